Source: an optimization exercise on an open RTL-to-GDS flow (aim: small area). Production flows keep margins and buffers that such runs may drop. RTL that was checked went through simulation tests only; none was proved equivalent to the original. Runs are listed by start time; runs that overlapped did not see each other's results, and the first one shown may already differ from the original design. Some runs may be left out. An edit can pass the tests and still lose a function that they never use. Function not checked in runs 1 and 3: the RTL went through the layout flow alone. No driver is modelled on the clock port, so clocking that relies on it looks cheaper here than on a real chip.

==> flow/design.v <==
module control
#(
    parameter NB_COUNTER = 2                 
)
(
    output [NB_COUNTER - 1 : 0] o_counter,   
    input                       i_rst    ,   
    input                       clk          
);
    reg [NB_COUNTER - 1 : 0] counter;        
    always @(posedge clk) begin
        if (i_rst) begin
            counter <= {NB_COUNTER{1'b0}};
        end
        else begin
            if (counter == 2'b11) begin
                counter <= 2'b00;
            end
            else begin
                counter <= counter + 1'b1;
            end
        end
    end
    assign o_counter = counter;
endmodule
module prbs9
#(
    parameter NB_REG = 9           ,   
    parameter SEED   = 9'b110101010    
)
(
    output         o_out_bit      ,    
    input  [1 : 0] i_enable_sample,    
    input          i_EnbTx        ,    
    input          i_rst          ,    
    input          clk                 
);
    reg [NB_REG - 1 : 0] bit_reg;      
    reg                  init   ;      
    always @(posedge clk) begin
        if (i_rst) begin
            bit_reg <= {NB_REG{1'b0}};
            init    <= 1'b0          ;
        end
        else begin
            if (init == 1'b0) begin
                bit_reg <= SEED;
                init    <= 1'b1;
            end
            else begin
                if ((i_EnbTx == 1'b1) && (i_enable_sample == 2'b11) && (init == 1'b1)) begin
                    bit_reg <= {bit_reg[NB_REG - 2 : 0], bit_reg[8] ^ bit_reg[4]};
                end
                else begin
                  bit_reg <= bit_reg;
                end
            end
        end
    end
    assign o_out_bit = bit_reg[NB_REG - 1];
endmodule
module fir_filter
#(
    parameter NB_SAMPLE  = 6 ,                                            
    parameter N_COEFF    = 6 ,                                            
    parameter NB_COEFF   = 12,                                            
    parameter NB_OUTPUT  = 12                                             
)
(
    output signed [NB_OUTPUT - 1 : 0] o_rcTx_data   ,                     
    input         [1             : 0] i_select_phase,                     
    input                             i_rcTx_input  ,                     
    input                             i_EnbTx       ,                     
    input                             i_rst         ,                     
    input                             clk                                 
);
    localparam NB_PROD = NB_COEFF        ;                                
    localparam N_PROD  = N_COEFF         ;                                
    localparam N_SUM   = N_COEFF  - 1    ;                                
    localparam NB_SUM  = NB_COEFF + N_SUM;                                
    reg         [NB_SAMPLE - 1 : 0] samples_register                  ;   
    reg signed  [NB_PROD   - 1 : 0] prod             [N_PROD  - 1 : 0];   
    wire signed [NB_COEFF - 1 : 0] phase0            [N_COEFF - 1 : 0];   
    wire signed [NB_COEFF - 1 : 0] phase1            [N_COEFF - 1 : 0];   
    wire signed [NB_COEFF - 1 : 0] phase2            [N_COEFF - 1 : 0];   
    wire signed [NB_COEFF - 1 : 0] phase3            [N_COEFF - 1 : 0];   
    wire signed [NB_SUM   - 1 : 0] sum               [N_SUM   - 1 : 0];   
    assign phase0[0] = 12'b0000_0000_0000;   
    assign phase0[1] = 12'b1111_1111_1111;   
    assign phase0[2] = 12'b0000_0000_0000;   
    assign phase0[3] = 12'b0100_0000_0000;   
    assign phase0[4] = 12'b1111_1111_1111;   
    assign phase0[5] = 12'b0000_0000_0000;   
    assign phase1[0] = 12'b0000_0000_0100;   
    assign phase1[1] = 12'b1111_1100_0101;   
    assign phase1[2] = 12'b0001_0000_1100;   
    assign phase1[3] = 12'b0011_1000_1100;   
    assign phase1[4] = 12'b1111_1000_0010;   
    assign phase1[5] = 12'b0000_0001_0111;   
    assign phase2[0] = 12'b0000_0001_0001;   
    assign phase2[1] = 12'b1111_1000_0101;   
    assign phase2[2] = 12'b0010_0110_0110;   
    assign phase2[3] = 12'b0010_0110_0110;   
    assign phase2[4] = 12'b1111_1000_0101;   
    assign phase2[5] = 12'b0000_0001_0001;   
    assign phase3[0] = 12'b0000_0001_0111;   
    assign phase3[1] = 12'b1111_1000_0010;   
    assign phase3[2] = 12'b0011_1000_1100;   
    assign phase3[3] = 12'b0001_0000_1100;   
    assign phase3[4] = 12'b1111_1100_0101;   
    assign phase3[5] = 12'b0000_0000_0100;   
    integer ptr;
    always @(posedge clk) begin
        if (i_rst) begin
            samples_register <= {NB_SAMPLE{1'b0}};
            for (ptr = 0; ptr < N_PROD; ptr = ptr + 1) begin
                prod[ptr] <= {NB_PROD{1'b0}};
            end
        end
        else begin
            if (i_EnbTx == 1'b1) begin
                if (i_select_phase == 2'b11) begin
                    samples_register <= {samples_register[NB_SAMPLE - 2 : 0], i_rcTx_input};
                end
                else begin
                    samples_register <= samples_register;
                end
                if (i_select_phase == 2'b00) begin
                    for (ptr = 0; ptr < NB_SAMPLE; ptr = ptr + 1) begin
                        if (samples_register[ptr] == 1'b0) begin
                            prod[ptr] <= phase0[ptr];
                        end
                        else begin
                            prod[ptr] <= -phase0[ptr];
                        end
                    end
                end
                else if (i_select_phase == 2'b01) begin
                    for (ptr = 0; ptr < NB_SAMPLE; ptr = ptr + 1) begin
                        if (samples_register[ptr] == 1'b0) begin
                            prod[ptr] <= phase1[ptr];
                        end
                        else begin
                            prod[ptr] <= -phase1[ptr];
                        end
                    end
                end
                else if (i_select_phase == 2'b10) begin
                    for (ptr = 0; ptr < NB_SAMPLE; ptr = ptr + 1) begin
                        if (samples_register[ptr] == 1'b0) begin
                            prod[ptr] <= phase2[ptr];
                        end
                        else begin
                            prod[ptr] <= -phase2[ptr];
                        end
                    end
                end
                else begin
                    for (ptr = 0; ptr < NB_SAMPLE; ptr = ptr + 1) begin
                        if (samples_register[ptr] == 1'b0) begin
                            prod[ptr] <= phase3[ptr];
                        end
                        else begin
                            prod[ptr] <= -phase3[ptr];
                        end
                    end
                end
            end
            else begin
                samples_register <= samples_register;
                for (ptr = 0; ptr < N_PROD; ptr = ptr + 1) begin
                    prod[ptr] <= prod[ptr];
                end
            end
        end
    end
    generate
        genvar ptr2;
        for(ptr2 = 0; ptr2 < N_SUM; ptr2 = ptr2 + 1) begin
            if (ptr2 == 0) begin 
                assign sum[ptr2] = prod[ptr2] + prod[ptr2 + 1];
            end
            else begin
                assign sum[ptr2] = sum[ptr2 - 1] + prod[ptr2 + 1];
            end
        end
    endgenerate
    assign o_rcTx_data = ( ~|sum[4][NB_SUM-1 -: N_SUM] || &sum[4][NB_SUM-1 -: N_SUM]) ? sum[4][0 +: NB_OUTPUT] :
                          (sum[4][NB_SUM-1]) ? {{1'b1},{NB_OUTPUT-1{1'b0}}} : {{1'b0},{NB_OUTPUT-1{1'b1}}};
endmodule
module downsampler
#(
    parameter NB_SAMPLE = 4 ,                                              
    parameter NB_OUTPUT = 12,                                              
    parameter NB_SELECT = 2                                                
)
(
    output signed [NB_OUTPUT - 1 : 0] o_data         ,                     
    input  signed [NB_OUTPUT - 1 : 0] i_rcTx_data    ,                     
    input         [NB_SELECT - 1 : 0] i_select       ,                     
    input         [1             : 0] i_enable_sample,                     
    input                             i_rst          ,                     
    input                             clk                                  
);
    reg signed [NB_OUTPUT - 1 : 0] samples_register [NB_SAMPLE - 1 : 0];   
    reg signed [NB_OUTPUT - 1 : 0] output_register                     ;   
    integer ptr;
    always @(posedge clk) begin
        if (i_rst) begin
            for (ptr = 0; ptr < NB_SAMPLE; ptr = ptr + 1) begin
                samples_register[ptr] <= {NB_OUTPUT{1'b0}};
            end
            output_register <= {NB_OUTPUT{1'b0}};
        end
        else begin
            for (ptr = 0; ptr < NB_SAMPLE; ptr = ptr + 1) begin
                if (ptr == 0) begin
                    samples_register[ptr] <= i_rcTx_data;
                end
                else begin
                    samples_register[ptr] <= samples_register[ptr - 1];
                end
            end
            if (i_enable_sample == 2'b11) begin
                if (i_select == 2'b00) begin
                    output_register <= samples_register[0];
                end
                else if (i_select == 2'b01) begin
                    output_register <= samples_register[1];
                end
                else if (i_select == 2'b10) begin
                    output_register <= samples_register[2];
                end
                else begin
                    output_register <= samples_register[3];
                end
            end
            else begin
                output_register <= output_register;
            end
        end
    end
    assign o_data = output_register;
endmodule
module ber_counter
#(
    parameter NB_INTPUT   = 12  ,                      
    parameter NB_BITS_REG = 1024,                      
    parameter NB_COUNT    = 9   ,
    parameter NB_ADDR_REG = 10  ,
    parameter NB_SAMPLES  = 64  ,
    parameter NB_ERRORS   = 64  
)
(
    output                           o_out_bit ,
    output                           o_led     ,         
    output       [NB_ERRORS   - 1 : 0] o_errors  ,       
    output       [NB_ADDR_REG - 1 : 0] o_min_addr,       
    output       [NB_COUNT    - 1 : 0] o_min_sum ,       
    output                           o_lock    ,         
    input signed [NB_INTPUT - 1 : 0] i_data    ,         
    input        [1             : 0] i_enable  ,         
    input                            i_prbs_bit,         
    input                            i_EnbRx   ,         
    input                            i_rst     ,         
    input                            clk                 
);                                                      
    reg [NB_BITS_REG - 1 : 0] prbs_input_reg;
    reg [NB_ADDR_REG - 1 : 0] input_reg_addr;
    reg [NB_COUNT    - 1 : 0] sum_reg       ;
    reg [NB_COUNT    - 1 : 0] min_sum_reg   ;
    reg [NB_ADDR_REG - 1 : 0] min_sum_addr  ;
    reg [NB_COUNT    - 1 : 0] counter       ;
    reg [NB_SAMPLES  - 1 : 0] samples       ;
    reg [NB_ERRORS   - 1 : 0] errors        ;
    reg                       stop_cal      ;
    always @(posedge clk) begin
        if (i_rst) begin
            prbs_input_reg <= {NB_BITS_REG{1'b0}};
            input_reg_addr <= {NB_ADDR_REG{1'b0}};
            sum_reg        <= {NB_COUNT{1'b0}   };
            min_sum_reg    <= {NB_COUNT{1'b0}   };
            min_sum_addr   <= {NB_ADDR_REG{1'b0}};
            counter        <= {NB_COUNT{1'b0}   };
            samples        <= {NB_SAMPLES{1'b0} };
            errors         <= {NB_ERRORS{1'b0}  };
            stop_cal       <= 1'b0               ;
        end
        else begin
            if (i_EnbRx == 1'b1) begin
                if (i_enable == 2'b11) begin
                    if (stop_cal == 1'b0) begin
                        prbs_input_reg <= {prbs_input_reg[NB_BITS_REG - 2 : 0], i_prbs_bit};
                        if (counter == {NB_COUNT{1'b1}}) begin
                            counter <= {NB_COUNT{1'b0}};
                            sum_reg <= {NB_COUNT{1'b0}};
                            if (input_reg_addr == {NB_ADDR_REG{1'b1}}) begin
                                input_reg_addr <= input_reg_addr;
                                stop_cal       <= 1'b1;
                                if (sum_reg < min_sum_reg) begin
                                    min_sum_reg  <= sum_reg       ;
                                    min_sum_addr <= input_reg_addr;
                                end
                                else begin
                                    min_sum_reg  <= min_sum_reg ;
                                    min_sum_addr <= min_sum_addr;
                                end
                            end
                            else if (input_reg_addr == {NB_ADDR_REG{1'b0}}) begin
                                input_reg_addr <= input_reg_addr + 1'b1;
                                stop_cal       <= stop_cal             ;
                                min_sum_reg    <= sum_reg              ;
                                min_sum_addr   <= input_reg_addr       ;
                            end
                            else begin
                                input_reg_addr <= input_reg_addr + 1'b1;
                                stop_cal       <= stop_cal             ;
                                if (sum_reg < min_sum_reg) begin
                                    min_sum_reg  <= sum_reg       ;
                                    min_sum_addr <= input_reg_addr;
                                end
                                else begin
                                    min_sum_reg  <= min_sum_reg ;
                                    min_sum_addr <= min_sum_addr;
                                end
                            end
                        end
                        else begin
                            input_reg_addr <= input_reg_addr                                                    ;
                            sum_reg        <= sum_reg + (prbs_input_reg[input_reg_addr] ^ i_data[NB_INTPUT - 1]);
                            min_sum_reg    <= min_sum_reg                                                       ;
                            min_sum_addr   <= min_sum_addr                                                      ;
                            counter        <= counter + 1'b1                                                    ;
                            samples        <= samples                                                           ;
                            errors         <= errors                                                            ;
                            stop_cal       <= stop_cal                                                          ;
                        end
                    end
                    else begin
                        prbs_input_reg <= {prbs_input_reg[NB_BITS_REG - 2 : 0], i_prbs_bit              };
                        input_reg_addr <= {NB_ADDR_REG{1'b0}                                            };
                        sum_reg        <= {NB_COUNT{1'b0}                                               };
                        min_sum_reg    <= min_sum_reg                                                    ;
                        min_sum_addr   <= min_sum_addr                                                   ;
                        counter        <= {NB_COUNT{1'b0}                                               };
                        samples        <= {samples[NB_SAMPLES - 2 : 0], i_data[NB_INTPUT - 1]           };
                        errors         <= errors + (prbs_input_reg[min_sum_addr] ^ i_data[NB_INTPUT - 1]);
                        stop_cal       <= 1'b1                                                           ;
                    end
                end
            end
            else begin
                prbs_input_reg <= prbs_input_reg;
                input_reg_addr <= input_reg_addr;
                sum_reg        <= sum_reg       ;
                min_sum_reg    <= min_sum_reg   ;
                min_sum_addr   <= min_sum_addr  ;
                counter        <= counter       ;
                samples        <= samples       ;
                errors         <= errors        ;
                stop_cal       <= stop_cal      ;
            end
        end
    end
    assign o_led     = (min_sum_reg == 1'b0)           ? 1'b1 : 1'b0;
    assign o_out_bit = (i_data[NB_INTPUT - 1] == 1'b0) ? 1'b0 : 1'b1;
    assign o_errors   = errors      ;
    assign o_min_addr = min_sum_addr;
    assign o_min_sum  = min_sum_reg ;
    assign o_lock     = stop_cal    ;
endmodule
module top
#(
    parameter NB_LEDS        = 4           ,
    parameter NB_SW          = 4           ,
    parameter NB_COUNTER     = 2           ,   
    parameter NB_REG         = 9           ,   
    parameter SEED_I         = 9'b110101010,   
    parameter SEED_Q         = 9'b111111110,   
    parameter NB_SAMPLE      = 5           ,   
    parameter N_COEFF        = 6           ,   
    parameter NB_COEFF       = 12          ,   
    parameter NB_OUTPUT      = 12          ,   
    parameter NB_DOWNSAMPLER = 4           ,   
    parameter NB_SELECT      = 2           ,   
    parameter NB_INTPUT    = 12  ,             
    parameter NB_BITS_REG  = 1024,             
    parameter NB_COUNT     = 9   , 
    parameter NB_ADDR_REG = 10   ,
    parameter NB_SAMPLES  = 64   ,
    parameter NB_ERRORS   = 64 
)
(
    output [NB_LEDS - 1  : 0] o_led,
    output [NB_OUTPUT   - 1 : 0] o_tx_i      ,   
    output [NB_OUTPUT   - 1 : 0] o_tx_q      ,   
    output [NB_OUTPUT   - 1 : 0] o_rx_i      ,   
    output [NB_OUTPUT   - 1 : 0] o_rx_q      ,   
    output [NB_ERRORS   - 1 : 0] o_errors_i  ,   
    output [NB_ERRORS   - 1 : 0] o_errors_q  ,   
    output [NB_ADDR_REG - 1 : 0] o_min_addr_i,   
    output [NB_ADDR_REG - 1 : 0] o_min_addr_q,   
    output [NB_COUNT    - 1 : 0] o_min_sum_i ,   
    output [NB_COUNT    - 1 : 0] o_min_sum_q ,   
    output                       o_lock_i    ,   
    output                       o_lock_q    ,   
    input  [NB_SW   - 1  : 0] i_sw ,
    input                     i_rst,
    input                     clk
);
    wire [NB_COUNTER - 1 : 0] connect_control_counter             ;   
    wire                      connect_prbs9I_output               ;   
    wire                      connect_prbs9Q_output               ;   
    wire [NB_OUTPUT  - 1 : 0] connect_rcTxI_downsampler_I         ;   
    wire [NB_OUTPUT  - 1 : 0] connect_rcTxQ_downsampler_Q         ;   
    wire [NB_OUTPUT  - 1 : 0] connect_downsamplerI_to_berI_counter;   
    wire [NB_OUTPUT  - 1 : 0] connect_downsamplerQ_to_berQ_counter;   
    wire                      out_ber_bit_I                       ;
    wire                      out_ber_bit_Q                       ;
    assign o_led[NB_LEDS - 1 : 2] = {(NB_LEDS - 2){1'b0}};
    assign o_tx_i = connect_rcTxI_downsampler_I;
    assign o_tx_q = connect_rcTxQ_downsampler_Q;
    assign o_rx_i = connect_downsamplerI_to_berI_counter;
    assign o_rx_q = connect_downsamplerQ_to_berQ_counter;
    control
    #(
        .NB_COUNTER(NB_COUNTER)
    )
        u_control
        (
            .o_counter (connect_control_counter),
            .i_rst     (~i_rst                 ),
            .clk       (clk                    )
        );
    prbs9
    #(
        .NB_REG (NB_REG),
        .SEED   (SEED_I)
    )
        u_prbs9_I
        (
            .o_out_bit       (connect_prbs9I_output  ),
            .i_enable_sample (connect_control_counter),
            .i_EnbTx         (i_sw[0]                ),
            .i_rst           (~i_rst                 ),
            .clk             (clk                    )
        );
    prbs9
    #(
        .NB_REG (NB_REG),
        .SEED   (SEED_Q)
    )
        u_prbs9_Q
        (
            .o_out_bit       (connect_prbs9Q_output  ),
            .i_enable_sample (connect_control_counter),
            .i_EnbTx         (i_sw[0]                ),
            .i_rst           (~i_rst                 ),
            .clk             (clk                    )
        );
    fir_filter
    #(
        .NB_SAMPLE (NB_SAMPLE),
        .N_COEFF   (N_COEFF  ),
        .NB_COEFF  (NB_COEFF ),
        .NB_OUTPUT (NB_OUTPUT)
    )
        u_fir_filter_I
        (
            .o_rcTx_data    (connect_rcTxI_downsampler_I),   
            .i_rcTx_input   (connect_prbs9I_output      ),   
            .i_select_phase (connect_control_counter    ),   
            .i_EnbTx        (i_sw[0]                    ),   
            .i_rst          (~i_rst                     ),   
            .clk            (clk                        )    
        );
    fir_filter
    #(
        .NB_SAMPLE (NB_SAMPLE),
        .N_COEFF   (N_COEFF  ),
        .NB_COEFF  (NB_COEFF ),
        .NB_OUTPUT (NB_OUTPUT)
    )
        u_fir_filter_Q
        (
            .o_rcTx_data    (connect_rcTxQ_downsampler_Q),   
            .i_rcTx_input   (connect_prbs9Q_output      ),   
            .i_select_phase (connect_control_counter    ),   
            .i_EnbTx        (i_sw[0]                    ),   
            .i_rst          (~i_rst                     ),   
            .clk            (clk                        )    
        );
    downsampler
    #(
        .NB_SAMPLE (NB_DOWNSAMPLER),   
        .NB_OUTPUT (NB_OUTPUT     ),   
        .NB_SELECT (NB_SELECT     )    
    )
        u_downsampler_I
        (
            .o_data          (connect_downsamplerI_to_berI_counter),   
            .i_rcTx_data     (connect_rcTxI_downsampler_I         ),   
            .i_select        (i_sw[NB_SW - 1 -: 2]                ),   
            .i_enable_sample (connect_control_counter             ),   
            .i_rst           (~i_rst                              ),   
            .clk             (clk                                 )    
        );
    downsampler
    #(
        .NB_SAMPLE (NB_DOWNSAMPLER),   
        .NB_OUTPUT (NB_OUTPUT     ),   
        .NB_SELECT (NB_SELECT     )    
    )
        u_downsampler_Q
        (
            .o_data          (connect_downsamplerQ_to_berQ_counter),   
            .i_rcTx_data     (connect_rcTxQ_downsampler_Q         ),   
            .i_select        (i_sw[NB_SW - 1 -: 2]                ),   
            .i_enable_sample (connect_control_counter             ),   
            .i_rst           (~i_rst                              ),   
            .clk             (clk                                 )    
        );
    ber_counter
    #(
        .NB_INTPUT    (NB_INTPUT   ),   
        .NB_BITS_REG  (NB_BITS_REG ),   
        .NB_COUNT     (NB_COUNT    ), 
        .NB_ADDR_REG  (NB_ADDR_REG ),
        .NB_SAMPLES   (NB_SAMPLES  ),
        .NB_ERRORS    (NB_ERRORS   )
    )
        u_ber_counter_I
        (
            .o_out_bit  (out_ber_bit_I                       ),   
            .o_led      (o_led[0]                            ),   
            .o_errors   (o_errors_i                          ),
            .o_min_addr (o_min_addr_i                        ),
            .o_min_sum  (o_min_sum_i                         ),
            .o_lock     (o_lock_i                            ),
            .i_data     (connect_downsamplerI_to_berI_counter),   
            .i_enable   (connect_control_counter             ),   
            .i_prbs_bit (connect_prbs9I_output               ),   
            .i_EnbRx    (i_sw[1]                             ),   
            .i_rst      (~i_rst                              ),   
            .clk        (clk                                 )    
        );
    ber_counter
    #(
        .NB_INTPUT    (NB_INTPUT   ),   
        .NB_BITS_REG  (NB_BITS_REG ),   
        .NB_COUNT     (NB_COUNT    ),
        .NB_ADDR_REG  (NB_ADDR_REG ),
        .NB_SAMPLES   (NB_SAMPLES  ),
        .NB_ERRORS    (NB_ERRORS   )
    )
        u_ber_counter_Q
        (
            .o_out_bit  (out_ber_bit_Q                       ),   
            .o_led      (o_led[1]                            ),   
            .o_errors   (o_errors_q                          ),
            .o_min_addr (o_min_addr_q                        ),
            .o_min_sum  (o_min_sum_q                         ),
            .o_lock     (o_lock_q                            ),
            .i_data     (connect_downsamplerQ_to_berQ_counter),   
            .i_enable   (connect_control_counter             ),   
            .i_prbs_bit (connect_prbs9Q_output               ),   
            .i_EnbRx    (i_sw[1]                             ),   
            .i_rst      (~i_rst                              ),   
            .clk        (clk                                 )    
        );
endmodule
==> flow/run.sh <==
#!/bin/bash
# synth_recipe.tcl (not shown) runs the flow's synth.tcl, then flattens the netlist and writes it again
# the make line also repeats each setting of config.mk as NAME=value (left out here)
make -C /OpenROAD-flow-scripts/flow DESIGN_CONFIG=/design/flow/config.mk WORK_HOME=/design/flow/orfs CLKGATE_MAP_FILE= SYNTH_SCRIPT=/design/flow/synth_recipe.tcl finish
==> flow/config.mk <==
export PLATFORM = sky130hd
export DESIGN_NAME = top
export DESIGN_NICKNAME = top
export VERILOG_FILES = /design/flow/design.v
export SDC_FILE = /design/flow/constraint.sdc
export NUM_CORES = 4
export LEC_CHECK = 0
export CAP_MARGIN = 20
export CORE_MARGIN = 2
export CORE_UTILIZATION = 40
export SLEW_MARGIN = 20
==> flow/constraint.sdc <==
create_clock -name core_clock -period 9.0 [get_ports {clk}]
set_input_delay 1.8000 -clock core_clock [delete_from_list [all_inputs] [get_ports {clk}]]
set_output_delay 1.8000 -clock core_clock [all_outputs]
set_load 0.01 [all_outputs]
==> impl_metrics.json, run 1 <==
{
  "cts.path.max_buffers": 4,
  "final_common_cell": "nand2_1",
  "detail_route.drc_violations": 0,
  "worstSetupEndpointType": "output pin",
  "post-dp-hpwl_um": 217000,
  "die-width_um": 558,
  "final_nets": 13200,
  "globalplace.congestion": 0.844,
  "finalNonFillerCells": 17400,
  "initial_core_util": 0.402,
  "synth-main-ff-cell": "dfxtp_1",
  "use_met3": 0.0370,
  "syn_area_per_cell_um2": 9.06,
  "seq_area_um2": 49800,
  "post_route_cells_drive_above_1_share": 0.137,
  "final_cell_mix": "4441 x nand2_1, 2460 x dfxtp_1, 2250 x a21oi_1, 1132 x mux4_2, 330 x nor2_1",
  "report.final.setup_viol": 0,
  "via_count": 98900,
  "grt_pass1_vias": 91600,
  "slew_headroom": 0.169,
  "gr-usage-met2": 0.340,
  "synth.yosys.warnings": 8,
  "grt_first_pass_wirelength_um": 552000,
  "synth.cell_area_um2": 123000,
  "antenna_violations_before_repair": 6,
  "largest_net_degree_at_the_start_of_global_routing": 220,
  "worst_path_largest_cell_delay_ns": 0.65,
  "clock_root_cell": "clkbuf_16",
  "number_of_enable_type_register_cells_in_the_synthesized_netlist": 0,
  "design.portCount": 226,
  "busiest_layer": "met2",
  "arrival_ns": 6.61,
  "worstMarginPinSlew_ns": 1.25,
  "fin_hold_ws_ns": 0.447,
  "async_s_r_ff_share_synth": 0,
  "std_cell_rows": 203,
  "worst_clock_skew_on_the_final_layout_ns": 0.0479,
  "synthDistinctLibCells": 81,
  "h-tree-depth": 5,
  "avgViaCountPerCell": 5.68,
  "path_class": "register to output pin",
  "finalHoldViolCount": 0,
  "multi_input_comb_area_um2": 68200,
  "die_height_um": 558,
  "dr.pass1.iters": 7,
  "worst_setup_hold_path_clk_slew_ns": 0.06,
  "postSynthRegisterBits": 2483,
  "clk-insertion-delay-late_ns": 0.89,
  "timing.hold.worst_path_depth": 1,
  "overflow": 0,
  "timing_max_transition_violations_final": 0,
  "worstPathMaxFanout": 8,
  "numPortBuffers": 223,
  "drt_first_iter_violations": 10400,
  "met1_usage": 0.314,
  "cts_sinks": 2483,
  "core_ar_um2": 306000,
  "worstPathCellList": "ha_1 > inv_1 > fa_1 > inv_1 > a21oi_1 > o21ai_0 > a21oi_1 > o21ai_0 > and2_1 > o31ai_1 > fa_1 > ha_1 > or3_1 > o2111a_1 > or2_1 > xnor2_1 > o211ai_1 > buf_4 > o21a_1 > clkdlybuf4s50_1",
  "timing.final.crit_period_ns": 8.41,
  "post_route_clock_period_utilization": 0.935,
  "cpMaxStageDelayCell": "o211ai_1",
  "max_clock_freq_mhz": 119,
  "cts_hold_buf": 0,
  "cp-start-kind": "register",
  "finalWorstSetupSlack_ns": 0.585,
  "worstHoldPathType": "register to register",
  "globalRouteTotalUtil": 0.220,
  "route.antenna.remaining_nets": 0,
  "rr_worst_depth": 22,
  "rsz_0062_raised_after_global_routing": "no",
  "fillerInstances": 29100,
  "post_synth_inst_count": 13600,
  "maxCapViolCount": 0,
  "wl_per_cell_um": 20.2,
  "placedCellCount": 16900,
  "area_delta_synth_final_pct": 11.6,
  "cts-buffers-inserted": 284,
  "synth.yosys.seq_area_share": 0.405,
  "drt_wl_total_um": 352000,
  "clock_tree_from_tritoncts": "yes",
  "timing.setup.tns_ns": 0,
  "pre_cts_setup_slack_ns": 1.14,
  "run_status": "no timing/DRC/antenna violations",
  "floorplan.die_area_um2": 311000,
  "cp.required_ns": 7.20
}
==> worst max-delay path, delay by kind of cell, from the launching register on <==
kind	cells	cell delay, ns
compound gates	8	1.93
xor+xnor	1	0.14
fa+ha+maj	4	1.37
buf+inv	4	1.03
flops	1	0.34
simple gates	3	0.91
==> metrics by stage <==
step	utilization	area, um^2
6_report	0.448	137000
5_1_grt	0.448	137000
4_1_cts	0.448	137000
3_5_place_dp	0.417	128000
3_3_place_gp	0.417	128000
2_1_floorplan	-	123000
==> layout make-up <==
type                    count  area share
inverters                  90     0.00252
repair buffers            399      0.0295
well taps                4100      0.0374
multi-input cells        9836       0.498
flip-flops and latches   2483       0.363
diodes                      2   0.0000365
clock buffers             428      0.0617
clock inverters            72     0.00731
==> cells in the mapped netlist, drive strengths merged, types with 121 or more instances <==
master | count | area share
a21oi | 2250 | 0.092
a22oi | 121 | 0.0074
and2 | 126 | 0.0064
buf | 280 | 0.011
clkbuf | 863 | 0.026
dfxtp | 2483 | 0.40
mux2i | 225 | 0.018
mux4 | 1132 | 0.21
nand2 | 4442 | 0.14
nand3 | 140 | 0.0057
nor2 | 335 | 0.010
o21ai | 133 | 0.0054
==> metal layers <==
metal	wire length, um	share of wire	up-vias
met1	158000	0.45	48700
li1	-	-	46600
met3	24900	0.071	522
met4	10600	0.030	2
met2	159000	0.45	3050
met5	13	0.000037	-
==> path summary, 6_finish.rpt <==
check	start	to	slack [ns]
max	u_fir_filter_I.prod[0][0]	o_tx_q[11]	0.59
min	u_downsampler_Q.samples_register[2][10]	u_downsampler_Q.samples_register[3][10]	0.45
min reg2reg	u_downsampler_Q.samples_register[2][10]	u_downsampler_Q.samples_register[3][10]	0.45
max reg2reg	u_ber_counter_I.min_sum_addr[0]	u_ber_counter_I.errors[61]	1.06
==> timing repair <==
item	CTS	global route
endpoints found under the setup margin	0	1
resized for setup	0	1
setup buffers	0	0
endpoints found under the hold margin	0	0
==> logic make-up (layout without fill, tap and decap cells) <==
group	Yosys count	after routing	share of synthesized area
muxes	1381	1381	0.228
AOI/OAI and AO/OA	2798	2798	0.124
buffers and inverters	1233	989	0.0402
and+or+nand+nor	5330	5330	0.173
DFF	2483	2483	0.405
adders and majority gates	143	143	0.0175
xor gates and xnor gates	182	182	0.0130
other	1	4	0.0000305
Power of run 1 is not shown: the default activity estimate is doubtful for this run.
==> inputs of run 2 (changes only) <==
--- a/flow/design.v
+++ b/flow/design.v
@@ -244,130 +244,94 @@
 endmodule
 module ber_counter
 #(
-    parameter NB_INTPUT   = 12  ,                      
-    parameter NB_BITS_REG = 1024,                      
+    parameter NB_BITS_REG = 1024,
     parameter NB_COUNT    = 9   ,
     parameter NB_ADDR_REG = 10  ,
-    parameter NB_SAMPLES  = 64  ,
-    parameter NB_ERRORS   = 64  
+    parameter NB_ERRORS   = 64  ,
+    parameter NB_FINE     = 4                           
 )
 (
-    output                           o_out_bit ,
-    output                           o_led     ,         
-    output       [NB_ERRORS   - 1 : 0] o_errors  ,       
-    output       [NB_ADDR_REG - 1 : 0] o_min_addr,       
-    output       [NB_COUNT    - 1 : 0] o_min_sum ,       
-    output                           o_lock    ,         
-    input signed [NB_INTPUT - 1 : 0] i_data    ,         
-    input        [1             : 0] i_enable  ,         
-    input                            i_prbs_bit,         
-    input                            i_EnbRx   ,         
-    input                            i_rst     ,         
-    input                            clk                 
-);                                                      
-    reg [NB_BITS_REG - 1 : 0] prbs_input_reg;
-    reg [NB_ADDR_REG - 1 : 0] input_reg_addr;
-    reg [NB_COUNT    - 1 : 0] sum_reg       ;
-    reg [NB_COUNT    - 1 : 0] min_sum_reg   ;
-    reg [NB_ADDR_REG - 1 : 0] min_sum_addr  ;
-    reg [NB_COUNT    - 1 : 0] counter       ;
-    reg [NB_SAMPLES  - 1 : 0] samples       ;
-    reg [NB_ERRORS   - 1 : 0] errors        ;
-    reg                       stop_cal      ;
+    output                       o_led     ,
+    output     [NB_ERRORS   - 1 : 0] o_errors  ,
+    output     [NB_ADDR_REG - 1 : 0] o_min_addr,
+    output     [NB_COUNT    - 1 : 0] o_min_sum ,
+    input                        i_data_sign,             
+    input                        i_prbs_bit ,             
+    input                        i_ev       ,             
+    input                        i_shift    ,             
+    input                        i_hold     ,             
+    input                        i_stop     ,             
+    input                        i_wend     ,             
+    input  [NB_ADDR_REG - 1 : 0] i_addr     ,             
+    input                        i_rst      ,             
+    input                        clk
+);
+    localparam N_FINE = 1 << NB_FINE;
+    localparam N_TAP  = NB_BITS_REG >> NB_FINE;
+    localparam NB_TAP = NB_ADDR_REG - NB_FINE;
+    reg  [NB_BITS_REG - 1 : 0] hist    ;
+    reg  [N_FINE      - 2 : 0] fine_s  ;                  
+    reg  [N_FINE      - 2 : 0] fine_m  ;                  
+    reg  [NB_COUNT    - 1 : 0] sum_reg ;
+    reg  [NB_COUNT    - 1 : 0] min_sum ;
+    reg  [NB_ADDR_REG - 1 : 0] min_addr;
+    reg  [NB_ERRORS   - 1 : 0] errors  ;
+    wire [N_TAP - 1 : 0] taps;
+    genvar g;
+    generate
+        for (g = 0; g < N_TAP; g = g + 1) begin : g_tap
+            assign taps[g] = hist[g << NB_FINE];
+        end
+    endgenerate
+    wire                  tap_s  = taps[i_addr  [NB_ADDR_REG - 1 -: NB_TAP]];
+    wire                  tap_m  = taps[min_addr[NB_ADDR_REG - 1 -: NB_TAP]];
+    wire [N_FINE - 1 : 0] line_s = {fine_s, tap_s};
+    wire [N_FINE - 1 : 0] line_m = {fine_m, tap_m};
+    wire                  bit_s  = line_s[i_addr  [NB_FINE - 1 : 0]];
+    wire                  bit_m  = line_m[min_addr[NB_FINE - 1 : 0]];
+    wire search = i_ev & ~i_stop;
+    wire upd    = search & i_wend & ((i_addr == {NB_ADDR_REG{1'b0}}) | (sum_reg < min_sum));
+    reg prbs_bit_d;
+    always @(posedge clk)
+        prbs_bit_d <= i_prbs_bit;
+    always @(posedge clk)
+        hist <= ({NB_BITS_REG{i_shift}} & {hist[NB_BITS_REG - 2 : 0], prbs_bit_d}) |
+                ({NB_BITS_REG{i_hold }} &  hist);
+    always @(posedge clk) begin
+        if (i_ev) begin
+            fine_s <= {fine_s[N_FINE - 3 : 0], tap_s};
+            if (upd)
+                fine_m <= {fine_s[N_FINE - 3 : 0], tap_s};
+            else
+                fine_m <= {fine_m[N_FINE - 3 : 0], tap_m};
+        end
+    end
     always @(posedge clk) begin
         if (i_rst) begin
-            prbs_input_reg <= {NB_BITS_REG{1'b0}};
-            input_reg_addr <= {NB_ADDR_REG{1'b0}};
-            sum_reg        <= {NB_COUNT{1'b0}   };
-            min_sum_reg    <= {NB_COUNT{1'b0}   };
-            min_sum_addr   <= {NB_ADDR_REG{1'b0}};
-            counter        <= {NB_COUNT{1'b0}   };
-            samples        <= {NB_SAMPLES{1'b0} };
-            errors         <= {NB_ERRORS{1'b0}  };
-            stop_cal       <= 1'b0               ;
+            sum_reg  <= {NB_COUNT{1'b0}};
+            min_sum  <= {NB_COUNT{1'b0}};
+            min_addr <= {NB_ADDR_REG{1'b0}};
+            errors   <= {NB_ERRORS{1'b0}};
         end
         else begin
-            if (i_EnbRx == 1'b1) begin
-                if (i_enable == 2'b11) begin
-                    if (stop_cal == 1'b0) begin
-                        prbs_input_reg <= {prbs_input_reg[NB_BITS_REG - 2 : 0], i_prbs_bit};
-                        if (counter == {NB_COUNT{1'b1}}) begin
-                            counter <= {NB_COUNT{1'b0}};
-                            sum_reg <= {NB_COUNT{1'b0}};
-                            if (input_reg_addr == {NB_ADDR_REG{1'b1}}) begin
-                                input_reg_addr <= input_reg_addr;
-                                stop_cal       <= 1'b1;
-                                if (sum_reg < min_sum_reg) begin
-                                    min_sum_reg  <= sum_reg       ;
-                                    min_sum_addr <= input_reg_addr;
-                                end
-                                else begin
-                                    min_sum_reg  <= min_sum_reg ;
-                                    min_sum_addr <= min_sum_addr;
-                                end
-                            end
-                            else if (input_reg_addr == {NB_ADDR_REG{1'b0}}) begin
-                                input_reg_addr <= input_reg_addr + 1'b1;
-                                stop_cal       <= stop_cal             ;
-                                min_sum_reg    <= sum_reg              ;
-                                min_sum_addr   <= input_reg_addr       ;
-                            end
-                            else begin
-                                input_reg_addr <= input_reg_addr + 1'b1;
-                                stop_cal       <= stop_cal             ;
-                                if (sum_reg < min_sum_reg) begin
-                                    min_sum_reg  <= sum_reg       ;
-                                    min_sum_addr <= input_reg_addr;
-                                end
-                                else begin
-                                    min_sum_reg  <= min_sum_reg ;
-                                    min_sum_addr <= min_sum_addr;
-                                end
-                            end
-                        end
-                        else begin
-                            input_reg_addr <= input_reg_addr                                                    ;
-                            sum_reg        <= sum_reg + (prbs_input_reg[input_reg_addr] ^ i_data[NB_INTPUT - 1]);
-                            min_sum_reg    <= min_sum_reg                                                       ;
-                            min_sum_addr   <= min_sum_addr                                                      ;
-                            counter        <= counter + 1'b1                                                    ;
-                            samples        <= samples                                                           ;
-                            errors         <= errors                                                            ;
-                            stop_cal       <= stop_cal                                                          ;
-                        end
-                    end
-                    else begin
-                        prbs_input_reg <= {prbs_input_reg[NB_BITS_REG - 2 : 0], i_prbs_bit              };
-                        input_reg_addr <= {NB_ADDR_REG{1'b0}                                            };
-                        sum_reg        <= {NB_COUNT{1'b0}                                               };
-                        min_sum_reg    <= min_sum_reg                                                    ;
-                        min_sum_addr   <= min_sum_addr                                                   ;
-                        counter        <= {NB_COUNT{1'b0}                                               };
-                        samples        <= {samples[NB_SAMPLES - 2 : 0], i_data[NB_INTPUT - 1]           };
-                        errors         <= errors + (prbs_input_reg[min_sum_addr] ^ i_data[NB_INTPUT - 1]);
-                        stop_cal       <= 1'b1                                                           ;
-                    end
-                end
+            if (search) begin
+                if (i_wend)
+                    sum_reg <= {NB_COUNT{1'b0}};
+                else
+                    sum_reg <= sum_reg + (bit_s ^ i_data_sign);
             end
-            else begin
-                prbs_input_reg <= prbs_input_reg;
-                input_reg_addr <= input_reg_addr;
-                sum_reg        <= sum_reg       ;
-                min_sum_reg    <= min_sum_reg   ;
-                min_sum_addr   <= min_sum_addr  ;
-                counter        <= counter       ;
-                samples        <= samples       ;
-                errors         <= errors        ;
-                stop_cal       <= stop_cal      ;
+            if (upd) begin
+                min_sum  <= sum_reg;
+                min_addr <= i_addr;
             end
+            if (i_ev & i_stop)
+                errors <= errors + (bit_m ^ i_data_sign);
         end
     end
-    assign o_led     = (min_sum_reg == 1'b0)           ? 1'b1 : 1'b0;
-    assign o_out_bit = (i_data[NB_INTPUT - 1] == 1'b0) ? 1'b0 : 1'b1;
-    assign o_errors   = errors      ;
-    assign o_min_addr = min_sum_addr;
-    assign o_min_sum  = min_sum_reg ;
-    assign o_lock     = stop_cal    ;
+    assign o_led      = (min_sum == {NB_COUNT{1'b0}});
+    assign o_errors   = errors  ;
+    assign o_min_addr = min_addr;
+    assign o_min_sum  = min_sum ;
 endmodule
 module top
 #(
@@ -520,52 +484,80 @@
             .i_rst           (~i_rst                              ),   
             .clk             (clk                                 )    
         );
+    reg  [NB_COUNT    - 1 : 0] win_cnt ;
+    reg  [NB_ADDR_REG - 1 : 0] cand    ;
+    reg                        stop_cal;
+    wire rx_ev = i_sw[1] & (connect_control_counter == 2'b11);
+    wire wend  = &win_cnt;
+    reg  hist_shift, hist_hold;
+    always @(posedge clk) begin
+        hist_shift <=  rx_ev & i_rst;
+        hist_hold  <= ~rx_ev & i_rst;
+    end
+    always @(posedge clk) begin
+        if (~i_rst) begin
+            win_cnt  <= {NB_COUNT{1'b0}};
+            cand     <= {NB_ADDR_REG{1'b0}};
+            stop_cal <= 1'b0;
+        end
+        else if (rx_ev & ~stop_cal) begin
+            win_cnt <= win_cnt + 1'b1;
+            if (wend) begin
+                if (&cand)
+                    stop_cal <= 1'b1;
+                else
+                    cand <= cand + 1'b1;
+            end
+        end
+    end
+    assign o_lock_i = stop_cal;
+    assign o_lock_q = stop_cal;
     ber_counter
     #(
-        .NB_INTPUT    (NB_INTPUT   ),   
-        .NB_BITS_REG  (NB_BITS_REG ),   
-        .NB_COUNT     (NB_COUNT    ), 
-        .NB_ADDR_REG  (NB_ADDR_REG ),
-        .NB_SAMPLES   (NB_SAMPLES  ),
-        .NB_ERRORS    (NB_ERRORS   )
+        .NB_BITS_REG (NB_BITS_REG),
+        .NB_COUNT    (NB_COUNT   ),
+        .NB_ADDR_REG (NB_ADDR_REG),
+        .NB_ERRORS   (NB_ERRORS  )
     )
         u_ber_counter_I
         (
-            .o_out_bit  (out_ber_bit_I                       ),   
-            .o_led      (o_led[0]                            ),   
-            .o_errors   (o_errors_i                          ),
-            .o_min_addr (o_min_addr_i                        ),
-            .o_min_sum  (o_min_sum_i                         ),
-            .o_lock     (o_lock_i                            ),
-            .i_data     (connect_downsamplerI_to_berI_counter),   
-            .i_enable   (connect_control_counter             ),   
-            .i_prbs_bit (connect_prbs9I_output               ),   
-            .i_EnbRx    (i_sw[1]                             ),   
-            .i_rst      (~i_rst                              ),   
-            .clk        (clk                                 )    
+            .o_led       (o_led[0]                                ),
+            .o_errors    (o_errors_i                              ),
+            .o_min_addr  (o_min_addr_i                            ),
+            .o_min_sum   (o_min_sum_i                             ),
+            .i_data_sign (connect_downsamplerI_to_berI_counter[NB_OUTPUT-1]),
+            .i_prbs_bit  (connect_prbs9I_output                   ),
+            .i_ev        (rx_ev                                   ),
+            .i_shift     (hist_shift                              ),
+            .i_hold      (hist_hold                               ),
+            .i_stop      (stop_cal                                ),
+            .i_wend      (wend                                    ),
+            .i_addr      (cand                                    ),
+            .i_rst       (~i_rst                                  ),
+            .clk         (clk                                     )
         );
     ber_counter
     #(
-        .NB_INTPUT    (NB_INTPUT   ),   
-        .NB_BITS_REG  (NB_BITS_REG ),   
-        .NB_COUNT     (NB_COUNT    ),
-        .NB_ADDR_REG  (NB_ADDR_REG ),
-        .NB_SAMPLES   (NB_SAMPLES  ),
-        .NB_ERRORS    (NB_ERRORS   )
+        .NB_BITS_REG (NB_BITS_REG),
+        .NB_COUNT    (NB_COUNT   ),
+        .NB_ADDR_REG (NB_ADDR_REG),
+        .NB_ERRORS   (NB_ERRORS  )
     )
         u_ber_counter_Q
         (
-            .o_out_bit  (out_ber_bit_Q                       ),   
-            .o_led      (o_led[1]                            ),   
-            .o_errors   (o_errors_q                          ),
-            .o_min_addr (o_min_addr_q                        ),
-            .o_min_sum  (o_min_sum_q                         ),
-            .o_lock     (o_lock_q                            ),
-            .i_data     (connect_downsamplerQ_to_berQ_counter),   
-            .i_enable   (connect_control_counter             ),   
-            .i_prbs_bit (connect_prbs9Q_output               ),   
-            .i_EnbRx    (i_sw[1]                             ),   
-            .i_rst      (~i_rst                              ),   
-            .clk        (clk                                 )    
+            .o_led       (o_led[1]                                ),
+            .o_errors    (o_errors_q                              ),
+            .o_min_addr  (o_min_addr_q                            ),
+            .o_min_sum   (o_min_sum_q                             ),
+            .i_data_sign (connect_downsamplerQ_to_berQ_counter[NB_OUTPUT-1]),
+            .i_prbs_bit  (connect_prbs9Q_output                   ),
+            .i_ev        (rx_ev                                   ),
+            .i_shift     (hist_shift                              ),
+            .i_hold      (hist_hold                               ),
+            .i_stop      (stop_cal                                ),
+            .i_wend      (wend                                    ),
+            .i_addr      (cand                                    ),
+            .i_rst       (~i_rst                                  ),
+            .clk         (clk                                     )
         );
 endmodule
==> run 2 against run 1 <==
Register-to-register slack better by 1.1 ns. Die area shrank 31%. Critical path depth rose by 1. Critical endpoint is now o_tx_i[2]. Cell count is 43% lower. Hold slack got worse by 0.030 ns. Highest routed layer is now met4. Still clean on timing, DRC and antenna. Utilization rose by 1.3 points. Non-clock buffer count shrank 126. Flip-flop and latch count up 14. Final area decreased by 29%. First-iteration DRC count down 59%.
==> impl_metrics.json, run 2 <==
{
  "grt_first_pass_wirelength_um": 278000,
  "async_s_r_ff_share_synth": 0,
  "rrSetupSlack_ns": 2.19,
  "post_synth_inst_count": 6982,
  "worstHoldPathType": "register to register",
  "path_class": "register to output pin",
  "worst_path_largest_cell_delay_ns": 0.71,
  "final_cell_mix": "2433 x dfxtp_1, 2018 x a22o_1, 261 x nor2_1, 237 x clkbuf_16, 220 x clkdlybuf4s50_1",
  "crit_path_frequent_cell": "nand2_1",
  "post_route_cells_drive_above_1_share": 0.0812,
  "die_height_um": 464,
  "cts_sinks": 2497,
  "finish.utilization": 0.461,
  "synth-main-ff-cell": "dfxtp_1",
  "placedCellCount": 9469,
  "h-tree-depth": 4,
  "via_count": 53500,
  "rr_worst_depth": 16,
  "critical_path.top_delay_family": "compound AO/OA/AOI/OAI gates",
  "cts-buffers-inserted": 234,
  "synthMostInstantiatedCell": "dfxtp_1",
  "drt_first_iter_violations": 4227,
  "worstPathMaxFanout": 12,
  "cp-start-kind": "register",
  "route.antenna.remaining_nets": 0,
  "cts_hold_buf": 0,
  "arrival_ns": 6.27,
  "synthDominantCellAreaShare": 0.577,
  "postSynthRegisterBits": 2497,
  "fillerInstances": 18700,
  "timing.critical_path.depth": 21,
  "critical_path.n_buffers_inverters": 2,
  "detail_route.drc_violations": 0,
  "finalNonFillerCells": 9903,
  "worst_setup_path_endpoint": "o_tx_i[2]",
  "die-width_um": 464,
  "clk-insertion-delay-late_ns": 0.88,
  "avgViaCountPerCell": 5.41,
  "syn_area_per_cell_um2": 12.1,
  "worstPathCellList": "ha_1 > inv_1 > fa_1 > nor2b_1 > o21ai_1 > a21boi_1 > o21ai_1 > nand2_1 > and2_1 > o31ai_1 > fa_1 > ha_1 > a21o_1 > nand2_1 > a22oi_1 > or3_1 > nand3_1 > mux2i_1 > o31ai_1 > nand2_1 > clkdlybuf4s50_1",
  "std_cell_rows": 168,
  "max_clock_freq_mhz": 124,
  "worst_clock_skew_on_the_final_layout_ns": 0.0501,
  "numPortBuffers": 223,
  "finalHoldViolCount": 0,
  "postCtsSetupBuffers": 0,
  "timing_max_transition_violations_final": 0,
  "report.final.setup_viol": 0,
  "worstMarginPinSlew_ns": 1.18,
  "clock_tree_from_tritoncts": "yes",
  "cts_resized": 0,
  "synth.yosys.seq_area_share": 0.598,
  "grt_pass1_vias": 50500,
  "wl_per_cell_um": 17.3,
  "synthDistinctLibCells": 71,
  "initial_core_util": 0.403,
  "antenna_violations_before_repair": 3,
  "worstReg2RegStart": "u_ber_counter_I.min_addr[4]",
  "maxCapViolCount": 0,
  "drt_wl_total_um": 172000,
  "run_status": "no timing/DRC/antenna violations",
  "clock_root_cell": "clkbuf_16",
  "core_ar_um2": 210000,
  "number_of_enable_type_register_cells_in_the_synthesized_netlist": 60,
  "cpMaxStageDelayCell": "mux2i_1",
  "final_common_cell": "dfxtp_1",
  "rsz_0062_raised_after_global_routing": "no",
  "post-dp-hpwl_um": 103000,
  "timing.setup.tns_ns": 0,
  "synth_top_area_cell": "dfxtp_1",
  "slew_headroom": 0.211,
  "worst_setup_hold_path_clk_slew_ns": 0.06,
  "globalRouteTotalUtil": 0.154,
  "overflow": 0,
  "floorplan.die_area_um2": 215000,
  "worstSetupStartpoint": "u_fir_filter_I.prod[1][0]",
  "timing.final.crit_period_ns": 8.07,
  "design.portCount": 226,
  "worstSetupEndpointType": "output pin",
  "final_nets": 7047,
  "synth.yosys.warnings": 9,
  "globalplace.congestion": 0.834,
  "r2r_end": "u_ber_counter_I.errors[50]",
  "cp.required_ns": 7.20,
  "synth.cell_area_um2": 84600,
  "netlist_top_cells_area": "dfxtp_1 58%, a22o_1 21%, mux4_2 3.0%",
  "post_route_clock_period_utilization": 0.896,
  "area_delta_synth_final_pct": 14.4,
  "dr.pass1.iters": 6,
  "synthTopCellsByCount": "2437 x dfxtp_1, 2018 x a22o_1, 537 x clkbuf_1, 262 x nor2_1, 207 x nand2_1",
  "cts.path.max_buffers": 3,
  "largest_net_degree_at_the_start_of_global_routing": 254
}
run 2: changes by cell type in the layout (fill, tap and decap cells not counted), sizes merged, moves of 114 or more:
| cell | delta |
|---|---|
| a21oi | -2081 |
| a22o | +1994 |
| a22oi | -114 |
| buf | -126 |
| mux2i | -160 |
| mux4 | -1017 |
| nand2 | -4235 |
run 2: metrics by stage:
step                setup slack (ns)  hold slack, ns  cell area (um^2)
floorplan                       2.88           0.376             84600
global placement                1.97           0.416             88600
detailed placement              1.79           0.410             88600
CTS                            0.845           0.422             96700
global route                   0.362           0.429             96700
finish                         0.935           0.417             96800
run 2: layout make-up:
| class | count | area (um^2) | share of cell area |
|---|---|---|---|
| tap | 2805 | 3510 | 0.0363 |
| sequential | 2497 | 50600 | 0.523 |
| clock inverter | 100 | 1400 | 0.0145 |
| multi-input combinational | 3811 | 31400 | 0.325 |
| antenna | 2 | 5.00 | 0.0000517 |
| clock buffer | 330 | 6720 | 0.0694 |
| inverter | 85 | 327 | 0.00338 |
| timing repair buffer | 273 | 2790 | 0.0288 |
run 2: worst min-delay path by stage:
stage | from | to | slack [ns] | depth (start not counted)
floorplan | u_prbs9_I.bit_reg[8] | u_ber_counter_I.prbs_bit_d | 0.38 | 0
detailed placement | u_prbs9_Q.bit_reg[8] | u_ber_counter_Q.prbs_bit_d | 0.41 | 0
CTS | u_prbs9_Q.bit_reg[8] | u_ber_counter_Q.prbs_bit_d | 0.42 | 0
global placement | u_prbs9_Q.bit_reg[8] | u_ber_counter_Q.prbs_bit_d | 0.42 | 0
global route | u_prbs9_Q.bit_reg[8] | u_ber_counter_Q.prbs_bit_d | 0.43 | 0
finish | u_prbs9_Q.bit_reg[8] | u_ber_counter_Q.prbs_bit_d | 0.42 | 0
run 2: cell families (layout without fill, tap and decap cells):
| group | count (synthesis) | count (layout) | synth area share |
|---|---|---|---|
| flops | 2497 | 2497 | 0.598 |
| compound gates | 2442 | 2442 | 0.238 |
| simple gates | 855 | 855 | 0.0486 |
| buf+inv | 675 | 788 | 0.0308 |
| mux | 214 | 214 | 0.0429 |
| xor+xnor | 159 | 159 | 0.0165 |
| fa+ha+maj | 139 | 139 | 0.0248 |
| other cells | 1 | 4 | 0.0000443 |
run 2: metal layers:
layer | up-vias | track usage | wire [um]
li1 | 26100 | - | -
met1 | 26300 | 0.220 | 85100
met2 | 851 | 0.236 | 75600
met3 | 240 | 0.0270 | 6850
met4 | 0 | 0.0471 | 4030
met5 | - | 0 | 0
run 2: worst register-to-register path: stages (launching register included):
cell      delay [ns]
dfxtp_1         0.88
mux4_2          0.64
mux4_2          0.52
mux4_2          0.55
mux4_2          0.48
nor2b_4         0.14
a211oi_2        0.19
a21oi_1         0.09
xor2_1          0.57
ha_1            0.32
ha_1            0.20
nand3_1         0.17
nor4_1          0.79
and4_1          0.46
nand2_1         0.23
or3_1           0.35
a21oi_1         0.17
Power of run 2 is not shown: the default activity estimate is doubtful for this run.
==> inputs of run 3 (changes only) <==
==> flow/design.v (replaced) <==
module control
#(
    parameter NB_COUNTER = 2                 
)
(
    output [NB_COUNTER - 1 : 0] o_counter,   
    input                       i_rst    ,   
    input                       clk          
);
    reg [NB_COUNTER - 1 : 0] counter;        
    always @(posedge clk) begin
        if (i_rst) begin
            counter <= {NB_COUNTER{1'b0}};
        end
        else begin
            if (counter == 2'b11) begin
                counter <= 2'b00;
            end
            else begin
                counter <= counter + 1'b1;
            end
        end
    end
    assign o_counter = counter;
endmodule
module prbs9
#(
    parameter NB_REG = 9           ,   
    parameter SEED   = 9'b110101010    
)
(
    output           o_out_bit,        
    output [8 : 1]   o_past   ,        
    input            i_init   ,        
    input            i_step   ,        
    input            i_rst    ,        
    input            clk               
);
    reg [NB_REG - 1 : 0] bit_reg;
    reg [8 : 1]          past   ;
    always @(posedge clk) begin
        if (i_rst) begin
            bit_reg <= {NB_REG{1'b0}};
            past    <= 8'd0;
        end
        else if (~i_init)
            bit_reg <= SEED;
        else if (i_step) begin
            bit_reg <= {bit_reg[NB_REG - 2 : 0], bit_reg[8] ^ bit_reg[4]};
            past    <= {past[7 : 1], bit_reg[8]};
        end
    end
    assign o_out_bit = bit_reg[NB_REG - 1];
    assign o_past    = past;
endmodule
module fir_filter
#(
    parameter NB_OUTPUT = 12
)
(
    output signed [NB_OUTPUT - 1 : 0] o_data ,
    input                             i_valid,    
    input         [1 : 0]             i_phase,    
    input         [1 : 0]             i_back ,    
    input         [8 : 1]             i_past      
);
    reg  [4 : 0] sym;
    integer j;
    always @(*) begin
        for (j = 0; j < 5; j = j + 1)
            sym[j] = i_past[j + 1 + i_back];
    end
    reg signed [NB_OUTPUT - 1 : 0] rom;
    always @(*) begin
        case ({i_phase, sym})
            7'd0: rom = 12'h3fe;
            7'd1: rom = 12'h3fe;
            7'd2: rom = 12'h400;
            7'd3: rom = 12'h400;
            7'd4: rom = 12'h3fe;
            7'd5: rom = 12'h3fe;
            7'd6: rom = 12'h400;
            7'd7: rom = 12'h400;
            7'd8: rom = 12'hbfe;
            7'd9: rom = 12'hbfe;
            7'd10: rom = 12'hc00;
            7'd11: rom = 12'hc00;
            7'd12: rom = 12'hbfe;
            7'd13: rom = 12'hbfe;
            7'd14: rom = 12'hc00;
            7'd15: rom = 12'hc00;
            7'd16: rom = 12'h400;
            7'd17: rom = 12'h400;
            7'd18: rom = 12'h402;
            7'd19: rom = 12'h402;
            7'd20: rom = 12'h400;
            7'd21: rom = 12'h400;
            7'd22: rom = 12'h402;
            7'd23: rom = 12'h402;
            7'd24: rom = 12'hc00;
            7'd25: rom = 12'hc00;
            7'd26: rom = 12'hc02;
            7'd27: rom = 12'hc02;
            7'd28: rom = 12'hc00;
            7'd29: rom = 12'hc00;
            7'd30: rom = 12'hc02;
            7'd31: rom = 12'hc02;
            7'd32: rom = 12'h3e3;
            7'd33: rom = 12'h3db;
            7'd34: rom = 12'h459;
            7'd35: rom = 12'h451;
            7'd36: rom = 12'h1cb;
            7'd37: rom = 12'h1c3;
            7'd38: rom = 12'h241;
            7'd39: rom = 12'h239;
            7'd40: rom = 12'hccb;
            7'd41: rom = 12'hcc3;
            7'd42: rom = 12'hd41;
            7'd43: rom = 12'hd39;
            7'd44: rom = 12'hab3;
            7'd45: rom = 12'haab;
            7'd46: rom = 12'hb29;
            7'd47: rom = 12'hb21;
            7'd48: rom = 12'h4df;
            7'd49: rom = 12'h4d7;
            7'd50: rom = 12'h555;
            7'd51: rom = 12'h54d;
            7'd52: rom = 12'h2c7;
            7'd53: rom = 12'h2bf;
            7'd54: rom = 12'h33d;
            7'd55: rom = 12'h335;
            7'd56: rom = 12'hdc7;
            7'd57: rom = 12'hdbf;
            7'd58: rom = 12'he3d;
            7'd59: rom = 12'he35;
            7'd60: rom = 12'hbaf;
            7'd61: rom = 12'hba7;
            7'd62: rom = 12'hc25;
            7'd63: rom = 12'hc1d;
            7'd64: rom = 12'h3e7;
            7'd65: rom = 12'h3c5;
            7'd66: rom = 12'h4dd;
            7'd67: rom = 12'h4bb;
            7'd68: rom = 12'hf1b;
            7'd69: rom = 12'hef9;
            7'd70: rom = 12'h011;
            7'd71: rom = 12'hfef;
            7'd72: rom = 12'hf1b;
            7'd73: rom = 12'hef9;
            7'd74: rom = 12'h011;
            7'd75: rom = 12'hfef;
            7'd76: rom = 12'ha4f;
            7'd77: rom = 12'ha2d;
            7'd78: rom = 12'hb45;
            7'd79: rom = 12'hb23;
            7'd80: rom = 12'h4dd;
            7'd81: rom = 12'h4bb;
            7'd82: rom = 12'h5d3;
            7'd83: rom = 12'h5b1;
            7'd84: rom = 12'h011;
            7'd85: rom = 12'hfef;
            7'd86: rom = 12'h107;
            7'd87: rom = 12'h0e5;
            7'd88: rom = 12'h011;
            7'd89: rom = 12'hfef;
            7'd90: rom = 12'h107;
            7'd91: rom = 12'h0e5;
            7'd92: rom = 12'hb45;
            7'd93: rom = 12'hb23;
            7'd94: rom = 12'hc3b;
            7'd95: rom = 12'hc19;
            7'd96: rom = 12'h3f6;
            7'd97: rom = 12'h3c8;
            7'd98: rom = 12'h4f2;
            7'd99: rom = 12'h4c4;
            7'd100: rom = 12'hcde;
            7'd101: rom = 12'hcb0;
            7'd102: rom = 12'hdda;
            7'd103: rom = 12'hdac;
            7'd104: rom = 12'h1de;
            7'd105: rom = 12'h1b0;
            7'd106: rom = 12'h2da;
            7'd107: rom = 12'h2ac;
            7'd108: rom = 12'hac6;
            7'd109: rom = 12'ha98;
            7'd110: rom = 12'hbc2;
            7'd111: rom = 12'hb94;
            7'd112: rom = 12'h46c;
            7'd113: rom = 12'h43e;
            7'd114: rom = 12'h568;
            7'd115: rom = 12'h53a;
            7'd116: rom = 12'hd54;
            7'd117: rom = 12'hd26;
            7'd118: rom = 12'he50;
            7'd119: rom = 12'he22;
            7'd120: rom = 12'h254;
            7'd121: rom = 12'h226;
            7'd122: rom = 12'h350;
            7'd123: rom = 12'h322;
            7'd124: rom = 12'hb3c;
            7'd125: rom = 12'hb0e;
            7'd126: rom = 12'hc38;
            7'd127: rom = 12'hc0a;
            default: rom = 12'h000;
        endcase
    end
    assign o_data = i_valid ? rom : {NB_OUTPUT{1'b0}};
endmodule
module downsampler
(
    output reg         o_valid ,                   
    output reg [1 : 0] o_phase ,                   
    output reg [1 : 0] o_back  ,                   
    input              i_valid ,                   
    input      [1 : 0] i_phase ,                   
    input      [1 : 0] i_select,                   
    input              i_strobe,                   
    input              i_step  ,                   
    input              i_rst   ,                   
    input              clk                         
);
    reg [2 : 0] slot [3 : 0];
    reg         step_d;                            
    wire [2 : 0] sel = slot[i_select];
    wire [1 : 0] back = {1'b0, &sel[1:0]} + {1'b0, (&i_select) & step_d} + {1'b0, i_step};
    integer ptr;
    always @(posedge clk) begin
        if (i_rst) begin
            for (ptr = 0; ptr < 4; ptr = ptr + 1)
                slot[ptr] <= 3'b000;
            step_d  <= 1'b0;
            o_valid <= 1'b0;
            o_phase <= 2'b00;
            o_back  <= 2'b00;
        end
        else begin
            slot[0] <= {i_valid, i_phase};
            for (ptr = 1; ptr < 4; ptr = ptr + 1)
                slot[ptr] <= slot[ptr - 1];
            if (i_strobe) begin
                step_d  <= i_step;
                o_valid <= sel[2];
                o_phase <= sel[1:0];
                o_back  <= back;
            end
        end
    end
endmodule
module ber_counter
#(
    parameter NB_BITS_REG = 1024,
    parameter NB_COUNT    = 9   ,
    parameter NB_ADDR_REG = 10  ,
    parameter NB_ERRORS   = 64  ,
    parameter NB_FINE     = 4                           
)
(
    output                       o_led     ,
    output     [NB_ERRORS   - 1 : 0] o_errors  ,
    output     [NB_ADDR_REG - 1 : 0] o_min_addr,
    output     [NB_COUNT    - 1 : 0] o_min_sum ,
    input                        i_data_sign,             
    input                        i_prbs_bit ,             
    input  [1 : 0]               i_cnt      ,             
    input                        i_ev       ,             
    input                        i_shift    ,             
    input                        i_hold     ,             
    input                        i_stop     ,             
    input                        i_wend     ,             
    input  [NB_ADDR_REG - 1 : 0] i_addr     ,             
    input                        i_rst      ,             
    input                        clk
);
    localparam N_FINE = 1 << NB_FINE;
    localparam N_TAP  = NB_BITS_REG >> NB_FINE;
    localparam NB_TAP = NB_ADDR_REG - NB_FINE;
    reg  [NB_BITS_REG - 1 : 0] hist    ;
    reg  [N_FINE      - 2 : 0] fine_s  ;                  
    reg  [N_FINE      - 2 : 0] fine_m  ;                  
    reg  [NB_COUNT    - 1 : 0] sum_reg ;
    reg  [NB_COUNT    - 1 : 0] min_sum ;
    reg  [NB_ADDR_REG - 1 : 0] min_addr;
    reg  [NB_ERRORS   - 1 : 0] errors  ;
    wire [N_TAP - 1 : 0] taps;
    genvar g;
    generate
        for (g = 0; g < N_TAP; g = g + 1) begin : g_tap
            assign taps[g] = hist[g << NB_FINE];
        end
    endgenerate
    wire [NB_TAP - 1 : 0] tap_sel = i_cnt[0] ? i_addr  [NB_ADDR_REG - 1 -: NB_TAP]
                                             : min_addr[NB_ADDR_REG - 1 -: NB_TAP];
    wire                  tap_s   = taps[tap_sel];
    reg                   tap_m;
    always @(posedge clk)
        tap_m <= tap_s;
    wire [N_FINE - 1 : 0] line_s = {fine_s, tap_s};
    wire [N_FINE - 1 : 0] line_m = {fine_m, tap_m};
    wire                  bit_s  = line_s[i_addr  [NB_FINE - 1 : 0]];
    wire                  bit_m  = (&min_addr) ? fine_s[N_FINE - 2]
                                               : line_m[min_addr[NB_FINE - 1 : 0]];
    wire search = i_ev & ~i_stop;
    wire upd    = search & i_wend & ((i_addr == {NB_ADDR_REG{1'b0}}) | (sum_reg < min_sum));
    reg prbs_bit_d;
    always @(posedge clk)
        prbs_bit_d <= i_prbs_bit;
    always @(posedge clk)
        hist <= ({NB_BITS_REG{i_shift}} & {hist[NB_BITS_REG - 2 : 0], prbs_bit_d}) |
                ({NB_BITS_REG{i_hold }} &  hist);
    always @(posedge clk) begin
        if (i_ev) begin
            fine_s <= {fine_s[N_FINE - 3 : 0], tap_s};
            fine_m <= {fine_m[N_FINE - 3 : 0], tap_m};
        end
    end
    always @(posedge clk) begin
        if (i_rst) begin
            sum_reg  <= {NB_COUNT{1'b0}};
            min_sum  <= {NB_COUNT{1'b0}};
            min_addr <= {NB_ADDR_REG{1'b0}};
            errors   <= {NB_ERRORS{1'b0}};
        end
        else begin
            if (search) begin
                if (i_wend)
                    sum_reg <= {NB_COUNT{1'b0}};
                else
                    sum_reg <= sum_reg + (bit_s ^ i_data_sign);
            end
            if (upd) begin
                min_sum  <= sum_reg;
                min_addr <= i_addr;
            end
            if (i_ev & i_stop)
                errors <= errors + (bit_m ^ i_data_sign);
        end
    end
    assign o_led      = (min_sum == {NB_COUNT{1'b0}});
    assign o_errors   = errors  ;
    assign o_min_addr = min_addr;
    assign o_min_sum  = min_sum ;
endmodule
module top
#(
    parameter NB_LEDS        = 4           ,
    parameter NB_SW          = 4           ,
    parameter NB_COUNTER     = 2           ,   
    parameter NB_REG         = 9           ,   
    parameter SEED_I         = 9'b110101010,   
    parameter SEED_Q         = 9'b111111110,   
    parameter NB_OUTPUT      = 12          ,   
    parameter NB_BITS_REG    = 1024        ,   
    parameter NB_COUNT       = 9           ,
    parameter NB_ADDR_REG    = 10          ,
    parameter NB_ERRORS      = 64          ,
    parameter NB_FINE        = 4               
)
(
    output [NB_LEDS - 1  : 0] o_led,
    output [NB_OUTPUT   - 1 : 0] o_tx_i      ,   
    output [NB_OUTPUT   - 1 : 0] o_tx_q      ,   
    output [NB_OUTPUT   - 1 : 0] o_rx_i      ,   
    output [NB_OUTPUT   - 1 : 0] o_rx_q      ,   
    output [NB_ERRORS   - 1 : 0] o_errors_i  ,   
    output [NB_ERRORS   - 1 : 0] o_errors_q  ,   
    output [NB_ADDR_REG - 1 : 0] o_min_addr_i,   
    output [NB_ADDR_REG - 1 : 0] o_min_addr_q,   
    output [NB_COUNT    - 1 : 0] o_min_sum_i ,   
    output [NB_COUNT    - 1 : 0] o_min_sum_q ,   
    output                       o_lock_i    ,   
    output                       o_lock_q    ,   
    input  [NB_SW   - 1  : 0] i_sw ,
    input                     i_rst,
    input                     clk
);
    wire                      rst = ~i_rst;
    wire [NB_COUNTER - 1 : 0] cnt;
    wire                      strobe = (cnt == 2'b11);
    assign o_led[NB_LEDS - 1 : 2] = {(NB_LEDS - 2){1'b0}};
    control
    #(
        .NB_COUNTER(NB_COUNTER)
    )
        u_control
        (
            .o_counter (cnt),
            .i_rst     (rst),
            .clk       (clk)
        );
    reg          init ;                  
    reg          tx_valid;               
    reg  [1 : 0] tx_phase;               
    wire         step = i_sw[0] & strobe;
    always @(posedge clk) begin
        if (rst) begin
            init     <= 1'b0;
            tx_valid <= 1'b0;
            tx_phase <= 2'b00;
        end
        else begin
            init <= 1'b1;
            if (i_sw[0]) begin
                tx_valid <= 1'b1;
                tx_phase <= cnt;
            end
        end
    end
    wire         bit_i, bit_q;
    wire [8 : 1] past_i, past_q;
    prbs9 #(.NB_REG(NB_REG), .SEED(SEED_I)) u_prbs9_I
        (.o_out_bit(bit_i), .o_past(past_i), .i_init(init), .i_step(step), .i_rst(rst), .clk(clk));
    prbs9 #(.NB_REG(NB_REG), .SEED(SEED_Q)) u_prbs9_Q
        (.o_out_bit(bit_q), .o_past(past_q), .i_init(init), .i_step(step), .i_rst(rst), .clk(clk));
    wire [1 : 0] tx_back = {1'b0, &tx_phase};
    fir_filter #(.NB_OUTPUT(NB_OUTPUT)) u_fir_tx_I
        (.o_data(o_tx_i), .i_valid(tx_valid), .i_phase(tx_phase), .i_back(tx_back), .i_past(past_i));
    fir_filter #(.NB_OUTPUT(NB_OUTPUT)) u_fir_tx_Q
        (.o_data(o_tx_q), .i_valid(tx_valid), .i_phase(tx_phase), .i_back(tx_back), .i_past(past_q));
    wire         rx_valid;
    wire [1 : 0] rx_phase, rx_back;
    downsampler u_downsampler
        (
            .o_valid  (rx_valid  ),
            .o_phase  (rx_phase  ),
            .o_back   (rx_back   ),
            .i_valid  (tx_valid  ),
            .i_phase  (tx_phase  ),
            .i_select (i_sw[3:2] ),
            .i_strobe (strobe    ),
            .i_step   (step      ),
            .i_rst    (rst       ),
            .clk      (clk       )
        );
    fir_filter #(.NB_OUTPUT(NB_OUTPUT)) u_fir_rx_I
        (.o_data(o_rx_i), .i_valid(rx_valid), .i_phase(rx_phase), .i_back(rx_back), .i_past(past_i));
    fir_filter #(.NB_OUTPUT(NB_OUTPUT)) u_fir_rx_Q
        (.o_data(o_rx_q), .i_valid(rx_valid), .i_phase(rx_phase), .i_back(rx_back), .i_past(past_q));
    reg  [NB_COUNT    - 1 : 0] win_cnt ;
    reg  [NB_ADDR_REG - 1 : 0] cand    ;
    reg                        stop_cal;
    reg                        hist_shift, hist_hold;
    wire rx_ev = i_sw[1] & strobe;
    wire wend  = &win_cnt;
    always @(posedge clk) begin
        if (rst) begin
            win_cnt  <= {NB_COUNT{1'b0}};
            cand     <= {NB_ADDR_REG{1'b0}};
            stop_cal <= 1'b0;
        end
        else if (rx_ev & ~stop_cal) begin
            win_cnt <= win_cnt + 1'b1;
            if (wend) begin
                if (&cand)
                    stop_cal <= 1'b1;
                else
                    cand <= cand + 1'b1;
            end
        end
    end
    always @(posedge clk) begin
        hist_shift <=  rx_ev & ~rst;
        hist_hold  <= ~rx_ev & ~rst;
    end
    assign o_lock_i = stop_cal;
    assign o_lock_q = stop_cal;
    ber_counter
    #(
        .NB_BITS_REG (NB_BITS_REG),
        .NB_COUNT    (NB_COUNT   ),
        .NB_ADDR_REG (NB_ADDR_REG),
        .NB_ERRORS   (NB_ERRORS  ),
        .NB_FINE     (NB_FINE    )
    )
        u_ber_counter_I
        (
            .o_led       (o_led[0]            ),
            .o_errors    (o_errors_i          ),
            .o_min_addr  (o_min_addr_i        ),
            .o_min_sum   (o_min_sum_i         ),
            .i_data_sign (o_rx_i[NB_OUTPUT-1] ),
            .i_prbs_bit  (bit_i               ),
            .i_cnt       (cnt                 ),
            .i_ev        (rx_ev               ),
            .i_shift     (hist_shift          ),
            .i_hold      (hist_hold           ),
            .i_stop      (stop_cal            ),
            .i_wend      (wend                ),
            .i_addr      (cand                ),
            .i_rst       (rst                 ),
            .clk         (clk                 )
        );
    ber_counter
    #(
        .NB_BITS_REG (NB_BITS_REG),
        .NB_COUNT    (NB_COUNT   ),
        .NB_ADDR_REG (NB_ADDR_REG),
        .NB_ERRORS   (NB_ERRORS  ),
        .NB_FINE     (NB_FINE    )
    )
        u_ber_counter_Q
        (
            .o_led       (o_led[1]            ),
            .o_errors    (o_errors_q          ),
            .o_min_addr  (o_min_addr_q        ),
            .o_min_sum   (o_min_sum_q         ),
            .i_data_sign (o_rx_q[NB_OUTPUT-1] ),
            .i_prbs_bit  (bit_q               ),
            .i_cnt       (cnt                 ),
            .i_ev        (rx_ev               ),
            .i_shift     (hist_shift          ),
            .i_hold      (hist_hold           ),
            .i_stop      (stop_cal            ),
            .i_wend      (wend                ),
            .i_addr      (cand                ),
            .i_rst       (rst                 ),
            .clk         (clk                 )
        );
endmodule
--- a/flow/config.mk
+++ b/flow/config.mk
@@ -7,5 +7,9 @@
 export LEC_CHECK = 0
 export CAP_MARGIN = 20
 export CORE_MARGIN = 2
-export CORE_UTILIZATION = 40
+export CORE_UTILIZATION = 75
+export CTS_BUF_LIST = sky130_fd_sc_hd__clkbuf_16
+export CTS_CLUSTER_DIAMETER = 60
+export CTS_CLUSTER_SIZE = 30
+export PLACE_DENSITY = 0.85
 export SLEW_MARGIN = 20
==> run 3 against run 2 <==
Fmax is 11% higher. Synthesized cell count is 1.5% lower. Clock skew is 0.022 ns lower. Highest routed layer unchanged. Hold slack better by 0.0040 ns.
==> impl_metrics.json, run 3 <==
{
  "cp.required_ns": 7.20,
  "worstSetupStartpoint": "u_downsampler.o_back[1]",
  "final_cell_mix": "2283 x dfxtp_1, 2020 x a22o_1, 268 x nand2_1, 258 x nor2_1, 223 x clkdlybuf4s50_1",
  "drt_wl_total_um": 163000,
  "post_route_clock_period_utilization": 0.807,
  "finalHoldViolCount": 0,
  "netlist_top_cells_area": "dfxtp_1 57%, a22o_1 22%, clkbuf_1 2.4%",
  "multi_input_comb_area_um2": 30200,
  "core_ar_um2": 107000,
  "worstReg2RegStart": "u_downsampler.o_back[1]",
  "area_delta_synth_final_pct": 7.84,
  "worstHoldPathType": "register to register",
  "arrival_ns": 5.46,
  "synth_top_area_cell": "dfxtp_1",
  "floorplan.die_area_um2": 110000,
  "largest_net_degree_at_the_start_of_global_routing": 271,
  "globalRouteTotalUtil": 0.285,
  "max_clock_freq_mhz": 138,
  "design.portCount": 226,
  "grt_pass1_vias": 50100,
  "syn_area_per_cell_um2": 11.7,
  "worstMarginPinSlew_ns": 1.18,
  "initial_core_util": 0.753,
  "final_common_cell": "dfxtp_1",
  "slew_headroom": 0.213,
  "rrSetupSlack_ns": 2.40,
  "cts-buffers-inserted": 116,
  "via_count": 53400,
  "std_cell_rows": 120,
  "synth.yosys.warnings": 8,
  "synthDominantCellAreaShare": 0.569,
  "worst_setup_hold_path_clk_slew_ns": 0.10,
  "post_synth_inst_count": 6877,
  "worstPathMaxFanout": 15,
  "final_nets": 6780,
  "clock_tree_from_tritoncts": "yes",
  "grt_first_pass_wirelength_um": 265000,
  "synth.cell_area_um2": 80400,
  "seq_area_um2": 47600,
  "timing_max_transition_violations_final": 0,
  "fin_hold_ws_ns": 0.421,
  "synthTopCellsByCount": "2286 x dfxtp_1, 2020 x a22o_1, 523 x clkbuf_1, 268 x nand2_1, 258 x nor2_1",
  "h-tree-depth": 3,
  "synth-main-ff-cell": "dfxtp_1",
  "worst_clock_skew_on_the_final_layout_ns": 0.0283,
  "cts.path.max_buffers": 3,
  "dr.pass1.iters": 6,
  "cts_resized": 0,
  "timing.setup.tns_ns": 0,
  "worstSetupEndpointType": "output pin",
  "run_status": "no timing/DRC/antenna violations",
  "postCtsSetupBuffers": 0,
  "clock_root_cell": "clkbuf_16",
  "synthMostInstantiatedCell": "dfxtp_1",
  "cp-start-kind": "register",
  "synth.yosys.seq_area_share": 0.592,
  "die-width_um": 331,
  "fillerInstances": 6143,
  "number_of_enable_type_register_cells_in_the_synthesized_netlist": 60,
  "overflow": 0,
  "cts_hold_buf": 0,
  "async_s_r_ff_share_synth": 0,
  "timing.final.crit_period_ns": 7.26,
  "synthDistinctLibCells": 87,
  "detail_route.drc_violations": 0,
  "postSynthRegisterBits": 2346,
  "maxCapViolCount": 0,
  "die_height_um": 331,
  "wl_per_cell_um": 19.9,
  "report.final.setup_viol": 0,
  "post_route_cells_drive_above_1_share": 0.0530,
  "drt_first_iter_violations": 4443,
  "min_from": "u_prbs9_Q.bit_reg[8]",
  "clk-insertion-delay-late_ns": 0.75,
  "cts_sinks": 2346,
  "avgViaCountPerCell": 6.54,
  "finish.utilization": 0.812,
  "post-dp-hpwl_um": 97900,
  "globalplace.congestion": 0.918,
  "route.antenna.remaining_nets": 0,
  "numPortBuffers": 223,
  "path_class": "register to output pin",
  "antenna_violations_before_repair": 0,
  "rsz_0062_raised_after_global_routing": "no"
}
[run 3: cell count changes after synthesis, sizes merged, moves of 21 or more]
cell    before   now
fa          48     1
nor3        21    48
dfxtp     2437  2286
nand2      207   268
buf         53    80
nand3       91   116
mux4       115    48
a211oi      15    40
o211ai       1    25
ha          91   112
and2        83    37
[run 3: per-stage QoR]
stage / std cells / area (um^2) / setup slack (ns)
floorplan: 6878 / 80400 / 3.29
global placement: 7944 / 82500 / 2.52
detailed placement: 7944 / 82500 / 2.35
CTS: 8162 / 86600 / 1.67
global route: 8164 / 86700 / 1.39
finish: 8165 / 86700 / 1.74
[run 3: final timing paths]
path                            cells past startpoint                    endpoint
worst max-delay path                               13                  o_rx_i[11]
worst min-delay path                                0  u_ber_counter_Q.prbs_bit_d
worst max register to register                     22  u_ber_counter_I.errors[52]
worst min register to register                      0  u_ber_counter_Q.prbs_bit_d
[run 3: logic make-up after synthesis]
family                   after synthesis  share of synthesized area
AND/OR/NAND/NOR                      892                     0.0520
flip-flops                          2346                      0.592
buffers and inverters                669                     0.0327
multiplexers                         144                     0.0262
AO/OA/AOI/OAI                       2544                      0.261
XOR/XNOR                             168                     0.0188
other                                  1                  0.0000467
adder cells (fa/ha/maj)              113                     0.0177
[run 3: per-layer routing]
metal / vias to the layer above / wire length (um) / track usage
li1: 25500 / - / -
met1: 26300 / 74200 / 0.403
met2: 1278 / 75700 / 0.454
met3: 265 / 8360 / 0.0409
met5: - / 0 / 0
met4: 0 / 4620 / 0.0936
[run 3: cell type report]
cell class / count / area share
sequential: 2346 / 0.549
tap: 1403 / 0.0202
timing repair buffer: 268 / 0.0318
inverter: 66 / 0.00297
antenna: 1 / 0.0000289
multi-input combinational: 3863 / 0.349
clock inverter: 98 / 0.0130
clock buffer: 120 / 0.0346
[run 3: critical path, cell delays in order (launching register included)]
cell             delay (ns)
dfxtp_1                0.41
inv_1                  0.09
ha_1                   0.70
mux4_2                 0.58
nor2_1                 0.10
a21oi_1                0.05
buf_4                  0.20
inv_1                  0.35
ha_1                   0.34
inv_1                  0.08
mux2_4                 0.27
o211ai_1               0.16
o2111a_1               0.58
clkdlybuf4s50_1        0.82
Power of run 3 is not shown: the default activity estimate is doubtful for this run.
==> inputs of run 4 (changes only) <==
--- a/flow/design.v
+++ b/flow/design.v
@@ -70,142 +70,150 @@
         for (j = 0; j < 5; j = j + 1)
             sym[j] = i_past[j + 1 + i_back];
     end
-    reg signed [NB_OUTPUT - 1 : 0] rom;
-    always @(*) begin
-        case ({i_phase, sym})
-            7'd0: rom = 12'h3fe;
-            7'd1: rom = 12'h3fe;
-            7'd2: rom = 12'h400;
-            7'd3: rom = 12'h400;
-            7'd4: rom = 12'h3fe;
-            7'd5: rom = 12'h3fe;
-            7'd6: rom = 12'h400;
-            7'd7: rom = 12'h400;
-            7'd8: rom = 12'hbfe;
-            7'd9: rom = 12'hbfe;
-            7'd10: rom = 12'hc00;
-            7'd11: rom = 12'hc00;
-            7'd12: rom = 12'hbfe;
-            7'd13: rom = 12'hbfe;
-            7'd14: rom = 12'hc00;
-            7'd15: rom = 12'hc00;
-            7'd16: rom = 12'h400;
-            7'd17: rom = 12'h400;
-            7'd18: rom = 12'h402;
-            7'd19: rom = 12'h402;
-            7'd20: rom = 12'h400;
-            7'd21: rom = 12'h400;
-            7'd22: rom = 12'h402;
-            7'd23: rom = 12'h402;
-            7'd24: rom = 12'hc00;
-            7'd25: rom = 12'hc00;
-            7'd26: rom = 12'hc02;
-            7'd27: rom = 12'hc02;
-            7'd28: rom = 12'hc00;
-            7'd29: rom = 12'hc00;
-            7'd30: rom = 12'hc02;
-            7'd31: rom = 12'hc02;
-            7'd32: rom = 12'h3e3;
-            7'd33: rom = 12'h3db;
-            7'd34: rom = 12'h459;
-            7'd35: rom = 12'h451;
-            7'd36: rom = 12'h1cb;
-            7'd37: rom = 12'h1c3;
-            7'd38: rom = 12'h241;
-            7'd39: rom = 12'h239;
-            7'd40: rom = 12'hccb;
-            7'd41: rom = 12'hcc3;
-            7'd42: rom = 12'hd41;
-            7'd43: rom = 12'hd39;
-            7'd44: rom = 12'hab3;
-            7'd45: rom = 12'haab;
-            7'd46: rom = 12'hb29;
-            7'd47: rom = 12'hb21;
-            7'd48: rom = 12'h4df;
-            7'd49: rom = 12'h4d7;
-            7'd50: rom = 12'h555;
-            7'd51: rom = 12'h54d;
-            7'd52: rom = 12'h2c7;
-            7'd53: rom = 12'h2bf;
-            7'd54: rom = 12'h33d;
-            7'd55: rom = 12'h335;
-            7'd56: rom = 12'hdc7;
-            7'd57: rom = 12'hdbf;
-            7'd58: rom = 12'he3d;
-            7'd59: rom = 12'he35;
-            7'd60: rom = 12'hbaf;
-            7'd61: rom = 12'hba7;
-            7'd62: rom = 12'hc25;
-            7'd63: rom = 12'hc1d;
-            7'd64: rom = 12'h3e7;
-            7'd65: rom = 12'h3c5;
-            7'd66: rom = 12'h4dd;
-            7'd67: rom = 12'h4bb;
-            7'd68: rom = 12'hf1b;
-            7'd69: rom = 12'hef9;
-            7'd70: rom = 12'h011;
-            7'd71: rom = 12'hfef;
-            7'd72: rom = 12'hf1b;
-            7'd73: rom = 12'hef9;
-            7'd74: rom = 12'h011;
-            7'd75: rom = 12'hfef;
-            7'd76: rom = 12'ha4f;
-            7'd77: rom = 12'ha2d;
-            7'd78: rom = 12'hb45;
-            7'd79: rom = 12'hb23;
-            7'd80: rom = 12'h4dd;
-            7'd81: rom = 12'h4bb;
-            7'd82: rom = 12'h5d3;
-            7'd83: rom = 12'h5b1;
-            7'd84: rom = 12'h011;
-            7'd85: rom = 12'hfef;
-            7'd86: rom = 12'h107;
-            7'd87: rom = 12'h0e5;
-            7'd88: rom = 12'h011;
-            7'd89: rom = 12'hfef;
-            7'd90: rom = 12'h107;
-            7'd91: rom = 12'h0e5;
-            7'd92: rom = 12'hb45;
-            7'd93: rom = 12'hb23;
-            7'd94: rom = 12'hc3b;
-            7'd95: rom = 12'hc19;
-            7'd96: rom = 12'h3f6;
-            7'd97: rom = 12'h3c8;
-            7'd98: rom = 12'h4f2;
-            7'd99: rom = 12'h4c4;
-            7'd100: rom = 12'hcde;
-            7'd101: rom = 12'hcb0;
-            7'd102: rom = 12'hdda;
-            7'd103: rom = 12'hdac;
-            7'd104: rom = 12'h1de;
-            7'd105: rom = 12'h1b0;
-            7'd106: rom = 12'h2da;
-            7'd107: rom = 12'h2ac;
-            7'd108: rom = 12'hac6;
-            7'd109: rom = 12'ha98;
-            7'd110: rom = 12'hbc2;
-            7'd111: rom = 12'hb94;
-            7'd112: rom = 12'h46c;
-            7'd113: rom = 12'h43e;
-            7'd114: rom = 12'h568;
-            7'd115: rom = 12'h53a;
-            7'd116: rom = 12'hd54;
-            7'd117: rom = 12'hd26;
-            7'd118: rom = 12'he50;
-            7'd119: rom = 12'he22;
-            7'd120: rom = 12'h254;
-            7'd121: rom = 12'h226;
-            7'd122: rom = 12'h350;
-            7'd123: rom = 12'h322;
-            7'd124: rom = 12'hb3c;
-            7'd125: rom = 12'hb0e;
-            7'd126: rom = 12'hc38;
-            7'd127: rom = 12'hc0a;
-            default: rom = 12'h000;
-        endcase
-    end
+    wire [NB_OUTPUT - 1 : 0] rom;
+    fir_rom u_rom (.p(i_phase), .g(sym), .o(rom));
     assign o_data = i_valid ? rom : {NB_OUTPUT{1'b0}};
 endmodule
+module fir_rom(input [1:0] p, input [4:0] g, output [11:0] o);
+  wire new_n20, new_n21, new_n23, new_n24, new_n25, new_n26, new_n27, new_n28, new_n29, new_n30, new_n31, new_n32, new_n33, new_n34, new_n35, new_n37, new_n38, new_n39, new_n40, new_n41, new_n42, new_n43, new_n44, new_n45, new_n46, new_n47, new_n48, new_n49, new_n50, new_n51, new_n52, new_n53, new_n54, new_n55, new_n56, new_n57, new_n58, new_n60, new_n61, new_n62, new_n63, new_n64, new_n65, new_n66, new_n67, new_n68, new_n69, new_n70, new_n71, new_n72, new_n73, new_n74, new_n75, new_n77, new_n78, new_n80, new_n81, new_n82, new_n83, new_n84, new_n85, new_n86, new_n87, new_n88, new_n89, new_n90, new_n91, new_n92, new_n93, new_n94, new_n95, new_n97, new_n98, new_n99, new_n100, new_n101, new_n102, new_n103, new_n104, new_n105, new_n106, new_n107, new_n108, new_n109, new_n110, new_n111, new_n112, new_n113, new_n114, new_n115, new_n116, new_n117, new_n118, new_n119, new_n121, new_n122, new_n123, new_n124, new_n125, new_n126, new_n127, new_n128, new_n129, new_n130, new_n131, new_n132, new_n133, new_n134, new_n135, new_n137, new_n138, new_n139, new_n140, new_n141, new_n142, new_n143, new_n144, new_n147, new_n148, new_n149, new_n150, new_n151, new_n152, new_n153, new_n155;
+  assign new_n20 = p[0]& ~p[1];
+  assign new_n21 = ~p[0]& p[1];
+  assign o[0]= new_n20 | new_n21;
+  assign new_n23 = ~g[1]& ~g[4];
+  assign new_n24 = g[1]& g[4];
+  assign new_n25 = ~p[0]& ~new_n24;
+  assign new_n26 = ~p[1]& g[1];
+  assign new_n27 = p[0]& g[4];
+  assign new_n28 = p[1]& new_n27;
+  assign new_n29 = ~new_n26 & ~new_n28;
+  assign new_n30 = p[0]& ~new_n29;
+  assign new_n31 = ~new_n25 & ~new_n30;
+  assign new_n32 = ~new_n23 & ~new_n31;
+  assign new_n33 = p[1]& g[0];
+  assign new_n34 = new_n32 & ~new_n33;
+  assign new_n35 = ~new_n32 & new_n33;
+  assign o[1]= ~new_n34 & ~new_n35;
+  assign new_n37 = g[2]& g[3];
+  assign new_n38 = ~g[2]& ~g[3];
+  assign new_n39 = ~new_n37 & ~new_n38;
+  assign new_n40 = ~p[0]& ~p[1];
+  assign new_n41 = new_n39 & ~new_n40;
+  assign new_n42 = p[1]& g[2];
+  assign new_n43 = p[0]& p[1];
+  assign new_n44 = g[3]& ~new_n43;
+  assign new_n45 = ~new_n42 & ~new_n44;
+  assign new_n46 = ~new_n23 & ~new_n24;
+  assign new_n47 = ~p[0]& new_n39;
+  assign new_n48 = p[1]& ~g[0];
+  assign new_n49 = new_n47 & new_n48;
+  assign new_n50 = ~new_n40 & ~new_n49;
+  assign new_n51 = ~new_n45 & new_n50;
+  assign new_n52 = new_n46 & new_n51;
+  assign new_n53 = ~new_n23 & ~new_n52;
+  assign new_n54 = new_n21 & new_n37;
+  assign new_n55 = g[4]& new_n40;
+  assign new_n56 = new_n29 & ~new_n55;
+  assign new_n57 = ~new_n54 & new_n56;
+  assign new_n58 = new_n53 & new_n57;
+  assign o[11]= ~new_n45 & ~new_n58;
+  assign new_n60 = new_n41 & o[11];
+  assign new_n61 = new_n21 & ~new_n60;
+  assign new_n62 = new_n33 & new_n46;
+  assign new_n63 = ~new_n61 & new_n62;
+  assign new_n64 = new_n24 & new_n47;
+  assign new_n65 = p[1]& ~new_n64;
+  assign new_n66 = ~p[1]& ~new_n27;
+  assign new_n67 = ~new_n65 & ~new_n66;
+  assign new_n68 = ~g[1]& new_n48;
+  assign new_n69 = p[0]& ~new_n68;
+  assign new_n70 = new_n23 & ~new_n41;
+  assign new_n71 = ~new_n47 & new_n48;
+  assign new_n72 = ~new_n24 & new_n71;
+  assign new_n73 = ~new_n70 & ~new_n72;
+  assign new_n74 = ~new_n69 & ~new_n73;
+  assign new_n75 = ~new_n67 & ~new_n74;
+  assign o[2]= new_n63 | ~new_n75;
+  assign new_n77 = ~new_n46 & ~new_n55;
+  assign new_n78 = ~new_n51 & new_n77;
+  assign o[8]= new_n52 | new_n78;
+  assign new_n80 = ~new_n39 & ~o[8];
+  assign new_n81 = new_n61 & ~new_n80;
+  assign new_n82 = g[0]& ~g[1];
+  assign new_n83 = ~g[4]& ~new_n82;
+  assign new_n84 = ~new_n39 & ~new_n83;
+  assign new_n85 = new_n39 & new_n83;
+  assign new_n86 = p[0]& ~new_n85;
+  assign new_n87 = ~new_n84 & new_n86;
+  assign new_n88 = ~new_n81 & ~new_n87;
+  assign new_n89 = ~g[0]& g[1];
+  assign new_n90 = ~new_n82 & ~new_n89;
+  assign new_n91 = p[0]& new_n90;
+  assign new_n92 = ~p[1]& ~new_n23;
+  assign new_n93 = ~new_n91 & new_n92;
+  assign new_n94 = ~new_n88 & ~new_n93;
+  assign new_n95 = new_n88 & new_n93;
+  assign o[3]= ~new_n94 & ~new_n95;
+  assign new_n97 = ~g[0]& ~new_n38;
+  assign new_n98 = g[0]& ~g[3];
+  assign new_n99 = ~new_n97 & ~new_n98;
+  assign new_n100 = new_n27 & new_n99;
+  assign new_n101 = g[0]& ~new_n23;
+  assign new_n102 = new_n39 & ~new_n101;
+  assign new_n103 = ~g[3]& ~new_n23;
+  assign new_n104 = new_n25 & ~new_n103;
+  assign new_n105 = p[0]& ~g[4];
+  assign new_n106 = ~new_n99 & new_n105;
+  assign new_n107 = ~new_n104 & ~new_n106;
+  assign new_n108 = ~new_n39 & new_n107;
+  assign new_n109 = ~new_n102 & ~new_n108;
+  assign new_n110 = ~new_n100 & ~new_n109;
+  assign new_n111 = new_n65 & new_n110;
+  assign new_n112 = new_n23 & new_n40;
+  assign new_n113 = ~g[4]& ~new_n38;
+  assign new_n114 = ~new_n37 & ~new_n90;
+  assign new_n115 = ~new_n113 & new_n114;
+  assign new_n116 = new_n90 & ~new_n110;
+  assign new_n117 = ~new_n115 & ~new_n116;
+  assign new_n118 = new_n20 & ~new_n117;
+  assign new_n119 = ~new_n112 & ~new_n118;
+  assign o[4]= new_n111 | ~new_n119;
+  assign new_n121 = ~g[0]& ~new_n109;
+  assign new_n122 = ~p[0]& new_n121;
+  assign new_n123 = ~new_n97 & ~new_n122;
+  assign new_n124 = ~new_n37 & ~new_n123;
+  assign new_n125 = ~new_n38 & ~new_n110;
+  assign new_n126 = ~new_n37 & new_n110;
+  assign new_n127 = g[0]& ~new_n126;
+  assign new_n128 = ~new_n125 & new_n127;
+  assign new_n129 = g[0]& new_n109;
+  assign new_n130 = new_n125 & ~new_n129;
+  assign new_n131 = ~new_n128 & ~new_n130;
+  assign new_n132 = ~new_n124 & new_n131;
+  assign new_n133 = p[0]& new_n39;
+  assign new_n134 = new_n53 & new_n133;
+  assign new_n135 = ~new_n53 & ~new_n133;
+  assign o[9]= new_n134 | new_n135;
+  assign new_n137 = ~new_n132 & ~o[9];
+  assign new_n138 = ~new_n40 & ~new_n132;
+  assign new_n139 = ~p[1]& ~o[9];
+  assign new_n140 = ~new_n138 & ~new_n139;
+  assign new_n141 = ~new_n37 & ~o[4];
+  assign new_n142 = new_n20 & ~new_n141;
+  assign new_n143 = ~new_n38 & new_n142;
+  assign new_n144 = ~new_n140 & ~new_n143;
+  assign o[5]= ~new_n137 & ~new_n144;
+  assign o[7]= ~new_n49 & new_n57;
+  assign new_n147 = ~new_n133 & o[7];
+  assign new_n148 = ~new_n71 & ~new_n147;
+  assign new_n149 = ~g[0]& new_n57;
+  assign new_n150 = ~new_n39 & ~new_n149;
+  assign new_n151 = new_n110 & new_n150;
+  assign new_n152 = ~new_n148 & ~new_n151;
+  assign new_n153 = ~new_n20 & ~new_n152;
+  assign o[6]= ~new_n143 & ~new_n153;
+  assign new_n155 = ~new_n41 & new_n53;
+  assign o[10]= new_n60 | new_n155;
+endmodule
 module downsampler
 (
     output reg         o_valid ,                   
==> run 4 against run 3 <==
Hold slack got worse by 0.012 ns. Utilization increased by 0.89 points. Routed wire length is 8.8% lower. Die area fell by 2.3%. Worst setup slack got worse by 0.80 ns. First-iteration DRC count is 6.6% lower. Final area is 1.8% lower. Synthesized cell count fell by 4.8%. Critical path depth up 3. Non-clock buffer count unchanged. Synthesized area down 2.4%. Via count is 5.6% lower. Critical path type unchanged.
==> impl_metrics.json, run 4 <==
{
  "numPortBuffers": 223,
  "cts_resized": 0,
  "final_common_cell": "dfxtp_1",
  "fillerInstances": 6039,
  "worst_clock_skew_on_the_final_layout_ns": 0.0519,
  "met1_usage": 0.389,
  "critical_path.top_delay_family": "adder cells",
  "rrSetupSlack_ns": 1.64,
  "synthMostInstantiatedCell": "dfxtp_1",
  "timing.critical_path.depth": 16,
  "postSynthRegisterBits": 2346,
  "netlist_top_cells_area": "dfxtp_1 58%, a22o_1 23%, clkbuf_1 2.4%",
  "floorplan.die_area_um2": 107000,
  "multi_input_comb_area_um2": 28300,
  "drt_first_iter_violations": 4150,
  "timing_max_transition_violations_final": 0,
  "worst_path_largest_cell_delay_ns": 0.73,
  "antenna_cells": 0,
  "worstReg2RegStart": "u_downsampler.o_back[0]",
  "synth.cell_area_um2": 78500,
  "worstPathCellList": "inv_2 > ha_1 > ha_1 > mux4_2 > mux2i_1 > nor2_1 > ha_1 > nand2b_1 > nor3_1 > nor3b_1 > and2_1 > a2111o_1 > a32oi_1 > xor2_1 > and2_1 > clkdlybuf4s50_1",
  "timing.hold.worst_path_depth": 0,
  "max_clock_freq_mhz": 124,
  "clk-insertion-delay-late_ns": 0.76,
  "worst_setup_path_endpoint": "o_rx_i[3]",
  "timing.final.crit_period_ns": 8.07,
  "run_status": "no timing/DRC/antenna violations",
  "antenna_violations_before_repair": 0,
  "seq_area_um2": 47600,
  "timing.setup.tns_ns": 0,
  "r2r_end": "u_ber_counter_I.errors[40]",
  "synthDominantCellAreaShare": 0.583,
  "busiest_layer": "met2",
  "finalHoldViolCount": 0,
  "cts.path.max_buffers": 3,
  "gr-usage-met2": 0.416,
  "placedCellCount": 7625,
  "post_route_cells_drive_above_1_share": 0.0607,
  "globalplace.congestion": 0.870,
  "clock_root_cell": "clkbuf_16",
  "synth-main-ff-cell": "dfxtp_1",
  "overflow": 0,
  "h-tree-depth": 3,
  "finalWorstSetupSlack_ns": 0.933,
  "arrival_ns": 6.27,
  "cts_sinks": 2346,
  "finish.utilization": 0.821,
  "maxCapViolCount": 0,
  "pre_cts_setup_slack_ns": 1.70,
  "initial_core_util": 0.757,
  "core_ar_um2": 104000,
  "critical_path.n_buffers_inverters": 2,
  "postCtsSetupBuffers": 0,
  "worstMarginPinSlew_ns": 1.12,
  "area_delta_synth_final_pct": 8.42,
  "via_count": 50400,
  "slew_headroom": 0.255,
  "die-width_um": 327,
  "use_met3": 0.0357,
  "post_synth_inst_count": 6550,
  "async_s_r_ff_share_synth": 0,
  "rsz_0062_raised_after_global_routing": "no",
  "worstPathMaxFanout": 16,
  "wl_per_cell_um": 18.9,
  "grt_pass1_vias": 46600,
  "largest_net_degree_at_the_start_of_global_routing": 292,
  "crit_path_frequent_cell": "ha_1",
  "worstHoldPathType": "register to register",
  "post-dp-hpwl_um": 87100,
  "globalRouteTotalUtil": 0.265,
  "worstSetupStartpoint": "u_downsampler.o_back[0]",
  "detail_route.drc_violations": 0,
  "worst_setup_hold_path_clk_slew_ns": 0.10,
  "drt_wl_total_um": 149000,
  "clock_tree_from_tritoncts": "yes",
  "route.antenna.remaining_nets": 0,
  "syn_area_per_cell_um2": 12.0,
  "final_nets": 6439,
  "cpMaxStageDelayCell": "dfxtp_1",
  "cp-start-kind": "register",
  "synthTopCellsByCount": "2286 x dfxtp_1, 2019 x a22o_1, 508 x clkbuf_1, 208 x nor2_1, 201 x nand2_1",
  "number_of_enable_type_register_cells_in_the_synthesized_netlist": 60,
  "dr.pass1.iters": 7,
  "die_height_um": 327,
  "std_cell_rows": 118,
  "post_route_clock_period_utilization": 0.896,
  "synthDistinctLibCells": 91,
  "avgViaCountPerCell": 6.42,
  "finalNonFillerCells": 7853,
  "worstSetupEndpointType": "output pin",
  "cp.required_ns": 7.20,
  "grt_first_pass_wirelength_um": 242000,
  "synth_top_area_cell": "dfxtp_1",
  "path_class": "register to output pin",
  "report.final.setup_viol": 0,
  "cts-buffers-inserted": 121,
  "synth.yosys.warnings": 8,
  "final_cell_mix": "2284 x dfxtp_1, 2019 x a22o_1, 223 x clkdlybuf4s50_1, 208 x nor2_1, 201 x nand2_1",
  "rr_worst_depth": 21,
  "design.portCount": 226,
  "cts_hold_buf": 0,
  "synth.yosys.seq_area_share": 0.606
}
## run 4: cell types whose count changed in the layout (fill, tap and decap cells not counted), sizes merged, moves of 16 or more
cell / delta
a21oi: -24
ha: -50
nand2: -65
nand3: -24
nor2: -49
o211ai: -16
o21ai: -30
xor2: -19
## run 4: how the worst min path moves through the flow
stage                    startpoint                          to  slack, ns
6_report       u_prbs9_Q.bit_reg[8]  u_ber_counter_Q.prbs_bit_d       0.41
5_1_grt        u_prbs9_Q.bit_reg[8]  u_ber_counter_Q.prbs_bit_d       0.42
4_1_cts        u_prbs9_Q.bit_reg[8]  u_ber_counter_Q.prbs_bit_d       0.40
3_3_place_gp   u_prbs9_Q.bit_reg[8]  u_ber_counter_Q.prbs_bit_d       0.41
2_1_floorplan  u_prbs9_I.bit_reg[8]  u_ber_counter_I.prbs_bit_d       0.38
3_5_place_dp   u_prbs9_Q.bit_reg[8]  u_ber_counter_Q.prbs_bit_d       0.40
## run 4: kinds of logic after synthesis
kind of cell / share of synthesized area
AO/OA/AOI/OAI: 0.257
XOR/XNOR: 0.0160
adder cells (fa/ha/maj): 0.0101
buffers and inverters: 0.0332
flip-flops: 0.606
multiplexers: 0.0281
other: 0.0000478
AND/OR/NAND/NOR: 0.0491
## run 4: through the flow
stage	instance area [um^2]	hold slack [ns]
after global routing	85100	0.424
after floorplan	78500	0.376
after detailed placement	80700	0.404
after CTS	85000	0.405
after global placement	80700	0.407
final	85100	0.409
## run 4: metal layers
layer,vias to the layer above,wire [um]
li1,24300,-
met1,24900,70000
met2,910,68700
met3,252,5910
met4,0,3890
met5,-,0
## run 4: cell type report
class | count | area share
clock buffer | 123 | 0.0362
clock inverter | 103 | 0.0150
inverter | 92 | 0.00412
multi-input combinational | 3541 | 0.333
sequential | 2346 | 0.559
tap | 1380 | 0.0203
timing repair buffer | 268 | 0.0323
Power of run 4 is not shown: the default activity estimate is doubtful for this run.
==> inputs of run 5 (changes only) <==
--- a/flow/design.v
+++ b/flow/design.v
@@ -29,29 +29,57 @@
     parameter SEED   = 9'b110101010    
 )
 (
-    output           o_out_bit,        
-    output [8 : 1]   o_past   ,        
+    output           o_bit_i  ,        
+    output           o_bit_q  ,        
+    output [8 : 1]   o_past_i ,        
+    output [8 : 1]   o_past_q ,        
     input            i_init   ,        
     input            i_step   ,        
     input            i_rst    ,        
     input            clk               
 );
-    reg [NB_REG - 1 : 0] bit_reg;
-    reg [8 : 1]          past   ;
+    reg [NB_REG - 1 : 0] s    ;        
+    reg [3 : 0]          nstep;        
     always @(posedge clk) begin
         if (i_rst) begin
-            bit_reg <= {NB_REG{1'b0}};
-            past    <= 8'd0;
+            s     <= {NB_REG{1'b0}};
+            nstep <= 4'd0;
         end
-        else if (~i_init)
-            bit_reg <= SEED;
-        else if (i_step) begin
-            bit_reg <= {bit_reg[NB_REG - 2 : 0], bit_reg[8] ^ bit_reg[4]};
-            past    <= {past[7 : 1], bit_reg[8]};
+        else begin
+            if (~i_init)
+                s <= SEED;
+            else if (i_step)
+                s <= {s[NB_REG - 2 : 0], s[8] ^ s[4]};
+            if (i_step & ~nstep[3])
+                nstep <= nstep + 1'b1;
         end
     end
-    assign o_out_bit = bit_reg[NB_REG - 1];
-    assign o_past    = past;
+    wire [8 : 1] pi, pq;
+    assign pi[1] = s[0] ^ s[5];
+    assign pi[2] = s[1] ^ s[6];
+    assign pi[3] = s[2] ^ s[7];
+    assign pi[4] = s[3] ^ s[8];
+    assign pi[5] = s[4] ^ pi[1];
+    assign pi[6] = s[5] ^ pi[2];
+    assign pi[7] = s[6] ^ pi[3];
+    assign pi[8] = s[7] ^ pi[4];
+    assign pq[1] = s[6] ^ s[7];
+    assign pq[2] = s[7] ^ s[8];
+    assign pq[3] = s[0] ^ s[5] ^ s[8];
+    assign pq[4] = s[0] ^ s[1] ^ s[5] ^ s[6];
+    assign pq[5] = s[1] ^ s[2] ^ s[6] ^ s[7];
+    assign pq[6] = s[2] ^ s[3] ^ s[7] ^ s[8];
+    assign pq[7] = s[0] ^ s[3] ^ s[4] ^ s[5] ^ s[8];
+    assign pq[8] = s[0] ^ s[1] ^ s[4] ^ s[6];
+    genvar k;
+    generate
+        for (k = 1; k <= 8; k = k + 1) begin : g_past
+            assign o_past_i[k] = (nstep >= k) & pi[k];
+            assign o_past_q[k] = (nstep >= k) & pq[k];
+        end
+    endgenerate
+    assign o_bit_i = s[8];
+    assign o_bit_q = s[5] ^ s[6];
 endmodule
 module fir_filter
 #(
@@ -415,10 +443,9 @@
     end
     wire         bit_i, bit_q;
     wire [8 : 1] past_i, past_q;
-    prbs9 #(.NB_REG(NB_REG), .SEED(SEED_I)) u_prbs9_I
-        (.o_out_bit(bit_i), .o_past(past_i), .i_init(init), .i_step(step), .i_rst(rst), .clk(clk));
-    prbs9 #(.NB_REG(NB_REG), .SEED(SEED_Q)) u_prbs9_Q
-        (.o_out_bit(bit_q), .o_past(past_q), .i_init(init), .i_step(step), .i_rst(rst), .clk(clk));
+    prbs9 #(.NB_REG(NB_REG), .SEED(SEED_I)) u_prbs9
+        (.o_bit_i(bit_i), .o_bit_q(bit_q), .o_past_i(past_i), .o_past_q(past_q),
+         .i_init(init), .i_step(step), .i_rst(rst), .clk(clk));
     wire [1 : 0] tx_back = {1'b0, &tx_phase};
     fir_filter #(.NB_OUTPUT(NB_OUTPUT)) u_fir_tx_I
         (.o_data(o_tx_i), .i_valid(tx_valid), .i_phase(tx_phase), .i_back(tx_back), .i_past(past_i));
==> flow/flow/run.sh (new file) <==
#!/bin/bash
# The standard layout (standard synthesis unchanged), with two changes:
# - the port buffers are the smallest buffer cell (buf_1) instead of the one
#   buffer_ports picks by default;
# - CTS inserts no dummy loads.
# make's output goes to flow_make.log; each ORFS step writes its own log
# under orfs/logs/.
set -o pipefail
bash standard.sh \
  "BUFFER_PORTS_ARGS=-buffer_cell sky130_fd_sc_hd__buf_1" \
  "CTS_ARGS=-sink_clustering_enable -repair_clock_nets -sink_clustering_size 30 -sink_clustering_max_diameter 60 -buf_list sky130_fd_sc_hd__clkbuf_16 -dont_use_dummy_load" \
  finish > flow_make.log 2>&1
==> flow/standard.sh (new file) <==
#!/bin/bash
# synth_recipe.tcl (not shown) runs the flow's synth.tcl, then flattens the netlist and writes it again
# the make line also repeats each setting of config.mk as NAME=value (left out here)
make -C /OpenROAD-flow-scripts/flow DESIGN_CONFIG=/design/flow/config.mk WORK_HOME=/design/flow/orfs CLKGATE_MAP_FILE= SYNTH_SCRIPT=/design/flow/synth_recipe.tcl "${@:-finish}"
removed: flow/run.sh
==> run 5 against run 4 <==
Still clean. Hold slack got worse by 0.023 ns. Via count shrank 1.2%. Worst setup slack better by 0.59 ns. Non-clock buffer count unchanged. Count of clock-buffer cells in the layout down 5. Synthesized area decreased by 0.53%. Critical path type is now register to register. Highest routed layer unchanged.
==> impl_metrics.json, run 5 <==
{
  "run_status": "no timing/DRC/antenna violations",
  "finalNonFillerCells": 7706,
  "wl_per_cell_um": 18.7,
  "cts_resized": 0,
  "grt_first_pass_wirelength_um": 237000,
  "met3_wl_post_dr_um": 5230,
  "synthTopCellsByCount": "2265 x dfxtp_1, 2020 x a22o_1, 492 x clkbuf_1, 240 x nor2_1, 190 x nand2_1",
  "seq_area_um2": 47200,
  "worst_clock_skew_on_the_final_layout_ns": 0.126,
  "cts_hold_buf": 0,
  "die-width_um": 327,
  "post-dp-hpwl_um": 85700,
  "report.final.setup_viol": 0,
  "timing_max_transition_violations_final": 0,
  "rsz_0062_raised_after_global_routing": "no",
  "worstHoldPathType": "register to register",
  "antenna_violations_before_repair": 1,
  "final_common_cell": "dfxtp_1",
  "fillerInstances": 6300,
  "finalHoldViolCount": 0,
  "design.portCount": 226,
  "drt_first_iter_violations": 3958,
  "route.antenna.remaining_nets": 0,
  "placedCellCount": 7587,
  "netlist_top_cells_area": "dfxtp_1 58%, a22o_1 23%, clkbuf_1 2.4%",
  "post_synth_inst_count": 6500,
  "area_delta_synth_final_pct": 4.95,
  "cts-buffers-inserted": 118,
  "worstPathMaxFanout": 24,
  "grt_pass1_vias": 46600,
  "synthDistinctLibCells": 94,
  "postCtsSetupBuffers": 0,
  "synth_top_area_cell": "dfxtp_1",
  "cp-start-kind": "register",
  "drt_wl_total_um": 144000,
  "final_cell_mix": "2263 x dfxtp_1, 2020 x a22o_1, 240 x nor2_1, 222 x buf_1, 190 x nand2_1",
  "topRoutingLayerUsed": "met4",
  "timing.setup.tns_ns": 0,
  "overflow": 0,
  "detail_route.drc_violations": 0,
  "core_ar_um2": 103000,
  "synthMostInstantiatedCell": "dfxtp_1",
  "std_cell_rows": 118,
  "syn_area_per_cell_um2": 12.0,
  "final_nets": 6399,
  "multi_input_comb_area_um2": 28500,
  "wl_met1_um": 68600,
  "maxCapViolCount": 0,
  "cts.path.max_buffers": 3,
  "async_s_r_ff_share_synth": 0,
  "globalRouteTotalUtil": 0.260,
  "arrival_ns": 8.04,
  "globalplace.congestion": 0.869,
  "worst_setup_hold_path_clk_slew_ns": 0.09,
  "cp.required_ns": 9.56,
  "synth.yosys.seq_area_share": 0.604,
  "post_route_clock_period_utilization": 0.831,
  "cts_sinks": 2325,
  "die_height_um": 327,
  "clock_tree_from_tritoncts": "yes",
  "numPortBuffers": 223,
  "post_route_cells_drive_above_1_share": 0.0416,
  "synthDominantCellAreaShare": 0.581,
  "postSynthRegisterBits": 2325,
  "max_clock_freq_mhz": 134,
  "dr.pass1.iters": 7,
  "worstMarginPinSlew_ns": 1.15,
  "slew_headroom": 0.214,
  "synth.cell_area_um2": 78100,
  "synth.yosys.warnings": 7,
  "timing.final.crit_period_ns": 7.48,
  "initial_core_util": 0.755,
  "clock_root_cell": "clkbuf_16",
  "worstSetupEndpointType": "register",
  "floorplan.die_area_um2": 107000,
  "avgViaCountPerCell": 6.46,
  "clk-insertion-delay-late_ns": 0.73,
  "synth-main-ff-cell": "dfxtp_1",
  "path_class": "register to register",
  "via_count": 49800,
  "h-tree-depth": 3,
  "largest_net_degree_at_the_start_of_global_routing": 277,
  "number_of_enable_type_register_cells_in_the_synthesized_netlist": 60,
  "met2WireLength_um": 66000
}
-- run 5: changes by cell type after synthesis, moves of 21 or more --
cell     previous run  this run
nand3_1            90        53
dfxtp_1          2286      2265
o21ai_0           101        65
xor2_1             74       102
nor2_1            208       240
a21oi_1           141       104
-- run 5: worst paths after layout --
path              slack, ns                          to                 startpoint  depth (start not counted)
setup reg to reg       1.52  u_ber_counter_I.errors[60]    u_downsampler.o_back[0]                         26
hold / removal         0.39   u_ber_counter_Q.fine_s[2]  u_ber_counter_Q.fine_s[1]                          0
hold reg to reg        0.39   u_ber_counter_Q.fine_s[2]  u_ber_counter_Q.fine_s[1]                          0
setup / recovery       1.52  u_ber_counter_I.errors[60]    u_downsampler.o_back[0]                         26
-- run 5: critical path, cell delays in order (launching register included) --
cell and delay [ns]:
dfxtp_1 0.77, inv_1 0.14, ha_1 0.32, buf_4 0.26
clkinv_1 0.12, nor3_1 0.19, a21oi_1 0.06, mux4_2 0.50
nor2_1 0.15, ha_1 0.37, inv_1 0.17, nor4_1 0.38
nor2_1 0.11, a21o_1 0.19, o21ai_0 0.35, nor2_1 0.25
xor2_1 0.23, ha_1 0.19, ha_1 0.17, nand2_1 0.08
or3_1 0.37, nor4_1 0.61, nand3b_1 0.31, nor2_1 0.37
nand2_1 0.19, or3_1 0.33, a21oi_1 0.14
-- run 5: cell type report --
type / instances / share of cell area
Inverter: 83 / 0.00386
Sequential cell: 2325 / 0.575
Clock buffer: 118 / 0.0360
Timing Repair Buffer: 268 / 0.0162
Multi-Input combinational cell: 3531 / 0.347
Tap cell: 1380 / 0.0211
Antenna cell: 1 / 0.0000305
-- run 5: kinds of logic (layout without fill, tap and decap cells) --
group	count (synthesis)	after routing	share of synthesized area
AND/OR/NAND/NOR	791	791	0.0490
other	1	3	0.0000480
buffers and inverters	645	469	0.0321
flip-flops	2325	2325	0.604
XOR/XNOR	163	163	0.0191
adder cells (fa/ha/maj)	66	66	0.0107
multiplexers	138	138	0.0284
AO/OA/AOI/OAI	2371	2371	0.257
-- run 5: per-layer routing --
| metal | track usage | up-vias |
|---|---|---|
| li1 | - | 24100 |
| met1 | 0.379 | 24500 |
| met2 | 0.411 | 922 |
| met3 | 0.0317 | 270 |
| met4 | 0.0726 | 0 |
| met5 | 0 | - |
-- run 5: stage by stage --
stage / hold slack, ns / setup slack [ns] / utilization / cell area (um^2)
final: 0.385 / 1.52 / 0.793 / 81900
after global routing: 0.395 / 0.676 / 0.793 / 81900
after floorplan: 0.332 / 2.32 / - / 78100
after detailed placement: 0.417 / 1.68 / 0.764 / 79000
after CTS: 0.386 / 1.52 / 0.793 / 81900
after global placement: 0.420 / 1.86 / 0.764 / 79000
Power of run 5 is not shown: the default activity estimate is doubtful for this run.
==> inputs of run 6 (changes only) <==
==> flow/run.sh (new file) <==
#!/bin/bash
# synth_recipe.tcl (not shown) runs the flow's synth.tcl, then flattens the netlist and writes it again
# the make line also repeats each setting of config.mk as NAME=value (left out here)
make -C /OpenROAD-flow-scripts/flow DESIGN_CONFIG=/design/flow/config.mk WORK_HOME=/design/flow/orfs CLKGATE_MAP_FILE= SYNTH_SCRIPT=/design/flow/synth_recipe.tcl finish
removed: flow/flow/run.sh
removed: flow/standard.sh
==> run 6 against run 5 <==
Still clean. Routed wire length grew 2.9%. Die area did not move. Non-clock buffer count unchanged. Highest routed layer unchanged.
==> impl_metrics.json, run 6 <==
{
  "run_status": "no timing/DRC/antenna violations",
  "rrSetupSlack_ns": 1.71,
  "final_nets": 6395,
  "floorplan.die_area_um2": 107000,
  "max_clock_freq_mhz": 132,
  "clock_root_cell": "clkbuf_16",
  "path_class": "register to output pin",
  "synth.yosys.warnings": 7,
  "synthDistinctLibCells": 94,
  "r2r_end": "u_ber_counter_I.errors[60]",
  "clk-insertion-delay-late_ns": 0.75,
  "synth.yosys.seq_area_share": 0.604,
  "worstPathMaxFanout": 16,
  "postCtsSetupBuffers": 0,
  "worstHoldPathType": "register to register",
  "post_route_clock_period_utilization": 0.842,
  "numPortBuffers": 223,
  "wl_per_cell_um": 19.0,
  "globalplace.congestion": 0.861,
  "worst_clock_skew_on_the_final_layout_ns": 0.0443,
  "cp.required_ns": 7.20,
  "die_height_um": 327,
  "rr_worst_depth": 23,
  "core_ar_um2": 103000,
  "number_of_enable_type_register_cells_in_the_synthesized_netlist": 60,
  "final_design_area_no_fill_um2": 84500,
  "synth-main-ff-cell": "dfxtp_1",
  "globalRouteTotalUtil": 0.269,
  "pre_cts_setup_slack_ns": 1.83,
  "synth_top_area_cell": "dfxtp_1",
  "cp-start-kind": "register",
  "worstReg2RegStart": "u_prbs9.s[0]",
  "arrival_ns": 5.78,
  "post_synth_inst_count": 6500,
  "worst_setup_hold_path_clk_slew_ns": 0.10,
  "grt_first_pass_wirelength_um": 245000,
  "cts.path.max_buffers": 3,
  "synthTopCellsByCount": "2265 x dfxtp_1, 2020 x a22o_1, 492 x clkbuf_1, 240 x nor2_1, 190 x nand2_1",
  "design.portCount": 226,
  "finalHoldViolCount": 0,
  "report.final.setup_viol": 0,
  "maxCapViolCount": 0,
  "detail_route.drc_violations": 0,
  "postSynthRegisterBits": 2325,
  "initial_core_util": 0.755,
  "finish.utilization": 0.818,
  "route.antenna.remaining_nets": 0,
  "timing.setup.tns_ns": 0,
  "timing.final.crit_period_ns": 7.58,
  "antenna_cells": 0,
  "cts_sinks": 2325,
  "antenna_violations_before_repair": 0,
  "cts_hold_buf": 0,
  "worstMarginPinSlew_ns": 1.06,
  "synthMostInstantiatedCell": "dfxtp_1",
  "min_from": "u_ber_counter_I.fine_m[5]",
  "finalWorstSetupSlack_ns": 1.42,
  "cts-buffers-inserted": 114,
  "largest_net_degree_at_the_start_of_global_routing": 257,
  "syn_area_per_cell_um2": 12.0,
  "final_common_cell": "dfxtp_1",
  "worstSetupEndpointType": "output pin",
  "synthDominantCellAreaShare": 0.581,
  "cts_resized": 0,
  "std_cell_rows": 118,
  "post_route_cells_drive_above_1_share": 0.0536,
  "rsz_0062_raised_after_global_routing": "no",
  "hold_end": "u_ber_counter_I.fine_m[6]",
  "synth.cell_area_um2": 78100,
  "async_s_r_ff_share_synth": 0,
  "drt_wl_total_um": 148000,
  "drt_first_iter_violations": 4111,
  "place_area_um2": 80400,
  "slew_headroom": 0.291,
  "post-dp-hpwl_um": 88000,
  "via_count": 50100,
  "final_cell_mix": "2263 x dfxtp_1, 2020 x a22o_1, 240 x nor2_1, 222 x clkdlybuf4s50_1, 190 x nand2_1",
  "grt_pass1_vias": 47300,
  "area_delta_synth_final_pct": 8.27,
  "avgViaCountPerCell": 6.43,
  "h-tree-depth": 3,
  "clock_tree_from_tritoncts": "yes",
  "timing.hold.worst_path_depth": 0,
  "netlist_top_cells_area": "dfxtp_1 58%, a22o_1 23%, clkbuf_1 2.4%",
  "dr.pass1.iters": 5,
  "die-width_um": 327,
  "timing_max_transition_violations_final": 0,
  "overflow": 0
}
[run 6: cell types whose count changed in the layout (fill, tap and decap cells not counted), moves of 3 or more]
cell	change
inv_16	+4
clkinvlp_4	+4
inv_1	+5
clkinv_1	+3
clkinv_16	+5
inv_8	+17
clkinv_4	+7
clkdlybuf4s50_1	+222
inv_12	+3
buf_1	-222
inv_6	+17
clkinv_2	+4
bufinv_16	+8
clkinv_8	+13
[run 6: area by class of cell]
class | instances | area [um^2]
Fill cell | 5937 | 18800
Clock inverter | 90 | 1210
Timing Repair Buffer | 268 | 2720
Sequential cell | 2325 | 47200
Clock buffer | 117 | 2930
Tap cell | 1380 | 1730
Inverter | 83 | 317
Multi-Input combinational cell | 3531 | 28500
[run 6: worst max path at each step]
stage                                       start                         end  slack [ns]  cells after the start
final                            u_prbs9.nstep[1]                   o_rx_q[3]        1.42                     15
after global routing             u_prbs9.nstep[1]                   o_rx_q[3]        1.01                     15
after CTS                            u_prbs9.s[6]                   o_rx_q[3]        1.46                     13
after detailed placement             u_prbs9.s[0]  u_ber_counter_I.errors[60]        1.83                     23
after global placement               u_prbs9.s[0]  u_ber_counter_I.errors[62]        2.22                     23
after floorplan           u_downsampler.o_back[0]  u_ber_counter_I.errors[60]        2.32                     29
[run 6: routing by layer]
layer  wire [um]  GRT usage  vias up
met3        5470     0.0304      243
met2       69200      0.429     1002
met5           0          0        -
li1            -          -    24200
met4        3860     0.0774        0
met1       69300      0.391    24700
[run 6: logic make-up after synthesis]
logic type | Yosys count | synth area share
muxes | 138 | 0.0284
buffers and inverters | 645 | 0.0321
DFF | 2325 | 0.604
adders and majority gates | 66 | 0.0107
other | 1 | 0.0000480
AOI/OAI and AO/OA | 2371 | 0.257
xor gates and xnor gates | 163 | 0.0191
and+or+nand+nor | 791 | 0.0490
[run 6: worst max-delay path: stages, from the launching register on]
cell	delay [ns]
dfxtp_1	0.47
inv_1	0.10
ha_1	0.22
nand2b_1	0.17
a21oi_1	0.53
o32ai_1	0.17
o221ai_1	0.43
nand2_1	0.15
ha_1	0.62
nor2b_1	0.40
a311oi_2	0.21
o311ai_1	0.44
o311ai_0	0.27
a21o_1	0.23
a21oi_1	0.11
clkdlybuf4s50_1	0.55
[run 6: metrics by stage]
step | hold slack [ns] | instances
floorplan | 0.332 | 6501
global placement | 0.420 | 7587
detailed placement | 0.424 | 7587
CTS | 0.437 | 7794
global route | 0.454 | 7794
finish | 0.446 | 7794
Power of run 6 is not shown: the default activity estimate is doubtful for this run.
==> inputs of run 7 (changes only) <==
--- a/flow/design.v
+++ b/flow/design.v
@@ -354,7 +354,6 @@
             sum_reg  <= {NB_COUNT{1'b0}};
             min_sum  <= {NB_COUNT{1'b0}};
             min_addr <= {NB_ADDR_REG{1'b0}};
-            errors   <= {NB_ERRORS{1'b0}};
         end
         else begin
             if (search) begin
@@ -367,10 +366,18 @@
                 min_sum  <= sum_reg;
                 min_addr <= i_addr;
             end
-            if (i_ev & i_stop)
-                errors <= errors + (bit_m ^ i_data_sign);
         end
     end
+    wire [NB_ERRORS : 0] err_carry;
+    assign err_carry[0] = i_ev & i_stop & (bit_m ^ i_data_sign);
+    genvar e;
+    generate
+        for (e = 0; e < NB_ERRORS; e = e + 1) begin : g_err
+            assign err_carry[e + 1] = err_carry[e] & errors[e];
+            always @(posedge clk)
+                errors[e] <= ~i_rst & (errors[e] ^ err_carry[e]);
+        end
+    endgenerate
     assign o_led      = (min_sum == {NB_COUNT{1'b0}});
     assign o_errors   = errors  ;
     assign o_min_addr = min_addr;
==> flow/flow/run.sh (new file) <==
#!/bin/bash
# The standard layout (standard synthesis unchanged), with two changes:
# - the port buffers are the smallest buffer cell (buf_1) instead of the one
#   buffer_ports picks by default;
# - CTS inserts no dummy loads.
# make's output goes to flow_make.log; each ORFS step writes its own log
# under orfs/logs/.
set -o pipefail
bash standard.sh \
  "BUFFER_PORTS_ARGS=-buffer_cell sky130_fd_sc_hd__buf_1" \
  "CTS_ARGS=-sink_clustering_enable -repair_clock_nets -sink_clustering_size 30 -sink_clustering_max_diameter 60 -buf_list sky130_fd_sc_hd__clkbuf_16 -dont_use_dummy_load" \
  finish > flow_make.log 2>&1
==> flow/standard.sh (new file) <==
#!/bin/bash
# synth_recipe.tcl (not shown) runs the flow's synth.tcl, then flattens the netlist and writes it again
# the make line also repeats each setting of config.mk as NAME=value (left out here)
make -C /OpenROAD-flow-scripts/flow DESIGN_CONFIG=/design/flow/config.mk WORK_HOME=/design/flow/orfs CLKGATE_MAP_FILE= SYNTH_SCRIPT=/design/flow/synth_recipe.tcl "${@:-finish}"
removed: flow/run.sh
==> run 7 against run 6 <==
Now fails the layout checks on negative setup slack. Register-to-register slack got worse by 6.0 ns. Cell count down 2.1%. Highest routed layer unchanged. Critical path depth rose by 64. Critical path type is now register to register.
==> impl_metrics.json, run 7 <==
{
  "path_class": "register to register",
  "grt_first_pass_wirelength_um": 245000,
  "report.final.setup_viol": 57,
  "fillerInstances": 5537,
  "drt_wl_total_um": 150000,
  "clock_root_cell": "clkbuf_16",
  "timing.hold.worst_path_depth": 1,
  "wl_per_cell_um": 19.7,
  "globalRouteTotalUtil": 0.274,
  "critical_path.top_delay_family": "adder cells",
  "floorplan.die_area_um2": 106000,
  "worstPathMaxFanout": 5,
  "via_count": 48900,
  "postSynthRegisterBits": 2325,
  "r2r_end": "u_ber_counter_Q.errors[63]",
  "avgViaCountPerCell": 6.41,
  "critical_path.n_buffers_inverters": 2,
  "synthMostInstantiatedCell": "dfxtp_1",
  "worstSetupEndpointType": "register",
  "post-dp-hpwl_um": 90500,
  "die-width_um": 325,
  "min_from": "u_ber_counter_I.hist[139]",
  "globalplace.congestion": 0.918,
  "design.portCount": 226,
  "post_route_cells_drive_above_1_share": 0.109,
  "slew_headroom": 0.209,
  "detail_route.drc_violations": 0,
  "async_s_r_ff_share_synth": 0,
  "arrival_ns": 13.82,
  "max_clock_freq_mhz": 75.4,
  "std_cell_rows": 117,
  "worst_setup_hold_path_clk_slew_ns": 0.10,
  "number_of_enable_type_register_cells_in_the_synthesized_netlist": 60,
  "cts_hold_buf": 0,
  "overflow": 0,
  "die_height_um": 325,
  "route.antenna.remaining_nets": 0,
  "h-tree-depth": 3,
  "drt_first_iter_violations": 4165,
  "rrSetupSlack_ns": -4.27,
  "crit_path_frequent_cell": "ha_4",
  "final_nets": 6458,
  "finalHoldViolCount": 0,
  "cpMaxStageDelayCell": "xor3_2",
  "worstReg2RegStart": "u_prbs9.s[5]",
  "cts.path.max_buffers": 3,
  "initial_core_util": 0.759,
  "clk-insertion-delay-late_ns": 0.74,
  "post_route_clock_period_utilization": 1.47,
  "antenna_violations_before_repair": 0,
  "antenna_cells": 0,
  "netlist_top_cells_area": "dfxtp_1 59%, a22o_1 23%, ha_1 3.0%",
  "final_common_cell": "dfxtp_1",
  "synthDistinctLibCells": 92,
  "timing_max_transition_violations_final": 0,
  "synth.cell_area_um2": 77400,
  "core_ar_um2": 102000,
  "grt_pass1_vias": 46800,
  "worst_clock_skew_on_the_final_layout_ns": 0.0737,
  "synth-main-ff-cell": "dfxtp_1",
  "timing.final.crit_period_ns": 13.27,
  "synthTopCellsByCount": "2265 x dfxtp_1, 2019 x a22o_1, 516 x clkbuf_1, 187 x ha_1, 158 x nor2_1",
  "cts-buffers-inserted": 119,
  "finalWorstSetupSlack_ns": -4.27,
  "dr.pass1.iters": 5,
  "check-failures": "negative setup slack",
  "cp.required_ns": 9.55,
  "numPortBuffers": 223,
  "synth_top_area_cell": "dfxtp_1",
  "area_delta_synth_final_pct": 9.56,
  "cts_sinks": 2325,
  "worst_path_largest_cell_delay_ns": 0.44,
  "maxCapViolCount": 0,
  "syn_area_per_cell_um2": 12.4,
  "post_synth_inst_count": 6252,
  "pre_cts_setup_slack_ns": -4.40,
  "final_cell_mix": "2253 x dfxtp_1, 2019 x a22o_1, 222 x buf_1, 210 x buf_4, 153 x nor2_1",
  "run_status": "complete, but fails checks",
  "worstHoldPathType": "register to register",
  "worstMarginPinSlew_ns": 1.19,
  "clock_tree_from_tritoncts": "yes",
  "cp-start-kind": "register",
  "synth.yosys.seq_area_share": 0.609,
  "rr_worst_depth": 79,
  "synthDominantCellAreaShare": 0.586,
  "synth.yosys.warnings": 7,
  "finish.utilization": 0.831,
  "hold_end": "u_ber_counter_I.hist[140]",
  "rsz_0062_raised_after_global_routing": "yes",
  "largest_net_degree_at_the_start_of_global_routing": 283
}
[run 7: cell families (layout without fill, tap and decap cells)]
group,count (synthesis),count (layout),synth area share
muxes,138,138,0.0270
AOI/OAI and AO/OA,2296,2296,0.253
and+or+nand+nor,589,589,0.0383
adders and majority gates,188,188,0.0305
buffers and inverters,639,648,0.0320
DFF,2325,2325,0.609
xor gates and xnor gates,76,76,0.0101
other,1,2,0.0000484
[run 7: metrics by stage]
step                instance area (um^2)  cells  setup TNS (ns)  hold slack [ns]
global placement                   81300   7498         -122.68            0.421
global route                       84800   7630         -139.62            0.433
detailed placement                 81300   7498         -132.76            0.424
CTS                                84500   7621         -122.64            0.422
finish                             84800   7630         -124.13            0.416
floorplan                          79100   6253         -114.15            0.326
[run 7: final cells by class]
cell class | count | area [um^2] | share of cell area
clock buffers | 119 | 2980 | 0.0351
inverters | 78 | 303 | 0.00357
multi-input cells | 3289 | 29900 | 0.352
flip-flops and latches | 2325 | 47200 | 0.556
well taps | 1368 | 1710 | 0.0202
repair buffers | 451 | 2760 | 0.0325
[run 7: what timing repair did]
action | in CTS | in global routing
endpoints found under the setup margin | 59 | 59
endpoints found under the hold margin | 0 | 0
gates resized for setup | 54 | 51
pin swaps | 18 | 10
setup buffers | 4 | 7
[run 7: how the worst max path moves through the flow]
stage | start | to | slack, ns | cells after the start
global route | u_prbs9.s[5] | u_ber_counter_Q.errors[63] | -4.60 | 79
CTS | u_prbs9.s[7] | u_ber_counter_I.errors[63] | -4.21 | 77
global placement | u_prbs9.nstep[1] | u_ber_counter_I.errors[63] | -4.16 | 80
finish | u_prbs9.s[5] | u_ber_counter_Q.errors[63] | -4.27 | 79
floorplan | u_downsampler.o_back[0] | u_ber_counter_I.errors[63] | -3.96 | 82
detailed placement | u_prbs9.nstep[1] | u_ber_counter_I.errors[63] | -4.40 | 80
[run 7: routing by layer]
metal  vias to the layer above  track usage  wire length [um]
met1                     24200        0.390             69700
met2                       972        0.447             71000
li1                      23500            -                 -
met5                         -            0                 0
met4                         0       0.0743              4000
met3                       253       0.0335              5510
[run 7: worst register-to-register path, delay by kind of cell (launching register included)]
| kind | cells | cell delay [ns] |
|---|---|---|
| AO/OA/AOI/OAI | 3 | 0.78 |
| XOR/XNOR | 4 | 0.96 |
| adder cells (fa/ha/maj) | 64 | 9.94 |
| buffers and inverters | 2 | 0.11 |
| flip-flops | 1 | 0.38 |
| AND/OR/NAND/NOR | 6 | 0.91 |
Power of run 7 is not shown: the default activity estimate is doubtful for this run.
==> inputs of run 8 (changes only) <==
--- a/flow/design.v
+++ b/flow/design.v
@@ -368,14 +368,26 @@
             end
         end
     end
+    localparam NB_GRP = 8;
+    localparam N_GRP  = NB_ERRORS / NB_GRP;
+    reg  [N_GRP - 1 : 1] err_low1;
+    wire [N_GRP - 1 : 0] grp_en = {err_low1, 1'b1};
+    wire                 err_inc = i_ev & i_stop & (bit_m ^ i_data_sign);
     wire [NB_ERRORS : 0] err_carry;
-    assign err_carry[0] = i_ev & i_stop & (bit_m ^ i_data_sign);
-    genvar e;
+    genvar e, f;
     generate
-        for (e = 0; e < NB_ERRORS; e = e + 1) begin : g_err
-            assign err_carry[e + 1] = err_carry[e] & errors[e];
-            always @(posedge clk)
-                errors[e] <= ~i_rst & (errors[e] ^ err_carry[e]);
+        for (e = 0; e < N_GRP; e = e + 1) begin : g_grp
+            assign err_carry[NB_GRP * e] = err_inc & grp_en[e];
+            for (f = NB_GRP * e; f < NB_GRP * e + NB_GRP; f = f + 1) begin : g_bit
+                if (f < NB_GRP * e + NB_GRP - 1)
+                    assign err_carry[f + 1] = err_carry[f] & errors[f];
+                always @(posedge clk)
+                    errors[f] <= ~i_rst & (errors[f] ^ err_carry[f]);
+            end
+            if (e > 0) begin : g_low
+                always @(posedge clk)
+                    err_low1[e] <= &errors[NB_GRP * e - 1 : 0];
+            end
         end
     endgenerate
     assign o_led      = (min_sum == {NB_COUNT{1'b0}});
--- a/flow/flow/run.sh
+++ b/flow/flow/run.sh
@@ -8,5 +8,5 @@
 set -o pipefail
 bash standard.sh \
   "BUFFER_PORTS_ARGS=-buffer_cell sky130_fd_sc_hd__buf_1" \
-  "CTS_ARGS=-sink_clustering_enable -repair_clock_nets -sink_clustering_size 30 -sink_clustering_max_diameter 60 -buf_list sky130_fd_sc_hd__clkbuf_16 -dont_use_dummy_load" \
+  "CTS_ARGS=-sink_clustering_enable -repair_clock_nets -sink_clustering_size 30 -sink_clustering_max_diameter 80 -buf_list sky130_fd_sc_hd__clkbuf_16 -dont_use_dummy_load" \
   finish > flow_make.log 2>&1
==> run 8 against run 7 <==
Cell count fell by 1.2%. Highest routed layer unchanged. Final area fell by 4.1%. Fmax rose by 79%. The run now finishes clean. First-iteration DRC count fell by 8.3%. Synthesized area rose by 1.1%. Synthesized cell count rose by 1.7%. Flip-flop and latch count rose by 14. Non-clock buffer count fell by 180.
==> impl_metrics.json, run 8 <==
{
  "worst_clock_skew_on_the_final_layout_ns": 0.0875,
  "core_ar_um2": 103000,
  "max_clock_freq_mhz": 135,
  "drt_wl_total_um": 144000,
  "run_status": "no timing/DRC/antenna violations",
  "globalplace.congestion": 0.895,
  "synthDistinctLibCells": 90,
  "worst_setup_hold_path_clk_slew_ns": 0.11,
  "grt_pass1_vias": 45000,
  "finalHoldViolCount": 0,
  "syn_area_per_cell_um2": 12.3,
  "report.final.setup_viol": 0,
  "synth.yosys.seq_area_share": 0.606,
  "worstMarginPinSlew_ns": 1.29,
  "postCtsSetupBuffers": 0,
  "grt_first_pass_wirelength_um": 236000,
  "route.antenna.remaining_nets": 0,
  "worstHoldPathType": "register to register",
  "clock_root_cell": "clkbuf_16",
  "cp.required_ns": 7.20,
  "maxCapViolCount": 0,
  "post_synth_inst_count": 6360,
  "clk-insertion-delay-late_ns": 0.69,
  "worstSetupEndpointType": "output pin",
  "overflow": 0,
  "timing.final.crit_period_ns": 7.39,
  "post_route_cells_drive_above_1_share": 0.0375,
  "final_nets": 6337,
  "async_s_r_ff_share_synth": 0,
  "detail_route.drc_violations": 0,
  "synth_top_area_cell": "dfxtp_1",
  "initial_core_util": 0.756,
  "area_delta_synth_final_pct": 3.99,
  "avgViaCountPerCell": 6.42,
  "globalRouteTotalUtil": 0.259,
  "slew_headroom": 0.142,
  "final_cell_mix": "2277 x dfxtp_1, 2020 x a22o_1, 222 x buf_1, 189 x nand2_1, 173 x ha_1",
  "dr.pass1.iters": 6,
  "synth.yosys.warnings": 7,
  "h-tree-depth": 3,
  "cts_resized": 0,
  "final_common_cell": "dfxtp_1",
  "rsz_0062_raised_after_global_routing": "no",
  "cts-buffers-inserted": 89,
  "cts_sinks": 2339,
  "antenna_violations_before_repair": 2,
  "synthTopCellsByCount": "2279 x dfxtp_1, 2020 x a22o_1, 514 x clkbuf_1, 189 x nand2_1, 173 x ha_1",
  "floorplan.die_area_um2": 107000,
  "die-width_um": 327,
  "synthDominantCellAreaShare": 0.583,
  "std_cell_rows": 118,
  "cts_hold_buf": 0,
  "numPortBuffers": 223,
  "clock_tree_from_tritoncts": "yes",
  "design.portCount": 226,
  "finish.utilization": 0.786,
  "synth-main-ff-cell": "dfxtp_1",
  "postSynthRegisterBits": 2339,
  "drt_first_iter_violations": 3821,
  "largest_net_degree_at_the_start_of_global_routing": 263,
  "via_count": 48400,
  "cp-start-kind": "register",
  "path_class": "register to output pin",
  "arrival_ns": 5.59,
  "wl_per_cell_um": 19.1,
  "post-dp-hpwl_um": 87400,
  "synth.cell_area_um2": 78200,
  "number_of_enable_type_register_cells_in_the_synthesized_netlist": 60,
  "timing.setup.tns_ns": 0,
  "synthMostInstantiatedCell": "dfxtp_1",
  "worstPathMaxFanout": 31,
  "post_route_clock_period_utilization": 0.822,
  "netlist_top_cells_area": "dfxtp_1 58%, a22o_1 23%, ha_1 2.8%",
  "die_height_um": 327,
  "timing_max_transition_violations_final": 0,
  "cts.path.max_buffers": 3
}
-- run 8: cell count changes after synthesis, moves of 8 or more --
cell and delta:
nand2_1 +67, nand4_1 +27, xnor2_1 +26, a21oi_1 -25, nor2_1 -20, dfxtp_1 +14
ha_1 -14, nand3_1 +14, o211ai_1 +14, mux4_1 +13, nor2b_1 -9, xor2_1 -8
-- run 8: through the flow --
stage / cell area, um^2 / worst slack [ns] / hold WS, ns / cells
after floorplan: 78200 / 2.51 / 0.332 / 6361
after global placement: 79100 / 2.28 / 0.421 / 7446
after detailed placement: 79100 / 2.39 / 0.427 / 7446
after CTS: 81400 / 1.61 / 0.383 / 7535
after global routing: 81400 / 1.22 / 0.388 / 7536
final: 81400 / 1.61 / 0.392 / 7536
-- run 8: worst max-delay path: stages (launching register included) --
cell	delay, ns
dfxtp_1	0.34
inv_1	0.22
ha_1	1.03
o31ai_1	0.17
o32ai_1	0.25
mux4_2	0.34
nand2_1	0.15
ha_1	0.37
inv_1	0.21
a31oi_1	0.10
a31oi_1	0.35
a2bb2oi_1	0.27
a31oi_1	0.14
o211ai_1	0.31
a21oi_1	0.12
o311a_1	0.36
buf_1	0.19
-- run 8: logic make-up after synthesis --
logic type / synth area share
xor gates and xnor gates: 0.0115
muxes: 0.0286
AOI/OAI and AO/OA: 0.250
buffers and inverters: 0.0321
adders and majority gates: 0.0279
and+or+nand+nor: 0.0435
other: 0.0000479
DFF: 0.606
-- run 8: layout make-up --
class                   count  area (um^2)
diodes                      1         2.50
clock buffers              89         2230
fillers                  6389        22100
inverters                  79          297
multi-input cells        3377        28300
flip-flops and latches   2339        47400
well taps                1380         1730
repair buffers            271         1340
-- run 8: per-layer routing --
metal | wire length (um) | global-route usage | vias to the layer above
li1 | - | - | 23500
met1 | 68300 | 0.380 | 23900
met2 | 66800 | 0.412 | 803
met3 | 4660 | 0.0291 | 227
met4 | 3940 | 0.0708 | 0
met5 | 0 | 0 | -
-- run 8: final timing paths --
kind / end / start / slack (ns) / cells after the start
setup reg to reg: u_ber_counter_Q.errors[46] / u_downsampler.o_back[0] / 2.67 / 23
setup / recovery: o_rx_q[5] / u_downsampler.o_back[0] / 1.61 / 16
hold reg to reg: u_ber_counter_Q.hist[872] / u_ber_counter_Q.hist[871] / 0.39 / 1
hold / removal: u_ber_counter_Q.hist[872] / u_ber_counter_Q.hist[871] / 0.39 / 1
Power of run 8 is not shown: the default activity estimate is doubtful for this run.
==> inputs of run 9 (changes only) <==
--- a/flow/flow/run.sh
+++ b/flow/flow/run.sh
@@ -8,5 +8,5 @@
 set -o pipefail
 bash standard.sh \
   "BUFFER_PORTS_ARGS=-buffer_cell sky130_fd_sc_hd__buf_1" \
-  "CTS_ARGS=-sink_clustering_enable -repair_clock_nets -sink_clustering_size 30 -sink_clustering_max_diameter 80 -buf_list sky130_fd_sc_hd__clkbuf_16 -dont_use_dummy_load" \
+  "CTS_ARGS=-sink_clustering_enable -repair_clock_nets -sink_clustering_size 30 -sink_clustering_max_diameter 60 -buf_list sky130_fd_sc_hd__clkbuf_16 -dont_use_dummy_load" \
   finish > flow_make.log 2>&1
==> run 9 against run 8 <==
First-iteration DRC count up 2.4%. Count of clock-buffer cells in the layout is 42 higher. Non-clock buffer count stayed put. Still clean on timing, DRC and antenna. Largest cell class unchanged. Final area up 1.3%. Register-to-register slack barely moved. Cell count grew 0.56%. Global-route usage increased by 0.50 points.
==> impl_metrics.json, run 9 <==
{
  "post_route_cells_drive_above_1_share": 0.0441,
  "cts-buffers-inserted": 131,
  "synth_top_area_cell": "dfxtp_1",
  "core_ar_um2": 103000,
  "post_route_clock_period_utilization": 0.827,
  "clock_root_cell": "clkbuf_16",
  "number_of_enable_type_register_cells_in_the_synthesized_netlist": 60,
  "final_nets": 6379,
  "timing_max_transition_violations_final": 0,
  "worst_setup_hold_path_clk_slew_ns": 0.10,
  "area_delta_synth_final_pct": 5.33,
  "report.final.setup_viol": 0,
  "worstSetupEndpointType": "output pin",
  "die_height_um": 327,
  "rsz_0062_raised_after_global_routing": "no",
  "clock_tree_from_tritoncts": "yes",
  "slew_headroom": 0.227,
  "route.antenna.remaining_nets": 0,
  "numPortBuffers": 223,
  "postCtsSetupBuffers": 0,
  "max_clock_freq_mhz": 134,
  "worstMarginPinSlew_ns": 1.16,
  "synth-main-ff-cell": "dfxtp_1",
  "cp-start-kind": "register",
  "async_s_r_ff_share_synth": 0,
  "final_common_cell": "dfxtp_1",
  "final_cell_mix": "2277 x dfxtp_1, 2020 x a22o_1, 222 x buf_1, 189 x nand2_1, 173 x ha_1",
  "timing.setup.tns_ns": 0,
  "wl_per_cell_um": 19.3,
  "worst_clock_skew_on_the_final_layout_ns": 0.0881,
  "overflow": 0,
  "timing.final.crit_period_ns": 7.45,
  "synthTopCellsByCount": "2279 x dfxtp_1, 2020 x a22o_1, 514 x clkbuf_1, 189 x nand2_1, 173 x ha_1",
  "post-dp-hpwl_um": 87400,
  "design.portCount": 226,
  "synth.cell_area_um2": 78200,
  "maxCapViolCount": 0,
  "floorplan.die_area_um2": 107000,
  "initial_core_util": 0.756,
  "path_class": "register to output pin",
  "finalHoldViolCount": 0,
  "globalRouteTotalUtil": 0.264,
  "synth.yosys.warnings": 7,
  "arrival_ns": 5.65,
  "cts_sinks": 2339,
  "cp.required_ns": 7.20,
  "synthDominantCellAreaShare": 0.583,
  "cts.path.max_buffers": 3,
  "globalplace.congestion": 0.895,
  "run_status": "no timing/DRC/antenna violations",
  "h-tree-depth": 4,
  "largest_net_degree_at_the_start_of_global_routing": 263,
  "syn_area_per_cell_um2": 12.3,
  "antenna_violations_before_repair": 1,
  "synthDistinctLibCells": 90,
  "via_count": 48900,
  "grt_first_pass_wirelength_um": 239000,
  "post_synth_inst_count": 6360,
  "synth.yosys.seq_area_share": 0.606,
  "cts_hold_buf": 0,
  "cts_resized": 0,
  "postSynthRegisterBits": 2339,
  "netlist_top_cells_area": "dfxtp_1 58%, a22o_1 23%, ha_1 2.8%",
  "die-width_um": 327,
  "worstPathMaxFanout": 31,
  "clk-insertion-delay-late_ns": 0.74,
  "avgViaCountPerCell": 6.45,
  "synthMostInstantiatedCell": "dfxtp_1",
  "drt_wl_total_um": 146000,
  "std_cell_rows": 118,
  "grt_pass1_vias": 45900,
  "drt_first_iter_violations": 3912,
  "detail_route.drc_violations": 0,
  "dr.pass1.iters": 6,
  "worstHoldPathType": "register to register"
}
run 9: cell counts after synthesis:
Identical to the previous run, type by type.
run 9: final timing paths:
| path | startpoint | end | slack, ns | cells past startpoint |
|---|---|---|---|---|
| min reg2reg | u_ber_counter_I.hist[226] | u_ber_counter_I.hist[227] | 0.43 | 1 |
| min | u_ber_counter_I.hist[226] | u_ber_counter_I.hist[227] | 0.43 | 1 |
| max reg2reg | u_downsampler.o_back[0] | u_ber_counter_Q.errors[38] | 2.68 | 23 |
| max | u_downsampler.o_back[0] | o_rx_q[5] | 1.55 | 16 |
run 9: routing by layer:
layer  routed length, um  share of wire  GRT usage
met5                   0              0          0
met4                4360          0.030     0.0869
met3                5310          0.036     0.0357
met2               67900           0.47      0.419
met1               68400           0.47      0.377
run 9: cell families (layout without fill, tap and decap cells):
| family | after synthesis | in the layout | share of synthesized area |
|---|---|---|---|
| flip-flops | 2339 | 2339 | 0.606 |
| AO/OA/AOI/OAI | 2287 | 2287 | 0.250 |
| AND/OR/NAND/NOR | 683 | 683 | 0.0435 |
| buffers and inverters | 645 | 481 | 0.0321 |
| adder cells (fa/ha/maj) | 174 | 174 | 0.0279 |
| multiplexers | 139 | 139 | 0.0286 |
| XOR/XNOR | 92 | 92 | 0.0115 |
| other | 1 | 3 | 0.0000479 |
run 9: cell type report:
| cell class | instances | area [um^2] |
|---|---|---|
| diodes | 1 | 2.50 |
| clock buffers | 131 | 3280 |
| fillers | 6202 | 21100 |
| inverters | 79 | 297 |
| multi-input cells | 3377 | 28300 |
| flip-flops and latches | 2339 | 47400 |
| well taps | 1380 | 1730 |
| repair buffers | 271 | 1340 |
run 9: critical path: stages, from the launching register on:
cell and delay [ns]:
dfxtp_1 0.32, inv_1 0.22, ha_1 1.03, o31ai_1 0.19
o32ai_1 0.25, mux4_2 0.33, nand2_1 0.16, ha_1 0.37
inv_1 0.20, a31oi_1 0.10, a31oi_1 0.34, a2bb2oi_1 0.28
a31oi_1 0.14, o211ai_1 0.30, a21oi_1 0.12, o311a_1 0.36
buf_1 0.18
run 9: stage by stage:
stage	area (um^2)	util	hold slack, ns	cells	setup slack (ns)
global route	82400	0.796	0.427	7578	1.20
floorplan	78200	-	0.332	6361	2.51
finish	82400	0.796	0.428	7578	1.55
detailed placement	79100	0.765	0.427	7446	2.39
CTS	82400	0.796	0.418	7577	1.58
global placement	79100	0.765	0.421	7446	2.28
Power of run 9 is not shown: the default activity estimate is doubtful for this run.

-- what the ideal ports hide --
No port has a modelled driver above. Below, the same layouts with a new extraction and two added sets of constraints. Step 1: set_driving_cell puts a clkbuf_16 on clk and a buf_2 on each other input, an assumption about the parent block. Step 2, shift: input delay + t, output delay - t, t = (earliest + latest rising clock arrival at the registers) / 2. This alone moves slack from input paths to output paths. a / b / c = ideal / step 1 / step 2; a / b = the first two.
run	shift t [ns]	slack for setup (ns)	worst data-port slew with drivers (ns)	cell pins on the clock port's net
run 1	0.962	0.585 / 0.493 / 1.061	0.13	1
run 2	0.948	0.935 / 0.842 / 1.789	0.09	1
run 3	0.806	1.738 / 1.662 / 2.396	0.08	1
run 4	0.806	0.933 / 0.859 / 1.640	0.10	1
run 5	0.746	1.525 / 1.480 / 1.525	0.11	1
run 6	0.802	1.420 / 1.343 / 1.710	0.11	1
run 7	0.779	-4.267 / -4.267 / -4.267	0.04	1
run 8	0.729	1.605 / 1.533 / 2.262	0.14	1
run 9	0.782	1.554 / 1.481 / 2.263	0.15	1
